From an optimization exercise on the open Yosys and OpenROAD flow, aimed at small area; shortcuts taken in it are not production practice. Where RTL was checked, it was by simulation tests only, not by an equivalence proof against the original. The runs stand in the order in which they began. Some may have run side by side, so a run need not build on the results above it, and the first need not be the original design. The series may have gaps, and a smaller design here may also do less where the tests do not look. Function not checked in run 4: the RTL went through the layout flow alone. Power is estimated from default activity; no workload was simulated.

==> config.mk <==
export PLATFORM = sky130hd
export DESIGN_NAME = final_project_6
export DESIGN_NICKNAME = final_project_6
export VERILOG_FILES = /design/flow/design.v
export SDC_FILE = /design/flow/constraint.sdc
export NUM_CORES = 4
export LEC_CHECK = 0
export CAP_MARGIN = 20
export CORE_MARGIN = 2
export CORE_UTILIZATION = 40
export SLEW_MARGIN = 20
==> run.sh <==
#!/bin/bash
# synth_recipe.tcl (not shown) runs the flow's synth.tcl, then flattens the netlist and writes it again
# the make line also repeats each setting of config.mk as NAME=value (left out here)
make -C /OpenROAD-flow-scripts/flow DESIGN_CONFIG=/design/flow/config.mk WORK_HOME=/design/flow/orfs CLKGATE_MAP_FILE= SYNTH_SCRIPT=/design/flow/synth_recipe.tcl finish
==> constraint.sdc <==
create_clock -name core_clock -period 20.0 [get_ports {CLOCK_50}]
set_input_delay 4.0000 -clock core_clock [delete_from_list [all_inputs] [get_ports {CLOCK_50}]]
set_output_delay 4.0000 -clock core_clock [all_outputs]
set_load 0.01 [all_outputs]
==> design.v <==
module final_project_6(
	input CLOCK_50,
	input RESET_N,           
	input [2:0] BUTTON,
	input [9:0] SW,
	output [0:6]	HEX0,HEX1,HEX2,HEX3,
	output VGA_HS,		 
	output VGA_VS,		 
	output VGA_BLANK,		 
	output VGA_SYNC,		 
	output [3:0] VGA_R,  	 
	output [3:0] VGA_G,		 
	output [3:0] VGA_B   	 
);
	wire [3:0]	mVGA_R;
	wire [3:0]	mVGA_G;
	wire [3:0]	mVGA_B;
	wire [9:0]	mCoord_X;
	wire [9:0]	mCoord_Y;
	wire [3:0] r, g, b;
	game game(BUTTON[1], BUTTON[0], BUTTON[2], CLOCK_50, RESET_N, mCoord_X, mCoord_Y, r, g, b, HEX0, HEX1, HEX2, HEX3);
	assign mVGA_R = r;
	assign mVGA_G = g;
	assign mVGA_B = b;
	vga u1(
	   .iCLK(CLOCK_50),
	   .iRST_N(RESET_N&SW[9]),
	   .iRed(mVGA_R),
	   .iGreen(mVGA_G),
	   .iBlue(mVGA_B),
	   .px(mCoord_X),
	   .py(mCoord_Y),
	   .VGA_R(VGA_R),
	   .VGA_G(VGA_G),
	   .VGA_B(VGA_B),
	   .VGA_H_SYNC(VGA_HS),
	   .VGA_V_SYNC(VGA_VS),
	   .VGA_SYNC(VGA_SYNC),
	   .VGA_BLANK(VGA_BLANK)
	);
endmodule
module game(input jump, input jump2, input reset, input clk, input rst_n, input [9:0] x, input [9:0] y,
	output [3:0] red, output [3:0] green, output [3:0] blue, 
	output [0:6] HEX0, output [0:6] HEX1, output [0:6] HEX2, output [0:6] HEX3);
	reg [2:0] idx;
	localparam [25:0] PIPE_DIV = 26'd500;
	localparam [25:0] BIRD_DIV = 26'd3000;
	reg [25:0] pipe1;
	reg [25:0] pipe2;
	reg [25:0] pipe3;
	reg [25:0] bird1;
	reg [25:0] bird2;
	reg pipe1_clk;
	reg pipe2_clk;
	reg pipe3_clk;
	reg hit;
	reg hit2;
	reg check1;
	reg check2;
	reg check3;
	reg check11;
	reg check22;
	reg check33;
	wire [9:0] pipe1_height_temp;
	wire [9:0] pipe2_height_temp;
	wire [9:0] pipe3_height_temp;
	integer pipe1_height;
	integer pipe2_height;
	integer pipe3_height;
	integer pipe1_x_left;
	integer pipe1_x_right;
	integer pipe2_x_left;
	integer pipe2_x_right;
	integer pipe3_x_left;
	integer pipe3_x_right;
	integer bird_x;
	integer bird_y;
	integer bird2_x;
	integer bird2_y;
	integer score1;
	integer score2;
	reg [3:0] scoreFirst;
	reg [3:0] scoreSecond;
	reg [3:0] scoreFirst2;
	reg [3:0] scoreSecond2;
	always @(posedge clk)
	if (!rst_n)
	begin
		pipe1 = 0;
		pipe1_clk <= 1;
		pipe1_x_left <= 120;
		pipe1_x_right <= 200;
	end
	else
	begin
		pipe1 = pipe1 + 1;
		if (pipe1 == PIPE_DIV)
		begin
			pipe1 = 0;
			if (pipe1_x_left <= 0) 
			begin 
				pipe1_clk <= 1;
				pipe1_x_left <= 800;
			end
			else if (pipe1_x_right <= 0) 
			begin
				pipe1_clk <= 0;
				pipe1_x_right <= 800;
			end
			else 
			begin
				pipe1_clk <= 0;
				pipe1_x_left <= pipe1_x_left - 1;
				pipe1_x_right <= pipe1_x_right - 1; 
			end
		end 
	end
	random1 cpipe1 (clk, rst_n, pipe1_clk, pipe1_height_temp);
	always @(posedge clk)
	if (!rst_n)
	begin
		pipe2 = 0;
		pipe2_clk <= 1;
		pipe2_x_left <= 360;
		pipe2_x_right <= 440;
	end
	else
	begin
		pipe2 = pipe2 + 1;
		if (pipe2 == PIPE_DIV)
		begin
			pipe2 = 0;
			if (pipe2_x_left <= 0) 
			begin 
				pipe2_x_left <= 800;
				pipe2_clk <= 1; 
			end
			else if (pipe2_x_right <= 0) 
			begin
				pipe2_x_right <= 800;
				pipe2_clk <= 0; 
			end
			else 
			begin
				pipe2_x_left <= pipe2_x_left - 1;
				pipe2_x_right <= pipe2_x_right - 1; 
				pipe2_clk <= 0; 
			end
		end 
	end
	random2 cpipe2 (clk, rst_n, pipe2_clk, pipe2_height_temp);
	always @(posedge clk)
	if (!rst_n)
	begin
		pipe3 = 0;
		pipe3_clk <= 1;
		pipe3_x_left <= 600;
		pipe3_x_right <= 680;
	end
	else
	begin
		pipe3 = pipe3 + 1;
		if (pipe3 == PIPE_DIV)
		begin
			pipe3 = 0;
			if (pipe3_x_left <= 0) 
			begin
				pipe3_x_left <= 800;
				pipe3_clk <= 1; 
			end
			else if (pipe3_x_right <= 0) 		
			begin
				pipe3_x_right <= 800;
				pipe3_clk <= 0; 
			end
			else
			begin
				pipe3_x_left <= pipe3_x_left - 1;
				pipe3_x_right <= pipe3_x_right - 1; 
				pipe3_clk <= 0; 
			end
		end 
	end
	random3 cpipe3 (clk, rst_n, pipe3_clk, pipe3_height_temp);
	always @*
	begin
		pipe1_height = pipe1_height_temp;
		pipe2_height = pipe2_height_temp;
		pipe3_height = pipe3_height_temp; 
	end
	always @(posedge clk)
	if (!rst_n)
	begin
		bird1 = 0;
		bird_x = 305;
		bird_y = 250;
		hit <= 0;
		check1 = 0;
		check2 = 0;
		check3 = 0;
		score1 = 0;
		scoreFirst <= 0;
		scoreSecond <= 0;
	end
	else
	begin
		bird1 = bird1 + 1;
		if (bird1 == BIRD_DIV)
		begin
			bird1 = 0;
			if (!jump && !hit)  
				bird_y = bird_y - 10;
			else if (!reset) 
			begin
				bird_y = 250;
				hit <= 0;
				scoreFirst <= 0; 
				scoreSecond <= 0;
				score1 = 0;
				bird_x = 305; 
			end
			else if (bird_y <= 0)
			begin
				bird_y = 250;
				hit <= 1; 
			end
			else if (bird_y >= 540) 
			begin
				bird_y = 540;
				hit <= 1; 
			end
			else if (pipe1_x_left <= bird_x && pipe1_x_right + 30 >= bird_x && pipe1_height <= bird_y) 
			begin
				bird_y = bird_y;
				bird_x = pipe1_x_left -30;
				hit <= 1; 
			end
			else if (pipe1_x_left <= bird_x && pipe1_x_right + 30 >= bird_x && pipe1_height - 90 >= bird_y )
			begin
				bird_y = bird_y;
				bird_x = pipe1_x_left -30;
				hit <= 1; 
			end
			else if (pipe2_x_left <= bird_x && pipe2_x_right + 30 >= bird_x && pipe2_height <= bird_y)
			begin
				bird_y = bird_y;
				bird_x = pipe2_x_left -30;
				hit <= 1; 
			end
			else if (pipe2_x_left <= bird_x && pipe2_x_right + 30 >= bird_x && pipe2_height - 90 >= bird_y)
			begin
				bird_y = bird_y;
				bird_x = pipe2_x_left -30;
				hit <= 1; 
			end
			else if (pipe3_x_left <= bird_x && pipe3_x_right + 30 >= bird_x && pipe3_height <= bird_y)
			begin
				bird_y = bird_y;
				bird_x = pipe3_x_left -30;
				hit <= 1; 
			end
			else if (pipe3_x_left <= bird_x && pipe3_x_right + 30 >= bird_x && pipe3_height - 90 >= bird_y)
			begin
				bird_y = bird_y;
				bird_x = pipe3_x_left -30;
				hit <= 1; 
			end
			else
				bird_y = bird_y + 10;
			if (pipe1_x_right > 5)
			begin
				if (!hit && pipe1_x_left-10 <= bird_x && pipe1_x_right-10 >= bird_x + 30 && bird_y >= pipe1_height - 120 && bird_y <= pipe1_height && !check1) 
				begin
					check1 = 1;
					score1 = score1 + 1;
					scoreFirst <= scoreFirst + 1'b1;
				end
				if (scoreFirst == 4'b1010) 
				begin
					scoreSecond <= scoreSecond + 1'b1;
					scoreFirst <= 0; 
				end 
			end
			if (pipe1_x_right < 5)
				check1 = 0;
			if (pipe2_x_right > 5 )
			begin
				if (!hit && pipe2_x_left-10 <= bird_x && pipe2_x_right-10 >= bird_x + 30 && bird_y >= pipe2_height - 120 && bird_y <= pipe2_height && !check2) 
				begin
					check2 = 1;
					score1 = score1 + 1;
					scoreFirst <= scoreFirst + 1'b1;
				end
				if (scoreFirst == 4'b1010) 
				begin
					scoreSecond <= scoreSecond + 1'b1;
					scoreFirst <= 0; 
				end
			end
			if (pipe2_x_right < 5)
				check2 = 0;
			if (pipe3_x_right > 5)
			begin
				if (!hit && pipe3_x_left -10 <= bird_x && pipe3_x_right-10 >= bird_x + 30 && bird_y >= pipe3_height - 120 && bird_y <= pipe3_height && !check3) 
				begin
					check3 = 1;
					score1 = score1 + 1;
					scoreFirst <= scoreFirst + 1'b1;
					if (scoreFirst == 4'b1010)
					begin
						scoreSecond <= scoreSecond + 1'b1;
						scoreFirst <= 0; 
					end 
				end
			end
			if (pipe3_x_right < 5)
				check3 = 0;
		end
	end	
	always @(posedge clk)
	if (!rst_n)
	begin
		bird2 = 0;
		bird2_x = 305;
		bird2_y = 250;
		hit2 <= 0;
		check11 = 0;
		check22 = 0;
		check33 = 0;
		score2 = 0;
		scoreFirst2 <= 0;
		scoreSecond2 <= 0;
	end
	else
	begin
		bird2 = bird2 + 1;
		if (bird2 == BIRD_DIV)
		begin
			bird2 = 0;
			if (!jump2 && !hit2)  
				bird2_y = bird2_y - 10;
			else if (!reset) 
			begin
				bird2_y = 250;
				hit2 <= 0;
				scoreFirst2 <= 0; 
				scoreSecond2 <= 0;
				bird2_x = 305; 
				score2 = 0;
			end
			else if (bird2_y <= 0)
			begin
				bird2_y = 250;
				hit2 <= 1; 
			end
			else if (bird2_y >= 540) 
			begin
				bird2_y = 540;
				hit2 <= 1; 
			end
			else if (pipe1_x_left <= bird2_x && pipe1_x_right + 30 >= bird2_x && pipe1_height <= bird2_y) 
			begin
				bird2_y = bird2_y;
				bird2_x = pipe1_x_left -30;
				hit2 <= 1; 
			end
			else if (pipe1_x_left <= bird2_x && pipe1_x_right + 30 >= bird2_x && pipe1_height - 90 >= bird2_y )
			begin
				bird2_y = bird2_y;
				bird2_x = pipe1_x_left -30;
				hit2 <= 1; 
			end
			else if (pipe2_x_left <= bird2_x && pipe2_x_right + 30 >= bird2_x && pipe2_height <= bird2_y)
			begin
				bird2_y = bird2_y;
				bird2_x = pipe2_x_left -30;
				hit2 <= 1; 
			end
			else if (pipe2_x_left <= bird2_x && pipe2_x_right + 30 >= bird2_x && pipe2_height - 90 >= bird2_y)
			begin
				bird2_y = bird2_y;
				bird2_x = pipe2_x_left -30;
				hit2 <= 1; 
			end
			else if (pipe3_x_left <= bird2_x && pipe3_x_right + 30 >= bird2_x && pipe3_height <= bird2_y)
			begin
				bird2_y = bird2_y;
				bird2_x = pipe3_x_left -30;
				hit2 <= 1; 
			end
			else if (pipe3_x_left <= bird2_x && pipe3_x_right + 30 >= bird2_x && pipe3_height - 90 >= bird2_y)
			begin
				bird2_y = bird2_y;
				bird2_x = pipe3_x_left -30;
				hit2 <= 1; 
			end
			else
				bird2_y = bird2_y + 10;
			if (pipe1_x_right > 5)
			begin
				if (!hit2 && pipe1_x_left-10 <= bird2_x && pipe1_x_right-10 >= bird2_x + 30 && bird2_y >= pipe1_height - 120 && bird2_y <= pipe1_height && !check11) 
				begin
					check11 = 1;
					score2 = score2 + 1;
					scoreFirst2 <= scoreFirst2 + 1'b1;
				end
				if (scoreFirst2 == 4'b1010) 
				begin
					scoreSecond2 <= scoreSecond2 + 1'b1;
					scoreFirst2 <= 0; 
				end 
			end
			if (pipe1_x_right < 5)
				check11 = 0;
			if (pipe2_x_right > 5 )
			begin
				if (!hit2 && pipe2_x_left-10 <= bird2_x && pipe2_x_right-10 >= bird2_x + 30 && bird2_y >= pipe2_height - 120 && bird2_y <= pipe2_height && !check22) 
				begin
					check22 = 1;
					score2 = score2 + 1;
					scoreFirst2 <= scoreFirst2 + 1'b1;
				end
				if (scoreFirst2 == 4'b1010) 
				begin
					scoreSecond2 <= scoreSecond2 + 1'b1;
					scoreFirst2 <= 0; 
				end
			end
			if (pipe2_x_right < 5)
				check22 = 0;
			if (pipe3_x_right > 5)
			begin
				if (!hit2 && pipe3_x_left -10 <= bird2_x && pipe3_x_right-10 >= bird2_x + 30 && bird2_y >= pipe3_height - 120 && bird2_y <= pipe3_height && !check33) 
				begin
					check33 = 1;
					score2 = score2 + 1;
					scoreFirst2 <= scoreFirst2 + 1'b1;
					if (scoreFirst2 == 4'b1010)
					begin
						scoreSecond2 <= scoreSecond2 + 1'b1;
						scoreFirst2 <= 0; 
					end 
				end
			end
			if (pipe3_x_right < 5)
				check33 = 0;
		end
	end		
	always @*
	begin
		idx = 3'd0;
		if (x >= 0 && x <= 800 && y >= 0 & y <= 540)  
			idx = 3'd6;
		if (x >= 0 && x <= 800 && y >= 540 && y <= 600)  
			idx = 3'd7; 
		else if (x >= bird_x && x <= bird_x + 30 && y >= bird_y -30 && y <= bird_y ) 
			idx = 3'd3; 
		else if (x >= bird2_x && x <= bird2_x + 30 && y >= bird2_y -30 && y <= bird2_y ) 
			idx = 3'd5;  
		else if (x >= pipe1_x_left && x <= pipe1_x_right && y >= pipe1_height && y <= 540) 
			idx = 3'd2;
		else if (x >= pipe1_x_left && x <= pipe1_x_right && y <= pipe1_height - 120 && y >= 0) 
			idx = 3'd2;
		else if (x >= pipe2_x_left && x <= pipe2_x_right && y >= pipe2_height && y <= 540) 
			idx = 3'd2;
		else if (x >= pipe2_x_left && x <= pipe2_x_right && y <= pipe2_height - 120 && y >= 0) 
			idx = 3'd2;
		else if (x >= pipe3_x_left && x <= pipe3_x_right && y >= pipe3_height && y <= 540) 
			idx = 3'd2; 
		else if (x >= pipe3_x_left && x <= pipe3_x_right && y <= pipe3_height - 120 && y >= 0) 
			idx = 3'd2;
		if (hit && hit2) 
		begin 
			if (x >= 30 && x <= 770 && y >= 50 && y <= 570) 
				idx = 3'd0;
			if (x >= 130 && x <=510 && y <= 400 && y >= 100) 
			begin
				idx = 3'd7; 
				if (x >= 130 && x <= 170 && y <= 350 && y >= 100) idx = 3'd0;
				if (x >= 240 && x <= 410 && y >= 200 && y <= 250) idx = 3'd0;
				if (x >= 290 && x <= 337 && y >= 150 && y <= 350) idx = 3'd0;
				if (x >= 460 && x <= 560 && y <= 350 && y >= 100) idx = 3'd0; 
			end
			if(score1 > score2)
			begin
				if (x >= 560 && x <= 620 && y <= 350 && y >= 100)
					idx = 3'd7; 
			end	
			else if(score1 < score2)
			begin
				if (x >= 560 && x <= 620 && y <= 350 && y >= 100)
					idx = 3'd7; 
				if (x >= 660 && x <= 720 && y <= 350 && y >= 100)
					idx = 3'd7; 
			end
			else
			begin
				if (x >= 560 && x <= 720 && y <= 220 && y >= 180)
					idx = 3'd7; 		
				if (x >= 560 && x <= 720 && y <= 290 && y >= 250)
					idx = 3'd7; 		
			end
		end
	end
	assign red = (idx[0]? 4'b1111: 4'b000);
	assign green = (idx[1]? 4'b1111: 4'b0000);
	assign blue = (idx[2]? 4'b1111: 4'b0000);
	BCD DisplayScoreFirst(scoreFirst, HEX2);
	BCD DisplayScoreSecond(scoreSecond, HEX3);
	BCD DisplayScoreFirst2(scoreFirst2, HEX0);
	BCD DisplayScoreSecond2(scoreSecond2, HEX1);
endmodule
module random1(clk, rst_n, clk1, height);
	input clk;
	input rst_n;
	input clk1;
	output reg [9:0] height;
	reg [0:3] fib;
	reg clk_d;
	always @ ( posedge clk )
	begin
	clk_d <= clk1;
	if (!rst_n)
	begin
	fib <= 4'b1111;
	clk_d <= 1'b1;
	end
	else if (clk1 && !clk_d)
	fib <= {fib[3]^fib[2], fib[0:2]};
	end
	always @* begin
    case (fib)
		0 : height = 10'b0100101100;
		1 : height = 10'b0011011100;
		2 : height = 10'b0010101010;
		3 : height = 10'b0100100010;
		4 : height = 10'b0011111010;
		5 : height = 10'b0010110100;
		6 : height = 10'b0110000110;
		7 : height = 10'b0101010100;
		8 : height = 10'b0100110001;
		9 : height = 10'b0010010110;
		10 : height = 10'b0110010000;
		11 : height = 10'b0011011110;
		12 : height = 10'b0101001101;
		13 : height = 10'b0010100110;
		14 : height = 10'b0100010100;
		15 : height = 10'b0011000111;
	endcase
	end
endmodule
module random2(clk, rst_n, clk2, height);
	input clk;
	input rst_n;
	input clk2;
	output reg [9:0] height;
	reg [0:3] fib;
	reg clk_d;
	always @ ( posedge clk )
	begin
	clk_d <= clk2;
	if (!rst_n)
	begin
	fib <= 4'b1111;
	clk_d <= 1'b1;
	end
	else if (clk2 && !clk_d)
	fib <= {fib[3]^fib[2], fib[0:2]};
	end
	always @* begin
    case (fib)
		0 : height = 10'b0011000111;
		1 : height = 10'b0011011110;
		2 : height = 10'b0010101010;
		3 : height = 10'b0011111010;
		4 : height = 10'b0010010110;
		5 : height = 10'b0110010000;
		6 : height = 10'b0100110001;
		7 : height = 10'b0010100110;
		8 : height = 10'b0010110100;
		9 : height = 10'b0101010100;
		10 : height = 10'b0100100010;
		11 : height = 10'b0100101100;
		12 : height = 10'b0110000110;
		13 : height = 10'b0011011100;
		14 : height = 10'b0100010100;
		15 : height = 10'b0101001101;
    endcase
	end
endmodule
module random3(clk, rst_n, clk3, height);
	input clk;
	input rst_n;
	input clk3;
	output reg [9:0] height;
	reg [0:3] fib;
	reg clk_d;
	always @ ( posedge clk )
	begin
	clk_d <= clk3;
	if (!rst_n)
	begin
	fib <= 4'b1111;
	clk_d <= 1'b1;
	end
	else if (clk3 && !clk_d)
	fib <= {fib[3]^fib[2], fib[0:2]};
	end
	always @* begin
    case (fib)
		0 : height = 10'b0010111111;
		1 : height = 10'b0110010000;
		2 : height = 10'b0100010001;
		3 : height = 10'b0011110100;
		4 : height = 10'b0110000110;
		5 : height = 10'b0101000000;
		6 : height = 10'b0010110010;
		7 : height = 10'b0010100110;
		8 : height = 10'b0010110100;
		9 : height = 10'b0011001000;
		10 : height = 10'b0100100010;
		11 : height = 10'b0110000110;
		12 : height = 10'b0011011110;
		13 : height = 10'b0100100100;
		14 : height = 10'b0100110111;
		15 : height = 10'b0101010100;
    endcase
	end
endmodule
module BCD(temp, Display);
	input [3:0] temp;
	output [0:6] Display;
	assign Display [0:6] = (temp[3:0] == 4'b0000) ? 7'b0000001:  
							(temp[3:0] == 4'b0001) ? 7'b1001111:  
							(temp[3:0] == 4'b0010) ? 7'b0010010:  
							(temp[3:0] == 4'b0011) ? 7'b0000110:  
							(temp[3:0] == 4'b0100) ? 7'b1001100:  
							(temp[3:0] == 4'b0101) ? 7'b0100100:  
							(temp[3:0] == 4'b0110) ? 7'b0100000:  
							(temp[3:0] == 4'b0111) ? 7'b0001111:  
							(temp[3:0] == 4'b1000) ? 7'b0000000: 7'b0000100;  
endmodule
module vga(
   input iCLK,  
   input iRST_N,  
   input [3:0] iRed,
   input [3:0] iGreen,
   input [3:0] iBlue,
   output [9:0] px,
   output [9:0] py,
   output  [3:0] VGA_R,
   output  [3:0] VGA_G,
   output  [3:0] VGA_B,
   output reg VGA_H_SYNC,
   output reg VGA_V_SYNC,
   output VGA_SYNC,
   output VGA_BLANK
);
assign	VGA_BLANK	=	VGA_H_SYNC & VGA_V_SYNC;
assign	VGA_SYNC	=	1'b0;
reg [9:0] h_count, v_count;
assign px = h_count;
assign py = v_count;
parameter H_SYNC_TOTAL = 1040;
parameter H_PIXELS =     800;
parameter H_SYNC_START = 0;
parameter H_SYNC_WIDTH =  128;
always@(posedge iCLK)
begin
	if(!iRST_N)
	begin
		h_count <= 10'h000;
		VGA_H_SYNC <= 1'b0;
	end
	else
	begin
		if (h_count < H_SYNC_TOTAL-1) 
			h_count <= h_count + 1'b1;
		else 
			h_count <= 10'h0000;
		if (h_count >= H_SYNC_START && h_count < H_SYNC_START+H_SYNC_WIDTH) 
			VGA_H_SYNC <= 1'b0;
		else
			VGA_H_SYNC <= 1'b1;
	end
end
parameter V_SYNC_TOTAL = 666;
parameter V_PIXELS     = 600;
parameter V_SYNC_START = 0;
parameter V_SYNC_WIDTH =   4;
parameter H_START = 0;
always @(posedge iCLK)
begin
	if (!iRST_N)
	begin
		v_count <= 10'h0000;
		VGA_V_SYNC <= 1'b0;
	end
	else if (h_count == H_START)
	begin
		if (v_count < V_SYNC_TOTAL-1) 
			v_count <= v_count + 1'b1;
		else 
			v_count <= 10'h0000;
		if (v_count >= V_SYNC_START && v_count < V_SYNC_START+V_SYNC_WIDTH) 
			VGA_V_SYNC <= 1'b0;
		else 
			VGA_V_SYNC <= 1'b1;
	end
end
	wire video_h_on = (h_count<H_PIXELS);
	wire video_v_on = (v_count<V_PIXELS);
	wire video_on = video_h_on & video_v_on;
	assign VGA_R = (video_on? iRed: 4'b0000);
	assign VGA_G = (video_on? iGreen: 4'b0000);
	assign VGA_B = (video_on? iBlue: 4'b0000);
endmodule
==> flow_summary.ini, run 1 <==
[setup_path]
r2r_end = game.score2[29]$_SDFFE_PN0P_
r2r_setup_slack_ns = 2.67
critPathLaunchType = register
slowest_stage = o221ai_1
end_kind = register
critPathMaxFanout = 29
critPathTopFamily = simple AND/OR/NAND/NOR gates
crit_buf_inv = 6
critPathRequiredTime_ns = 20.60
worstPathArrival_ns = 17.92
worstSetupPathType = register to register
slowest_delay_ns = 1.03
timing.rr.start = game.pipe1_x_right[1]$_SDFFE_PN0P_
cp_common_cell = nand2_1
reg2reg_depth = 52

[finish]
regArea_um2 = 12100
layout.nets = 12466
area.growth.synth_to_final_pct = 7.93
multi_input_area_um2 = 66900
final_cell_mix = ha_1, nand2_1, nor2_1
layout-drive-gt1-share_pct = 5.20
n_fill_cell = 20798
fin_cells = 13680
final_common_cell = ha_1

[timing]
max_freq_mhz = 57.7
fin_skew_ns = 0.0491
slew_headroom_pct = 14.1
drv_slew = 0
fin_crit_ns = 17.33
setup_viol = 0
setup-tns-final_ns = 0
worst_pin_slew_ns = 1.29
fin_crit_sh_pct = 86.6
hold_violations = 0
rsz0062_at_grt = false

[worst_hold_path]
whs_path_depth = 1
min_delay_worst_endpoint = game.pipe2[0]$_SDFF_PP0_
min_from = game.pipe2[0]$_SDFF_PP0_
hold_path_class = register to register

[clocking]
numCtsBuffers = 84
clkLatencyLatePin_ns = 0.79
cts.sinks = 605
cts.htree.levels = 3
clk_path_buf_depth = 3
hold_buffers = 0
cts_resized = 0
cts_setup_buffers = 0
cts_tree = built
cts_root_buf = clkbuf_16
clk_pin_slew_ns = 0.06

[synth]
ys.warnings.count = 5
ys.flop_type = dfxtp_1
synth_edf_count = 0
synth-async-reset-ratio_pct = 0
synth-seq-area-share_pct = 14.7
netlist_instances = 11084
yosys.cell_types.count = 127
yosys_register_bits = 605
syn-num-nets = 12637
avgSynthCellArea_um2 = 7.45
synth_area_um2 = 82600

[die]
die_w_um = 458
num_rows = 166
core_um2 = 205000
die_y_um = 458
initial_core_util_pct = 40.3
pin_count = 59
die_area_um2 = 210000

[run]
cap_violations = 0

[place]
placed_cells = 13514
numPortBuffers = 48
gp_congestion = 1.09
detailed_place_hpwl_mm = 304

[detailed_routing]
ant_nets = 0
firstDrtPassIters = 8
routed_wirelength_mm = 381
via_per_inst = 6.37
drc = 0
first_iter_violations = 9104
vias = 87093
wl_per_cell_um = 27.9

[global_routing]
grt_pass1_vias = 81064
grt_pass1_wl_mm = 547
grt_max_degree = 72
grt.total_usage_pct = 34.8
gr-total-overflow = 0
antenna_found_initial = 27

[power_and_ir_drop]
power_density_nw_per_um2 = 34.6
total_leakage_power_nw = 37.8
peakVddDrop_mv = 0.0643

[run_status]
status = timing/DRC/antenna clean
-- cell type report --
cell class,count,share of cell area (%)
multi-input combinational,9523,75.1
tap,2688,3.77
sequential,605,13.6
clock buffer,121,2.79
timing repair buffer,262,2.36
inverter,437,1.85
antenna,9,0.0253
clock inverter,35,0.534
-- how the worst max path moves through the flow --
stage,startpoint,end,slack (ns),depth (start not counted)
floorplan,game.cpipe2.height[3]$_DFF_P_,game.score1[28]$_SDFFE_PN0P_,6.66,49
global placement,game.pipe1_x_right[1]$_SDFFE_PN0P_,game.score2[20]$_SDFFE_PN0P_,3.57,52
detailed placement,game.pipe1_x_right[1]$_SDFFE_PN0P_,game.score2[29]$_SDFFE_PN0P_,3.42,52
CTS,game.pipe1_x_right[1]$_SDFFE_PN0P_,game.score2[29]$_SDFFE_PN0P_,3.31,52
global route,game.pipe1_x_right[1]$_SDFFE_PN0P_,game.score2[24]$_SDFFE_PN0P_,2.36,52
finish,game.pipe1_x_right[1]$_SDFFE_PN0P_,game.score2[29]$_SDFFE_PN0P_,2.67,52
-- synth_stat cells (17+ instances only) --
master     count  area [µm²]
a2111oi_0     21         184
a211o_1       18         158
a211oi_1      95         713
a21o_1       263        1970
a21oi_1      794        3970
a22o_1        33         289
a22oi_1       18         135
a31o_2        17         149
a31oi_1       99         619
and2_1        69         432
and3_1       122         763
and4_1        45         394
buf_1         45         169
buf_2         26         130
buf_4         19         143
clkbuf_1     422        1580
dfxtp_1      605       12100
ha_1        1538       19200
inv_1        428        1610
mux2i_1       40         400
nand2_1     1060        3980
nand2b_1     185        1160
nand3_1      409        2050
nand3b_1      21         158
nand4_1      392        2450
nor2_1      1028        3860
nor2b_1      187        1170
nor3_1       343        1720
nor3b_1       26         195
nor4_1       194        1210
o211ai_1     157        1180
o21a_1        98         736
o21ai_0      534        2670
o21ai_1       28         140
o21bai_1      20         150
o22ai_1       37         231
o31ai_1       51         383
or2_2         34         213
or3_1        149         932
or4_1         55         413
xnor2_1      655        5740
xor2_1       281        2460
-- kinds of logic (layout without fill, tap and decap cells) --
group,after synthesis,count (layout),synth area share (%)
other,1,10,0.00454
AO/OA/AOI/OAI,2552,2552,19.7
flip-flops,605,605,14.7
adder cells (fa/ha/maj),1539,1539,23.3
buffers and inverters,956,855,4.54
XOR/XNOR,939,939,10.0
multiplexers,59,59,0.756
AND/OR/NAND/NOR,4433,4433,27.0
-- sequential cells by signal, summed over array words and instances, names as in the netlist, 26 cells and up --
signal              flops
game.bird2_x           32
game.bird2_y           32
game.bird_x            32
game.bird_y            32
game.pipe1_x_left      32
game.pipe1_x_right     32
game.pipe2_x_left      32
game.pipe2_x_right     32
game.pipe3_x_left      32
game.pipe3_x_right     32
game.score1            32
game.score2            32
game.bird1             26
game.bird2             26
game.pipe1             26
game.pipe2             26
game.pipe3             26
-- power by group --
group / switching (mW) / internal (mW) / total [mW]
logic: 0.144 / 0.0572 / 0.201
registers: 0.00409 / 1.21 / 1.21
clock network: 0.717 / 0.950 / 1.67
-- layer usage --
layer | share of wire [%] | vias up | GRT usage, %
met1 | 41 | 41567 | 45.5
met3 | 9.9 | 1002 | 7.23
met5 | 0.020 | - | 0
met2 | 42 | 4321 | 53.2
li1 | - | 40191 | -
met4 | 6.4 | 12 | 19.5
-- metrics by stage --
step | util, % | hold slack, ns | power (mW) | setup WS [ns] | cell area (µm²)
global placement | 42.0 | 0.437 | 1.43 | 3.57 | 86100
global route | 43.5 | 0.480 | 3.16 | 2.36 | 89100
detailed placement | 42.0 | 0.439 | 1.43 | 3.42 | 86100
finish | 43.5 | 0.452 | 3.08 | 2.67 | 89100
floorplan | - | 0.421 | 1.35 | 6.66 | 82600
CTS | 43.5 | 0.453 | 3.10 | 3.31 | 89000
==> run 2: changes to the inputs <==
==> design.v (replaced) <==
module final_project_6(
	input CLOCK_50,
	input RESET_N,           
	input [2:0] BUTTON,
	input [9:0] SW,
	output [0:6]	HEX0,HEX1,HEX2,HEX3,
	output VGA_HS,		 
	output VGA_VS,		 
	output VGA_BLANK,		 
	output VGA_SYNC,		 
	output [3:0] VGA_R,  	 
	output [3:0] VGA_G,		 
	output [3:0] VGA_B   	 
);
	wire [3:0]	mVGA_R;
	wire [3:0]	mVGA_G;
	wire [3:0]	mVGA_B;
	wire [9:0]	mCoord_X;
	wire [9:0]	mCoord_Y;
	wire [3:0] r, g, b;
	game game(BUTTON[1], BUTTON[0], BUTTON[2], CLOCK_50, RESET_N, mCoord_X, mCoord_Y, r, g, b, HEX0, HEX1, HEX2, HEX3);
	assign mVGA_R = r;
	assign mVGA_G = g;
	assign mVGA_B = b;
	vga u1(
	   .iCLK(CLOCK_50),
	   .iRST_N(RESET_N&SW[9]),
	   .iRed(mVGA_R),
	   .iGreen(mVGA_G),
	   .iBlue(mVGA_B),
	   .px(mCoord_X),
	   .py(mCoord_Y),
	   .VGA_R(VGA_R),
	   .VGA_G(VGA_G),
	   .VGA_B(VGA_B),
	   .VGA_H_SYNC(VGA_HS),
	   .VGA_V_SYNC(VGA_VS),
	   .VGA_SYNC(VGA_SYNC),
	   .VGA_BLANK(VGA_BLANK)
	);
endmodule
module game(input jump, input jump2, input reset, input clk, input rst_n, input [9:0] x, input [9:0] y,
	output [3:0] red, output [3:0] green, output [3:0] blue,
	output [0:6] HEX0, output [0:6] HEX1, output [0:6] HEX2, output [0:6] HEX3);
	localparam SCW = 16;
	function [10:0] diff;
		input [9:0] a, b;
		integer i;
		reg bw;
		begin
			bw = 1'b0;
			for (i = 0; i < 10; i = i + 1) begin
				diff[i] = a[i] ^ b[i] ^ bw;
				bw = (~a[i] & b[i]) | (~(a[i] ^ b[i]) & bw);
			end
			diff[10] = bw;
		end
	endfunction
	function ge10;
		input [9:0] a, b;
		integer i;
		reg g;
		begin
			g = 1'b1;
			for (i = 0; i < 10; i = i + 1)
				g = (a[i] & ~b[i]) | ((a[i] | ~b[i]) & g);
			ge10 = g;
		end
	endfunction
	function sge11;
		input [10:0] a, b;
		integer i;
		reg g;
		reg [10:0] ua, ub;
		begin
			ua = a ^ 11'h400;
			ub = b ^ 11'h400;
			g = 1'b1;
			for (i = 0; i < 11; i = i + 1)
				g = (ua[i] & ~ub[i]) | ((ua[i] | ~ub[i]) & g);
			sge11 = g;
		end
	endfunction
	function gtsc;
		input [SCW-1:0] a, b;
		integer i;
		reg g;
		begin
			g = 1'b0;
			for (i = 0; i < SCW; i = i + 1)
				g = (a[i] & ~b[i]) | ((a[i] | ~b[i]) & g);
			gtsc = g;
		end
	endfunction
	function [9:0] dec10;
		input [9:0] a;
		integer i;
		reg bw;
		begin
			bw = 1'b1;
			for (i = 0; i < 10; i = i + 1) begin
				dec10[i] = a[i] ^ bw;
				bw = ~a[i] & bw;
			end
		end
	endfunction
	function [8:0] inc9;
		input [8:0] a;
		integer i;
		reg c;
		begin
			c = 1'b1;
			for (i = 0; i < 9; i = i + 1) begin
				inc9[i] = a[i] ^ c;
				c = a[i] & c;
			end
		end
	endfunction
	function inr;
		input [9:0] v, lo, hi;
		inr = ge10(v, lo) & ge10(hi, v);
	endfunction
	reg [8:0] cnt;
	reg [2:0] sub;
	wire ptick = (cnt == 9'd499);
	wire btick = ptick & (sub == 3'd5);
	always @(posedge clk)
		if (!rst_n) begin
			cnt <= 9'd0;
			sub <= 3'd0;
		end else begin
			cnt <= ptick ? 9'd0 : inc9(cnt);
			if (ptick) sub <= (sub == 3'd5) ? 3'd0 : {sub[1:0] == 2'b11 ? ~sub[2] : sub[2],
			                                          sub[1] ^ sub[0], ~sub[0]};
		end
	reg [9:0] l1, l2, l3;
	reg n1, n2, n3;
	reg [3:0] f1, f2, f3;
	always @(posedge clk)
		if (!rst_n) begin
			l1 <= 10'd120; n1 <= 1'b1; f1 <= 4'hf;
			l2 <= 10'd360; n2 <= 1'b1; f2 <= 4'hf;
			l3 <= 10'd600; n3 <= 1'b1; f3 <= 4'hf;
		end else if (ptick) begin
			if (n1 && l1 == 10'd0) begin
				l1 <= 10'd800; n1 <= 1'b0; f1 <= {f1[0] ^ f1[1], f1[3:1]};
			end else if (!n1 && l1 == 10'd720) n1 <= 1'b1;
			else l1 <= dec10(l1);
			if (n2 && l2 == 10'd0) begin
				l2 <= 10'd800; n2 <= 1'b0; f2 <= {f2[0] ^ f2[1], f2[3:1]};
			end else if (!n2 && l2 == 10'd720) n2 <= 1'b1;
			else l2 <= dec10(l2);
			if (n3 && l3 == 10'd0) begin
				l3 <= 10'd800; n3 <= 1'b0; f3 <= {f3[0] ^ f3[1], f3[3:1]};
			end else if (!n3 && l3 == 10'd720) n3 <= 1'b1;
			else l3 <= dec10(l3);
		end
	wire [9:0] h1 = (f1 == 4'd0) ? 10'd300 : (f1 == 4'd1) ? 10'd220 : (f1 == 4'd2) ? 10'd170 : (f1 == 4'd3) ? 10'd290 :
	                (f1 == 4'd4) ? 10'd250 : (f1 == 4'd5) ? 10'd180 : (f1 == 4'd6) ? 10'd390 : (f1 == 4'd7) ? 10'd340 :
	                (f1 == 4'd8) ? 10'd305 : (f1 == 4'd9) ? 10'd150 : (f1 == 4'd10) ? 10'd400 : (f1 == 4'd11) ? 10'd222 :
	                (f1 == 4'd12) ? 10'd333 : (f1 == 4'd13) ? 10'd166 : (f1 == 4'd14) ? 10'd276 : 10'd199;
	wire [9:0] h2 = (f2 == 4'd0) ? 10'd199 : (f2 == 4'd1) ? 10'd222 : (f2 == 4'd2) ? 10'd170 : (f2 == 4'd3) ? 10'd250 :
	                (f2 == 4'd4) ? 10'd150 : (f2 == 4'd5) ? 10'd400 : (f2 == 4'd6) ? 10'd305 : (f2 == 4'd7) ? 10'd166 :
	                (f2 == 4'd8) ? 10'd180 : (f2 == 4'd9) ? 10'd340 : (f2 == 4'd10) ? 10'd290 : (f2 == 4'd11) ? 10'd300 :
	                (f2 == 4'd12) ? 10'd390 : (f2 == 4'd13) ? 10'd220 : (f2 == 4'd14) ? 10'd276 : 10'd333;
	wire [9:0] h3 = (f3 == 4'd0) ? 10'd191 : (f3 == 4'd1) ? 10'd400 : (f3 == 4'd2) ? 10'd273 : (f3 == 4'd3) ? 10'd244 :
	                (f3 == 4'd4) ? 10'd390 : (f3 == 4'd5) ? 10'd320 : (f3 == 4'd6) ? 10'd178 : (f3 == 4'd7) ? 10'd166 :
	                (f3 == 4'd8) ? 10'd180 : (f3 == 4'd9) ? 10'd200 : (f3 == 4'd10) ? 10'd290 : (f3 == 4'd11) ? 10'd390 :
	                (f3 == 4'd12) ? 10'd222 : (f3 == 4'd13) ? 10'd292 : (f3 == 4'd14) ? 10'd311 : 10'd340;
	wire [9:0] bx1, by1, bx2, by2;
	wire hit1, hit2;
	wire [SCW-1:0] score1, score2;
	wire [3:0] sF1, sS1, sF2, sS2;
	wire eng = (sub == 3'd5) && (cnt[8:4] == 5'd0) && (cnt[2:1] != 2'd3);
	wire eb = cnt[3];
	wire [1:0] ek = cnt[2:1];
	wire eop = cnt[0];
	reg [9:0] eu, ev;
	reg en;
	always @* begin
		case ({eb, eop})
			2'b00: eu = bx1;
			2'b01: eu = by1;
			2'b10: eu = bx2;
			default: eu = by2;
		endcase
		case ({ek, eop})
			3'b000: ev = l1;
			3'b001: ev = h1;
			3'b010: ev = l2;
			3'b011: ev = h2;
			3'b100: ev = l3;
			default: ev = h3;
		endcase
		case (ek)
			2'd0: en = n1;
			2'd1: en = n2;
			default: en = n3;
		endcase
	end
	wire [10:0] ed = diff(eu, ev);
	wire colx = en && sge11(ed, 11'd30) && sge11(11'd140, ed);
	wire sx = en && sge11(ed, 11'd20) && sge11(11'd70, ed);
	wire rowc = !ed[10] || sge11(-11'sd90, ed);
	wire syup = sge11(ed, -11'sd110) && sge11(11'd10, ed);
	wire sydn = sge11(ed, -11'sd130) && sge11(-11'sd10, ed);
	reg t_colx, t_sx;
	reg [1:0] colidx1, colidx2, sxidx1, sxidx2;
	reg up1, up2, dn1, dn2;
	wire [1:0] kk = {ek[0], ~ek[0]} | {ek[1], ek[1]};
	always @(posedge clk)
		if (eng) begin
			if (!eop) begin
				t_colx <= colx;
				t_sx <= sx;
			end else if (!eb) begin
				if (t_colx && rowc) colidx1 <= kk; else if (ek == 2'd0) colidx1 <= 2'd0;
				if (t_sx) begin sxidx1 <= kk; up1 <= syup; dn1 <= sydn; end
				else if (ek == 2'd0) sxidx1 <= 2'd0;
			end else begin
				if (t_colx && rowc) colidx2 <= kk; else if (ek == 2'd0) colidx2 <= 2'd0;
				if (t_sx) begin sxidx2 <= kk; up2 <= syup; dn2 <= sydn; end
				else if (ek == 2'd0) sxidx2 <= 2'd0;
			end
		end
	wire [3:1] h250 = {inr(h3, 10'd250, 10'd370), inr(h2, 10'd250, 10'd370), inr(h1, 10'd250, 10'd370)};
	wire [3:1] rstwin = {n3 && inr(l3, 10'd265, 10'd315), n2 && inr(l2, 10'd265, 10'd315),
	                     n1 && inr(l1, 10'd265, 10'd315)};
	wire [3:1] rstsc = h250 & rstwin;
	wire [3:1] aok = {n3 || ge10(l3, 10'd726), n2 || ge10(l2, 10'd726), n1 || ge10(l1, 10'd726)};
	wire [3:1] clr = ~aok & {l3 != 10'd725, l2 != 10'd725, l1 != 10'd725};
	bird #(.SCW(SCW)) b1 (clk, rst_n, btick, jump, reset, l1, l2, l3, h250, rstsc, aok, clr,
		colidx1, sxidx1, up1, dn1, bx1, by1, hit1, score1, sF1, sS1);
	bird #(.SCW(SCW)) b2 (clk, rst_n, btick, jump2, reset, l1, l2, l3, h250, rstsc, aok, clr,
		colidx2, sxidx2, up2, dn2, bx2, by2, hit2, score2, sF2, sS2);
	wire [10:0] dxb1 = diff(bx1, x);
	wire [10:0] dyb1 = diff(by1, y);
	wire [10:0] dxb2 = diff(bx2, x);
	wire [10:0] dyb2 = diff(by2, y);
	wire bird1_on = ge10(bx1, 10'd30) && !dxb1[10] && ge10(10'd30, dxb1[9:0]) &&
	                ge10(by1, 10'd30) && !dyb1[10] && ge10(10'd30, dyb1[9:0]);
	wire bird2_on = ge10(bx2, 10'd30) && !dxb2[10] && ge10(10'd30, dxb2[9:0]) &&
	                ge10(by2, 10'd30) && !dyb2[10] && ge10(10'd30, dyb2[9:0]);
	wire [10:0] dxp1 = diff(x, l1);
	wire [10:0] dxp2 = diff(x, l2);
	wire [10:0] dxp3 = diff(x, l3);
	wire [10:0] dyp1 = diff(y, h1);
	wire [10:0] dyp2 = diff(y, h2);
	wire [10:0] dyp3 = diff(y, h3);
	wire pipe1_on = n1 && !dxp1[10] && ge10(10'd80, dxp1[9:0]) && (!dyp1[10] || sge11(-11'sd120, dyp1));
	wire pipe2_on = n2 && !dxp2[10] && ge10(10'd80, dxp2[9:0]) && (!dyp2[10] || sge11(-11'sd120, dyp2));
	wire pipe3_on = n3 && !dxp3[10] && ge10(10'd80, dxp3[9:0]) && (!dyp3[10] || sge11(-11'sd120, dyp3));
	wire gt12 = gtsc(score1, score2);
	wire lt12 = gtsc(score2, score1);
	reg [2:0] idx;
	always @* begin
		if (ge10(y, 10'd540))
			idx = 3'd7;
		else if (bird1_on)
			idx = 3'd3;
		else if (bird2_on)
			idx = 3'd5;
		else if (pipe1_on || pipe2_on || pipe3_on)
			idx = 3'd2;
		else
			idx = 3'd6;
		if (hit1 && hit2) begin
			if (inr(x, 30, 770) && inr(y, 50, 570))
				idx = 3'd0;
			if (inr(x, 130, 510) && inr(y, 100, 400)) begin
				idx = 3'd7;
				if (inr(x, 130, 170) && inr(y, 100, 350)) idx = 3'd0;
				if (inr(x, 240, 410) && inr(y, 200, 250)) idx = 3'd0;
				if (inr(x, 290, 337) && inr(y, 150, 350)) idx = 3'd0;
				if (inr(x, 460, 560) && inr(y, 100, 350)) idx = 3'd0;
			end
			if (gt12) begin
				if (inr(x, 560, 620) && inr(y, 100, 350))
					idx = 3'd7;
			end else if (lt12) begin
				if (inr(x, 560, 620) && inr(y, 100, 350))
					idx = 3'd7;
				if (inr(x, 660, 720) && inr(y, 100, 350))
					idx = 3'd7;
			end else begin
				if (inr(x, 560, 720) && inr(y, 180, 220))
					idx = 3'd7;
				if (inr(x, 560, 720) && inr(y, 250, 290))
					idx = 3'd7;
			end
		end
	end
	assign red = {4{idx[0]}};
	assign green = {4{idx[1]}};
	assign blue = {4{idx[2]}};
	BCD DisplayScoreFirst(sF1, HEX2);
	BCD DisplayScoreSecond(sS1, HEX3);
	BCD DisplayScoreFirst2(sF2, HEX0);
	BCD DisplayScoreSecond2(sS2, HEX1);
endmodule
module bird #(parameter SCW = 16) (
	input clk, input rst_n, input tick, input jump_n, input reset_n,
	input [9:0] l1, input [9:0] l2, input [9:0] l3,
	input [3:1] h250, input [3:1] rstsc, input [3:1] aok, input [3:1] clr,
	input [1:0] colidx, input [1:0] sxidx, input up, input dn,
	output reg [9:0] bxp, output reg [9:0] by, output reg hit,
	output reg [SCW-1:0] score, output reg [3:0] sF, output reg [3:0] sS);
	function [9:0] add10;
		input [9:0] a, b;
		integer i;
		reg c;
		begin
			c = 1'b0;
			for (i = 0; i < 10; i = i + 1) begin
				add10[i] = a[i] ^ b[i] ^ c;
				c = (a[i] & b[i]) | (a[i] & c) | (b[i] & c);
			end
		end
	endfunction
	function [SCW-1:0] incs;
		input [SCW-1:0] a;
		input ci;
		integer i;
		reg c;
		begin
			c = ci;
			for (i = 0; i < SCW; i = i + 1) begin
				incs[i] = a[i] ^ c;
				c = a[i] & c;
			end
		end
	endfunction
	function [3:0] inc4;
		input [3:0] a;
		inc4 = {a[3] ^ (a[2] & a[1] & a[0]), a[2] ^ (a[1] & a[0]), a[1] ^ a[0], ~a[0]};
	endfunction
	reg [3:1] c;
	reg [9:0] nbx, nby;
	reg nhit, rst_b;
	reg [3:1] s;
	wire [3:1] sxh = {sxidx == 2'd3, sxidx == 2'd2, sxidx == 2'd1};
	always @* begin
		nbx = bxp;
		nby = by;
		nhit = hit;
		rst_b = 1'b0;
		s = 3'b000;
		if (!jump_n && !hit) begin
			nby = (by == 10'd0) ? 10'd0 : add10(by, -10'sd10);
			if (up) s = sxh;
		end else if (!reset_n) begin
			nby = 10'd250;
			nhit = 1'b0;
			nbx = 10'd335;
			rst_b = 1'b1;
			s = rstsc;
		end else if (by == 10'd0) begin
			nby = 10'd250;
			nhit = 1'b1;
			s = sxh & h250;
		end else if (by == 10'd540) begin
			nby = 10'd540;
			nhit = 1'b1;
		end else if (colidx != 2'd0) begin
			nbx = (colidx == 2'd1) ? l1 : (colidx == 2'd2) ? l2 : l3;
			nhit = 1'b1;
		end else begin
			nby = add10(by, 10'd10);
			if (dn) s = sxh;
		end
		s = hit ? 3'b000 : (s & ~c);
	end
	wire sc = |s;
	wire ten = (sF == 4'd10);
	wire carry = ten & (aok[1] | aok[2] | s[3]);
	always @(posedge clk)
		if (!rst_n) begin
			bxp <= 10'd335;
			by <= 10'd250;
			hit <= 1'b0;
			c <= 3'b000;
			score <= 0;
			sF <= 4'd0;
			sS <= 4'd0;
		end else if (tick) begin
			bxp <= nbx;
			by <= nby;
			hit <= nhit;
			c <= s | (c & ~clr);
			score <= incs(rst_b ? {SCW{1'b0}} : score, sc);
			if (carry) begin
				sF <= 4'd0;
				sS <= inc4(sS);
			end else if (sc) begin
				sF <= inc4(sF);
				if (rst_b) sS <= 4'd0;
			end else if (rst_b) begin
				sF <= 4'd0;
				sS <= 4'd0;
			end
		end
endmodule
module BCD(temp, Display);
	input [3:0] temp;
	output [0:6] Display;
	assign Display [0:6] = (temp[3:0] == 4'b0000) ? 7'b0000001:
							(temp[3:0] == 4'b0001) ? 7'b1001111:
							(temp[3:0] == 4'b0010) ? 7'b0010010:
							(temp[3:0] == 4'b0011) ? 7'b0000110:
							(temp[3:0] == 4'b0100) ? 7'b1001100:
							(temp[3:0] == 4'b0101) ? 7'b0100100:
							(temp[3:0] == 4'b0110) ? 7'b0100000:
							(temp[3:0] == 4'b0111) ? 7'b0001111:
							(temp[3:0] == 4'b1000) ? 7'b0000000: 7'b0000100;
endmodule
module vga(
   input iCLK,
   input iRST_N,
   input [3:0] iRed,
   input [3:0] iGreen,
   input [3:0] iBlue,
   output [9:0] px,
   output [9:0] py,
   output  [3:0] VGA_R,
   output  [3:0] VGA_G,
   output  [3:0] VGA_B,
   output reg VGA_H_SYNC,
   output reg VGA_V_SYNC,
   output VGA_SYNC,
   output VGA_BLANK
);
function [9:0] inc10;
	input [9:0] a;
	integer i;
	reg c;
	begin
		c = 1'b1;
		for (i = 0; i < 10; i = i + 1) begin
			inc10[i] = a[i] ^ c;
			c = a[i] & c;
		end
	end
endfunction
function lt10;
	input [9:0] a, b;
	integer i;
	reg l;
	begin
		l = 1'b0;
		for (i = 0; i < 10; i = i + 1)
			l = (~a[i] & b[i]) | ((~a[i] | b[i]) & l);
		lt10 = l;
	end
endfunction
assign VGA_BLANK = VGA_H_SYNC & VGA_V_SYNC;
assign VGA_SYNC  = 1'b0;
reg [9:0] h_count, v_count;
assign px = h_count;
assign py = v_count;
always @(posedge iCLK)
	if (!iRST_N) begin
		h_count <= 10'd0;
		VGA_H_SYNC <= 1'b0;
	end else begin
		h_count <= inc10(h_count);
		VGA_H_SYNC <= (h_count[9:7] != 3'd0);
	end
wire v_last = (v_count == 10'd665);
always @(posedge iCLK)
	if (!iRST_N) begin
		v_count <= 10'd0;
		VGA_V_SYNC <= 1'b0;
	end else if (h_count == 10'd0) begin
		v_count <= v_last ? 10'd0 : inc10(v_count);
		VGA_V_SYNC <= (v_count[9:2] != 8'd0);
	end
wire video_on = lt10(h_count, 10'd800) & lt10(v_count, 10'd600);
assign VGA_R = video_on ? iRed : 4'b0000;
assign VGA_G = video_on ? iGreen : 4'b0000;
assign VGA_B = video_on ? iBlue : 4'b0000;
endmodule
==> run 2 against run 1 <==
  * Still clean
  * Critical path depth shrank 27
  * Worst setup slack better by 4.9 ns
  * Worst hold slack better by 0.0054 ns
  * Register-to-register slack better by 10 ns
  * First-iteration DRC count down 85%
  * Global-route usage down 11 points
  * Area after synthesis shrank 80%
  * Clock power shrank 79%
  * Cell count shrank 81%
  * Synthesized cell count fell by 81%
  * Utilization grew 0.12 points
  * Routed wire length fell by 87%
  * Critical path type is now register to output pin
  * Critical endpoint is now VGA_B[2]
==> flow_summary.ini, run 2 <==
[clocking]
cts_tree = built
cts_setup_buffers = 0
hold_buffers = 0
clk_path_buf_depth = 2
clk_pin_slew_ns = 0.08
clkLatencyLatePin_ns = 0.48
cts_resized = 0
cts_root_buf = clkbuf_16
cts.sinks = 187
cts.htree.levels = 4
numCtsBuffers = 17

[timing]
slew_headroom_pct = 22.5
setup_viol = 0
whs_ns = 0.458
worst_pin_slew_ns = 1.15
max_freq_mhz = 80.2
setup-tns-final_ns = 0
fin_skew_ns = 0.0157
hold_violations = 0
drv_slew = 0
rsz0062_at_grt = false
fin_crit_sh_pct = 62.4
fin_crit_ns = 12.47

[synth]
synth-async-reset-ratio_pct = 0
synth_top_cell_by_area = dfxtp_1
synth_commonest_cells = nand2_1, nor2_1, inv_1
avgSynthCellArea_um2 = 7.87
synth.area.top_cells = dfxtp_1, ha_1, fa_1
yosysMostFrequentCell = nand2_1
yosys.cell_types.count = 91
netlist_instances = 2142
synth_area_um2 = 16900
ys.warnings.count = 3
synth.top_cell.area_share_pct = 20.5
yosys_register_bits = 187
synth_edf_count = 14
synth-seq-area-share_pct = 23.0
ys.flop_type = dfxtp_1
syn-num-nets = 2421

[detailed_routing]
routed_wirelength_mm = 51.1
wl_per_cell_um = 19.3
ant_nets = 0
via_per_inst = 5.78
firstDrtPassIters = 7
vias = 15305
drc = 0
first_iter_violations = 1393

[global_routing]
grt_max_degree = 75
grt_pass1_vias = 14574
grt_pass1_wl_mm = 82.0
gr-total-overflow = 0
antenna_found_initial = 1
grt.total_usage_pct = 23.9

[setup_path]
slowest_stage = ha_1
worstSetupPathType = register to output pin
worstPathArrival_ns = 8.47
crit_buf_inv = 5
cp_common_cell = fa_1
slowest_delay_ns = 0.72
critPathRequiredTime_ns = 16.00
end_kind = output pin
critPathMaxFanout = 21
critPathTopFamily = adder cells
critPathLaunchType = register

[die]
pin_count = 59
die_y_um = 209
num_rows = 75
die_w_um = 209
die_area_um2 = 43800
initial_core_util_pct = 40.4
core_um2 = 41800

[finish]
final_cell_mix = nand2_1, nor2_1, inv_1
final_common_cell = nand2_1
n_fill_cell = 4162
area.growth.synth_to_final_pct = 8.02
fin_cells = 2648
postLayoutCellArea_um2 = 18200
layout.nets = 2375
layout-drive-gt1-share_pct = 4.46
n_antenna_cell = 0
reg_top3 = game.b1.score: 16 flops, game.b2.score: 16 flops

[place]
numPortBuffers = 48
detailed_place_hpwl_mm = 39.2
placed_cells = 2615
gp_congestion = 0.965
placed_cell_area_um2 = 17600

[power_and_ir_drop]
peakVddDrop_mv = 0.0470
power_density_nw_per_um2 = 44.9
total_leakage_power_nw = 7.53

[run_status]
status = timing/DRC/antenna clean

[worst_hold_path]
hold_path_class = register to register

[run]
cap_violations = 0
run 2: cell count changes in the layout (fill, tap and decap cells not counted), moves of 280 or more:
cell / before / now
a21oi_1: 792 / 152
dfxtp_1: 605 / 173
ha_1: 1538 / 168
nand2_1: 1052 / 251
nand3_1: 409 / 42
nand4_1: 392 / 24
nor2_1: 1020 / 204
o21ai_0: 531 / 131
xnor2_1: 655 / 6
xor2_1: 281 / 1
run 2: path summary, 6_finish.rpt:
| kind | depth (start not counted) | to | slack (ns) | startpoint |
|---|---|---|---|---|
| worst max-delay path | 25 | VGA_B[2] | 7.53 | game.f2[1]$_SDFFE_PN1P_ |
| worst min-delay path | 2 | game.b1.score[3]$_SDFFE_PN0P_ | 0.46 | game.b1.score[3]$_SDFFE_PN0P_ |
| worst max register to register | 26 | game.colidx2[0]$_DFFE_PP_ | 12.90 | game.cnt[0]$_SDFF_PP0_ |
| worst min register to register | 2 | game.b1.score[3]$_SDFFE_PN0P_ | 0.46 | game.b1.score[3]$_SDFFE_PN0P_ |
run 2: layer usage:
layer | share of wire [%] | wire length [µm] | track usage, % | vias up
li1 | - | - | - | 7427
met1 | 45 | 23000 | 32.2 | 7347
met2 | 46 | 23300 | 38.2 | 467
met3 | 6.4 | 3270 | 4.83 | 62
met4 | 2.9 | 1490 | 8.23 | 2
met5 | 0.023 | 12 | 0 | -
run 2: through the flow:
| stage | util (%) | power, mW | setup slack [ns] |
|---|---|---|---|
| finish | 43.6 | 0.818 | 7.53 |
| detailed placement | 42.2 | 0.481 | 8.05 |
| global placement | 42.2 | 0.481 | 8.18 |
| floorplan | - | 0.452 | 9.60 |
| CTS | 43.6 | 0.825 | 7.50 |
| global route | 43.6 | 0.850 | 7.03 |
run 2: area by class of cell:
cell class / instances / area, µm² / share of cell area (%)
sequential: 187 / 3880 / 21.3
multi-input combinational: 1617 / 11700 / 64.1
inverter: 203 / 762 / 4.18
clock inverter: 15 / 155 / 0.852
timing repair buffer: 70 / 638 / 3.50
tap: 539 / 674 / 3.70
clock buffer: 17 / 425 / 2.34
run 2: kinds of logic after synthesis:
family | Yosys count | synth area share [%]
other cells | 1 | 0.0222
fa+ha+maj | 267 | 24.0
buf+inv | 338 | 7.83
compound gates | 532 | 20.2
xor+xnor | 7 | 0.364
mux | 18 | 1.77
simple gates | 792 | 22.7
flops | 187 | 23.0
run 2: worst min-delay path, delay by kind of cell (launching register included):
kind / cells / cell delay (ns)
compound gates: 1 / 0.05
flops: 1 / 0.31
simple gates: 1 / 0.05
run 2: power by group:
part	switching (mW)	internal (mW)
combinational	0.0623	0.0319
sequential	0.00308	0.378
clock	0.177	0.166
==> run 3: changes to the inputs <==
--- a/design.v
+++ b/design.v
@@ -14,20 +14,14 @@
 );
-	wire [3:0]	mVGA_R;
-	wire [3:0]	mVGA_G;
-	wire [3:0]	mVGA_B;
-	wire [9:0]	mCoord_X;
-	wire [9:0]	mCoord_Y;
-	wire [3:0] r, g, b;
-	game game(BUTTON[1], BUTTON[0], BUTTON[2], CLOCK_50, RESET_N, mCoord_X, mCoord_Y, r, g, b, HEX0, HEX1, HEX2, HEX3);
-	assign mVGA_R = r;
-	assign mVGA_G = g;
-	assign mVGA_B = b;
+	wire [9:0] x;
+	wire [6:0] yq;
+	wire [3:0] yr;
+	wire [2:0] idx;
+	game game(BUTTON[1], BUTTON[0], BUTTON[2], CLOCK_50, RESET_N, x, yq, yr, idx, HEX0, HEX1, HEX2, HEX3);
 	vga u1(
 	   .iCLK(CLOCK_50),
-	   .iRST_N(RESET_N&SW[9]),
-	   .iRed(mVGA_R),
-	   .iGreen(mVGA_G),
-	   .iBlue(mVGA_B),
-	   .px(mCoord_X),
-	   .py(mCoord_Y),
+	   .iRST_N(RESET_N & SW[9]),
+	   .idx(idx),
+	   .px(x),
+	   .pyq(yq),
+	   .pyr(yr),
 	   .VGA_R(VGA_R),
@@ -41,6 +35,13 @@
 endmodule
-module game(input jump, input jump2, input reset, input clk, input rst_n, input [9:0] x, input [9:0] y,
-	output [3:0] red, output [3:0] green, output [3:0] blue,
+module game(input jump, input jump2, input reset, input clk, input rst_n,
+	input [9:0] x, input [6:0] yq, input [3:0] yr,
+	output reg [2:0] idx,
 	output [0:6] HEX0, output [0:6] HEX1, output [0:6] HEX2, output [0:6] HEX3);
-	localparam SCW = 16;
+	localparam SCW = 12;
+	localparam [159:0] TAB1 = 160'h4e5b641a1358a803c1e5882704819074110581e0;
+	localparam [15:0] TAB1_MID = 16'h5199;
+	localparam [159:0] TAB2 = 160'h84db658270781d088120419e5a00f06411058939;
+	localparam [15:0] TAB2_MID = 16'hce48;
+	localparam [159:0] TAB3 = 160'h881f1749629c1d0501204191880270611b3a0131;
+	localparam [15:0] TAB3_MID = 16'he424;
 	function [10:0] diff;
@@ -53,3 +54,3 @@
 				diff[i] = a[i] ^ b[i] ^ bw;
-				bw = (~a[i] & b[i]) | (~(a[i] ^ b[i]) & bw);
+				bw = (~a[i] & b[i]) | ((~a[i] | b[i]) & bw);
 			end
@@ -58,2 +59,15 @@
 	endfunction
+	function [7:0] diff7;
+		input [6:0] a, b;
+		integer i;
+		reg bw;
+		begin
+			bw = 1'b0;
+			for (i = 0; i < 7; i = i + 1) begin
+				diff7[i] = a[i] ^ b[i] ^ bw;
+				bw = (~a[i] & b[i]) | ((~a[i] | b[i]) & bw);
+			end
+			diff7[7] = bw;
+		end
+	endfunction
 	function ge10;
@@ -69,2 +83,24 @@
 	endfunction
+	function ge7;
+		input [6:0] a, b;
+		integer i;
+		reg g;
+		begin
+			g = 1'b1;
+			for (i = 0; i < 7; i = i + 1)
+				g = (a[i] & ~b[i]) | ((a[i] | ~b[i]) & g);
+			ge7 = g;
+		end
+	endfunction
+	function ge4;
+		input [3:0] a, b;
+		integer i;
+		reg g;
+		begin
+			g = 1'b1;
+			for (i = 0; i < 4; i = i + 1)
+				g = (a[i] & ~b[i]) | ((a[i] | ~b[i]) & g);
+			ge4 = g;
+		end
+	endfunction
 	function sge11;
@@ -122,2 +158,8 @@
 	endfunction
+	function yin;
+		input [6:0] q;
+		input [3:0] r;
+		input [6:0] lo, hi;
+		yin = ge7(q, lo) & (ge7(hi, q) & ((q != hi) | (r == 4'd0)));
+	endfunction
 	reg [8:0] cnt;
@@ -157,15 +199,10 @@
 		end
-	wire [9:0] h1 = (f1 == 4'd0) ? 10'd300 : (f1 == 4'd1) ? 10'd220 : (f1 == 4'd2) ? 10'd170 : (f1 == 4'd3) ? 10'd290 :
-	                (f1 == 4'd4) ? 10'd250 : (f1 == 4'd5) ? 10'd180 : (f1 == 4'd6) ? 10'd390 : (f1 == 4'd7) ? 10'd340 :
-	                (f1 == 4'd8) ? 10'd305 : (f1 == 4'd9) ? 10'd150 : (f1 == 4'd10) ? 10'd400 : (f1 == 4'd11) ? 10'd222 :
-	                (f1 == 4'd12) ? 10'd333 : (f1 == 4'd13) ? 10'd166 : (f1 == 4'd14) ? 10'd276 : 10'd199;
-	wire [9:0] h2 = (f2 == 4'd0) ? 10'd199 : (f2 == 4'd1) ? 10'd222 : (f2 == 4'd2) ? 10'd170 : (f2 == 4'd3) ? 10'd250 :
-	                (f2 == 4'd4) ? 10'd150 : (f2 == 4'd5) ? 10'd400 : (f2 == 4'd6) ? 10'd305 : (f2 == 4'd7) ? 10'd166 :
-	                (f2 == 4'd8) ? 10'd180 : (f2 == 4'd9) ? 10'd340 : (f2 == 4'd10) ? 10'd290 : (f2 == 4'd11) ? 10'd300 :
-	                (f2 == 4'd12) ? 10'd390 : (f2 == 4'd13) ? 10'd220 : (f2 == 4'd14) ? 10'd276 : 10'd333;
-	wire [9:0] h3 = (f3 == 4'd0) ? 10'd191 : (f3 == 4'd1) ? 10'd400 : (f3 == 4'd2) ? 10'd273 : (f3 == 4'd3) ? 10'd244 :
-	                (f3 == 4'd4) ? 10'd390 : (f3 == 4'd5) ? 10'd320 : (f3 == 4'd6) ? 10'd178 : (f3 == 4'd7) ? 10'd166 :
-	                (f3 == 4'd8) ? 10'd180 : (f3 == 4'd9) ? 10'd200 : (f3 == 4'd10) ? 10'd290 : (f3 == 4'd11) ? 10'd390 :
-	                (f3 == 4'd12) ? 10'd222 : (f3 == 4'd13) ? 10'd292 : (f3 == 4'd14) ? 10'd311 : 10'd340;
-	wire [9:0] bx1, by1, bx2, by2;
+	wire [9:0] e1 = TAB1[f1*10 +: 10];
+	wire [9:0] e2 = TAB2[f2*10 +: 10];
+	wire [9:0] e3 = TAB3[f3*10 +: 10];
+	wire [5:0] hq1 = e1[9:4], hq2 = e2[9:4], hq3 = e3[9:4];
+	wire [3:0] hr1 = e1[3:0], hr2 = e2[3:0], hr3 = e3[3:0];
+	wire [3:1] h250 = {TAB3_MID[f3], TAB2_MID[f2], TAB1_MID[f1]};
+	wire [9:0] bx1, bx2;
+	wire [5:0] k1, k2;
 	wire hit1, hit2;
@@ -178,3 +215,3 @@
 	reg [9:0] eu, ev;
-	reg en;
+	reg en, ez;
 	always @* begin
@@ -182,5 +219,5 @@
 			2'b00: eu = bx1;
-			2'b01: eu = by1;
+			2'b01: eu = {4'd0, k1};
 			2'b10: eu = bx2;
-			default: eu = by2;
+			default: eu = {4'd0, k2};
 		endcase
@@ -188,12 +225,12 @@
 			3'b000: ev = l1;
-			3'b001: ev = h1;
+			3'b001: ev = {4'd0, hq1};
 			3'b010: ev = l2;
-			3'b011: ev = h2;
+			3'b011: ev = {4'd0, hq2};
 			3'b100: ev = l3;
-			default: ev = h3;
+			default: ev = {4'd0, hq3};
 		endcase
 		case (ek)
-			2'd0: en = n1;
-			2'd1: en = n2;
-			default: en = n3;
+			2'd0: begin en = n1; ez = (hr1 == 4'd0); end
+			2'd1: begin en = n2; ez = (hr2 == 4'd0); end
+			default: begin en = n3; ez = (hr3 == 4'd0); end
 		endcase
@@ -203,5 +240,6 @@
 	wire sx = en && sge11(ed, 11'd20) && sge11(11'd70, ed);
-	wire rowc = !ed[10] || sge11(-11'sd90, ed);
-	wire syup = sge11(ed, -11'sd110) && sge11(11'd10, ed);
-	wire sydn = sge11(ed, -11'sd130) && sge11(-11'sd10, ed);
+	wire e_0 = (ed == 11'd0);
+	wire rowc = sge11(ed, 11'd1) || (e_0 && ez) || sge11(-11'sd9, ed);
+	wire syup = (sge11(ed, -11'sd10) && sge11(11'd1, ed)) || (ed == -11'sd11 && ez);
+	wire sydn = (sge11(ed, -11'sd12) && sge11(-11'sd1, ed)) || (ed == -11'sd13 && ez);
 	reg t_colx, t_sx;
@@ -225,3 +263,2 @@
 		end
-	wire [3:1] h250 = {inr(h3, 10'd250, 10'd370), inr(h2, 10'd250, 10'd370), inr(h1, 10'd250, 10'd370)};
 	wire [3:1] rstwin = {n3 && inr(l3, 10'd265, 10'd315), n2 && inr(l2, 10'd265, 10'd315),
@@ -232,13 +269,13 @@
 	bird #(.SCW(SCW)) b1 (clk, rst_n, btick, jump, reset, l1, l2, l3, h250, rstsc, aok, clr,
-		colidx1, sxidx1, up1, dn1, bx1, by1, hit1, score1, sF1, sS1);
+		colidx1, sxidx1, up1, dn1, bx1, k1, hit1, score1, sF1, sS1);
 	bird #(.SCW(SCW)) b2 (clk, rst_n, btick, jump2, reset, l1, l2, l3, h250, rstsc, aok, clr,
-		colidx2, sxidx2, up2, dn2, bx2, by2, hit2, score2, sF2, sS2);
+		colidx2, sxidx2, up2, dn2, bx2, k2, hit2, score2, sF2, sS2);
 	wire [10:0] dxb1 = diff(bx1, x);
-	wire [10:0] dyb1 = diff(by1, y);
 	wire [10:0] dxb2 = diff(bx2, x);
-	wire [10:0] dyb2 = diff(by2, y);
+	wire [7:0] dyb1 = diff7({1'b0, k1}, yq);
+	wire [7:0] dyb2 = diff7({1'b0, k2}, yq);
 	wire bird1_on = ge10(bx1, 10'd30) && !dxb1[10] && ge10(10'd30, dxb1[9:0]) &&
-	                ge10(by1, 10'd30) && !dyb1[10] && ge10(10'd30, dyb1[9:0]);
+	                ge7({1'b0, k1}, 7'd3) && !dyb1[7] && (dyb1[6:2] == 5'd0) && ((dyb1[1:0] != 2'd0) || (yr == 4'd0));
 	wire bird2_on = ge10(bx2, 10'd30) && !dxb2[10] && ge10(10'd30, dxb2[9:0]) &&
-	                ge10(by2, 10'd30) && !dyb2[10] && ge10(10'd30, dyb2[9:0]);
+	                ge7({1'b0, k2}, 7'd3) && !dyb2[7] && (dyb2[6:2] == 5'd0) && ((dyb2[1:0] != 2'd0) || (yr == 4'd0));
 	wire [10:0] dxp1 = diff(x, l1);
@@ -246,13 +283,15 @@
 	wire [10:0] dxp3 = diff(x, l3);
-	wire [10:0] dyp1 = diff(y, h1);
-	wire [10:0] dyp2 = diff(y, h2);
-	wire [10:0] dyp3 = diff(y, h3);
-	wire pipe1_on = n1 && !dxp1[10] && ge10(10'd80, dxp1[9:0]) && (!dyp1[10] || sge11(-11'sd120, dyp1));
-	wire pipe2_on = n2 && !dxp2[10] && ge10(10'd80, dxp2[9:0]) && (!dyp2[10] || sge11(-11'sd120, dyp2));
-	wire pipe3_on = n3 && !dxp3[10] && ge10(10'd80, dxp3[9:0]) && (!dyp3[10] || sge11(-11'sd120, dyp3));
+	wire xin1 = n1 && !dxp1[10] && ge10(10'd80, dxp1[9:0]);
+	wire xin2 = n2 && !dxp2[10] && ge10(10'd80, dxp2[9:0]);
+	wire xin3 = n3 && !dxp3[10] && ge10(10'd80, dxp3[9:0]);
+	wire [5:0] hqs = ({6{xin1}} & hq1) | ({6{xin2}} & hq2) | ({6{xin3}} & hq3);
+	wire [3:0] hrs = ({4{xin1}} & hr1) | ({4{xin2}} & hr2) | ({4{xin3}} & hr3);
+	wire [7:0] dyp = diff7(yq, {1'b0, hqs});
+	wire rowp = (!dyp[7] && ((dyp[6:0] != 7'd0) || ge4(yr, hrs))) ||
+	            (dyp[7] && (!ge7(dyp[6:0], 7'd116) || ((dyp[6:0] == 7'd116) && ge4(hrs, yr))));
+	wire pipe_on = (xin1 | xin2 | xin3) && rowp;
 	wire gt12 = gtsc(score1, score2);
 	wire lt12 = gtsc(score2, score1);
-	reg [2:0] idx;
 	always @* begin
-		if (ge10(y, 10'd540))
+		if (ge7(yq, 7'd54))
 			idx = 3'd7;
@@ -262,3 +301,3 @@
 			idx = 3'd5;
-		else if (pipe1_on || pipe2_on || pipe3_on)
+		else if (pipe_on)
 			idx = 3'd2;
@@ -267,23 +306,23 @@
 		if (hit1 && hit2) begin
-			if (inr(x, 30, 770) && inr(y, 50, 570))
+			if (inr(x, 30, 770) && yin(yq, yr, 5, 57))
 				idx = 3'd0;
-			if (inr(x, 130, 510) && inr(y, 100, 400)) begin
+			if (inr(x, 130, 510) && yin(yq, yr, 10, 40)) begin
 				idx = 3'd7;
-				if (inr(x, 130, 170) && inr(y, 100, 350)) idx = 3'd0;
-				if (inr(x, 240, 410) && inr(y, 200, 250)) idx = 3'd0;
-				if (inr(x, 290, 337) && inr(y, 150, 350)) idx = 3'd0;
-				if (inr(x, 460, 560) && inr(y, 100, 350)) idx = 3'd0;
+				if (inr(x, 130, 170) && yin(yq, yr, 10, 35)) idx = 3'd0;
+				if (inr(x, 240, 410) && yin(yq, yr, 20, 25)) idx = 3'd0;
+				if (inr(x, 290, 337) && yin(yq, yr, 15, 35)) idx = 3'd0;
+				if (inr(x, 460, 560) && yin(yq, yr, 10, 35)) idx = 3'd0;
 			end
 			if (gt12) begin
-				if (inr(x, 560, 620) && inr(y, 100, 350))
+				if (inr(x, 560, 620) && yin(yq, yr, 10, 35))
 					idx = 3'd7;
 			end else if (lt12) begin
-				if (inr(x, 560, 620) && inr(y, 100, 350))
+				if (inr(x, 560, 620) && yin(yq, yr, 10, 35))
 					idx = 3'd7;
-				if (inr(x, 660, 720) && inr(y, 100, 350))
+				if (inr(x, 660, 720) && yin(yq, yr, 10, 35))
 					idx = 3'd7;
 			end else begin
-				if (inr(x, 560, 720) && inr(y, 180, 220))
+				if (inr(x, 560, 720) && yin(yq, yr, 18, 22))
 					idx = 3'd7;
-				if (inr(x, 560, 720) && inr(y, 250, 290))
+				if (inr(x, 560, 720) && yin(yq, yr, 25, 29))
 					idx = 3'd7;
@@ -292,5 +331,2 @@
 	end
-	assign red = {4{idx[0]}};
-	assign green = {4{idx[1]}};
-	assign blue = {4{idx[2]}};
 	BCD DisplayScoreFirst(sF1, HEX2);
@@ -300,3 +336,3 @@
 endmodule
-module bird #(parameter SCW = 16) (
+module bird #(parameter SCW = 12) (
 	input clk, input rst_n, input tick, input jump_n, input reset_n,
@@ -305,16 +341,4 @@
 	input [1:0] colidx, input [1:0] sxidx, input up, input dn,
-	output reg [9:0] bxp, output reg [9:0] by, output reg hit,
+	output reg [9:0] bxp, output reg [5:0] k, output reg hit,
 	output reg [SCW-1:0] score, output reg [3:0] sF, output reg [3:0] sS);
-	function [9:0] add10;
-		input [9:0] a, b;
-		integer i;
-		reg c;
-		begin
-			c = 1'b0;
-			for (i = 0; i < 10; i = i + 1) begin
-				add10[i] = a[i] ^ b[i] ^ c;
-				c = (a[i] & b[i]) | (a[i] & c) | (b[i] & c);
-			end
-		end
-	endfunction
 	function [SCW-1:0] incs;
@@ -332,2 +356,26 @@
 	endfunction
+	function [5:0] inc6;
+		input [5:0] a;
+		integer i;
+		reg c;
+		begin
+			c = 1'b1;
+			for (i = 0; i < 6; i = i + 1) begin
+				inc6[i] = a[i] ^ c;
+				c = a[i] & c;
+			end
+		end
+	endfunction
+	function [5:0] dec6;
+		input [5:0] a;
+		integer i;
+		reg c;
+		begin
+			c = 1'b1;
+			for (i = 0; i < 6; i = i + 1) begin
+				dec6[i] = a[i] ^ c;
+				c = ~a[i] & c;
+			end
+		end
+	endfunction
 	function [3:0] inc4;
@@ -337,3 +385,4 @@
 	reg [3:1] c;
-	reg [9:0] nbx, nby;
+	reg [9:0] nbx;
+	reg [5:0] nk;
 	reg nhit, rst_b;
@@ -343,3 +392,3 @@
 		nbx = bxp;
-		nby = by;
+		nk = k;
 		nhit = hit;
@@ -348,6 +397,6 @@
 		if (!jump_n && !hit) begin
-			nby = (by == 10'd0) ? 10'd0 : add10(by, -10'sd10);
+			nk = (k == 6'd0) ? 6'd0 : dec6(k);
 			if (up) s = sxh;
 		end else if (!reset_n) begin
-			nby = 10'd250;
+			nk = 6'd25;
 			nhit = 1'b0;
@@ -356,8 +405,7 @@
 			s = rstsc;
-		end else if (by == 10'd0) begin
-			nby = 10'd250;
+		end else if (k == 6'd0) begin
+			nk = 6'd25;
 			nhit = 1'b1;
 			s = sxh & h250;
-		end else if (by == 10'd540) begin
-			nby = 10'd540;
+		end else if (k == 6'd54) begin
 			nhit = 1'b1;
@@ -367,3 +415,3 @@
 		end else begin
-			nby = add10(by, 10'd10);
+			nk = inc6(k);
 			if (dn) s = sxh;
@@ -378,3 +426,3 @@
 			bxp <= 10'd335;
-			by <= 10'd250;
+			k <= 6'd25;
 			hit <= 1'b0;
@@ -386,3 +434,3 @@
 			bxp <= nbx;
-			by <= nby;
+			k <= nk;
 			hit <= nhit;
@@ -418,7 +466,6 @@
    input iRST_N,
-   input [3:0] iRed,
-   input [3:0] iGreen,
-   input [3:0] iBlue,
+   input [2:0] idx,
    output [9:0] px,
-   output [9:0] py,
+   output [6:0] pyq,
+   output [3:0] pyr,
    output  [3:0] VGA_R,
@@ -443,11 +490,12 @@
 endfunction
-function lt10;
-	input [9:0] a, b;
+function [6:0] inc7;
+	input [6:0] a;
 	integer i;
-	reg l;
+	reg c;
 	begin
-		l = 1'b0;
-		for (i = 0; i < 10; i = i + 1)
-			l = (~a[i] & b[i]) | ((~a[i] | b[i]) & l);
-		lt10 = l;
+		c = 1'b1;
+		for (i = 0; i < 7; i = i + 1) begin
+			inc7[i] = a[i] ^ c;
+			c = a[i] & c;
+		end
 	end
@@ -456,5 +504,8 @@
 assign VGA_SYNC  = 1'b0;
-reg [9:0] h_count, v_count;
+reg [9:0] h_count;
+reg [6:0] yq;
+reg [3:0] yr;
 assign px = h_count;
-assign py = v_count;
+assign pyq = yq;
+assign pyr = yr;
 always @(posedge iCLK)
@@ -467,15 +518,26 @@
 	end
-wire v_last = (v_count == 10'd665);
+wire v_last = (yq == 7'd66) && (yr == 4'd5);
+wire r_last = (yr == 4'd9);
 always @(posedge iCLK)
 	if (!iRST_N) begin
-		v_count <= 10'd0;
+		yq <= 7'd0;
+		yr <= 4'd0;
 		VGA_V_SYNC <= 1'b0;
 	end else if (h_count == 10'd0) begin
-		v_count <= v_last ? 10'd0 : inc10(v_count);
-		VGA_V_SYNC <= (v_count[9:2] != 8'd0);
+		if (v_last) begin
+			yq <= 7'd0;
+			yr <= 4'd0;
+		end else if (r_last) begin
+			yq <= inc7(yq);
+			yr <= 4'd0;
+		end else
+			yr <= {yr[3] ^ (yr[2] & yr[1] & yr[0]), yr[2] ^ (yr[1] & yr[0]), yr[1] ^ yr[0], ~yr[0]};
+		VGA_V_SYNC <= (yq != 7'd0) || (yr[3:2] != 2'd0);
 	end
-wire video_on = lt10(h_count, 10'd800) & lt10(v_count, 10'd600);
-assign VGA_R = video_on ? iRed : 4'b0000;
-assign VGA_G = video_on ? iGreen : 4'b0000;
-assign VGA_B = video_on ? iBlue : 4'b0000;
+wire h_on = ~(h_count[9] & h_count[8] & (h_count[7] | h_count[6] | h_count[5]));
+wire v_on = ~(yq[6] | (yq[5] & yq[4] & yq[3] & yq[2]));
+wire video_on = h_on & v_on;
+assign VGA_R = {4{video_on & idx[0]}};
+assign VGA_G = {4{video_on & idx[1]}};
+assign VGA_B = {4{video_on & idx[2]}};
 endmodule
--- a/config.mk
+++ b/config.mk
@@ -9,3 +9,4 @@
 export CORE_MARGIN = 2
-export CORE_UTILIZATION = 40
+export CORE_UTILIZATION = 70
+export PLACE_DENSITY = 0.8
 export SLEW_MARGIN = 20
==> run 3 against run 2 <==
  * Cell count shrank 17%
  * Critical endpoint is now VGA_B[3]
  * Die area down 47%
  * Highest routed layer is now met4
  * First-iteration DRC count is 9.5% higher
==> flow_summary.ini, run 3 <==
[synth]
yosysMostFrequentCell = nand2_1
synth-seq-area-share_pct = 23.7
yosys.cell_types.count = 82
netlist_instances = 1948
avgSynthCellArea_um2 = 7.84
synth_edf_count = 14
synth_commonest_cells = nand2_1, inv_1, dfxtp_1
synth-async-reset-ratio_pct = 0
ys.warnings.count = 3
synth_top_cell_by_area = dfxtp_1
syn-num-nets = 2185
synth.area.top_cells = dfxtp_1, ha_1, fa_1
synth_area_um2 = 15300
synth.top_cell.area_share_pct = 21.0
yosys_register_bits = 174
ys.flop_type = dfxtp_1

[detailed_routing]
ant_nets = 0
vias = 14528
wl_per_cell_um = 20.1
via_per_inst = 6.62
first_iter_violations = 1525
routed_wirelength_mm = 44.1
firstDrtPassIters = 10
drc = 0

[power_and_ir_drop]
power_density_nw_per_um2 = 47.2
p_sw_share_pct = 28.2
internal_power_mw = 0.553
peakVddDrop_mv = 0.0478
combPwrFrac_pct = 8.8
p_clk_share_pct = 45.2
total_leakage_power_nw = 6.80
power_mw = 0.770
p_sw_mw = 0.217
seq_power_share_pct = 45.9

[clocking]
cts_setup_buffers = 0
hold_buffers = 0
clk_pin_slew_ns = 0.08
clk_path_buf_depth = 2
numCtsBuffers = 17
cts_root_buf = clkbuf_16
cts.sinks = 174
cts_resized = 0
cts.htree.levels = 4
cts_tree = built
clkLatencyLatePin_ns = 0.45

[finish]
n_fill_cell = 1679
layout.nets = 2139
reg_top3 = game.b1.score: 12 flops, game.b2.score: 12 flops
final_common_cell = nand2_1
regArea_um2 = 3620
fin_cells = 2195
area.growth.synth_to_final_pct = 6.86
n_antenna_cell = 0
multi_input_area_um2 = 10500
postLayoutCellArea_um2 = 16300
layout-drive-gt1-share_pct = 4.91
final_cell_mix = nand2_1, inv_1, dfxtp_1

[global_routing]
grt_pass1_vias = 12998
gr-total-overflow = 0
antenna_found_initial = 0
grt_pass1_wl_mm = 68.5
grt_max_degree = 46
grt.total_usage_pct = 38.4

[timing]
fin_crit_ns = 13.51
max_freq_mhz = 74.0
worst_pin_slew_ns = 0.884
setup_viol = 0
slew_headroom_pct = 40.6
drv_slew = 0
rsz0062_at_grt = false
fin_crit_sh_pct = 67.5
whs_ns = 0.456
hold_violations = 0
setup-tns-final_ns = 0
fin_skew_ns = 0.0175

[die]
die_area_um2 = 23000
die_y_um = 152
die_w_um = 152
core_um2 = 21600
num_rows = 54
pin_count = 59
initial_core_util_pct = 70.7

[setup_path]
critPathMaxFanout = 7
critPathLaunchType = register
critPathRequiredTime_ns = 16.00
end_kind = output pin
worstSetupPathType = register to output pin
cp_common_cell = fa_1
slowest_delay_ns = 0.68
worstPathArrival_ns = 9.51
slowest_stage = nor3_1

[place]
placed_cell_area_um2 = 15700
numPortBuffers = 48
detailed_place_hpwl_mm = 33.1
placed_cells = 2163
gp_congestion = 1.01

[worst_hold_path]
hold_path_class = register to register

[run]
cap_violations = 0

[run_status]
status = timing/DRC/antenna clean
-- run 3: cell families after synthesis --
logic type	Yosys count	synth area share, %
fa+ha+maj	223	21.6
compound gates	461	19.4
xor+xnor	6	0.344
flops	174	23.7
simple gates	742	23.7
buf+inv	303	7.81
other cells	1	0.0245
mux	38	3.36
-- run 3: final timing paths --
kind                                               startpoint                       endpoint  slack, ns  cells after the start
worst min-delay path            game.b2.score[6]$_SDFFE_PN0P_  game.b2.score[6]$_SDFFE_PN0P_       0.46                      2
worst min register to register  game.b2.score[6]$_SDFFE_PN0P_  game.b2.score[6]$_SDFFE_PN0P_       0.46                      2
worst max register to register         game.cnt[0]$_SDFF_PP0_      game.colidx1[1]$_DFFE_PP_      12.77                     27
worst max-delay path                 u1.h_count[0]$_SDFF_PN0_                       VGA_B[3]       6.49                     37
-- run 3: critical path: cells and delay by family (launching register included) --
| kind | cells | cell delay, ns |
|---|---|---|
| adders and majority gates | 16 | 5.05 |
| and+or+nand+nor | 6 | 1.37 |
| buffers and inverters | 11 | 1.36 |
| AOI/OAI and AO/OA | 4 | 0.86 |
| DFF | 1 | 0.41 |
-- run 3: routing by layer --
| metal | part of all wire [%] | global-route usage (%) | up-vias |
|---|---|---|---|
| li1 | - | - | 6797 |
| met1 | 41 | 50.7 | 6850 |
| met2 | 44 | 59.5 | 724 |
| met3 | 9.0 | 8.62 | 157 |
| met4 | 5.6 | 19.5 | 0 |
| met5 | 0 | 0 | - |
-- run 3: per-stage QoR --
stage	setup slack [ns]	util, %
2_1_floorplan	8.28	-
3_3_place_gp	7.32	72.6
3_5_place_dp	7.13	72.7
4_1_cts	6.64	75.4
5_1_grt	6.17	75.5
6_report	6.49	75.5
-- run 3: cell type report --
| cell class | instances | area share (%) |
|---|---|---|
| Clock inverter | 15 | 1.06 |
| Tap cell | 280 | 2.15 |
| Sequential cell | 174 | 22.2 |
| Clock buffer | 17 | 2.61 |
| Inverter | 174 | 4.00 |
| Timing Repair Buffer | 64 | 3.65 |
| Multi-Input combinational cell | 1471 | 64.3 |
-- run 3: power by group through the flow --
stage	logic, mW	registers (mW)	clock network, mW
floorplan	0.0473	0.361	0
global placement	0.0644	0.362	0
detailed placement	0.0648	0.362	0
CTS	0.0657	0.354	0.349
global route	0.0734	0.354	0.362
finish	0.0681	0.354	0.349
==> run 4: changes to the inputs <==
--- a/design.v
+++ b/design.v
@@ -178,22 +178,21 @@
 	reg [9:0] l1, l2, l3;
-	reg n1, n2, n3;
 	reg [3:0] f1, f2, f3;
+	wire n1 = !ge10(l1, 10'd721);
+	wire n2 = !ge10(l2, 10'd721);
+	wire n3 = !ge10(l3, 10'd721);
 	always @(posedge clk)
 		if (!rst_n) begin
-			l1 <= 10'd120; n1 <= 1'b1; f1 <= 4'hf;
-			l2 <= 10'd360; n2 <= 1'b1; f2 <= 4'hf;
-			l3 <= 10'd600; n3 <= 1'b1; f3 <= 4'hf;
+			l1 <= 10'd120; f1 <= 4'hf;
+			l2 <= 10'd360; f2 <= 4'hf;
+			l3 <= 10'd600; f3 <= 4'hf;
 		end else if (ptick) begin
-			if (n1 && l1 == 10'd0) begin
-				l1 <= 10'd800; n1 <= 1'b0; f1 <= {f1[0] ^ f1[1], f1[3:1]};
-			end else if (!n1 && l1 == 10'd720) n1 <= 1'b1;
-			else l1 <= dec10(l1);
-			if (n2 && l2 == 10'd0) begin
-				l2 <= 10'd800; n2 <= 1'b0; f2 <= {f2[0] ^ f2[1], f2[3:1]};
-			end else if (!n2 && l2 == 10'd720) n2 <= 1'b1;
-			else l2 <= dec10(l2);
-			if (n3 && l3 == 10'd0) begin
-				l3 <= 10'd800; n3 <= 1'b0; f3 <= {f3[0] ^ f3[1], f3[3:1]};
-			end else if (!n3 && l3 == 10'd720) n3 <= 1'b1;
-			else l3 <= dec10(l3);
+			if (l1 == 10'd0) begin
+				l1 <= 10'd801; f1 <= {f1[0] ^ f1[1], f1[3:1]};
+			end else l1 <= dec10(l1);
+			if (l2 == 10'd0) begin
+				l2 <= 10'd801; f2 <= {f2[0] ^ f2[1], f2[3:1]};
+			end else l2 <= dec10(l2);
+			if (l3 == 10'd0) begin
+				l3 <= 10'd801; f3 <= {f3[0] ^ f3[1], f3[3:1]};
+			end else l3 <= dec10(l3);
 		end
@@ -266,4 +265,4 @@
 	wire [3:1] rstsc = h250 & rstwin;
-	wire [3:1] aok = {n3 || ge10(l3, 10'd726), n2 || ge10(l2, 10'd726), n1 || ge10(l1, 10'd726)};
-	wire [3:1] clr = ~aok & {l3 != 10'd725, l2 != 10'd725, l1 != 10'd725};
+	wire [3:1] aok = {n3 || ge10(l3, 10'd727), n2 || ge10(l2, 10'd727), n1 || ge10(l1, 10'd727)};
+	wire [3:1] clr = ~aok & {l3 != 10'd726, l2 != 10'd726, l1 != 10'd726};
 	bird #(.SCW(SCW)) b1 (clk, rst_n, btick, jump, reset, l1, l2, l3, h250, rstsc, aok, clr,
@@ -385,2 +384,4 @@
 	reg [3:1] c;
+	wire r = !rst_n;
+	wire go = tick | r;
 	reg [9:0] nbx;
@@ -396,6 +397,6 @@
 		s = 3'b000;
-		if (!jump_n && !hit) begin
+		if (!r && !jump_n && !hit) begin
 			nk = (k == 6'd0) ? 6'd0 : dec6(k);
 			if (up) s = sxh;
-		end else if (!reset_n) begin
+		end else if (r || !reset_n) begin
 			nk = 6'd25;
@@ -418,3 +419,3 @@
 		end
-		s = hit ? 3'b000 : (s & ~c);
+		s = (hit | r) ? 3'b000 : (s & ~c);
 	end
@@ -422,13 +423,5 @@
 	wire ten = (sF == 4'd10);
-	wire carry = ten & (aok[1] | aok[2] | s[3]);
+	wire carry = !r & ten & (aok[1] | aok[2] | s[3]);
 	always @(posedge clk)
-		if (!rst_n) begin
-			bxp <= 10'd335;
-			k <= 6'd25;
-			hit <= 1'b0;
-			c <= 3'b000;
-			score <= 0;
-			sF <= 4'd0;
-			sS <= 4'd0;
-		end else if (tick) begin
+		if (go) begin
 			bxp <= nbx;
@@ -436,3 +429,3 @@
 			hit <= nhit;
-			c <= s | (c & ~clr);
+			c <= r ? 3'b000 : (s | (c & ~clr));
 			score <= incs(rst_b ? {SCW{1'b0}} : score, sc);
==> flow/run.sh (new file) <==
#!/bin/bash
# Layout flow: the standard synthesis, then the combinational logic between the
# registers is re-mapped by ABC for area (the registers are kept as they are, same
# cells and names), then the standard layout from floorplan to the end.
set -euo pipefail
HERE=$(pwd)
R=$HERE/orfs/results/sky130hd/final_project_6/base
LIB=$FLOW_HOME/platforms/sky130hd/lib/sky130_fd_sc_hd__tt_025C_1v80.lib
YOSYS=$FLOW_HOME/../tools/install/yosys/bin/yosys
[ -x "$YOSYS" ] || YOSYS=$(command -v yosys)

# 1. standard synthesis
bash standard.sh synth > 1_standard_synth.log 2>&1

# 2. re-map the logic
cp $R/1_2_yosys.v $HERE/standard_netlist.v
DU=""
for c in $(cat flow/dont_use.txt); do DU="$DU -dont_use $c"; done
cat > $HERE/abc_area.abc <<EOA
strash
&get -n
&deepsyn -I 4 -T 60
&put
dch -f
amap
EOA
$YOSYS -p "
read_liberty -ignore_miss_func $LIB
blackbox sky130_fd_sc_hd__dfxtp_1 sky130_fd_sc_hd__edfxtp_1 sky130_fd_sc_hd__dfrtp_1 sky130_fd_sc_hd__dfstp_1 sky130_fd_sc_hd__conb_1
read_verilog $HERE/standard_netlist.v
hierarchy -check -top final_project_6
flatten
opt -purge
tee -o $HERE/stat_before.txt stat -liberty $LIB
abc -liberty $LIB $DU -script $HERE/abc_area.abc
read_liberty -lib -ignore_redef $LIB
hierarchy -check -top final_project_6
opt_clean -purge
splitnets
opt_clean -purge
hilomap -singleton -hicell sky130_fd_sc_hd__conb_1 HI -locell sky130_fd_sc_hd__conb_1 LO
insbuf -buf sky130_fd_sc_hd__buf_1 A X
opt_clean -purge
check -assert -mapped
tee -o $HERE/stat_after.txt stat -liberty $LIB
write_verilog -noattr -nohex -nodec $HERE/reopt_netlist.v
" > 2_reopt.log 2>&1
cp $HERE/reopt_netlist.v $R/1_2_yosys.v
rm -f $R/1_synth.odb $R/1_synth.sdc

# 3. standard layout from the new netlist
# smallest buffer on the ports; a lighter clock tree
bash standard.sh BUFFER_PORTS_ARGS="-buffer_cell sky130_fd_sc_hd__buf_1" \
	CTS_ARGS="$(cat flow/cts_args.txt)" finish > 3_standard_finish.log 2>&1
==> flow/cts_args.txt (new file) <==
-sink_clustering_enable -repair_clock_nets -dont_use_dummy_load -buf_list sky130_fd_sc_hd__clkbuf_8 -sink_clustering_size 20
==> flow/dont_use.txt (new file) <==
sky130_fd_sc_hd__lpflow_bleeder_1
sky130_fd_sc_hd__lpflow_clkbufkapwr_1
sky130_fd_sc_hd__lpflow_clkbufkapwr_16
sky130_fd_sc_hd__lpflow_clkbufkapwr_2
sky130_fd_sc_hd__lpflow_clkbufkapwr_4
sky130_fd_sc_hd__lpflow_clkbufkapwr_8
sky130_fd_sc_hd__lpflow_clkinvkapwr_1
sky130_fd_sc_hd__lpflow_clkinvkapwr_16
sky130_fd_sc_hd__lpflow_clkinvkapwr_2
sky130_fd_sc_hd__lpflow_clkinvkapwr_4
sky130_fd_sc_hd__lpflow_clkinvkapwr_8
sky130_fd_sc_hd__lpflow_decapkapwr_12
sky130_fd_sc_hd__lpflow_decapkapwr_3
sky130_fd_sc_hd__lpflow_decapkapwr_4
sky130_fd_sc_hd__lpflow_decapkapwr_6
sky130_fd_sc_hd__lpflow_decapkapwr_8
sky130_fd_sc_hd__lpflow_inputiso0n_1
sky130_fd_sc_hd__lpflow_inputiso0p_1
sky130_fd_sc_hd__lpflow_inputiso1n_1
sky130_fd_sc_hd__lpflow_inputiso1p_1
sky130_fd_sc_hd__lpflow_inputisolatch_1
sky130_fd_sc_hd__lpflow_isobufsrc_1
sky130_fd_sc_hd__lpflow_isobufsrc_16
sky130_fd_sc_hd__lpflow_isobufsrc_2
sky130_fd_sc_hd__lpflow_isobufsrc_4
sky130_fd_sc_hd__lpflow_isobufsrc_8
sky130_fd_sc_hd__lpflow_isobufsrckapwr_16
sky130_fd_sc_hd__lpflow_lsbuf_lh_hl_isowell_tap_1
sky130_fd_sc_hd__lpflow_lsbuf_lh_hl_isowell_tap_2
sky130_fd_sc_hd__lpflow_lsbuf_lh_hl_isowell_tap_4
sky130_fd_sc_hd__lpflow_lsbuf_lh_isowell_4
sky130_fd_sc_hd__lpflow_lsbuf_lh_isowell_tap_1
sky130_fd_sc_hd__lpflow_lsbuf_lh_isowell_tap_2
sky130_fd_sc_hd__lpflow_lsbuf_lh_isowell_tap_4
sky130_fd_sc_hd__probe_p_8
sky130_fd_sc_hd__probec_p_8
==> standard.sh (new file) <==
#!/bin/bash
# synth_recipe.tcl (not shown) runs the flow's synth.tcl, then flattens the netlist and writes it again
# the make line also repeats each setting of config.mk as NAME=value (left out here)
make -C /OpenROAD-flow-scripts/flow DESIGN_CONFIG=/design/flow/config.mk WORK_HOME=/design/flow/orfs CLKGATE_MAP_FILE= SYNTH_SCRIPT=/design/flow/synth_recipe.tcl "${@:-finish}"
--- a/config.mk
+++ b/config.mk
@@ -7,2 +7,3 @@
 export LEC_CHECK = 0
+export ABC_AREA = 1
 export CAP_MARGIN = 20
removed: run.sh
==> run 4 against run 3 <==
  * Combinational power increased by 32%
  * Synthesized cell count shrank 15%
  * Maximum frequency grew 24%
  * Largest cell class unchanged
  * Area after synthesis down 23%
  * Non-clock buffer count fell by 5
  * Sequential power is about 10% higher
  * Clock skew increased by 0.032 ns
==> flow_summary.ini, run 4 <==
[timing]
max_freq_mhz = 91.8
setup-tns-final_ns = 0
setup_viol = 0
fin_skew_ns = 0.0496
worst_pin_slew_ns = 0.919
fin_crit_sh_pct = 54.5
whs_ns = 0.474
layout_setup_ws_ns = 9.11
drv_slew = 0
slew_headroom_pct = 38.5
fin_crit_ns = 10.89
hold_violations = 0
rsz0062_at_grt = false

[global_routing]
grt_pass1_vias = 12133
grt.total_usage_pct = 44.2
grt_pass1_wl_mm = 61.6
gr-total-overflow = 0
antenna_found_initial = 0
grt_max_degree = 33

[die]
die_w_um = 133
core_um2 = 16500
die_area_um2 = 17800
num_rows = 47
initial_core_util_pct = 71.1
die_y_um = 133
pin_count = 59

[clocking]
clkLatencyLatePin_ns = 0.51
cts_tree = built
cts.sinks = 171
cts_root_buf = clkbuf_8
cts.htree.levels = 4
clk_path_buf_depth = 2
numCtsBuffers = 17
cts_resized = 0
clk_pin_slew_ns = 0.08
cts_setup_buffers = 0
hold_buffers = 0

[finish]
reg_top3 = game.b1.score: 12 flops, game.b2.score: 12 flops
fin_util_pct = 74.9
layout.nets = 1713
final_common_cell = nor2_1
final_cell_mix = nor2_1, clkinv_1, nand2_1
area.growth.synth_to_final_pct = 5.41
layout-drive-gt1-share_pct = 1.71
n_antenna_cell = 0
postLayoutCellArea_um2 = 12300
fin_cells = 1916

[place]
gp_congestion = 1.05
placed_cells = 1899
numPortBuffers = 48
place_ws_ns = 10.14
detailed_place_hpwl_mm = 29.4
placed_cell_area_um2 = 12100

[power_and_ir_drop]
power_mw = 0.671
internal_power_mw = 0.482
peakVddDrop_mv = 0.0501
total_leakage_power_nw = 4.11
p_clk_share_pct = 28.5
power_density_nw_per_um2 = 54.4
p_sw_share_pct = 28.1
p_sw_mw = 0.189
combPwrFrac_pct = 13.4
seq_power_share_pct = 58.1

[setup_path]
timing.rr.start = game.cnt[0]$_SDFF_PP0_
worstPathArrival_ns = 6.89
critPathMaxFanout = 13
critPathTopFamily = compound AO/OA/AOI/OAI gates
r2r_setup_slack_ns = 14.19
end_kind = output pin
endpoint = VGA_B[3]
critPathRequiredTime_ns = 16.00
cp.depth = 18
path_cells = clkinv_1 -> o22ai_1 -> clkinv_1 -> o211ai_1 -> o32a_1 -> a21oi_1 -> nor3_1 -> clkinv_1 -> o21ai_0 -> nor2_1 -> a2111oi_0 -> o221ai_1 -> nor3_1 -> nor4b_1 -> nor4bb_1 -> or2_0 -> a21oi_1 -> buf_1
r2r_end = game.colidx2[1]$_DFFE_PP_
startpoint = u1.h_count[6]$_SDFF_PN0_
worstSetupPathType = register to output pin
cp_common_cell = clkinv_1
slowest_stage = a2111oi_0
slowest_delay_ns = 0.72
critPathLaunchType = register
crit_buf_inv = 4
reg2reg_depth = 22

[detailed_routing]
ant_nets = 0
firstDrtPassIters = 10
via_per_inst = 6.81
first_iter_violations = 1963
vias = 13048
wl_per_cell_um = 20.5
drc = 0
routed_wirelength_mm = 39.2

[worst_hold_path]
hold_path_class = register to register

[run]
cap_violations = 0

[synth]
synth_area_um2 = 11700
syn-num-nets = 1675
avgSynthCellArea_um2 = 7.05
ys.warnings.count = 3
netlist_instances = 1660

[run_status]
status = timing/DRC/antenna clean
## run 4: changes by cell type in the layout (fill, tap and decap cells not counted), moves of 39 or more
cell             change
o22ai_1             +39
nand3_1             -46
clkdlybuf4s50_1     -47
inv_1              -173
ha_1               -153
nand2_1             -89
dfxtp_1             -83
nor2_1             +256
buf_1               +48
clkinv_1           +213
fa_1                -69
edfxtp_1            +80
## run 4: how the worst min path moves through the flow
stage	start	to	cells past startpoint
6_report	game.sub[1]$_SDFFE_PN0N_	game.sub[1]$_SDFFE_PN0N_	2
3_5_place_dp	game.sub[2]$_SDFFE_PN0P_	game.sub[2]$_SDFFE_PN0P_	2
5_1_grt	game.sub[1]$_SDFFE_PN0N_	game.sub[1]$_SDFFE_PN0N_	2
4_1_cts	game.sub[1]$_SDFFE_PN0N_	game.sub[1]$_SDFFE_PN0N_	2
3_3_place_gp	game.sub[2]$_SDFFE_PN0P_	game.sub[2]$_SDFFE_PN0P_	2
2_1_floorplan	game.sub[2]$_SDFFE_PN0P_	game.sub[2]$_SDFFE_PN0P_	2
## run 4: worst min-delay path: cells and delay by family (launching register included)
kind                   cells  cell delay (ns)
AOI/OAI and AO/OA          1             0.06
buffers and inverters      1             0.06
DFF                        1             0.31
## run 4: power groups by stage
stage | Combinational (mW) | Sequential [mW] | Clock, mW
6_report | 0.0897 | 0.390 | 0.191
3_3_place_gp | 0.0830 | 0.397 | 0
2_1_floorplan | 0.0637 | 0.394 | 0
5_1_grt | 0.0980 | 0.390 | 0.199
4_1_cts | 0.0863 | 0.389 | 0.186
3_5_place_dp | 0.0858 | 0.397 | 0
## run 4: layout make-up
type | count | area [µm²]
Clock buffer | 17 | 234
Fill cell | 1349 | 4130
Inverter | 214 | 803
Multi-Input combinational cell | 1235 | 6400
Sequential cell | 171 | 4360
Tap cell | 220 | 275
Timing Repair Buffer | 59 | 263
## run 4: routing by layer
layer | up-vias | track usage [%] | wire, µm | part of all wire, %
li1 | 6007 | - | - | -
met1 | 5809 | 55.6 | 14200 | 36
met2 | 1003 | 68.0 | 16800 | 43
met3 | 229 | 13.7 | 5680 | 15
met4 | 0 | 24.2 | 2530 | 6.5
met5 | - | 0 | 0 | 0
==> run 5: changes to the inputs <==
--- a/design.v
+++ b/design.v
@@ -248,3 +248,7 @@
 	always @(posedge clk)
-		if (eng) begin
+		if (!rst_n) begin
+			t_colx <= 1'b0; t_sx <= 1'b0;
+			colidx1 <= 2'd0; colidx2 <= 2'd0; sxidx1 <= 2'd0; sxidx2 <= 2'd0;
+			up1 <= 1'b0; up2 <= 1'b0; dn1 <= 1'b0; dn2 <= 1'b0;
+		end else if (eng) begin
 			if (!eop) begin
@@ -384,4 +388,2 @@
 	reg [3:1] c;
-	wire r = !rst_n;
-	wire go = tick | r;
 	reg [9:0] nbx;
@@ -397,6 +399,6 @@
 		s = 3'b000;
-		if (!r && !jump_n && !hit) begin
+		if (!jump_n && !hit) begin
 			nk = (k == 6'd0) ? 6'd0 : dec6(k);
 			if (up) s = sxh;
-		end else if (r || !reset_n) begin
+		end else if (!reset_n) begin
 			nk = 6'd25;
@@ -419,3 +421,3 @@
 		end
-		s = (hit | r) ? 3'b000 : (s & ~c);
+		s = hit ? 3'b000 : (s & ~c);
 	end
@@ -423,5 +425,13 @@
 	wire ten = (sF == 4'd10);
-	wire carry = !r & ten & (aok[1] | aok[2] | s[3]);
+	wire carry = ten & (aok[1] | aok[2] | s[3]);
 	always @(posedge clk)
-		if (go) begin
+		if (!rst_n) begin
+			bxp <= 10'd335;
+			k <= 6'd25;
+			hit <= 1'b0;
+			c <= 3'b000;
+			score <= 0;
+			sF <= 4'd0;
+			sS <= 4'd0;
+		end else if (tick) begin
 			bxp <= nbx;
@@ -429,3 +439,3 @@
 			hit <= nhit;
-			c <= r ? 3'b000 : (s | (c & ~clr));
+			c <= s | (c & ~clr);
 			score <= incs(rst_b ? {SCW{1'b0}} : score, sc);
==> run 5 against run 4 <==
  * Still clean on timing, DRC and antenna
  * Sequential cell count did not move
  * Maximum frequency down 1.5%
  * Worst setup slack got worse by 0.16 ns
  * Power shrank 12%
  * Clock-buffer cell count unchanged
  * Non-clock buffer count down 3
  * Utilization down 0.27 points
  * Critical endpoint is now VGA_B[2]
  * Largest cell class unchanged
  * Highest routed layer unchanged
==> flow_summary.ini, run 5 <==
[run_status]
status = timing/DRC/antenna clean

[finish]
final_cell_mix = nor2_1, clkinv_1, dfxtp_1
area.growth.synth_to_final_pct = 5.40
final_common_cell = nor2_1
reg_top3 = game.b1.score: 12 flops, game.b2.score: 12 flops
layout-drive-gt1-share_pct = 1.49
fin_util_pct = 74.7
n_fill_cell = 1318
n_antenna_cell = 0
postLayoutCellArea_um2 = 11700
layout.nets = 1758

[global_routing]
grt_max_degree = 42
grt_pass1_wl_mm = 58.0
grt.total_usage_pct = 44.3
antenna_found_initial = 0
grt_pass1_vias = 11319
gr-total-overflow = 0

[setup_path]
critPathTopFamily = compound AO/OA/AOI/OAI gates
slowest_stage = nor4_1
critPathMaxFanout = 9
critPathLaunchType = register
reg2reg_depth = 26
crit_buf_inv = 2
worstSetupPathType = register to output pin
slowest_delay_ns = 0.81
worstPathArrival_ns = 7.05
critPathRequiredTime_ns = 16.00
cp_common_cell = nor2_1
end_kind = output pin
cp.depth = 25

[detailed_routing]
vias = 13283
wl_per_cell_um = 19.5
via_per_inst = 6.79
first_iter_violations = 1889
routed_wirelength_mm = 38.1
drc = 0
firstDrtPassIters = 9
ant_nets = 0

[power_and_ir_drop]
p_clk_share_pct = 32.0
seq_power_share_pct = 58.2
power_mw = 0.592
combPwrFrac_pct = 9.8
internal_power_mw = 0.434
p_sw_mw = 0.158
power_density_nw_per_um2 = 50.5
total_leakage_power_nw = 3.78
peakVddDrop_mv = 0.0674
p_sw_share_pct = 26.7

[synth]
ys.warnings.count = 3
syn-num-nets = 1723
avgSynthCellArea_um2 = 6.52
netlist_instances = 1708
synth_area_um2 = 11100

[place]
placed_cell_area_um2 = 11500
gp_congestion = 1.05
numPortBuffers = 48
detailed_place_hpwl_mm = 28.5

[timing]
fin_skew_ns = 0.0301
max_freq_mhz = 90.5
fin_crit_sh_pct = 55.3
slew_headroom_pct = 31.0
setup-tns-final_ns = 0
rsz0062_at_grt = false
worst_pin_slew_ns = 1.03
drv_slew = 0
fin_crit_ns = 11.05
setup_viol = 0
hold_violations = 0

[clocking]
clk_path_buf_depth = 2
hold_buffers = 0
clkLatencyLatePin_ns = 0.49
cts_root_buf = clkbuf_8
cts_setup_buffers = 0
cts.sinks = 171
cts_resized = 0
clk_pin_slew_ns = 0.09
cts_tree = built
cts.htree.levels = 4
numCtsBuffers = 17

[die]
initial_core_util_pct = 70.8
die_w_um = 130
core_um2 = 15700
die_y_um = 130
num_rows = 46
die_area_um2 = 16900
pin_count = 59

[run]
cap_violations = 0

[worst_hold_path]
whs_path_depth = 2
hold_path_class = register to register
## run 5: area by class of cell
| cell class | instances | area (µm²) | area share (%) |
|---|---|---|---|
| Clock buffer | 17 | 234 | 1.99 |
| Inverter | 213 | 800 | 6.82 |
| Multi-Input combinational cell | 1284 | 6760 | 57.7 |
| Sequential cell | 171 | 3420 | 29.2 |
| Tap cell | 216 | 270 | 2.30 |
| Timing Repair Buffer | 56 | 240 | 2.05 |
## run 5: through the flow
stage          hold WS, ns  setup WS (ns)  instances
3_3_place_gp         0.442          10.09       1940
5_1_grt              0.493           8.70       1957
3_5_place_dp         0.448           9.95       1940
2_1_floorplan        0.419          11.74       1708
6_report             0.476           8.95       1957
4_1_cts              0.473           9.46       1957
## run 5: layer usage
layer | part of all wire [%] | wire (µm) | GRT usage, %
met5 | 0 | 0 | 0
met4 | 6.7 | 2560 | 26.4
met3 | 15 | 5530 | 12.8
met2 | 41 | 15700 | 64.9
met1 | 38 | 14300 | 58.1
## run 5: tightest hold or removal path: stages (launching register included)
cell,delay (ns)
dfxtp_1,0.32
clkinv_1,0.06
a21oi_1,0.05
## run 5: worst paths after layout
path                            slack, ns                          end                        start
worst min-delay path                 0.48  game.sxidx2[1]$_SDFFE_PN0P_  game.sxidx2[1]$_SDFFE_PN0P_
worst max-delay path                 8.95                     VGA_B[2]      game.l2[3]$_SDFFE_PN1N_
worst min register to register       0.48  game.sxidx2[1]$_SDFFE_PN0P_  game.sxidx2[1]$_SDFFE_PN0P_
worst max register to register      14.24       game.t_sx$_SDFFE_PN0P_       game.cnt[3]$_SDFF_PP0_
## run 5: power by group through the flow
| stage | Combinational (mW) | Clock [mW] | Sequential (mW) |
|---|---|---|---|
| CTS | 0.0555 | 0.187 | 0.344 |
| global route | 0.0633 | 0.198 | 0.345 |
| finish | 0.0581 | 0.189 | 0.345 |
| detailed placement | 0.0551 | 0 | 0.352 |
| floorplan | 0.0397 | 0 | 0.351 |
| global placement | 0.0536 | 0 | 0.352 |
==> run 6: changes to the inputs <==
==> flow/cts_args.txt (replaced) <==
-sink_clustering_enable -repair_clock_nets -dont_use_dummy_load -buf_list sky130_fd_sc_hd__clkbuf_8 -sink_clustering_size 12
==> run 6 against run 5 <==
  * Still clean on timing, DRC and antenna
  * Cell count is the same
  * Non-clock buffer count stayed put
  * Power unchanged
  * Area after synthesis stayed put
  * Global-route usage did not move
  * Combinational power is essentially flat
  * Register-to-register slack hardly changed
  * Via count unchanged
  * Critical path depth unchanged
  * Clock-buffer cell count unchanged
  * Critical path type unchanged
  * Critical endpoint unchanged
  * Largest cell class unchanged
==> flow_summary.ini, run 6 <==
[run_status]
status = timing/DRC/antenna clean

[finish]
area.growth.synth_to_final_pct = 5.40
layout-drive-gt1-share_pct = 1.49
fin_cells = 1957
fin_util_pct = 74.7
layout.nets = 1758
postLayoutCellArea_um2 = 11700
n_antenna_cell = 0
final_common_cell = nor2_1
reg_top3 = game.b1.score: 12 flops, game.b2.score: 12 flops
final_cell_mix = nor2_1, clkinv_1, dfxtp_1

[global_routing]
grt_pass1_wl_mm = 58.0
grt_pass1_vias = 11319
gr-total-overflow = 0
grt.total_usage_pct = 44.3
grt_max_degree = 42
antenna_found_initial = 0

[setup_path]
end_kind = output pin
critPathMaxFanout = 9
worstSetupPathType = register to output pin
worstPathArrival_ns = 7.05
critPathRequiredTime_ns = 16.00
critPathLaunchType = register

[die]
pin_count = 59
die_w_um = 130
num_rows = 46
core_um2 = 15700
die_y_um = 130
initial_core_util_pct = 70.8
die_area_um2 = 16900

[power_and_ir_drop]
seq_power_share_pct = 58.2
p_sw_share_pct = 26.7
p_sw_mw = 0.158
combPwrFrac_pct = 9.8
power_density_nw_per_um2 = 50.5
total_leakage_power_nw = 3.78
peakVddDrop_mv = 0.0674
internal_power_mw = 0.434
p_clk_share_pct = 32.0

[place]
numPortBuffers = 48
place_ws_ns = 9.95
detailed_place_hpwl_mm = 28.5
placed_cell_area_um2 = 11500
placed_cells = 1940
gp_congestion = 1.05

[clocking]
clk_pin_slew_ns = 0.09
numCtsBuffers = 17
cts_setup_buffers = 0
cts.htree.levels = 4
cts_root_buf = clkbuf_8
cts.sinks = 171
cts_resized = 0
clk_path_buf_depth = 2
hold_buffers = 0
cts_tree = built
clkLatencyLatePin_ns = 0.49

[timing]
hold_violations = 0
layout_setup_ws_ns = 8.95
drv_slew = 0
fin_skew_ns = 0.0301
fin_crit_ns = 11.05
worst_pin_slew_ns = 1.03
fin_crit_sh_pct = 55.3
max_freq_mhz = 90.5
setup_viol = 0
setup-tns-final_ns = 0
slew_headroom_pct = 31.0
rsz0062_at_grt = false

[synth]
avgSynthCellArea_um2 = 6.52
ys.warnings.count = 3
synth_area_um2 = 11100
netlist_instances = 1708
syn-num-nets = 1723

[detailed_routing]
wl_per_cell_um = 19.5
ant_nets = 0
drc = 0
routed_wirelength_mm = 38.1
vias = 13283
via_per_inst = 6.79
first_iter_violations = 1889
firstDrtPassIters = 9

[worst_hold_path]
hold_path_class = register to register

[run]
cap_violations = 0
-- run 6: metal layers --
layer | vias up | track usage (%) | part of all wire, %
li1 | 6219 | - | -
met3 | 209 | 12.8 | 15
met2 | 970 | 64.9 | 41
met5 | - | 0 | 0
met1 | 5885 | 58.1 | 38
met4 | 0 | 26.4 | 6.7
-- run 6: layout make-up --
type	count	area [µm²]
sequential	171	3420
timing repair buffer	56	240
tap	216	270
multi-input combinational	1284	6760
fill	1318	3980
clock buffer	17	234
inverter	213	800
-- run 6: final timing paths --
| check | start | endpoint | slack, ns | depth (start not counted) |
|---|---|---|---|---|
| worst max-delay path | game.l2[3]$_SDFFE_PN1N_ | VGA_B[2] | 8.95 | 25 |
| worst max register to register | game.cnt[3]$_SDFF_PP0_ | game.t_sx$_SDFFE_PN0P_ | 14.24 | 26 |
| worst min register to register | game.sxidx2[1]$_SDFFE_PN0P_ | game.sxidx2[1]$_SDFFE_PN0P_ | 0.48 | 2 |
| worst min-delay path | game.sxidx2[1]$_SDFFE_PN0P_ | game.sxidx2[1]$_SDFFE_PN0P_ | 0.48 | 2 |
-- run 6: per-stage QoR --
step                total power [mW]  hold slack [ns]
global route                   0.606            0.493
global placement               0.406            0.442
floorplan                      0.391            0.419
detailed placement             0.407            0.448
CTS                            0.587            0.473
finish                         0.592            0.476
-- run 6: worst max-delay path, stage by stage (launching register included) --
cell and delay (ns):
dfxtp_1 0.48, clkinv_1 0.29, nor2_1 0.20, a221oi_1 0.09, a221o_1 0.36, nor2_1 0.12
a21oi_1 0.05, a2111oi_0 0.31, a31oi_1 0.09, o221ai_1 0.68, or2_0 0.24, o22ai_1 0.10
a311oi_1 0.70, nor2_1 0.27, nor4_1 0.81, nor2_1 0.07, nor2_1 0.17, o21a_1 0.14
nor2_1 0.04, a211oi_1 0.16, nor2_1 0.07, o2111ai_1 0.26, nor2b_1 0.19, nor2_1 0.06
nor4_1 0.41, buf_1 0.21
-- run 6: power by group through the flow --
| stage | Clock [mW] | Sequential, mW | Combinational (mW) |
|---|---|---|---|
| 2_1_floorplan | 0 | 0.351 | 0.0397 |
| 5_1_grt | 0.198 | 0.345 | 0.0633 |
| 6_report | 0.189 | 0.345 | 0.0581 |
| 4_1_cts | 0.187 | 0.344 | 0.0555 |
| 3_5_place_dp | 0 | 0.352 | 0.0551 |
| 3_3_place_gp | 0 | 0.352 | 0.0536 |
==> run 7: changes to the inputs <==
==> flow/cts_args.txt (replaced) <==
-sink_clustering_enable -repair_clock_nets -dont_use_dummy_load -buf_list sky130_fd_sc_hd__clkbuf_16 -sink_clustering_size 30 -sink_clustering_max_diameter 150
==> run 7 against run 6 <==
  * Still clean on timing, DRC and antenna
  * Worst setup slack got worse by 0.021 ns
  * Non-clock buffer count did not move
  * Via count rose by 1.6%
  * Area after synthesis did not move
  * Critical path type unchanged
  * Largest power group unchanged
==> flow_summary.ini, run 7 <==
[die]
core_um2 = 15700
die_y_um = 130
num_rows = 46
die_w_um = 130
pin_count = 59
initial_core_util_pct = 70.8
die_area_um2 = 16900

[detailed_routing]
first_iter_violations = 2246
wl_per_cell_um = 19.9
firstDrtPassIters = 10
drc = 0
routed_wirelength_mm = 39.0
vias = 13495
via_per_inst = 6.90
ant_nets = 0

[finish]
layout.nets = 1758
fin_util_pct = 75.8
final_common_cell = nor2_1
reg_top3 = game.b1.score: 12 flops, game.b2.score: 12 flops
postLayoutCellArea_um2 = 11900
area.growth.synth_to_final_pct = 7.06
layout-drive-gt1-share_pct = 1.44
final_cell_mix = nor2_1, clkinv_1, dfxtp_1
n_fill_cell = 1281
n_antenna_cell = 0

[power_and_ir_drop]
p_clk_share_pct = 40.3
p_sw_share_pct = 25.3
power_mw = 0.678
peakVddDrop_mv = 0.0659
combPwrFrac_pct = 8.8
total_leakage_power_nw = 3.86
seq_power_share_pct = 50.9
internal_power_mw = 0.507
power_density_nw_per_um2 = 56.9
p_sw_mw = 0.172

[clocking]
numCtsBuffers = 17
clk_path_buf_depth = 2
hold_buffers = 0
clkLatencyLatePin_ns = 0.44
cts_resized = 0
clk_pin_slew_ns = 0.06
cts_setup_buffers = 0
cts.sinks = 171
cts.htree.levels = 4
cts_root_buf = clkbuf_16
cts_tree = built

[timing]
hold_violations = 0
fin_crit_sh_pct = 55.4
drv_slew = 0
fin_skew_ns = 0.0214
layout_setup_ws_ns = 8.92
setup-tns-final_ns = 0
rsz0062_at_grt = false
setup_viol = 0
max_freq_mhz = 90.3
worst_pin_slew_ns = 1.05
fin_crit_ns = 11.08
slew_headroom_pct = 30.3

[global_routing]
antenna_found_initial = 0
grt.total_usage_pct = 45.6
grt_pass1_vias = 11603
grt_pass1_wl_mm = 59.6
gr-total-overflow = 0
grt_max_degree = 42

[setup_path]
cp_common_cell = nor2_1
endpoint = VGA_B[0]
slowest_delay_ns = 0.87
worstSetupPathType = register to output pin
critPathRequiredTime_ns = 16.00
r2r_end = game.t_sx$_SDFFE_PN0P_
worstPathArrival_ns = 7.08
reg2reg_depth = 26
slowest_stage = nor4_1
r2r_setup_slack_ns = 14.21
critPathTopFamily = compound AO/OA/AOI/OAI gates
startpoint = game.l2[3]$_SDFFE_PN1N_
end_kind = output pin
cp.depth = 25
timing.rr.start = game.cnt[3]$_SDFF_PP0_
critPathMaxFanout = 9
critPathLaunchType = register
crit_buf_inv = 2

[place]
gp_congestion = 1.05
detailed_place_hpwl_mm = 28.5
placed_cell_area_um2 = 11500
numPortBuffers = 48
place_ws_ns = 9.95

[synth]
syn-num-nets = 1723
avgSynthCellArea_um2 = 6.52
ys.warnings.count = 3
netlist_instances = 1708
synth_area_um2 = 11100

[run_status]
status = timing/DRC/antenna clean

[worst_hold_path]
min_from = game.b2.c[2]$_SDFFE_PN0P_
hold_path_class = register to register

[run]
cap_violations = 0
[run 7: worst min-delay path by stage]
stage	end	cells after the start
after floorplan	game.b2.c[1]$_SDFFE_PN0P_	2
after global placement	game.b2.c[1]$_SDFFE_PN0P_	2
after detailed placement	game.b2.c[2]$_SDFFE_PN0P_	2
after CTS	game.b2.c[2]$_SDFFE_PN0P_	2
after global routing	game.b2.c[1]$_SDFFE_PN0P_	2
final	game.b2.c[2]$_SDFFE_PN0P_	2
[run 7: power groups by stage]
stage	Clock [mW]	Combinational, mW	Sequential, mW
floorplan	0	0.0397	0.351
global placement	0	0.0536	0.352
detailed placement	0	0.0551	0.352
CTS	0.269	0.0564	0.345
global route	0.281	0.0642	0.345
finish	0.274	0.0598	0.345
[run 7: worst min-delay path: cells and delay by family, from the launching register on]
kind / cells / cell delay, ns
flops: 1 / 0.33
simple gates: 1 / 0.05
compound gates: 1 / 0.06
[run 7: cell type report]
class / count / area [µm²] / share of cell area [%]
flip-flops and latches: 171 / 3420 / 28.7
well taps: 216 / 270 / 2.27
repair buffers: 56 / 240 / 2.02
inverters: 213 / 800 / 6.71
clock buffers: 17 / 425 / 3.57
multi-input cells: 1284 / 6760 / 56.7
[run 7: per-stage QoR]
step,hold slack (ns),cells
2_1_floorplan,0.419,1708
3_3_place_gp,0.442,1940
3_5_place_dp,0.448,1940
4_1_cts,0.467,1957
5_1_grt,0.486,1957
6_report,0.470,1957
[run 7: per-layer routing]
layer | global-route usage, % | wire [µm] | up-vias
met5 | 2.65 | 58 | -
met4 | 26.7 | 2830 | 2
met3 | 13.9 | 5720 | 260
met2 | 67.6 | 16000 | 1043
met1 | 58.3 | 14400 | 5968
li1 | - | - | 6222
==> run 8: changes to the inputs <==
--- a/design.v
+++ b/design.v
@@ -72,2 +72,15 @@
 	endfunction
+	function [10:0] addc;
+		input [9:0] a, b;
+		integer i;
+		reg c;
+		begin
+			c = 1'b0;
+			for (i = 0; i < 10; i = i + 1) begin
+				addc[i] = a[i] ^ b[i] ^ c;
+				c = (a[i] & b[i]) | ((a[i] | b[i]) & c);
+			end
+			addc[10] = c;
+		end
+	endfunction
 	function ge10;
@@ -154,2 +167,6 @@
 	endfunction
+	function sin;
+		input [10:0] d, lo, hi;
+		sin = sge11(d, lo) & sge11(hi, d);
+	endfunction
 	function inr;
@@ -177,23 +194,22 @@
 		end
-	reg [9:0] l1, l2, l3;
+	reg [9:0] P;
 	reg [3:0] f1, f2, f3;
-	wire n1 = !ge10(l1, 10'd721);
-	wire n2 = !ge10(l2, 10'd721);
-	wire n3 = !ge10(l3, 10'd721);
+	wire w2 = ge10(P, 10'd562);    
+	wire w3 = ge10(P, 10'd322);    
+	wire n1 = !ge10(P, 10'd721);
+	wire n2 = !inr(P, 10'd481, 10'd561);
+	wire n3 = !inr(P, 10'd241, 10'd321);
 	always @(posedge clk)
 		if (!rst_n) begin
-			l1 <= 10'd120; f1 <= 4'hf;
-			l2 <= 10'd360; f2 <= 4'hf;
-			l3 <= 10'd600; f3 <= 4'hf;
+			P <= 10'd120;
+			f1 <= 4'hf; f2 <= 4'hf; f3 <= 4'hf;
 		end else if (ptick) begin
-			if (l1 == 10'd0) begin
-				l1 <= 10'd801; f1 <= {f1[0] ^ f1[1], f1[3:1]};
-			end else l1 <= dec10(l1);
-			if (l2 == 10'd0) begin
-				l2 <= 10'd801; f2 <= {f2[0] ^ f2[1], f2[3:1]};
-			end else l2 <= dec10(l2);
-			if (l3 == 10'd0) begin
-				l3 <= 10'd801; f3 <= {f3[0] ^ f3[1], f3[3:1]};
-			end else l3 <= dec10(l3);
-		end
+			P <= (P == 10'd0) ? 10'd801 : dec10(P);
+			if (P == 10'd0) f1 <= {f1[0] ^ f1[1], f1[3:1]};
+			if (P == 10'd562) f2 <= {f2[0] ^ f2[1], f2[3:1]};
+			if (P == 10'd322) f3 <= {f3[0] ^ f3[1], f3[3:1]};
+		end
+	wire [10:0] l2s = addc(P, w2 ? 10'd462 : 10'd240);
+	wire [10:0] l3s = addc(P, w3 ? 10'd702 : 10'd480);
+	wire [9:0] l1 = P, l2 = l2s[9:0], l3 = l3s[9:0];
 	wire [9:0] e1 = TAB1[f1*10 +: 10];
@@ -223,8 +239,6 @@
 		case ({ek, eop})
-			3'b000: ev = l1;
 			3'b001: ev = {4'd0, hq1};
-			3'b010: ev = l2;
 			3'b011: ev = {4'd0, hq2};
-			3'b100: ev = l3;
-			default: ev = {4'd0, hq3};
+			3'b101: ev = {4'd0, hq3};
+			default: ev = P;
 		endcase
@@ -237,4 +251,8 @@
 	wire [10:0] ed = diff(eu, ev);
-	wire colx = en && sge11(ed, 11'd30) && sge11(11'd140, ed);
-	wire sx = en && sge11(ed, 11'd20) && sge11(11'd70, ed);
+	wire colx = en && ((ek == 2'd0) ? sin(ed, 11'd30, 11'd140) :
+	                   (ek == 2'd1) ? (w2 ? sin(ed, -11'sd532, -11'sd422) : sin(ed, 11'd270, 11'd380)) :
+	                                  (w3 ? sin(ed, -11'sd292, -11'sd182) : sin(ed, 11'd510, 11'd620)));
+	wire sx = en && ((ek == 2'd0) ? sin(ed, 11'd20, 11'd70) :
+	                 (ek == 2'd1) ? (w2 ? sin(ed, -11'sd542, -11'sd492) : sin(ed, 11'd260, 11'd310)) :
+	                                (w3 ? sin(ed, -11'sd302, -11'sd252) : sin(ed, 11'd500, 11'd550)));
 	wire e_0 = (ed == 11'd0);
@@ -266,7 +284,6 @@
 		end
-	wire [3:1] rstwin = {n3 && inr(l3, 10'd265, 10'd315), n2 && inr(l2, 10'd265, 10'd315),
-	                     n1 && inr(l1, 10'd265, 10'd315)};
+	wire [3:1] rstwin = {inr(P, 10'd587, 10'd637), inr(P, 10'd25, 10'd75), inr(P, 10'd265, 10'd315)};
 	wire [3:1] rstsc = h250 & rstwin;
-	wire [3:1] aok = {n3 || ge10(l3, 10'd727), n2 || ge10(l2, 10'd727), n1 || ge10(l1, 10'd727)};
-	wire [3:1] clr = ~aok & {l3 != 10'd726, l2 != 10'd726, l1 != 10'd726};
+	wire [3:1] aok = ~{inr(P, 10'd241, 10'd246), inr(P, 10'd481, 10'd486), inr(P, 10'd721, 10'd726)};
+	wire [3:1] clr = {inr(P, 10'd241, 10'd245), inr(P, 10'd481, 10'd485), inr(P, 10'd721, 10'd725)};
 	bird #(.SCW(SCW)) b1 (clk, rst_n, btick, jump, reset, l1, l2, l3, h250, rstsc, aok, clr,
@@ -283,8 +300,6 @@
 	                ge7({1'b0, k2}, 7'd3) && !dyb2[7] && (dyb2[6:2] == 5'd0) && ((dyb2[1:0] != 2'd0) || (yr == 4'd0));
-	wire [10:0] dxp1 = diff(x, l1);
-	wire [10:0] dxp2 = diff(x, l2);
-	wire [10:0] dxp3 = diff(x, l3);
-	wire xin1 = n1 && !dxp1[10] && ge10(10'd80, dxp1[9:0]);
-	wire xin2 = n2 && !dxp2[10] && ge10(10'd80, dxp2[9:0]);
-	wire xin3 = n3 && !dxp3[10] && ge10(10'd80, dxp3[9:0]);
+	wire [10:0] dxp = diff(x, P);
+	wire xin1 = n1 && sin(dxp, 11'd0, 11'd80);
+	wire xin2 = n2 && (w2 ? sin(dxp, -11'sd562, -11'sd482) : sin(dxp, 11'd240, 11'd320));
+	wire xin3 = n3 && (w3 ? sin(dxp, -11'sd322, -11'sd242) : sin(dxp, 11'd480, 11'd560));
 	wire [5:0] hqs = ({6{xin1}} & hq1) | ({6{xin2}} & hq2) | ({6{xin3}} & hq3);
==> flow/cts_args.txt (replaced) <==
-sink_clustering_enable -repair_clock_nets -dont_use_dummy_load -buf_list sky130_fd_sc_hd__clkbuf_8 -sink_clustering_size 12
==> run 8 against run 7 <==
  * Area after synthesis shrank 5.3%
  * Maximum frequency shrank 2.4%
  * Clock power shrank 34%
  * Cell count shrank 3.5%
  * Worst hold slack is essentially flat
  * Sequential share of layout area shrank 1.4 points
  * Critical path depth grew 8
  * Critical endpoint is now VGA_B[2]
==> flow_summary.ini, run 8 <==
[timing]
setup-tns-final_ns = 0
fin_crit_sh_pct = 56.7
hold_violations = 0
max_freq_mhz = 88.2
slew_headroom_pct = 21.8
drv_slew = 0
worst_pin_slew_ns = 1.16
setup_viol = 0
rsz0062_at_grt = false
fin_crit_ns = 11.34
fin_skew_ns = 0.0278

[die]
initial_core_util_pct = 72.0
num_rows = 44
core_um2 = 14600
die_area_um2 = 16100
die_w_um = 127
die_y_um = 127
pin_count = 59

[place]
gp_congestion = 1.14
numPortBuffers = 48
detailed_place_hpwl_mm = 26.8

[setup_path]
cp_common_cell = o21ai_0
critPathRequiredTime_ns = 16.00
r2r_setup_slack_ns = 14.16
timing.rr.start = game.cnt[0]$_SDFF_PP0_
slowest_stage = o21ai_0
reg2reg_depth = 27
end_kind = output pin
worstSetupPathType = register to output pin
critPathMaxFanout = 13
r2r_end = game.t_sx$_SDFFE_PN0P_
worstPathArrival_ns = 7.34
slowest_delay_ns = 0.52
critPathLaunchType = register

[clocking]
numCtsBuffers = 17
clk_pin_slew_ns = 0.07
clk_path_buf_depth = 2
cts.sinks = 151
hold_buffers = 0
cts_root_buf = clkbuf_8
cts_resized = 0
clkLatencyLatePin_ns = 0.48
cts_tree = built
cts_setup_buffers = 0
cts.htree.levels = 4

[finish]
final_common_cell = nor2_1
n_antenna_cell = 0
fin_util_pct = 75.7
layout-drive-gt1-share_pct = 1.35
area.growth.synth_to_final_pct = 5.12
reg_top3 = game.b1.score: 12 flops, game.b2.score: 12 flops
final_cell_mix = nor2_1, clkinv_1, dfxtp_1
layout.nets = 1721

[synth]
netlist_instances = 1673
synth_area_um2 = 10500
avgSynthCellArea_um2 = 6.30
ys.warnings.count = 3
syn-num-nets = 1688

[detailed_routing]
drc = 0
ant_nets = 0
vias = 12915
routed_wirelength_mm = 35.4
first_iter_violations = 2229
via_per_inst = 6.84
wl_per_cell_um = 18.7
firstDrtPassIters = 8

[global_routing]
gr-total-overflow = 0
grt.total_usage_pct = 43.8
antenna_found_initial = 0
grt_max_degree = 30
grt_pass1_vias = 11518
grt_pass1_wl_mm = 56.5

[worst_hold_path]
min_delay_worst_endpoint = game.b2.c[3]$_SDFFE_PN0P_
hold_path_class = register to register
min_from = game.b2.c[3]$_SDFFE_PN0P_
whs_path_depth = 2

[power_and_ir_drop]
power_density_nw_per_um2 = 48.6
peakVddDrop_mv = 0.0666
total_leakage_power_nw = 3.57

[run]
cap_violations = 0

[run_status]
status = timing/DRC/antenna clean
[run 8: routing by layer]
metal,track usage (%),vias up,part of all wire [%]
met2,68.2,995,43
met3,11.4,195,13
met5,0,-,0
met4,20.8,0,5.4
li1,-,6007,-
met1,56.8,5718,39
[run 8: layout make-up]
type	instances	area, µm²
Clock buffer	17	234
Tap cell	184	230
Inverter	229	860
Timing Repair Buffer	54	225
Sequential cell	151	3020
Fill cell	1207	3560
Multi-Input combinational cell	1253	6510
[run 8: per-stage QoR]
| step | instance area (µm²) | cells | setup slack, ns | hold WS [ns] | power [mW] |
|---|---|---|---|---|---|
| after floorplan | 10500 | 1673 | 10.47 | 0.430 | 0.347 |
| after global placement | 10800 | 1871 | 9.58 | 0.443 | 0.363 |
| after detailed placement | 10800 | 1871 | 9.33 | 0.450 | 0.364 |
| after CTS | 11100 | 1888 | 8.84 | 0.463 | 0.534 |
| after global routing | 11100 | 1888 | 7.94 | 0.487 | 0.557 |
| final | 11100 | 1888 | 8.66 | 0.470 | 0.539 |
[run 8: worst max-delay path by stage]
stage,slack (ns),startpoint,to
after floorplan,10.47,game.P[1]$_SDFFE_PN0P_,VGA_B[0]
after CTS,8.84,game.P[1]$_SDFFE_PN0P_,VGA_B[2]
after global placement,9.58,game.P[1]$_SDFFE_PN0P_,VGA_B[0]
after detailed placement,9.33,game.P[1]$_SDFFE_PN0P_,VGA_B[2]
after global routing,7.94,game.P[1]$_SDFFE_PN0P_,VGA_B[2]
final,8.66,game.P[1]$_SDFFE_PN0P_,VGA_B[2]
[run 8: worst max-delay path: cells and delay by family, from the launching register on]
family,cells,cell delay (ns)
and+or+nand+nor,16,3.02
AOI/OAI and AO/OA,12,2.25
buffers and inverters,5,1.19
DFF,1,0.46
[run 8: power breakdown]
group	total [mW]	switching, mW	leakage (nW)	internal, mW
logic	0.0564	0.0419	2.23	0.0145
clock network	0.180	0.105	0.122	0.0749
registers	0.303	0.00134	1.22	0.302
==> run 9: changes to the inputs <==
--- a/flow/run.sh
+++ b/flow/run.sh
@@ -21,3 +21,3 @@
 &get -n
-&deepsyn -I 4 -T 60
+&deepsyn -I 4 -T 240
 &put
==> run 9 against run 8 <==
  * Still clean on timing, DRC and antenna
  * Critical path depth up 2
  * Worst setup slack worse by 0.19 ns
  * Sequential share of layout area rose by 0.27 points
  * Area after synthesis decreased by 1.2%
  * Maximum frequency decreased by 1.7%
  * Global-route usage decreased by 2.0 points
  * Non-clock buffer count rose by 1
  * Power fell by 0.33%
  * Sequential cell count stayed put
  * Utilization shrank 0.18 points
==> flow_summary.ini, run 9 <==
[clocking]
hold_buffers = 0
cts_setup_buffers = 0
clk_path_buf_depth = 2
cts.sinks = 151
cts_root_buf = clkbuf_8
cts_tree = built
numCtsBuffers = 17
clkLatencyLatePin_ns = 0.47
cts_resized = 0
clk_pin_slew_ns = 0.07
cts.htree.levels = 4

[detailed_routing]
ant_nets = 0
wl_per_cell_um = 18.5
vias = 12544
drc = 0
first_iter_violations = 1863
routed_wirelength_mm = 34.2
via_per_inst = 6.77
firstDrtPassIters = 8

[power_and_ir_drop]
power_mw = 0.537
power_density_nw_per_um2 = 49.0
total_leakage_power_nw = 3.53
peakVddDrop_mv = 0.0473

[place]
placed_cells = 1836
numPortBuffers = 48
detailed_place_hpwl_mm = 26.0
placed_cell_area_um2 = 10700
gp_congestion = 1.04

[finish]
layout.nets = 1686
reg_top3 = game.b1.score: 12 flops, game.b2.score: 12 flops
layout-drive-gt1-share_pct = 1.56
fin_cells = 1853
final_common_cell = nor2_1
n_antenna_cell = 0
postLayoutCellArea_um2 = 11000
area.growth.synth_to_final_pct = 5.31
final_cell_mix = nor2_1, clkinv_1, dfxtp_1

[synth]
netlist_instances = 1637
synth_area_um2 = 10400
ys.warnings.count = 3
avgSynthCellArea_um2 = 6.36
syn-num-nets = 1652

[setup_path]
slowest_delay_ns = 0.54
startpoint = u1.h_count[2]$_SDFF_PN0_
critPathMaxFanout = 9
r2r_setup_slack_ns = 13.95
timing.rr.start = game.cnt[0]$_SDFF_PP0_
end_kind = output pin
critPathRequiredTime_ns = 16.00
worstPathArrival_ns = 7.54
critPathLaunchType = register
worstSetupPathType = register to output pin
slowest_stage = dfxtp_1

[timing]
slew_headroom_pct = 31.3
setup_viol = 0
fin_skew_ns = 0.0274
setup-tns-final_ns = 0
drv_slew = 0
fin_crit_sh_pct = 57.7
hold_violations = 0
rsz0062_at_grt = false
worst_pin_slew_ns = 1.02
fin_crit_ns = 11.54
max_freq_mhz = 86.7

[die]
die_w_um = 126
die_y_um = 126
die_area_um2 = 15900
core_um2 = 14500
num_rows = 44
pin_count = 59
initial_core_util_pct = 71.7

[global_routing]
grt_pass1_wl_mm = 54.1
grt_pass1_vias = 11087
grt.total_usage_pct = 41.8
gr-total-overflow = 0
grt_max_degree = 35
antenna_found_initial = 0

[run]
cap_violations = 0

[worst_hold_path]
hold_path_class = register to register
min_from = game.b2.c[3]$_SDFFE_PN0P_

[run_status]
status = timing/DRC/antenna clean
## run 9: layer usage
layer	track usage, %	share of wire [%]
met5	0	0
met2	63.8	43
met3	11.3	13
met4	20.5	5.5
met1	54.7	39
## run 9: power breakdown
| group | leakage (nW) | total, mW | internal (mW) | switching, mW |
|---|---|---|---|---|
| Clock | 0.122 | 0.177 | 0.0749 | 0.102 |
| Combinational | 2.18 | 0.0555 | 0.0144 | 0.0411 |
| Sequential | 1.22 | 0.305 | 0.302 | 0.00296 |
## run 9: per-stage QoR
step / setup slack (ns) / hold slack, ns / utilization (%)
after CTS: 8.71 / 0.458 / 75.5
after global placement: 9.53 / 0.444 / 73.9
after detailed placement: 9.22 / 0.448 / 73.9
after global routing: 7.82 / 0.470 / 75.5
after floorplan: 10.43 / 0.430 / -
final: 8.46 / 0.458 / 75.5
## run 9: critical path: cells and delay by family (launching register included)
kind	cells	cell delay (ns)
AOI/OAI and AO/OA	18	3.51
buffers and inverters	6	1.13
DFF	1	0.54
and+or+nand+nor	11	1.91
## run 9: cell type report
| type | instances | area [µm²] |
|---|---|---|
| Multi-Input combinational cell | 1221 | 6410 |
| Fill cell | 1213 | 3560 |
| Sequential cell | 151 | 3020 |
| Inverter | 225 | 845 |
| Clock buffer | 17 | 234 |
| Timing Repair Buffer | 55 | 234 |
| Tap cell | 184 | 230 |
## run 9: path summary, 6_finish.rpt
path                                             endpoint  cells past startpoint
worst min-delay path            game.b2.c[3]$_SDFFE_PN0P_                      2
worst max register to register     game.t_sx$_SDFFE_PN0P_                     28
worst max-delay path                             VGA_B[3]                     35
worst min register to register  game.b2.c[3]$_SDFFE_PN0P_                      2
==> run 10: changes to the inputs <==
--- a/design.v
+++ b/design.v
@@ -239,6 +239,8 @@
 		case ({ek, eop})
+			3'b000: ev = l1;
 			3'b001: ev = {4'd0, hq1};
+			3'b010: ev = l2;
 			3'b011: ev = {4'd0, hq2};
-			3'b101: ev = {4'd0, hq3};
-			default: ev = P;
+			3'b100: ev = l3;
+			default: ev = {4'd0, hq3};
 		endcase
@@ -251,8 +253,4 @@
 	wire [10:0] ed = diff(eu, ev);
-	wire colx = en && ((ek == 2'd0) ? sin(ed, 11'd30, 11'd140) :
-	                   (ek == 2'd1) ? (w2 ? sin(ed, -11'sd532, -11'sd422) : sin(ed, 11'd270, 11'd380)) :
-	                                  (w3 ? sin(ed, -11'sd292, -11'sd182) : sin(ed, 11'd510, 11'd620)));
-	wire sx = en && ((ek == 2'd0) ? sin(ed, 11'd20, 11'd70) :
-	                 (ek == 2'd1) ? (w2 ? sin(ed, -11'sd542, -11'sd492) : sin(ed, 11'd260, 11'd310)) :
-	                                (w3 ? sin(ed, -11'sd302, -11'sd252) : sin(ed, 11'd500, 11'd550)));
+	wire colx = en && sin(ed, 11'd30, 11'd140);
+	wire sx = en && sin(ed, 11'd20, 11'd70);
 	wire e_0 = (ed == 11'd0);
==> run 10 against run 9 <==
  * Clock power is essentially flat
  * Highest routed layer unchanged
  * Non-clock buffer count shrank 4
  * Combinational power shrank 18%
  * Clock-buffer cell count is the same
  * Sequential cell count is the same
  * Die area shrank 1.0%
  * Largest power group unchanged
  * Critical path depth shrank 2
  * Critical endpoint unchanged
  * Via count shrank 0.41%
==> flow_summary.ini, run 10 <==
[global_routing]
grt_pass1_wl_mm = 56.5
grt_max_degree = 26
gr-total-overflow = 0
grt.total_usage_pct = 44.1
grt_pass1_vias = 11352
antenna_found_initial = 0

[clocking]
cts.htree.levels = 4
cts_tree = built
clkLatencyLatePin_ns = 0.47
clk_path_buf_depth = 2
cts.sinks = 151
cts_resized = 0
cts_root_buf = clkbuf_8
numCtsBuffers = 17
cts_setup_buffers = 0
hold_buffers = 0
clk_pin_slew_ns = 0.08

[power_and_ir_drop]
peakVddDrop_mv = 0.0483
p_sw_mw = 0.140
total_leakage_power_nw = 3.50
p_clk_share_pct = 33.9
combPwrFrac_pct = 8.6
p_sw_share_pct = 26.5
seq_power_share_pct = 57.5
internal_power_mw = 0.389
power_density_nw_per_um2 = 48.9

[detailed_routing]
firstDrtPassIters = 8
via_per_inst = 6.82
ant_nets = 0
drc = 0
wl_per_cell_um = 19.2
routed_wirelength_mm = 35.2
vias = 12492
first_iter_violations = 1933

[finish]
final_common_cell = nor2_1
reg_top3 = game.b1.score: 12 flops, game.b2.score: 12 flops
fin_cells = 1833
layout.nets = 1666
final_cell_mix = nor2_1, clkinv_1, nand2_1
n_antenna_cell = 0
area.growth.synth_to_final_pct = 5.01
layout-drive-gt1-share_pct = 1.21

[timing]
setup-tns-final_ns = 0
fin_crit_ns = 11.83
hold_violations = 0
max_freq_mhz = 84.6
whs_ns = 0.482
slew_headroom_pct = 27.2
layout_setup_ws_ns = 8.17
drv_slew = 0
fin_crit_sh_pct = 59.1
setup_viol = 0
worst_pin_slew_ns = 1.08
rsz0062_at_grt = false
fin_skew_ns = 0.0300

[synth]
syn-num-nets = 1636
ys.warnings.count = 3
avgSynthCellArea_um2 = 6.36
synth_area_um2 = 10300
netlist_instances = 1621

[place]
placed_cells = 1816
detailed_place_hpwl_mm = 26.7
gp_congestion = 1.09
place_ws_ns = 9.13
numPortBuffers = 48

[setup_path]
critPathRequiredTime_ns = 16.00
critPathMaxFanout = 12
slowest_delay_ns = 0.75
end_kind = output pin
r2r_setup_slack_ns = 13.32
critPathLaunchType = register
slowest_stage = nor3_1
worstPathArrival_ns = 7.83
worstSetupPathType = register to output pin

[die]
die_y_um = 125
die_area_um2 = 15700
initial_core_util_pct = 71.2
die_w_um = 125
num_rows = 44
pin_count = 59
core_um2 = 14500

[run]
cap_violations = 0

[worst_hold_path]
hold_path_class = register to register

[run_status]
status = timing/DRC/antenna clean
run 10: layout make-up:
| cell class | instances | area (µm²) |
|---|---|---|
| sequential | 151 | 3020 |
| clock buffer | 17 | 234 |
| tap | 184 | 230 |
| fill | 1154 | 3650 |
| timing repair buffer | 51 | 203 |
| inverter | 217 | 815 |
| multi-input combinational | 1213 | 6320 |
run 10: final timing paths:
| kind | to | cells after the start | from |
|---|---|---|---|
| setup / recovery | VGA_B[3] | 33 | game.P[1]$_SDFFE_PN0P_ |
| hold / removal | game.b1.score[1]$_SDFFE_PN0P_ | 1 | game.b1.score[1]$_SDFFE_PN0P_ |
| setup reg to reg | game.b2.bxp[6]$_SDFFE_PN1P_ | 14 | game.cnt[0]$_SDFF_PP0_ |
| hold reg to reg | game.b1.score[1]$_SDFFE_PN0P_ | 1 | game.b1.score[1]$_SDFFE_PN0P_ |
run 10: metal layers:
| metal | global-route usage (%) | up-vias | part of all wire, % |
|---|---|---|---|
| met5 | 0 | - | 0 |
| met4 | 21.3 | 0 | 5.4 |
| met3 | 11.1 | 178 | 13 |
| met2 | 67.2 | 922 | 42 |
| met1 | 58.6 | 5522 | 39 |
| li1 | - | 5870 | - |
run 10: through the flow:
step	power, mW	utilization (%)	area, µm²
2_1_floorplan	0.341	-	10300
3_3_place_gp	0.353	73.2	10600
3_5_place_dp	0.355	73.2	10600
4_1_cts	0.524	74.8	10800
5_1_grt	0.543	74.8	10800
6_report	0.530	74.8	10800
run 10: power groups by stage:
stage	combinational, mW	sequential, mW	clock (mW)
detailed placement	0.0433	0.311	0
finish	0.0457	0.304	0.179
floorplan	0.0307	0.310	0
global placement	0.0419	0.311	0
CTS	0.0435	0.304	0.176
global route	0.0498	0.305	0.189
run 10: worst max-delay path: cells and delay by family (launching register included):
kind            cells  cell delay [ns]
buf+inv             5             1.18
compound gates     17             3.61
flops               1             0.64
simple gates       11             1.96
==> run 11: changes to the inputs <==
--- a/design.v
+++ b/design.v
@@ -195,3 +195,3 @@
 	reg [9:0] P;
-	reg [3:0] f1, f2, f3;
+	reg [3:0] f1;
 	wire w2 = ge10(P, 10'd562);    
@@ -204,3 +204,3 @@
 			P <= 10'd120;
-			f1 <= 4'hf; f2 <= 4'hf; f3 <= 4'hf;
+			f1 <= 4'hf;
 		end else if (ptick) begin
@@ -208,5 +208,6 @@
 			if (P == 10'd0) f1 <= {f1[0] ^ f1[1], f1[3:1]};
-			if (P == 10'd562) f2 <= {f2[0] ^ f2[1], f2[3:1]};
-			if (P == 10'd322) f3 <= {f3[0] ^ f3[1], f3[3:1]};
 		end
+	wire [3:0] f1p = {f1[2:0], f1[3] ^ f1[0]};
+	wire [3:0] f2 = w2 ? f1p : f1;
+	wire [3:0] f3 = w3 ? f1p : f1;
 	wire [10:0] l2s = addc(P, w2 ? 10'd462 : 10'd240);
==> run 11 against run 10 <==
  * Still clean on timing, DRC and antenna
  * Register-to-register slack got worse by 0.25 ns
  * Worst setup slack improved by 0.80 ns
  * Final area rose by 0.75%
  * Non-clock buffer count rose by 5
  * Via count rose by 4.3%
  * Cell count rose by 2.6%
  * Routed wire length rose by 2.8%
  * Combinational power rose by 21%
  * Clock-buffer cell count did not move
  * Critical path type unchanged
==> flow_summary.ini, run 11 <==
[run_status]
status = timing/DRC/antenna clean

[setup_path]
critPathMaxFanout = 9
slowest_stage = a2111oi_0
critPathRequiredTime_ns = 16.00
worstSetupPathType = register to output pin
worstPathArrival_ns = 7.02
critPathLaunchType = register
critPathTopFamily = compound AO/OA/AOI/OAI gates
timing.rr.start = game.P[2]$_SDFFE_PN0N_
slowest_delay_ns = 0.82
cp_common_cell = o21ai_0
crit_buf_inv = 5
end_kind = output pin
startpoint = game.P[2]$_SDFFE_PN0N_

[finish]
n_fill_cell = 1154
fin_util_pct = 75.3
layout.nets = 1714
area.growth.synth_to_final_pct = 5.40
n_antenna_cell = 0
final_cell_mix = nor2_1, clkinv_1, nand2_1
reg_top3 = game.b1.score: 12 flops, game.b2.score: 12 flops
layout-drive-gt1-share_pct = 1.53
final_common_cell = nor2_1

[die]
num_rows = 44
die_y_um = 126
die_area_um2 = 15800
core_um2 = 14500
initial_core_util_pct = 71.5
pin_count = 59
die_w_um = 126

[clocking]
cts_tree = built
clkLatencyLatePin_ns = 0.48
cts_setup_buffers = 0
cts.sinks = 143
hold_buffers = 0
cts_resized = 0
clk_pin_slew_ns = 0.07
cts_root_buf = clkbuf_8
clk_path_buf_depth = 2
cts.htree.levels = 4
numCtsBuffers = 17

[timing]
max_freq_mhz = 90.7
slew_headroom_pct = 29.9
fin_crit_sh_pct = 55.1
worst_pin_slew_ns = 1.05
drv_slew = 0
fin_crit_ns = 11.02
rsz0062_at_grt = false
setup-tns-final_ns = 0
fin_skew_ns = 0.0282
hold_violations = 0
whs_ns = 0.480
setup_viol = 0

[worst_hold_path]
hold_path_class = register to register
min_from = game.b1.c[1]$_SDFFE_PN0P_

[place]
gp_congestion = 1.10
detailed_place_hpwl_mm = 27.6
numPortBuffers = 48

[synth]
syn-num-nets = 1679
ys.warnings.count = 3
synth_area_um2 = 10300
netlist_instances = 1664
avgSynthCellArea_um2 = 6.22

[global_routing]
grt_pass1_wl_mm = 58.4
gr-total-overflow = 0
grt_max_degree = 30
grt.total_usage_pct = 45.2
grt_pass1_vias = 12084
antenna_found_initial = 0

[power_and_ir_drop]
peakVddDrop_mv = 0.0544
power_mw = 0.523
power_density_nw_per_um2 = 47.9
total_leakage_power_nw = 3.55

[detailed_routing]
firstDrtPassIters = 10
first_iter_violations = 2069
drc = 0
routed_wirelength_mm = 36.2
via_per_inst = 6.92
wl_per_cell_um = 19.2
vias = 13025
ant_nets = 0

[run]
cap_violations = 0
==> run 11: layout make-up <==
| class | instances | area, µm² | area share [%] |
|---|---|---|---|
| multi-input cells | 1265 | 6530 | 59.9 |
| flip-flops and latches | 143 | 2860 | 26.2 |
| inverters | 216 | 811 | 7.43 |
| clock buffers | 17 | 234 | 2.14 |
| repair buffers | 56 | 240 | 2.20 |
| well taps | 184 | 230 | 2.11 |
==> run 11: per-stage QoR <==
stage / setup slack (ns) / cell area [µm²] / instances
detailed placement: 9.73 / 10700 / 1864
finish: 8.98 / 10900 / 1881
global placement: 9.93 / 10700 / 1864
global route: 8.24 / 10900 / 1881
CTS: 9.23 / 10900 / 1881
floorplan: 10.79 / 10300 / 1664
==> run 11: final timing paths <==
path / depth (start not counted) / slack [ns] / end
setup / recovery: 28 / 8.98 / VGA_B[2]
hold / removal: 1 / 0.48 / game.b1.c[1]$_SDFFE_PN0P_
setup reg to reg: 30 / 13.07 / game.colidx1[1]$_SDFFE_PN0P_
hold reg to reg: 1 / 0.48 / game.b1.c[1]$_SDFFE_PN0P_
==> run 11: metal layers <==
metal / track usage, % / routed length (µm) / up-vias
li1: - / - / 6008
met1: 53.9 / 12900 / 5665
met2: 71.1 / 15800 / 1065
met3: 12.5 / 4830 / 287
met4: 30.1 / 2640 / 0
met5: 0 / 0 / -
==> run 11: power breakdown <==
group	internal [mW]	leakage (nW)	switching, mW
Sequential	0.287	1.15	0.00375
Combinational	0.0161	2.27	0.0392
Clock	0.0748	0.122	0.102
Total	0.378	3.55	0.145

## re-timing with driven ports
Ports are ideal in the flow. The routed layouts listed here were re-timed in OpenROAD. Step 1: set_driving_cell puts a clkbuf_16 on CLOCK_50 and a buf_2 on each other input, an assumption about the parent block. Step 2 moves the port delays by t, midway between the first and last clock arrival at a register: inputs arrive t later, outputs are due t later. That takes back most of the time a late clock gives input paths. Three values: ideal, step 1, step 2; two values: the first two.
| run | t (ns) | setup WS [ns] | hold slack, ns |
|---|---|---|---|
| run 1 | 0.857 | 2.673 / 2.673 / 2.673 | 0.452 / 0.452 / 0.452 |
| run 2 | 0.527 | 7.529 / 7.471 / 7.998 | 0.458 / 0.458 / 0.458 |
| run 3 | 0.490 | 6.490 / 6.441 / 6.931 | 0.456 / 0.456 / 0.456 |
| run 4 | 0.529 | 9.109 / 9.065 / 9.594 | 0.474 / 0.474 / 0.474 |
| run 5 | 0.517 | 8.946 / 8.900 / 9.417 | 0.476 / 0.476 / 0.476 |
| run 6 | 0.517 | 8.946 / 8.900 / 9.417 | 0.476 / 0.476 / 0.476 |
| run 7 | 0.473 | 8.925 / 8.878 / 9.351 | 0.470 / 0.470 / 0.470 |
| run 8 | 0.505 | 8.657 / 8.615 / 9.120 | 0.470 / 0.470 / 0.470 |
| run 9 | 0.492 | 8.465 / 8.426 / 8.918 | 0.458 / 0.458 / 0.458 |
| run 10 | 0.493 | 8.175 / 8.135 / 8.628 | 0.482 / 0.482 / 0.482 |
| run 11 | 0.506 | 8.978 / 8.934 / 9.441 | 0.480 / 0.480 / 0.480 |
After both steps setup and hold are still met in every run listed.
